This design comes from an exercise in tuning for small area, a short achievable clock period and few clock cycles on the open sky130 flow, not from production work.
Where RTL was checked, it was by simulation tests only, not by an equivalence proof against the original.
Order is by start time. A run may have started before the one above it ended, and the first run may already hold edits.
Not every run is shown, and edits may drop behaviour that the tests do not exercise.
Only the layout flow was run in runs 2 to 4; the RTL was not checked for function there.
Power is estimated from default activity; no workload was simulated.

==> design.v <==
module PC (
    input clk,
    input reset,
    input en,
    input [31:0] NPC,
    output reg [31:0] PC
);
    always@(posedge clk)begin
        if(reset)begin
            PC<=32'h0000_3000;
        end
        else if(en) begin
            PC<=NPC;
        end
    end
endmodule  
module NPC (
    input [31:0] PC_F,
    input [31:0] PC_D,
    input [31:0] rs,
    input [15:0] imm,
    input [25:0] ins_index,
    input isJr,
    input isJ,
    input isBranchSuccess,
    output [31:0] NPC
);
    assign NPC  =   (isJ)?                  {PC_D[31:28],   ins_index,  2'b00}:
                    (isBranchSuccess)?      PC_D + 4 + { {14{imm[15]}}, imm, 2'b00}:
                    (isJr)?                 rs:
                                            PC_F+4;
endmodule
module GRF (
    input clk,
    input reset,
    input [31:0] PC_W,
    input [4:0] A1,A2,A3,
    input [31:0] WD,
    output [31:0]RD1,RD2
);
    reg [31:0]GRFdeReg[0:31];
    integer i;
    always @(posedge clk) begin
        if(reset)begin
            for(i=0;i<32;i=i+1)begin
                GRFdeReg[i]<=32'h0000_0000;
            end
        end
        else if(A3!=5'd0)begin
            GRFdeReg[A3]<=WD;
        end
    end
    assign RD1  =   ((A1==A3)&(A1!=5'd0))? WD:
                                                GRFdeReg[A1];
    assign RD2  =   ((A2==A3)&(A2!=5'd0))? WD:
                                                GRFdeReg[A2];
endmodule
module ALU(
    input [31:0] A,B,
    input [3:0] ALUOp,
    output [31:0] C
);
    wire isSlt;
    assign isSlt = $signed(A) < $signed(B);
    wire isSltu;
    assign isSltu = A < B;
    assign C =  (ALUOp==4'd0)?  A+B:
                (ALUOp==4'd1)?  A-B:
                (ALUOp==4'd2)?  A&B:
                (ALUOp==4'd3)?  A|B:
                (ALUOp==4'd4)?  B<<16:
                (ALUOp==4'd5)?  {31'd0,isSlt}:
                (ALUOp==4'd6)?  {31'd0,isSltu}:
                                32'd0;
endmodule 
module BE_WD(
    input [31:0]    RD2_M_final,
    input [31:0]    DM_A,
    input           DM_WE_01,
    input [1:0]     DM_Width_02,
    output reg [31:0]   DM_WD_11,
    output reg [3:0]    DM_Byteen_12
);
    always @(*) begin
        if (DM_WE_01) begin
            case (DM_Width_02)
                2'd2: begin
                    case (DM_A[1:0])
                        2'b00:begin
                            DM_WD_11        = {24'd0,RD2_M_final[7:0]};
                            DM_Byteen_12    = 4'b0001;
                        end 
                        2'b01:begin
                            DM_WD_11        = {16'd0,RD2_M_final[7:0],8'd0};
                            DM_Byteen_12    = 4'b0010;
                        end
                        2'b10:begin
                            DM_WD_11        = {8'd0,RD2_M_final[7:0],16'd0};
                            DM_Byteen_12    = 4'b0100;
                        end
                        2'b11:begin
                            DM_WD_11        = {RD2_M_final[7:0],24'd0};
                            DM_Byteen_12    = 4'b1000;
                        end
                    endcase
                end
                2'd1:begin
                    case (DM_A[1])
                        1'b0: begin
                            DM_WD_11        = {16'd0,RD2_M_final[15:0]};
                            DM_Byteen_12    = 4'b0011;
                        end 
                        1'b1:begin
                            DM_WD_11        = {RD2_M_final[15:0],16'd0};
                            DM_Byteen_12    = 4'b1100;
                        end
                    endcase
                end
                default:begin
                            DM_WD_11        = RD2_M_final;
                            DM_Byteen_12    = 4'b1111;
                end
            endcase
        end
        else begin
            DM_WD_11    = 32'd0;
            DM_Byteen_12= 4'b0000;
        end
    end
endmodule  
module BE_RD(
    input [31:0]    DM_RD,
    input [31:0]    DM_A,
    input [1:0]     DM_Width_02,
    output reg [31:0]   DM_RD_13
);
    always @(*) begin
        case (DM_Width_02)
            2'd2: begin
                case (DM_A[1:0])        
                    2'b00: begin
                        DM_RD_13 = {{24{DM_RD[7]}},DM_RD[7:0]};
                    end
                    2'b01:begin
                        DM_RD_13 = {{24{DM_RD[15]}},DM_RD[15:8]};
                    end
                    2'b10:begin
                        DM_RD_13 = {{24{DM_RD[23]}},DM_RD[23:16]};
                    end
                    2'b11:begin
                        DM_RD_13 = {{24{DM_RD[31]}},DM_RD[31:24]};
                    end
                endcase
            end
            2'd1:begin
                case (DM_A[1])
                    1'b0: begin
                        DM_RD_13 = {{16{DM_RD[15]}},DM_RD[15:0]};
                    end
                    1'b1: begin
                        DM_RD_13 = {{16{DM_RD[31]}},DM_RD[31:16]};
                    end
                endcase
            end
            default:begin
                        DM_RD_13 = DM_RD;
            end
        endcase
    end
endmodule  
module EXT(
    input [15:0]imm,
    input zeroOrSigned,
    output [31:0]immHasExted
);
    assign immHasExted  =   (zeroOrSigned==0)?  {16'd0,imm}:
                                                {{16{imm[15]}},imm};
endmodule 
module Controller(
    input [31:0]    ins,
    output          NPC_isJr_01,
    output          NPC_isJ_02,
    output          NPC_isBranch_03,
    output          CMP_Select,
    output          isMDFT,
    output          OutSelect_D,
    output [4:0]    A3_D,
    output [1:0]    Tuse_Rs_D,
    output [1:0]    Tuse_Rt_D,
    output [1:0]    Tnew_D,
    output          ALU_B_01,
    output          ALU_immExt_02,
    output [3:0]    ALU_Op_03,
    output          MDU_Start_01,
    output [2:0]    MDU_Op_02,
    output          MDU_HI_Write_03,
    output          MDU_LO_Write_04,
    output [1:0]    OutSelect_E,
    output          DM_WE_01,
    output [1:0]    DM_Width_02,
    output          OutSelect_M,
    output          isRead_Rs,
    output          isRead_Rt
);
    wire [5:0]  op      =   ins[31:26];
    wire [5:0]  func    =   ins[5:0];
    wire [4:0]  Rs      =   ins[25:21];
    wire [4:0]  Rt      =   ins[20:16];
    wire [4:0]  Rd      =   ins[15:11];
    wire R;
    wire add,sub,and_,or_,slt,sltu;
    wire mult,multu,div,divu;
    wire mfhi,mflo,mthi,mtlo;
    wire jr,jalr;
    wire addi,andi,ori,lui;
    wire beq,bne;
    wire lw,lh,lb;
    wire sw,sh,sb;
    wire j,jal;
    wire nop;
        assign R    = (op==6'b000000);
        assign add  = (R)&(func==6'b100_000);
        assign sub  = (R)&(func==6'b100_010);
        assign and_ = (R)&(func==6'b100_100);
        assign or_  = (R)&(func==6'b100_101);
        assign slt  = (R)&(func==6'b101_010);
        assign sltu = (R)&(func==6'b101_011);
        assign mult = (R)&(func==6'b011_000);
        assign multu= (R)&(func==6'b011_001);
        assign div  = (R)&(func==6'b011_010);
        assign divu = (R)&(func==6'b011_011);
        assign mfhi = (R)&(func==6'b010_000);
        assign mflo = (R)&(func==6'b010_010);
        assign mthi = (R)&(func==6'b010_001);
        assign mtlo = (R)&(func==6'b010_011);
        assign jr   = (R)&(func==6'b001_000);
        assign jalr = (R)&(func==6'b001_001);
        assign addi = (op==6'b001_000);
        assign andi = (op==6'b001_100);
        assign ori  = (op==6'b001_101);
        assign lui  = (op==6'b001_111);
        assign beq  = (op==6'b000_100);
        assign bne  = (op==6'b000_101);
        assign lw   = (op==6'b100_011);
        assign lh   = (op==6'b100_001);
        assign lb   = (op==6'b100_000);
        assign sw   = (op==6'b101_011);
        assign sh   = (op==6'b101_001);
        assign sb   = (op==6'b101_000);
        assign j    = (op==6'b000_010);
        assign jal  = (op==6'b000_011);
        assign nop  = (ins==32'h0000_0000);
    wire isCal_r,isMd,isMf,isMt,isJReg;
    wire isCal_i,isBranch,isLoad,isStore;
    wire isLink,isJ;
    assign isCal_r  =   (add||sub||and_||or_||slt||sltu);
    assign isMd     =   (mult||multu||div||divu);
    assign isMf     =   (mfhi||mflo);
    assign isMt     =   (mthi||mtlo);
    assign isJReg   =   (jr||jalr);
    assign isCal_i  =   (addi||andi||ori||lui);
    assign isBranch =   (beq||bne);
    assign isLoad   =   (lw||lh||lb);
    assign isStore  =   (sw||sh||sb);
    assign isLink   =   (jal||jalr);
    assign isJ      =   (j||jal);
        assign NPC_isJr_01      =   isJReg;
        assign NPC_isJ_02       =   isJ;
        assign NPC_isBranch_03  =   isBranch;
        assign CMP_Select       =   (beq)? 0:1;
        assign isMDFT           = (isMd||isMf||isMt);
        assign OutSelect_D      =   isLink;
        assign A3_D = 
            (isCal_r||isMf)?    Rd:
            (isCal_i||isLoad)?  Rt:
            (isLink)?           5'd31:
                                5'd0;
        assign Tuse_Rs_D = 
            (isJReg||isBranch)?                                 2'd0:
            (isCal_r||isMd||isMt||isCal_i||isLoad||isStore)?    2'd1:
                                                                2'd3;
        assign Tuse_Rt_D = 
            (isBranch)?         2'd0:
            (isCal_r||isMd)?    2'd1:
            (isStore)?          2'd2:
                                2'd3;
        assign Tnew_D = 
            (isLoad)?                   2'd3:
            (isCal_r||isMf||isCal_i)?   2'd2:
            (isLink)?                   2'd1:
                                        2'd0;
        assign ALU_B_01         = (isCal_i||isLoad||isStore);
        assign ALU_immExt_02    = (addi||isLoad||isStore);
        assign ALU_Op_03        = 
            (add||addi||isLoad||isStore)?   4'd0:
            (sub)?                          4'd1:
            (and_||andi)?                   4'd2:
            (or_||ori)?                     4'd3:
            (lui)?                          4'd4:
            (slt)?                          4'd5:
            (sltu)?                         4'd6:
                                            4'd0;
        assign MDU_Start_01 = (isMd);
        assign MDU_Op_02    = 
            (divu)?     3'd3:
            (div)?      3'd2:
            (multu)?    3'd1:
                        3'd0;
        assign MDU_HI_Write_03 = mthi;
        assign MDU_LO_Write_04 = mtlo;
        assign OutSelect_E      = 
            (mflo)?                 2'd3:
            (mfhi)?                 2'd2:
            (isCal_r||isCal_i)?     2'd1:
                                    2'd0;
        assign DM_WE_01     = isStore;
        assign DM_Width_02  = 
            (sb||lb)?   2'd2:
            (sh||lh)?   2'd1:
                        2'd0;
        assign OutSelect_M  = isLoad;
        assign isRead_Rs = (isCal_r||isMd||isMt||isJReg||isCal_i||isBranch||isLoad||isStore);
        assign isRead_Rt = (isCal_r||isMd||isBranch||isStore);
endmodule  
module CMP(
    input [31:0]Rs,
    input [31:0]Rt,
    input CMP_Select,
    output isSuc
);
    assign isSuc = (CMP_Select==1'b0)?  Rs==Rt:
                                        Rs!=Rt;
endmodule  
module DEMW(
    input           clk,reset,en,
    input [31:0]    INS,
    input [31:0]    PC,
    input [4:0]     A3,
    input [1:0]     Tuse_Rs,
    input [1:0]     Tuse_Rt,
    input [1:0]     Tnew,
    input [31:0]    RD1,
    input [31:0]    RD2,
    input [31:0]    Data,
    input [31:0]    ALU,
    output reg [31:0]    INS_n,
    output reg [31:0]    PC_n,
    output reg [4:0]     A3_n,
    output reg [1:0]     Tuse_Rs_n,
    output reg [1:0]     Tuse_Rt_n,
    output reg [1:0]     Tnew_n,
    output reg [31:0]    RD1_n,
    output reg [31:0]    RD2_n,
    output reg [31:0]    Data_n,
    output reg [31:0]    ALU_n
);
    always @(posedge clk) begin
        if(reset)begin
            INS_n       <=32'd0;
            PC_n        <=32'd0;
            A3_n        <=5'd0;
            Tuse_Rs_n   <=2'd3;
            Tuse_Rt_n   <=2'd3;
            Tnew_n      <=2'd0;
            RD1_n       <=32'd0;
            RD2_n       <=32'd0;
            Data_n      <=32'd0;
            ALU_n       <=32'd0;
        end
        else if(en)begin
            INS_n       <=INS;
            PC_n        <=PC;
            A3_n        <=A3;
            Tuse_Rs_n   <=
                ((Tuse_Rs-2'b01)==2'b11)?   2'd0:
                                            Tuse_Rs-2'b01;
            Tuse_Rt_n   <=
                ((Tuse_Rt-2'b01)==2'b11)?   2'd0:
                                            Tuse_Rt-2'b01;
            Tnew_n      <=
                ((Tnew-2'b01)   ==2'b11)?      2'd0:
                                            Tnew-2'b01;
            RD1_n       <=RD1;
            RD2_n       <=RD2;
            Data_n      <=Data;
            ALU_n       <=ALU;
        end
    end
endmodule  
module Hazard(
    input       isRead_Rs_D,
    input [1:0] Tuse_Rs_D,
    input [4:0] Rs_D,
    input       isRead_Rt_D,
    input [1:0] Tuse_Rt_D,
    input [4:0] Rt_D,
    input       isMDFT_D,
    input [4:0] A3_E,
    input [1:0] Tnew_E,
    input       E_Start,
    input       E_Busy,
    input [4:0] A3_M,
    input [1:0] Tnew_M,
    output stallPC,stallID,flushEX
);
    wire clash1;
    assign clash1 = 
        (isRead_Rs_D 
        & (Rs_D===A3_E) & (A3_E!=5'd0) 
        & (Tuse_Rs_D<Tnew_E) );
    wire clash2;
    assign clash2 = 
        (isRead_Rt_D 
        & (Rt_D===A3_E) & (A3_E!=5'd0) 
        & (Tuse_Rt_D<Tnew_E) );
    wire clashMD;
    assign clashMD = 
        ( isMDFT_D
        & (E_Start || E_Busy)
        );
    wire clash3;
    assign clash3 = 
        (isRead_Rs_D 
        & (Rs_D===A3_M) & (A3_M!=5'd0) 
        & (Tuse_Rs_D<Tnew_M) );
    wire clash4;
    assign clash4 = 
        (isRead_Rt_D 
        & (Rt_D===A3_M) & (A3_M!=5'd0) 
        & (Tuse_Rt_D<Tnew_M) );
    wire stall;
    assign stall = (clash1||clash2||clashMD||clash3||clash4);
    assign stallPC = stall;
    assign stallID = stall;
    assign flushEX = stall;
endmodule  
module Forward(
    input [4:0]     D_A1,
    input [4:0]     D_A2,
    input           D_Use_1,
    input           D_Use_2,
    input [31:0]    D_RD1,
    input [31:0]    D_RD2,
    input [4:0]     D_A3,
    input [4:0]     E_A1,
    input [4:0]     E_A2,
    input           E_Use_1,
    input           E_Use_2,
    input [31:0]    E_RD1,
    input [31:0]    E_RD2,
    input [4:0]     E_A3,
    input [4:0]     M_A1,
    input [4:0]     M_A2,
    input           M_Use_1,
    input           M_Use_2,
    input [31:0]    M_RD1,
    input [31:0]    M_RD2,
    input [4:0]     M_A3,
    input [4:0]     W_A3,
    input [31:0]    Data_E,
    input [31:0]    Data_M,
    input [31:0]    Data_W,
    output [31:0]   RD1_D_final,
    output [31:0]   RD2_D_final,
    output [31:0]   RD1_E_final,
    output [31:0]   RD2_E_final,
    output [31:0]   RD1_M_final,
    output [31:0]   RD2_M_final
);
    wire nfd1;
    wire nfd2;
    wire nfd3;
    wire nfd4;
    wire nfd5;
    wire nfd6;
    wire nfd7;
    wire nfd8;
    wire nfd9;
    wire nfd10;
    assign nfd1 = (D_Use_1 & (D_A1===E_A3) & (E_A3!=5'd0));
    assign nfd2 = (D_Use_1 & (D_A1===M_A3) & (M_A3!=5'd0));
    assign nfd3 = (D_Use_2 & (D_A2===E_A3) & (E_A3!=5'd0));
    assign nfd4 = (D_Use_2 & (D_A2===M_A3) & (M_A3!=5'd0));
    assign nfd5 = (E_Use_1 & (E_A1===M_A3) & (M_A3!=5'd0));
    assign nfd6 = (E_Use_1 & (E_A1===W_A3) & (W_A3!=5'd0));
    assign nfd7 = (E_Use_2 & (E_A2===M_A3) & (M_A3!=5'd0));
    assign nfd8 = (E_Use_2 & (E_A2===W_A3) & (W_A3!=5'd0));
   assign nfd9 = (M_Use_1 & (M_A1==W_A3) & (W_A3!=5'd0));
   assign nfd10 = (M_Use_2 & (M_A2==W_A3) & (W_A3!=5'd0));
    assign RD1_D_final =    
        (nfd1)?     Data_E:
        (nfd2)?     Data_M:
                    D_RD1;
    assign RD2_D_final =
        (nfd3)?     Data_E:
        (nfd4)?     Data_M:
                    D_RD2;
    assign RD1_E_final = 
        (nfd5)?     Data_M:
        (nfd6)?     Data_W:
                    E_RD1;
    assign RD2_E_final =
        (nfd7)?     Data_M:
        (nfd8)?     Data_W:
                    E_RD2;
    assign RD1_M_final = 
        (nfd9)?     Data_W:
                    M_RD1;
    assign RD2_M_final = 
        (nfd10)?    Data_W:
                    M_RD2;
endmodule 
module MDU(
    input           clk,reset,start,
    input [31:0]    A,
    input [31:0]    B,
    input [2:0]     MDU_Op, 
    input           HI_Write,
    input           LO_Write,
    output reg [31:0]   HI,
    output reg [31:0]   LO,
    output reg busy
);
    reg [31:0]  HI_temp;
    reg [31:0]  LO_temp;
    reg [3:0]   cnt;
    always @(posedge clk) begin
        if(reset)begin
            HI      <= 32'd0;
            LO      <= 32'd0;
            HI_temp <= 32'd0;
            LO_temp <= 32'd0;
            cnt     <= 4'd0;
            busy    <= 1'b0;
        end
        else if(start) begin
            case (MDU_Op)
                3'd3: begin
                    if(B!=32'd0)begin
                        LO_temp <= A / B;
                        HI_temp <= A % B;
                        cnt <= 10;
                    end 
                    else begin
                        LO_temp <= LO;
                        HI_temp <= HI;
                        cnt <= 10;
                    end
                end
                3'd2: begin
                    if((A==32'h8000_0000)&&(B==32'hffff_ffff))begin
                        LO_temp <= 32'h8000_0000;
                        HI_temp <= 32'd0;
                        cnt <= 10;
                    end
                    else if(B!=32'd0)begin
                        LO_temp <= $signed(A) / $signed(B);
                        HI_temp <= $signed(A) % $signed(B);
                        cnt <= 10;
                    end
                    else begin
                        LO_temp <= LO;
                        HI_temp <= HI;
                        cnt <= 10;
                    end
                end
                3'd1: begin
                    {HI_temp, LO_temp} <= A * B;
					cnt <= 5;
                end
                3'd0: begin
                    {HI_temp, LO_temp} <= $signed(A) * $signed(B);
					cnt <= 5;  
                end
            endcase
            busy <= 1'b1;
        end
        else if(HI_Write)begin
            HI <= A;
        end
        else if(LO_Write)begin
            LO <= A;
        end
        else if( (cnt!=4'd1) & (cnt!=4'd0) )begin
            cnt <= cnt-1;
        end
        else if(cnt==4'd1)begin
            cnt <= cnt - 4'd1;
            busy <= 1'b0;
            HI <= HI_temp;
            LO <= LO_temp;
        end
    end
endmodule  
module mips(
    input clk,
    input reset,
    output  [31:0]  i_inst_addr,  
    input   [31:0]  i_inst_rdata, 
    output  [31:0]  m_data_addr,
    output  [31:0]  m_data_wdata,
    output  [3:0]   m_data_byteen,
    output  [31:0]  m_inst_addr,
    input   [31:0]  m_data_rdata,
    output          w_grf_we,
    output [4:0]    w_grf_addr,
    output [31:0]   w_grf_wdata,
    output [31:0]   w_inst_addr
);
        wire [31:0] PC_F, IN_F;
        wire [31:0] IN_D, PC_D;
        wire [31:0] IN_E, PC_E;
        wire [4:0]  A3_E;
        wire [1:0]  Tuse_Rs_E;
        wire [1:0]  Tuse_Rt_E;
        wire [1:0]  Tnew_E;
        wire [31:0] RD1_E;
        wire [31:0] RD2_E;
        wire [31:0] Data_E;
        wire [31:0] IN_M, PC_M;
        wire [4:0]  A3_M;
        wire [1:0]  Tuse_Rs_M;
        wire [1:0]  Tuse_Rt_M;
        wire [1:0]  Tnew_M;
        wire [31:0] RD1_M;
        wire [31:0] RD2_M;
        wire [31:0] Data_M;
        wire [31:0] DM_A;
        wire [31:0] IN_W, PC_W;
        wire [4:0]  A3_W;
        wire [1:0]  Tuse_Rs_W;
        wire [1:0]  Tuse_Rt_W;
        wire [1:0]  Tnew_W;
        wire [31:0] RD1_W;
        wire [31:0] RD2_W;
        wire [31:0] Data_W;
        wire NPC_isJr_01,   NPC_isJ_02,     NPC_isBranch_03;
        wire CMP_Select;
        wire isMDFT_D;
        wire OutSelect_D;
        wire [4:0] A3_D;
        wire [1:0] Tuse_Rs_D,   Tuse_Rt_D,  Tnew_D;
        wire isRead_Rs_D,   isRead_Rt_D;
        wire ALU_B_01,  ALU_immExt_02;
        wire [3:0] ALU_Op_03;
        wire MDU_Start_01;
        wire [2:0]  MDU_Op_02;
        wire MDU_HI_Write_03,   MDU_LO_Write_04;
        wire [1:0] OutSelect_E;
        wire isRead_Rs_E,   isRead_Rt_E;
        wire DM_WE_01;
        wire [1:0] DM_Width_02;
        wire OutSelect_M;
        wire isRead_Rs_M,   isRead_Rt_M;
        wire isRead_Rs_W,   isRead_Rt_W;
        wire [31:0] RD1_D,  RD2_D;
        wire [31:0] NPC;
        wire isSuc_CMP;
        wire [31:0] Data_D_final;
        wire [31:0] ALU_C;
        wire [31:0] HI, LO;
        wire E_Busy;
        wire [31:0] imm_E_final;
        wire [31:0] Data_E_final;
        wire [31:0] DM_WD;
        wire [3:0]  DM_Byteen;
        wire [31:0] DM_RD;
        wire [31:0] Data_M_final;
        wire stallPC, stallID, flushEX;
        wire [31:0] RD1_D_final, RD2_D_final;
        wire [31:0] RD1_E_final, RD2_E_final;
        wire [31:0] RD1_M_final, RD2_M_final;
    wire enEX,  enMEM,  enWB;
    assign enEX = 1'b1;
    assign enMEM = 1'b1;
    assign enWB = 1'b1;
    wire [4:0]  Rs_D,    Rt_D,   Rd_D;
    wire [15:0] imm_D;
    wire [25:0] ins_index_D; 
    wire [4:0]  Rs_E,    Rt_E,   Rd_E;
    wire [15:0] imm_E;
    wire [25:0] ins_index_E; 
    wire [4:0]  Rs_M,    Rt_M,   Rd_M;
    wire [15:0] imm_M;
    wire [25:0] ins_index_M; 
    wire [4:0]  Rs_W,    Rt_W,   Rd_W;
    wire [15:0] imm_W;
    wire [25:0] ins_index_W; 
    assign Rs_D         = IN_D[25:21];
    assign Rt_D         = IN_D[20:16];
    assign Rd_D         = IN_D[15:11];
    assign imm_D        = IN_D[15:0];
    assign ins_index_D  = IN_D[25:0];
    assign Rs_E         = IN_E[25:21];
    assign Rt_E         = IN_E[20:16];
    assign Rd_E         = IN_E[15:11];
    assign imm_E        = IN_E[15:0];
    assign ins_index_E  = IN_E[25:0];
    assign Rs_M         = IN_M[25:21];
    assign Rt_M         = IN_M[20:16];
    assign Rd_M         = IN_M[15:11];
    assign imm_M        = IN_M[15:0];
    assign ins_index_M  = IN_M[25:0];
    assign Rs_W         = IN_W[25:21];
    assign Rt_W         = IN_W[20:16];
    assign Rd_W         = IN_W[15:11];
    assign imm_W        = IN_W[15:0];
    assign ins_index_W  = IN_W[25:0];
        PC u_PC(
            .clk   	( clk       ),
            .reset 	( reset     ),
            .en    	( ~stallPC  ),
            .NPC   	( NPC       ),
            .PC    	( PC_F      )
        );
        assign i_inst_addr = PC_F;
        assign IN_F = i_inst_rdata;
        DEMW ID(
            .clk       	( clk           ),
            .reset     	( reset         ),
            .en        	( ~stallID      ),
            .INS       	( IN_F        ),
            .PC        	( PC_F         ),
            .INS_n     	( IN_D    ),
            .PC_n      	( PC_D     )
        );
        wire tmp_01;
        assign tmp_01 = (reset||flushEX);
        DEMW EX(
            .clk       	( clk           ),
            .reset     	( tmp_01  ),
            .en        	( enEX         ),
            .INS       	( IN_D       ),
            .PC        	( PC_D         ),
            .A3        	( A3_D         ),
            .Tuse_Rs   	( Tuse_Rs_D    ),
            .Tuse_Rt   	( Tuse_Rt_D    ),
            .Tnew      	( Tnew_D       ),
            .RD1       	( RD1_D_final        ),
            .RD2       	( RD2_D_final        ),
            .Data      	( Data_D_final       ),
            .INS_n     	( IN_E      ),
            .PC_n      	( PC_E       ),
            .A3_n      	( A3_E       ),
            .Tuse_Rs_n 	( Tuse_Rs_E  ),
            .Tuse_Rt_n 	( Tuse_Rt_E  ),
            .Tnew_n    	( Tnew_E     ),
            .RD1_n     	( RD1_E      ),
            .RD2_n     	( RD2_E      ),
            .Data_n    	( Data_E     )
        );
        DEMW MEM(
            .clk       	( clk           ),
            .reset     	( reset  ),
            .en        	( enMEM         ),
            .INS       	( IN_E       ),
            .PC        	( PC_E         ),
            .A3        	( A3_E         ),
            .Tuse_Rs   	( Tuse_Rs_E    ),
            .Tuse_Rt   	( Tuse_Rt_E    ),
            .Tnew      	( Tnew_E       ),
            .RD1       	( RD1_E_final        ),
            .RD2       	( RD2_E_final        ),
            .Data      	( Data_E_final       ),
            .ALU        ( ALU_C     ),
            .INS_n     	( IN_M      ),
            .PC_n      	( PC_M       ),
            .A3_n      	( A3_M       ),
            .Tuse_Rs_n 	( Tuse_Rs_M  ),
            .Tuse_Rt_n 	( Tuse_Rt_M  ),
            .Tnew_n    	( Tnew_M     ),
            .RD1_n     	( RD1_M      ),
            .RD2_n     	( RD2_M      ),
            .Data_n    	( Data_M     ),
            .ALU_n      ( DM_A       )
        );
        DEMW WB(
            .clk       	( clk           ),
            .reset     	( reset  ),
            .en        	( enWB         ),
            .INS       	( IN_M       ),
            .PC        	( PC_M         ),
            .A3        	( A3_M         ),
            .Tuse_Rs   	( Tuse_Rs_M    ),
            .Tuse_Rt   	( Tuse_Rt_M    ),
            .Tnew      	( Tnew_M       ),
            .RD1       	( RD1_M_final        ),
            .RD2       	( RD2_M_final        ),
            .Data      	( Data_M_final       ),
            .INS_n     	( IN_W      ),
            .PC_n      	( PC_W       ),
            .A3_n      	( A3_W       ),
            .Tuse_Rs_n 	( Tuse_Rs_W  ),
            .Tuse_Rt_n 	( Tuse_Rt_W  ),
            .Tnew_n    	( Tnew_W     ),
            .RD1_n     	( RD1_W      ),
            .RD2_n     	( RD2_W      ),
            .Data_n    	( Data_W     )
        );
        Controller u_Controller_D(
            .ins           	( IN_D           ),
            .NPC_isJr_01   	( NPC_isJr_01    ),
            .NPC_isJ_02    	( NPC_isJ_02     ),
            .NPC_isBranch_03  	( NPC_isBranch_03   ),
            .CMP_Select     ( CMP_Select),
            .isMDFT           ( isMDFT_D  ),
            .OutSelect_D   	( OutSelect_D    ),
            .A3_D          	( A3_D           ),
            .Tuse_Rs_D     	( Tuse_Rs_D      ),
            .Tuse_Rt_D     	( Tuse_Rt_D      ),
            .Tnew_D        	( Tnew_D         ),
            .isRead_Rs     	( isRead_Rs_D      ),
            .isRead_Rt     	( isRead_Rt_D      )
        );
        Controller u_Controller_E(
            .ins           	( IN_E            ),
            .ALU_B_01      	( ALU_B_01       ),
            .ALU_immExt_02 	( ALU_immExt_02  ),
            .ALU_Op_03     	( ALU_Op_03      ),
            .MDU_Start_01   (MDU_Start_01   ),
            .MDU_Op_02      (MDU_Op_02      ),
            .MDU_HI_Write_03(MDU_HI_Write_03),
            .MDU_LO_Write_04(MDU_LO_Write_04),
            .OutSelect_E   	( OutSelect_E    ),
            .isRead_Rs     	( isRead_Rs_E      ),
            .isRead_Rt     	( isRead_Rt_E      )
        );
        Controller u_Controller_M(
            .ins           	( IN_M            ),
            .DM_WE_01      	( DM_WE_01       ),
            .DM_Width_02    ( DM_Width_02 ),
            .OutSelect_M   	( OutSelect_M    ),
            .isRead_Rs     	( isRead_Rs_M      ),
            .isRead_Rt     	( isRead_Rt_M      )
        );
        Controller u_Controller_W(
            .ins           	( IN_W            ),
            .isRead_Rs     	( isRead_Rs_W      ),
            .isRead_Rt     	( isRead_Rt_W      )
        );
        GRF u_GRF(
            .clk   	( clk    ),
            .reset 	( reset  ),
            .PC_W  	( PC_W   ),
            .A1    	( Rs_D    ),
            .A2    	( Rt_D    ),
            .A3    	( A3_W     ),
            .WD    	( Data_W     ),
            .RD1   	( RD1_D    ),
            .RD2   	( RD2_D   )
        );
        assign w_grf_we     = (A3_W!=5'd0);
        assign w_grf_addr   = A3_W;
        assign w_grf_wdata  = Data_W;
        assign w_inst_addr  = PC_W;
        wire tmp_02;
        assign tmp_02 = (NPC_isBranch_03 & isSuc_CMP);
        NPC u_NPC(
            .PC_F            	( PC_F             ),
            .PC_D            	( PC_D             ),
            .rs              	( RD1_D_final      ),
            .imm             	( imm_D             ),
            .ins_index       	( ins_index_D        ),
            .isJr            	( NPC_isJr_01           ),
            .isJ             	( NPC_isJ_02             ),
            .isBranchSuccess 	( tmp_02  ),
            .NPC             	( NPC              )
        );
        CMP u_CMP(
            .Rs      	( RD1_D_final       ),
            .Rt      	(  RD2_D_final       ),
            .CMP_Select (CMP_Select),
            .isSuc 	    ( isSuc_CMP )
        );
        EXT u_EXT(
            .imm          	( imm_E           ),
            .zeroOrSigned 	( ALU_immExt_02  ),
            .immHasExted  	( imm_E_final   )
        );
        wire [31:0] tmp_03;
        assign tmp_03 = 
            (ALU_B_01)? imm_E_final: 
                        RD2_E_final;
        ALU u_ALU(
            .A     	( RD1_E_final      ),
            .B     	( tmp_03      ),
            .ALUOp 	( ALU_Op_03  ),
            .C     	( ALU_C      )
        );
        MDU u_MDU(
            .clk        (clk),
            .reset      (reset),
            .start      (MDU_Start_01),
            .A          (RD1_E_final),
            .B          (RD2_E_final),
            .MDU_Op     (MDU_Op_02),
            .HI_Write   (MDU_HI_Write_03),
            .LO_Write   (MDU_LO_Write_04),
            .HI         (HI),
            .LO         (LO),
            .busy       (E_Busy)
        );
        BE_WD u_BE_WD(
                .RD2_M_final    (RD2_M_final),
                .DM_A           (DM_A),
                .DM_WE_01       (DM_WE_01),
                .DM_Width_02    (DM_Width_02),
                .DM_WD_11       (DM_WD),
                .DM_Byteen_12   (DM_Byteen)
        );
        assign m_data_addr      = DM_A;
        assign m_data_wdata     = DM_WD;
        assign m_data_byteen    = DM_Byteen;
        assign m_inst_addr      = PC_M;
        BE_RD u_BE_RD(
            .DM_RD          (m_data_rdata),
            .DM_A           (DM_A),
            .DM_Width_02    (DM_Width_02),
            .DM_RD_13       (DM_RD)
        );
        Hazard u_Hazard(
            .isRead_Rs_D 	( isRead_Rs_D  ),
            .Tuse_Rs_D   	( Tuse_Rs_D    ),
            .Rs_D        	( Rs_D         ),
            .isRead_Rt_D 	( isRead_Rt_D  ),
            .Tuse_Rt_D   	( Tuse_Rt_D    ),
            .Rt_D        	( Rt_D         ),
            .isMDFT_D       ( isMDFT_D     ),
            .A3_E        	( A3_E         ),
            .Tnew_E      	( Tnew_E       ),
            .E_Start        ( MDU_Start_01 ),
            .E_Busy         ( E_Busy       ),
            .A3_M        	( A3_M         ),
            .Tnew_M      	( Tnew_M       ),
            .stallPC     	( stallPC      ),
            .stallID     	( stallID      ),
            .flushEX     	( flushEX      )
        );
        Forward u_Forward(
            .D_A1        	( Rs_D         ),
            .D_A2        	( Rt_D         ),
            .D_Use_1     	( isRead_Rs_D      ),
            .D_Use_2     	( isRead_Rt_D      ),
            .D_RD1       	( RD1_D        ),
            .D_RD2       	( RD2_D        ),
            .D_A3        	( A3_D         ),
            .E_A1        	( Rs_E         ),
            .E_A2        	( Rt_E         ),
            .E_Use_1     	( isRead_Rs_E      ),
            .E_Use_2     	( isRead_Rt_E      ),
            .E_RD1       	( RD1_E        ),
            .E_RD2       	(  RD2_E        ),
            .E_A3        	( A3_E         ),
            .M_A1        	( Rs_M         ),
            .M_A2        	( Rt_M         ),
            .M_Use_1     	( isRead_Rs_M      ),
            .M_Use_2     	( isRead_Rt_M      ),
            .M_RD1       	( RD1_M        ),
            .M_RD2       	(  RD2_M        ),
            .M_A3        	( A3_M         ),
            .W_A3        	( A3_W         ),
            .Data_E      	( Data_E       ),
            .Data_M      	( Data_M       ),
            .Data_W      	( Data_W       ),
            .RD1_D_final 	( RD1_D_final  ),
            .RD2_D_final 	( RD2_D_final  ),
            .RD1_E_final 	( RD1_E_final  ),
            .RD2_E_final 	( RD2_E_final  ),
            .RD1_M_final 	( RD1_M_final  ),
            .RD2_M_final 	( RD2_M_final  )
        );
    assign Data_D_final = (OutSelect_D)?    (PC_D+32'h0000_0008) : 32'd0;
    assign Data_E_final = 
        (OutSelect_E==2'd3)?    LO: 
        (OutSelect_E==2'd2)?    HI: 
        (OutSelect_E==2'd1)?    ALU_C: 
                                Data_E;
    assign Data_M_final = (OutSelect_M)?    DM_RD : Data_M;
endmodule
==> run.sh <==
#!/bin/bash
# synth_recipe.tcl (not shown) runs the flow's synth.tcl, then flattens the netlist and writes it again
# the make line also repeats each setting of config.mk as NAME=value (left out here)
make -C /OpenROAD-flow-scripts/flow DESIGN_CONFIG=/design/flow/config.mk WORK_HOME=/design/flow/orfs CLKGATE_MAP_FILE= SYNTH_SCRIPT=/design/flow/synth_recipe.tcl finish
==> config.mk <==
export PLATFORM = sky130hd
export DESIGN_NAME = mips
export DESIGN_NICKNAME = mips
export VERILOG_FILES = /design/flow/design.v
export SDC_FILE = /design/flow/constraint.sdc
export NUM_CORES = 4
export LEC_CHECK = 0
export CAP_MARGIN = 35
export CORE_MARGIN = 2
export CORE_UTILIZATION = 40
export SLEW_MARGIN = 35
==> constraint.sdc <==
create_clock -name core_clock -period 130.0 [get_ports {clk}]
set_input_delay 26.0000 -clock core_clock [delete_from_list [all_inputs] [get_ports {clk}]]
set_output_delay 26.0000 -clock core_clock [all_outputs]
set_load 0.01 [all_outputs]
==> results by group, run 1 <==
Floorplan
  • Chip height: 711 um
  • I/O Pins: 268
  • Area of the placeable core: 0.498 mm^2
  • Row count: 259
  • Area of the die: 0.506 mm^2
  • Die outline width: 711 um
  • Initial Utilization: 40.2%

STA
  • Slew Limit Fails: 0
  • Final critical path time including I/O delays and setup: 114,750 ps
  • Maximum clock frequency: 8.71 MHz
  • Relative slew margins: 22.2%
  • Total count of hold-check failures in the final report: 0
  • Slew at the pin closest to its max-slew limit: 1170 ps
  • Final worst hold slack: 435 ps
  • Final critical-path setup slack: 15,250 ps
  • Setup repair after global routing missed its margin: no
  • Worst Clk Skew: 117 ps
  • Finish-stage setup viols: 0
  • Setup TNS after final layout: 0 ps
  • Period utilization: 88.3%

Hold path
  • Worst hold path startpoint: EX.PC_n[27]$_SDFF_PP0_
  • Hold EP: MEM.PC_n[27]$_SDFF_PP0_
  • Min-Delay Path Class: reg2reg
  • Count of cells along the worst hold path: 1

Global routing
  • Initial antenna violation count: 136
  • Pin count of the biggest net entering global routing: 132
  • Via count of the first global-routing pass: 181,000
  • Gr ovfl total: 0
  • Overall routing resource usage: 40.3%
  • Global-route wire length before repair: 1,440,000 um

Detailed routing
  • Via-to-Cell Ratio: 6.46
  • Total wire length after detailed routing: 1,050,000 um
  • Length of the first detailed-routing pass in iterations: 8
  • DRC marker count from the first detailed-route iteration: 25,600
  • Residual DRC: 0
  • Antenna-violating nets left: 0
  • Via count: 190,000
  • Routed len/inst: 35.8 um

Placement
  • Post-detail-place hpwl: 792,000 um
  • Port Buf Inserts: 267
  • Last weighted congestion value of the routability-driven placer: 1.12
  • Setup slack at placement: 18,220 ps
  • Cell total after placement: 29,000

Clock tree
  • CTS Root Buffer Type: sky130_fd_sc_hd__clkbuf_16
  • Quantity of hold-fixing buffers added after cts: 0
  • Clock sink count: 1,651
  • Clock latency on the worst-skew pair: 1000 ps
  • Total clock buffers created by CTS: 193
  • CTS-repair resized insts: 0
  • Setup Buffers After CTS: 0
  • Number of levels the H-tree was split into: 4
  • Deepest clock path buffer count: 4
  • Post-CTS clock slew at the launch and capture registers of the worst setup and hold paths: 60 ps
  • CTS tree: yes

Cells and area
  • Total Nets Final: 25,700
  • Commonest non-fill, non-tap cell in the layout: sky130_fd_sc_hd__nand2_1
  • Number of filler instances in the final layout: 49,000
  • Non-filler instance count after layout: 29,400
  • Most frequent cells in the layout: sky130_fd_sc_hd__nand2_1, sky130_fd_sc_hd__nor2_1, sky130_fd_sc_hd__inv_1
  • Layout area overhead: 9.87%
  • Share of post-route cells with drive strength above 1: 10.5%

Synthesis
  • Fraction of registers with async set or reset after synthesis: 0%
  • Avg Cell Area, Syn: 8.83 um^2
  • Share of Yosys cell area claimed by the top area cell type: 15.4%
  • Number of enable flip-flop cells after synthesis: 1,024
  • Number of unique standard cell types used by synthesis: 129
  • Post-synthesis cell count: 22,700
  • Count of synthesis-stage warnings from yosys: 6
  • Cells taking the most area after synthesis: sky130_fd_sc_hd__edfxtp_1, sky130_fd_sc_hd__fa_1, sky130_fd_sc_hd__ha_1
  • Main synth FF type: sky130_fd_sc_hd__edfxtp_1
  • Synth Cell Area: 0.200 mm^2
  • Sequential fraction of the synthesis area: 21.6%
  • Cell accounting for the most synthesized area: sky130_fd_sc_hd__edfxtp_1
  • Number of synthesized register bits: 1,651

Worst setup path
  • Max stage delay cell, worst path: sky130_fd_sc_hd__a21oi_1
  • Crit path max fanout: 43
  • Required time of the worst setup path: 130,810 ps
  • Startpoint of the lowest-slack register-to-register path: WB.A3_n[4]$_SDFF_PP0_
  • Longest individual stage delay on the worst path: 780 ps
  • Terminus of the critical flop-to-flop path: u_MDU.HI_temp[31]$_SDFFE_PP0P_
  • Cell with the most instances on the worst path: sky130_fd_sc_hd__o21a_1
  • Nature of the critical path startpoint: register
  • Data arrival at the endpoint of the critical path: 115,560 ps
  • Endpoint class of the critical path: register
  • CP Class: reg2reg
  • Worst Reg-to-Reg Cells: 416
  • Worst setup slack for register-to-register paths: 15,250 ps

Run status
  • Run status: timing/DRC/antenna clean

Flow run
  • Max-cap violation count: 0
[state kept, by name (all words and copies together), names as in the netlist, 32 cells and up, named ones only]
signal,count
u_MDU.LO_temp,32
u_PC.PC,32
EX.Data_n,32
MEM.ALU_n,32
EX.PC_n,32
EX.INS_n,32
u_MDU.HI,32
WB.Data_n,32
MEM.Data_n,32
WB.PC_n,32
EX.RD1_n,32
u_MDU.HI_temp,32
MEM.PC_n,32
ID.PC_n,32
u_GRF.GRFdeReg,1024
MEM.RD2_n,32
ID.INS_n,32
EX.RD2_n,32
u_MDU.LO,32
[per-stage QoR]
stage | cell area [um^2] | util [%]
6_report | 220000 | 44.2
5_1_grt | 220000 | 44.1
4_1_cts | 219000 | 44.1
3_5_place_dp | 213000 | 42.8
3_3_place_gp | 212000 | 42.7
2_1_floorplan | 200000 | -
[how the worst max path moves through the flow]
stage / start / to / slack [ps] / cells after the start
CTS: WB.A3_n[4]$_SDFF_PP0_ / u_MDU.HI_temp[31]$_SDFFE_PP0P_ / 17840 / 417
global route: WB.A3_n[2]$_SDFF_PP0_ / u_MDU.HI_temp[30]$_SDFFE_PP0P_ / 8430 / 418
detailed placement: WB.A3_n[2]$_SDFF_PP0_ / u_MDU.HI_temp[31]$_SDFFE_PP0P_ / 18220 / 416
global placement: WB.A3_n[4]$_SDFF_PP0_ / u_MDU.HI_temp[31]$_SDFFE_PP0P_ / 18480 / 413
floorplan: WB.A3_n[2]$_SDFF_PP0_ / u_MDU.LO_temp[30]$_SDFFE_PP0P_ / 35180 / 454
finish: WB.A3_n[4]$_SDFF_PP0_ / u_MDU.HI_temp[31]$_SDFFE_PP0P_ / 15250 / 416
[critical path, delay by kind of cell, from the launching register on]
family	cells	cell delay [ps]
AND/OR/NAND/NOR	137	36830
multiplexers	3	1060
flip-flops	1	760
adder cells (fa/ha/maj)	31	10120
XOR/XNOR	1	100
AO/OA/AOI/OAI	218	58030
buffers and inverters	26	7240
[cell families (layout without fill, tap and decap cells)]
logic type               after synthesis  after routing  share of synthesized area [%]
AND/OR/NAND/NOR                     7904           7904                           18.3
multiplexers                         978            978                           8.98
adder cells (fa/ha/maj)             3094           3094                           24.9
flip-flops                          1651           1651                           21.6
buffers and inverters               3320           3299                           6.32
XOR/XNOR                             967            967                           4.24
other                                  1            125                        0.00187
AO/OA/AOI/OAI                       4740           4740                           15.6
[cell usage after synthesis, types with 111 or more instances]
library cell	number
sky130_fd_sc_hd__a21oi_1	1362
sky130_fd_sc_hd__nand3_1	366
sky130_fd_sc_hd__or3_1	167
sky130_fd_sc_hd__mux2i_1	222
sky130_fd_sc_hd__mux2_2	113
sky130_fd_sc_hd__inv_1	1929
sky130_fd_sc_hd__ha_1	1617
sky130_fd_sc_hd__mux4_2	641
sky130_fd_sc_hd__o21a_1	373
sky130_fd_sc_hd__buf_1	233
sky130_fd_sc_hd__o21ai_0	817
sky130_fd_sc_hd__edfxtp_1	1024
sky130_fd_sc_hd__nor2b_1	255
sky130_fd_sc_hd__nand2_1	2241
sky130_fd_sc_hd__xnor2_1	598
sky130_fd_sc_hd__a211oi_1	247
sky130_fd_sc_hd__nor4_1	178
sky130_fd_sc_hd__nor2_1	2211
sky130_fd_sc_hd__o31ai_1	111
sky130_fd_sc_hd__a21o_1	354
sky130_fd_sc_hd__and3_1	127
sky130_fd_sc_hd__o211ai_1	131
sky130_fd_sc_hd__a31oi_1	230
sky130_fd_sc_hd__nand2b_1	138
sky130_fd_sc_hd__clkbuf_1	1044
sky130_fd_sc_hd__fa_1	1477
sky130_fd_sc_hd__o21bai_1	124
sky130_fd_sc_hd__xor2_1	368
sky130_fd_sc_hd__or2_2	153
sky130_fd_sc_hd__nand4_1	185
sky130_fd_sc_hd__nor3_1	1355
sky130_fd_sc_hd__dfxtp_1	627
sky130_fd_sc_hd__and2_1	339
[routing by layer]
metal / part of all wire, % / global-route usage, % / wire length (um)
met1: 38 / 50.1 / 395000
met2: 42 / 59.2 / 442000
met3: 12 / 13.4 / 126000
met4: 8.4 / 27.5 / 88100
met5: 0.077 / 0.547 / 807
[final cells by class]
type | instances | area, um^2 | share of cell area, %
multi-input combinational | 17700 | 146000 | 66.4
tap | 6655 | 8330 | 3.79
antenna | 93 | 233 | 0.106
sequential | 1651 | 43400 | 19.7
timing repair buffer | 980 | 8310 | 3.78
inverter | 1964 | 7370 | 3.36
clock inverter | 105 | 1020 | 0.466
clock buffer | 250 | 5240 | 2.38
Testbench counts, summed over its fixed seeds: cycles 75,323.
Power of run 1 is left out: the tool's default activity adds up to more than one toggle a clock period on the data nets, which glitch-free logic cannot reach.
==> run 2, diff against run 1 <==
==> design.v (replaced) <==
module NPC (
    input  [31:0] PC_F,
    input  [31:0] PC_X,
    input  [31:0] rs,
    input  [15:0] imm,
    input  [25:0] ins_index,
    input         isJ,
    input         isJr,
    input         isBranchSuccess,
    output [31:0] NPC
);
    wire [29:0] btgt = PC_X[31:2] + {{14{imm[15]}}, imm} + 30'd1;
    assign NPC = (isJ)             ? {PC_X[31:28], ins_index, 2'b00} :
                 (isBranchSuccess) ? {btgt, PC_X[1:0]} :
                 (isJr)            ? rs :
                                     PC_F + 32'd4;
endmodule
module GRF (
    input         clk,
    input         reset,
    input  [4:0]  A1, A2, A3,
    input  [31:0] WD,
    output [31:0] RD1, RD2
);
    reg [31:0] r [1:31];
    integer i;
    always @(posedge clk) begin
        if (reset) begin
            for (i = 1; i < 32; i = i + 1) r[i] <= 32'd0;
        end else if (A3 != 5'd0) begin
            r[A3] <= WD;
        end
    end
    assign RD1 = (A1 == 5'd0) ? 32'd0 : r[A1];
    assign RD2 = (A2 == 5'd0) ? 32'd0 : r[A2];
endmodule
module ALU(
    input  [31:0] A, B,
    input  [2:0]  ALUOp,
    output [31:0] C
);
    wire        sb = (ALUOp != 3'd0);
    wire [32:0] s  = {1'b0, A} + {1'b0, B ^ {32{sb}}} + {32'd0, sb};
    wire        ltu = ~s[32];
    wire        lt  = (A[31] ^ B[31]) ? A[31] : s[31];
    assign C =  (ALUOp == 3'd2) ? (A & B) :
                (ALUOp == 3'd3) ? (A | B) :
                (ALUOp == 3'd4) ? {B[15:0], 16'd0} :
                (ALUOp == 3'd5) ? {31'd0, lt} :
                (ALUOp == 3'd6) ? {31'd0, ltu} :
                                  s[31:0];
endmodule
module BE_WD(
    input  [31:0] rt,
    input  [1:0]  addr,
    input         store,
    input  [1:0]  width,
    output [31:0] wd,
    output [3:0]  be
);
    assign wd = (width == 2'd2) ? {4{rt[7:0]}} :
                (width == 2'd1) ? {2{rt[15:0]}} :
                                  rt;
    assign be = ~store          ? 4'b0000 :
                (width == 2'd2) ? (4'b0001 << addr) :
                (width == 2'd1) ? (addr[1] ? 4'b1100 : 4'b0011) :
                                  4'b1111;
endmodule
module BE_RD(
    input  [31:0] rdata,
    input  [1:0]  addr,
    input  [1:0]  width,
    output [31:0] out
);
    wire [15:0] h = addr[1] ? rdata[31:16] : rdata[15:0];
    wire [7:0]  b = addr[0] ? h[15:8] : h[7:0];
    assign out = (width == 2'd2) ? {{24{b[7]}}, b} :
                 (width == 2'd1) ? {{16{h[15]}}, h} :
                                   rdata;
endmodule
module Controller(
    input  [31:0] ins,
    output        rtype,
    output        alu_r,       
    output        imm_sx,      
    output        use_imm,     
    output        lui,
    output        load,
    output        store,
    output        beq,
    output        bne,
    output        j,
    output        jal,
    output        jr,
    output        jalr,
    output        md,          
    output [2:0]  md_fn,       
    output        mfhi,
    output        mflo,
    output        mthi,
    output        mtlo,
    output [2:0]  aluop,       
    output [1:0]  width,       
    output [4:0]  a3,
    output        use_rs,
    output        use_rt
);
    wire [5:0] op = ins[31:26];
    wire [5:0] fn = ins[5:0];
    assign rtype = (op == 6'b000000);
    wire add  = rtype & (fn == 6'b100000);
    wire sub  = rtype & (fn == 6'b100010);
    wire and_ = rtype & (fn == 6'b100100);
    wire or_  = rtype & (fn == 6'b100101);
    wire slt  = rtype & (fn == 6'b101010);
    wire sltu = rtype & (fn == 6'b101011);
    wire mult = rtype & (fn == 6'b011000);
    wire multu= rtype & (fn == 6'b011001);
    wire div  = rtype & (fn == 6'b011010);
    wire divu = rtype & (fn == 6'b011011);
    assign mfhi = rtype & (fn == 6'b010000);
    assign mflo = rtype & (fn == 6'b010010);
    assign mthi = rtype & (fn == 6'b010001);
    assign mtlo = rtype & (fn == 6'b010011);
    assign jr   = rtype & (fn == 6'b001000);
    assign jalr = rtype & (fn == 6'b001001);
    wire addi = (op == 6'b001000);
    wire andi = (op == 6'b001100);
    wire ori  = (op == 6'b001101);
    assign lui  = (op == 6'b001111);
    assign beq  = (op == 6'b000100);
    assign bne  = (op == 6'b000101);
    wire lw   = (op == 6'b100011);
    wire lh   = (op == 6'b100001);
    wire lb   = (op == 6'b100000);
    wire sw   = (op == 6'b101011);
    wire sh   = (op == 6'b101001);
    wire sb   = (op == 6'b101000);
    assign j    = (op == 6'b000010);
    assign jal  = (op == 6'b000011);
    assign load  = lw | lh | lb;
    assign store = sw | sh | sb;
    assign alu_r = add | sub | and_ | or_ | slt | sltu;
    wire   alu_i = addi | andi | ori | lui;
    assign md    = mult | multu | div | divu;
    assign md_fn = {div | divu, multu | divu, 1'b0};
    assign imm_sx  = addi | load | store;
    assign use_imm = alu_i | load | store;
    assign aluop =
        (sub)  ? 3'd1 :
        (and_ | andi) ? 3'd2 :
        (or_  | ori)  ? 3'd3 :
        (lui)  ? 3'd4 :
        (slt)  ? 3'd5 :
        (sltu) ? 3'd6 :
                 3'd0;
    assign width = (sb | lb) ? 2'd2 : (sh | lh) ? 2'd1 : 2'd0;
    assign a3 =
        (alu_r | mfhi | mflo) ? ins[15:11] :
        (alu_i | load)        ? ins[20:16] :
        (jal | jalr)          ? 5'd31 :
                                5'd0;
    assign use_rs = ~(j | jal);
    assign use_rt = rtype | beq | bne | store;
endmodule
module MDU(
    input             clk, reset, start,
    input      [2:0]  md_fn,           
    input             hi_we, lo_we,
    input      [31:0] A, B,
    output reg [31:0] HI, LO,
    output            busy
);
    reg  [31:0] M;         
    reg         ms;        
    reg         hx;        
    reg         mul;       
    reg         sgn;       
    reg  [2:0]  cnt;       
    reg  [1:0]  nch;       
    reg         fix;       
    reg         negq, negr;
    assign busy = (cnt != 3'd0) | fix;
    wire is_div = md_fn[2];
    wire is_uns = md_fn[1];
    wire        bsg  = ~is_uns & B[31];
    wire [31:0] bx   = B ^ {32{bsg}};
    wire        b4   = is_uns ? (bx[31:24] != 8'd0) : (bx[31:23] != 9'd0);
    wire        b3   = is_uns ? (bx[23:16] != 8'd0) : (bx[23:15] != 9'd0);
    wire        b2   = is_uns ? (bx[15:8]  != 8'd0) : (bx[15:7]  != 9'd0);
    wire [1:0]  bn   = b4 ? 2'd3 : b3 ? 2'd2 : b2 ? 2'd1 : 2'd0;
    wire        m_first = start & ~is_div;
    wire [32:0] m_acc = m_first ? 33'd0 : {hx, HI};
    wire [32:0] m_m   = m_first ? {~is_uns & A[31], A} : {ms, M};
    wire [7:0]  m_c   = m_first ? B[7:0] : LO[7:0];
    wire        m_last = m_first ? (bn == 2'd0) : (cnt == 3'd1);
    wire        m_cs  = (m_first ? ~is_uns : sgn) & m_last;
    wire [41:0] m_p   = $signed({{9{m_acc[32]}}, m_acc}) +
                        $signed({{9{m_m[32]}}, m_m}) * $signed({{34{m_cs & m_c[7]}}, m_c});
    wire [1:0]  m_n   = m_first ? bn : nch;
    wire [64:0] m_full = {m_p[40:0], LO[31:8]};
    wire [63:0] m_res =
        (m_n == 2'd3) ? m_full[63:0] :
        (m_n == 2'd2) ? {{8{m_p[40]}}, m_full[63:8]} :
        (m_n == 2'd1) ? {{16{m_p[40]}}, m_full[63:16]} :
                        {{24{m_p[40]}}, m_full[63:24]};
    wire        as  = ~is_uns & A[31];
    wire        bs  = ~is_uns & B[31];
    wire [31:0] aa  = as ? (32'd0 - A) : A;
    wire [31:0] ab  = bs ? (32'd0 - B) : B;
    wire [1:0]  az  = (aa[31:24] != 8'd0) ? 2'd0 :
                      (aa[23:16] != 8'd0) ? 2'd1 :
                      (aa[15:8]  != 8'd0) ? 2'd2 : 2'd3;
    wire [31:0] ash = (az == 2'd0) ? aa :
                      (az == 2'd1) ? {aa[23:0], 8'd0} :
                      (az == 2'd2) ? {aa[15:0], 16'd0} :
                                     {aa[7:0], 24'd0};
    wire        d_first = start & is_div;
    wire [31:0] d_r = d_first ? 32'd0 : HI;
    wire [31:0] d_q = d_first ? ash : LO;
    wire [31:0] d_d = d_first ? ab : M;
    reg  [31:0] r [0:4];
    reg  [31:0] q [0:4];
    reg  [32:0] t;
    integer i;
    always @(*) begin
        r[0] = d_r; q[0] = d_q;
        for (i = 0; i < 4; i = i + 1) begin
            t = {r[i], q[i][31]} - {1'b0, d_d};
            if (!t[32]) begin r[i+1] = t[31:0];            q[i+1] = {q[i][30:0], 1'b1}; end
            else        begin r[i+1] = {r[i][30:0], q[i][31]}; q[i+1] = {q[i][30:0], 1'b0}; end
        end
    end
    wire [2:0]  d_cnt = (az == 2'd0) ? 3'd7 : (az == 2'd1) ? 3'd5 :
                        (az == 2'd2) ? 3'd3 : 3'd1;
    wire [31:0] nq = 32'd0 - LO;
    wire [31:0] nr = 32'd0 - HI;
    always @(posedge clk) begin
        if (reset) begin
            HI <= 32'd0; LO <= 32'd0; M <= 32'd0; ms <= 1'b0; hx <= 1'b0;
            mul <= 1'b0; sgn <= 1'b0; cnt <= 3'd0; nch <= 2'd0; fix <= 1'b0;
            negq <= 1'b0; negr <= 1'b0;
        end else if (start) begin
            mul <= ~is_div;
            sgn <= ~is_uns;
            if (~is_div) begin
                M   <= A;
                ms  <= ~is_uns & A[31];
                nch <= bn;
                cnt <= {1'b0, bn};
                if (bn == 2'd0) begin
                    {HI, LO} <= m_res;
                end else begin
                    {hx, HI} <= m_p[40:8];
                    LO <= {m_p[7:0], B[31:8]};
                end
            end else if (B != 32'd0) begin
                M    <= ab;
                HI   <= r[4];
                LO   <= q[4];
                cnt  <= d_cnt;
                fix  <= as | bs;
                negq <= as ^ bs;
                negr <= as;
            end
        end else if (hi_we) begin
            HI <= A;
        end else if (lo_we) begin
            LO <= A;
        end else if (cnt != 3'd0) begin
            cnt <= cnt - 3'd1;
            if (mul) begin
                if (cnt == 3'd1) {HI, LO} <= m_res;
                else begin
                    {hx, HI} <= m_p[40:8];
                    LO <= {m_p[7:0], LO[31:8]};
                end
            end else begin
                HI <= r[4];
                LO <= q[4];
            end
        end else if (fix) begin
            fix <= 1'b0;
            if (negq) LO <= nq;
            if (negr) HI <= nr;
        end
    end
endmodule
module mips(
    input           clk,
    input           reset,
    output  [31:0]  i_inst_addr,
    input   [31:0]  i_inst_rdata,
    output  [31:0]  m_data_addr,
    output  [31:0]  m_data_wdata,
    output  [3:0]   m_data_byteen,
    output  [31:0]  m_inst_addr,
    input   [31:0]  m_data_rdata,
    output          w_grf_we,
    output  [4:0]   w_grf_addr,
    output  [31:0]  w_grf_wdata,
    output  [31:0]  w_inst_addr
);
    reg  [31:0] pc_f;
    reg  [31:0] ir, pc_x;
    reg  [31:0] res_m, wd_m, pc_m;
    reg  [3:0]  be_m;
    reg  [4:0]  a3_m;
    reg         ld_m;
    reg  [1:0]  lw_m;            
    reg  [31:0] data_w, pc_w;
    reg  [4:0]  a3_w;
    wire [5:0]  op = ir[31:26];
    wire [5:0]  fn = ir[5:0];
    wire [4:0]  rs = ir[25:21];
    wire [4:0]  rt = ir[20:16];
    wire [4:0]  rd = ir[15:11];
    wire [15:0] imm = ir[15:0];
    wire [2:0]  mdu_fn;
    wire        c_rtype, c_alu_r, c_imm_sx, c_imm, c_lui, c_load, c_store;
    wire        c_beq, c_bne, c_j, c_jal, c_jr, c_jalr, c_md, c_mfhi, c_mflo;
    wire        c_mthi, c_mtlo, c_use_rs, c_use_rt;
    wire [2:0]  c_aluop;
    wire [1:0]  c_width;
    wire [4:0]  c_a3;
    Controller u_ctrl(
        .ins(ir), .rtype(c_rtype), .alu_r(c_alu_r), .imm_sx(c_imm_sx), .use_imm(c_imm),
        .lui(c_lui), .load(c_load), .store(c_store), .beq(c_beq), .bne(c_bne),
        .j(c_j), .jal(c_jal), .jr(c_jr), .jalr(c_jalr), .md(c_md), .md_fn(mdu_fn),
        .mfhi(c_mfhi), .mflo(c_mflo), .mthi(c_mthi), .mtlo(c_mtlo),
        .aluop(c_aluop), .width(c_width), .a3(c_a3), .use_rs(c_use_rs), .use_rt(c_use_rt)
    );
    wire [31:0] grf_rs, grf_rt;
    GRF u_grf(
        .clk(clk), .reset(reset),
        .A1(rs), .A2(rt), .A3(a3_w), .WD(data_w),
        .RD1(grf_rs), .RD2(grf_rt)
    );
    wire fw_rs_m = (rs == a3_m) & (a3_m != 5'd0);
    wire fw_rs_w = (rs == a3_w) & (a3_w != 5'd0);
    wire fw_rt_m = (rt == a3_m) & (a3_m != 5'd0);
    wire fw_rt_w = (rt == a3_w) & (a3_w != 5'd0);
    wire [31:0] v_rs = fw_rs_m ? res_m : fw_rs_w ? data_w : grf_rs;
    wire [31:0] v_rt = fw_rt_m ? res_m : fw_rt_w ? data_w : grf_rt;
    wire        mdu_busy;
    wire stall_ld = ld_m & ((c_use_rs & fw_rs_m) | (c_use_rt & fw_rt_m));
    wire stall_md = mdu_busy & (c_md | c_mfhi | c_mflo | c_mthi | c_mtlo);
    wire stall    = stall_ld | stall_md;
    wire [31:0] immx = {{16{c_imm_sx & imm[15]}}, imm};
    wire [31:0] alu_b = c_imm ? immx : v_rt;
    wire [31:0] alu_c;
    ALU u_alu(.A(v_rs), .B(alu_b), .ALUOp(c_aluop), .C(alu_c));
    wire [31:0] hi, lo;
    MDU u_mdu(
        .clk(clk), .reset(reset),
        .start(c_md & ~stall), .md_fn(mdu_fn),
        .hi_we(c_mthi & ~stall), .lo_we(c_mtlo & ~stall),
        .A(v_rs), .B(v_rt),
        .HI(hi), .LO(lo), .busy(mdu_busy)
    );
    wire        eq = (v_rs == v_rt);
    wire        taken = (c_beq & eq) | (c_bne & ~eq);
    wire [31:0] npc;
    NPC u_npc(
        .PC_F(pc_f), .PC_X(pc_x), .rs(v_rs), .imm(imm), .ins_index(ir[25:0]),
        .isJ(c_j | c_jal), .isJr(c_jr | c_jalr), .isBranchSuccess(taken),
        .NPC(npc)
    );
    wire [31:0] link = {pc_x[31:3] + 29'd1, pc_x[2:0]};
    wire [31:0] res_x =
        (c_mfhi)          ? hi   :
        (c_mflo)          ? lo   :
        (c_jal | c_jalr)  ? link :
                            alu_c;
    wire [31:0] wd_x;
    wire [3:0]  be_x;
    BE_WD u_bewd(.rt(v_rt), .addr(alu_c[1:0]), .store(c_store), .width(c_width),
                 .wd(wd_x), .be(be_x));
    always @(posedge clk) begin
        if (reset) begin
            pc_f <= 32'h0000_3000;
            ir   <= 32'd0;
            pc_x <= 32'd0;
        end else if (~stall) begin
            pc_f <= npc;
            ir   <= i_inst_rdata;
            pc_x <= pc_f;
        end
    end
    always @(posedge clk) begin
        if (reset) begin
            res_m <= 32'd0;
            wd_m  <= 32'd0;
            pc_m  <= 32'd0;
            be_m  <= 4'd0;
            a3_m  <= 5'd0;
            ld_m  <= 1'b0;
            lw_m  <= 2'd0;
        end else begin
            res_m <= res_x;
            wd_m  <= wd_x;
            pc_m  <= pc_x;
            be_m  <= stall ? 4'd0 : be_x;
            a3_m  <= stall ? 5'd0 : c_a3;
            ld_m  <= ~stall & c_load;
            lw_m  <= c_width;
        end
    end
    wire [31:0] ld_data;
    BE_RD u_berd(.rdata(m_data_rdata), .addr(res_m[1:0]), .width(lw_m), .out(ld_data));
    always @(posedge clk) begin
        if (reset) begin
            data_w <= 32'd0;
            pc_w   <= 32'd0;
            a3_w   <= 5'd0;
        end else begin
            data_w <= ld_m ? ld_data : res_m;
            pc_w   <= pc_m;
            a3_w   <= a3_m;
        end
    end
    assign i_inst_addr   = pc_f;
    assign m_data_addr   = res_m;
    assign m_data_wdata  = wd_m;
    assign m_data_byteen = be_m;
    assign m_inst_addr   = pc_m;
    assign w_grf_we      = (a3_w != 5'd0);
    assign w_grf_addr    = a3_w;
    assign w_grf_wdata   = data_w;
    assign w_inst_addr   = pc_w;
endmodule
--- a/config.mk
+++ b/config.mk
@@ -6,4 +6,5 @@
 export NUM_CORES = 4
 export LEC_CHECK = 0
+export ABC_AREA = 1
 export CAP_MARGIN = 35
 export CORE_MARGIN = 2
==> results by group, run 2 <==
Detailed routing
  • Length of the first detailed-routing pass in iterations: 6 (-2)
  • Antenna-violating nets left: 0 (unchanged)
  • Via-to-Cell Ratio: 5.97 (-7.7%)
  • Total wire length after detailed routing: 507,000 um (-52%)
  • Via count: 107,000 (-43%)
  • Residual DRC: 0 (unchanged)
  • Routed len/inst: 28.1 um (-21%)
  • DRC marker count from the first detailed-route iteration: 15,600 (-39%)

Worst setup path
  • Endpoint class of the critical path: output pin
  • Worst Reg-to-Reg Cells: 101 (-76%)
  • CP Class: reg2out
  • Nature of the critical path startpoint: register
  • Worst setup slack for register-to-register paths: 109,380 ps (+94,130 ps)
  • Data arrival at the endpoint of the critical path: 2720 ps (-112,840 ps)
  • Crit path max fanout: 8 (-81%)
  • Required time of the worst setup path: 104,000 ps (-26,810 ps)
  • Terminus of the critical flop-to-flop path: u_mdu.HI[5]$_SDFFE_PP0P_

Hold path
  • Count of cells along the worst hold path: 2 (+1)
  • Hold EP: pc_w[21]$_SDFF_PP0_
  • Worst hold path startpoint: pc_m[21]$_SDFF_PP0_
  • Min-Delay Path Class: reg2reg

Run status
  • Run status: timing/DRC/antenna clean

Global routing
  • Gr ovfl total: 0 (unchanged)
  • Pin count of the biggest net entering global routing: 201 (+52%)
  • Via count of the first global-routing pass: 97,500 (-46%)
  • Overall routing resource usage: 36.1% (-4.2 points)
  • Initial antenna violation count: 23 (-83%)
  • Global-route wire length before repair: 715,000 um (-50%)

Placement
  • Last weighted congestion value of the routability-driven placer: 1.04 (-7.0%)
  • Post-detail-place hpwl: 361,000 um (-54%)
  • Port Buf Inserts: 267 (unchanged)

Clock tree
  • CTS-repair resized insts: 0 (unchanged)
  • Clock latency on the worst-skew pair: 890 ps (-110 ps)
  • Quantity of hold-fixing buffers added after cts: 0 (unchanged)
  • CTS tree: yes
  • Post-CTS clock slew at the launch and capture registers of the worst setup and hold paths: 60 ps (about the same)
  • Deepest clock path buffer count: 3 (-1)
  • CTS Root Buffer Type: sky130_fd_sc_hd__clkbuf_16
  • Setup Buffers After CTS: 0 (unchanged)
  • Number of levels the H-tree was split into: 4 (unchanged)
  • Total clock buffers created by CTS: 168 (-13%)
  • Clock sink count: 1,415 (-14%)

Synthesis
  • Cells taking the most area after synthesis: sky130_fd_sc_hd__edfxtp_1, sky130_fd_sc_hd__nand2_1, sky130_fd_sc_hd__dfxtp_1
  • Number of unique standard cell types used by synthesis: 76 (-41%)
  • Share of Yosys cell area claimed by the top area cell type: 28.7% (+13 points)
  • Fraction of registers with async set or reset after synthesis: 0% (unchanged)
  • Main synth FF type: sky130_fd_sc_hd__edfxtp_1
  • Count of synthesis-stage warnings from yosys: 5 (-1)
  • Synth Cell Area: 0.107 mm^2 (-46%)
  • Avg Cell Area, Syn: 7.39 um^2 (-16%)
  • Count leader, synth: sky130_fd_sc_hd__nand2_1
  • Post-synthesis cell count: 14,500 (-36%)
  • Sequential fraction of the synthesis area: 36.0% (+14 points)
  • Number of enable flip-flop cells after synthesis: 1,024 (unchanged)
  • Cell accounting for the most synthesized area: sky130_fd_sc_hd__edfxtp_1
  • Ranking of synthesized cells by instance count: sky130_fd_sc_hd__nand2_1, sky130_fd_sc_hd__nor2_1, sky130_fd_sc_hd__inv_1
  • Number of synthesized register bits: 1,415 (-14%)

STA
  • Relative slew margins: 20.8% (-1.3 points)
  • Finish-stage setup viols: 0 (unchanged)
  • Maximum clock frequency: 34.8 MHz (+300%)
  • Worst Clk Skew: 101 ps (-15.4 ps)
  • Total count of hold-check failures in the final report: 0 (unchanged)
  • Setup TNS after final layout: 0 ps (unchanged)
  • Slew at the pin closest to its max-slew limit: 1170 ps (+5.35 ps)
  • Final critical path time including I/O delays and setup: 28,720 ps (-86,040 ps)
  • Period utilization: 22.1% (-66 points)
  • Setup repair after global routing missed its margin: no
  • Slew Limit Fails: 0 (unchanged)

Cells and area
  • Max FFs per register: 1,024 (unchanged)
  • Layout area overhead: 10.2%
  • Post-layout util: 44.2% (+0.072 points)
  • Share of post-route cells with drive strength above 1: 6.06% (-4.4 points)
  • Total Nets Final: 14,900 (-42%)
  • Most frequent cells in the layout: sky130_fd_sc_hd__nand2_1, sky130_fd_sc_hd__nor2_1, sky130_fd_sc_hd__inv_1
  • Largest register by flop count: u_grf.r
  • Commonest non-fill, non-tap cell in the layout: sky130_fd_sc_hd__nand2_1

Floorplan
  • Area of the die: 0.272 mm^2 (-46%)
  • Row count: 190 (-27%)
  • Chip height: 522 um (-27%)
  • Initial Utilization: 40.1% (-0.065 points)
  • I/O Pins: 268 (unchanged)
  • Area of the placeable core: 0.267 mm^2 (-46%)
  • Die outline width: 522 um (-27%)

Flow run
  • Max-cap violation count: 0 (unchanged)
-- run 2: cell types whose count changed after synthesis, moves of 480 or more --
cell / change
sky130_fd_sc_hd__ha_1: -1322
sky130_fd_sc_hd__nor2_1: -480
sky130_fd_sc_hd__mux4_2: -641
sky130_fd_sc_hd__nand3_1: +1009
sky130_fd_sc_hd__nor3_1: -1247
sky130_fd_sc_hd__clkbuf_1: -506
sky130_fd_sc_hd__o211ai_1: +482
sky130_fd_sc_hd__fa_1: -1200
-- run 2: worst max-delay path by stage --
stage	start	end	slack, ps
final	a3_w[3]$_SDFF_PP0_	w_grf_we	101290
after global routing	reset	u_grf.r[20][24]$_SDFFCE_PN0P_	101300
after CTS	reset	u_grf.r[24][27]$_SDFFCE_PN0P_	101340
after detailed placement	reset	u_grf.r[9][23]$_SDFFCE_PN0P_	100480
after global placement	reset	u_grf.r[11][17]$_SDFFCE_PN0P_	100470
after floorplan	reset	u_grf.r[10][0]$_SDFFCE_PN0P_	101770
-- run 2: worst max-delay path, stage by stage, from the launching register on --
cell and delay, ps:
sky130_fd_sc_hd__dfxtp_1 760, sky130_fd_sc_hd__nor3_4 130, sky130_fd_sc_hd__nand2_2 340, sky130_fd_sc_hd__clkdlybuf4s50_1 620
-- run 2: logic make-up (layout without fill, tap and decap cells) --
| logic type | Yosys count | after routing | synth area share, % |
|---|---|---|---|
| muxes | 11 | 11 | 0.103 |
| and+or+nand+nor | 6174 | 6174 | 24.2 |
| AOI/OAI and AO/OA | 3249 | 3249 | 17.6 |
| xor gates and xnor gates | 388 | 388 | 3.17 |
| DFF | 1415 | 1415 | 36.0 |
| buffers and inverters | 2711 | 2594 | 10.3 |
| adders and majority gates | 572 | 572 | 8.61 |
| other | 1 | 52 | 0.00349 |
-- run 2: area by class of cell --
| class | instances | area [um^2] |
|---|---|---|
| multi-input cells | 10400 | 58200 |
| clock inverters | 80 | 852 |
| inverters | 1719 | 6490 |
| fillers | 27400 | 149000 |
| clock buffers | 221 | 4520 |
| flip-flops and latches | 1415 | 38600 |
| well taps | 3552 | 4440 |
| diodes | 20 | 50.0 |
| repair buffers | 574 | 5130 |
-- run 2: routing by layer --
layer  GRT usage, %  wire length, um
met1           47.7           195000
met2           54.4           218000
met3           6.93            55700
met4           22.3            37800
met5              0               72
-- run 2: per-stage QoR --
stage	instance area (um^2)	instances	hold slack (ps)	setup slack (ps)
2_1_floorplan	107000	14600	438	101770
3_3_place_gp	113000	17700	410	100470
3_5_place_dp	113000	17700	415	100480
4_1_cts	118000	18000	426	101340
5_1_grt	118000	18000	448	101300
6_report	118000	18000	421	101290
Power of run 2 is left out for the same reason.
==> run 3, diff against run 2 <==
--- a/design.v
+++ b/design.v
@@ -8,30 +8,44 @@
     input         isJr,
     input         isBranchSuccess,
-    output [31:0] NPC
+    output [31:0] NPC,
+    output [31:0] LINK
 );
-    wire [29:0] btgt = PC_X[31:2] + {{14{imm[15]}}, imm} + 30'd1;
+    wire [29:0] btgt;
+    wire        bco;
+    RADD #(30) u_bt(.a(PC_X[31:2]), .b({{14{imm[15]}}, imm}), .ci(1'b1), .s(btgt), .co(bco));
+    wire [29:0] seq;
+    RINC #(30) u_seq(.a(PC_F[31:2]), .ci(1'b1), .s(seq));
+    wire [28:0] lk;
+    RINC #(29) u_lk(.a(PC_X[31:3]), .ci(1'b1), .s(lk));
+    assign LINK = {lk, PC_X[2:0]};
     assign NPC = (isJ)             ? {PC_X[31:28], ins_index, 2'b00} :
                  (isBranchSuccess) ? {btgt, PC_X[1:0]} :
                  (isJr)            ? rs :
-                                     PC_F + 32'd4;
+                                     {seq, PC_F[1:0]};
 endmodule
 module GRF (
     input         clk,
-    input         reset,
+    input         clr,
     input  [4:0]  A1, A2, A3,
     input  [31:0] WD,
     output [31:0] RD1, RD2
 );
-    reg [31:0] r [1:31];
-    integer i;
-    always @(posedge clk) begin
-        if (reset) begin
-            for (i = 1; i < 32; i = i + 1) r[i] <= 32'd0;
-        end else if (A3 != 5'd0) begin
-            r[A3] <= WD;
-        end
+    wire [31:0] wdg = WD & {32{~clr}};
+    wire [31:0] s1 = 32'd1 << A1;
+    wire [31:0] s2 = 32'd1 << A2;
+    wire [31:0] o1 [0:31];
+    wire [31:0] o2 [0:31];
+    assign o1[0] = 32'd0;
+    assign o2[0] = 32'd0;
+    genvar i;
+    for (i = 1; i < 32; i = i + 1) begin : g
+        reg [31:0] q;
+        always @(posedge clk)
+            if (clr | (A3 == i)) q <= wdg;
+        assign o1[i] = o1[i-1] | (q & {32{s1[i]}});
+        assign o2[i] = o2[i-1] | (q & {32{s2[i]}});
     end
-    assign RD1 = (A1 == 5'd0) ? 32'd0 : r[A1];
-    assign RD2 = (A2 == 5'd0) ? 32'd0 : r[A2];
+    assign RD1 = o1[31];
+    assign RD2 = o2[31];
 endmodule
 module ALU(
@@ -41,6 +55,8 @@
 );
     wire        sb = (ALUOp != 3'd0);
-    wire [32:0] s  = {1'b0, A} + {1'b0, B ^ {32{sb}}} + {32'd0, sb};
-    wire        ltu = ~s[32];
+    wire [31:0] s;
+    wire        co;
+    RADD #(32) u_add(.a(A), .b(B ^ {32{sb}}), .ci(sb), .s(s), .co(co));
+    wire        ltu = ~co;
     wire        lt  = (A[31] ^ B[31]) ? A[31] : s[31];
     assign C =  (ALUOp == 3'd2) ? (A & B) :
@@ -49,5 +65,5 @@
                 (ALUOp == 3'd5) ? {31'd0, lt} :
                 (ALUOp == 3'd6) ? {31'd0, ltu} :
-                                  s[31:0];
+                                  s;
 endmodule
 module BE_WD(
@@ -79,4 +95,32 @@
                                    rdata;
 endmodule
+module RADD #(parameter N = 32) (
+    input  [N-1:0] a, b,
+    input          ci,
+    output [N-1:0] s,
+    output         co
+);
+    wire [N:0] c;
+    assign c[0] = ci;
+    genvar i;
+    for (i = 0; i < N; i = i + 1) begin : fa
+        assign s[i]   = a[i] ^ b[i] ^ c[i];
+        assign c[i+1] = (a[i] & b[i]) | (c[i] & (a[i] ^ b[i]));
+    end
+    assign co = c[N];
+endmodule
+module RINC #(parameter N = 32) (
+    input  [N-1:0] a,
+    input          ci,
+    output [N-1:0] s
+);
+    wire [N:0] c;
+    assign c[0] = ci;
+    genvar i;
+    for (i = 0; i < N; i = i + 1) begin : ha
+        assign s[i]   = a[i] ^ c[i];
+        assign c[i+1] = a[i] & c[i];
+    end
+endmodule
 module Controller(
     input  [31:0] ins,
@@ -164,6 +208,38 @@
     assign use_rt = rtype | beq | bne | store;
 endmodule
+module BKADD #(parameter N = 33) (
+    input  [N-1:0] a, b,
+    input          ci,
+    output [N-1:0] s,
+    output         co
+);
+    localparam LG = $clog2(N + 1);
+    reg [N:0] g, p, cg, cp;    
+    integer i, l, d;
+    always @(*) begin
+        g[0] = ci; p[0] = 1'b0;
+        for (i = 0; i < N; i = i + 1) begin
+            g[i+1] = a[i] & b[i];
+            p[i+1] = a[i] ^ b[i];
+        end
+        cg = g; cp = p;
+        for (l = 0; l < LG; l = l + 1)
+            for (i = (2 << l) - 1; i <= N; i = i + (2 << l)) begin
+                d = 1 << l;
+                cg[i] = cg[i] | (cp[i] & cg[i-d]);
+                cp[i] = cp[i] & cp[i-d];
+            end
+        for (l = LG - 2; l >= 0; l = l - 1)
+            for (i = 3 * (1 << l) - 1; i <= N; i = i + (2 << l)) begin
+                d = 1 << l;
+                cg[i] = cg[i] | (cp[i] & cg[i-d]);
+                cp[i] = cp[i] & cp[i-d];
+            end
+    end
+    assign s  = p[N:1] ^ cg[N-1:0];
+    assign co = cg[N];
+endmodule
 module MDU(
-    input             clk, reset, start,
+    input             clk, clr, start,
     input      [2:0]  md_fn,           
     input             hi_we, lo_we,
@@ -175,19 +251,18 @@
     reg         ms;        
     reg         hx;        
-    reg         mul;       
-    reg         sgn;       
+    reg         mul;
+    reg         sgn;
     reg  [2:0]  cnt;       
     reg  [1:0]  nch;       
-    reg         fix;       
-    reg         negq, negr;
+    reg         fix, negq, negr;
     assign busy = (cnt != 3'd0) | fix;
     wire is_div = md_fn[2];
     wire is_uns = md_fn[1];
-    wire        bsg  = ~is_uns & B[31];
-    wire [31:0] bx   = B ^ {32{bsg}};
-    wire        b4   = is_uns ? (bx[31:24] != 8'd0) : (bx[31:23] != 9'd0);
-    wire        b3   = is_uns ? (bx[23:16] != 8'd0) : (bx[23:15] != 9'd0);
-    wire        b2   = is_uns ? (bx[15:8]  != 8'd0) : (bx[15:7]  != 9'd0);
-    wire [1:0]  bn   = b4 ? 2'd3 : b3 ? 2'd2 : b2 ? 2'd1 : 2'd0;
+    wire        bsg = ~is_uns & B[31];
+    wire [31:0] bx  = B ^ {32{bsg}};
+    wire        b4  = is_uns ? (bx[31:24] != 8'd0) : (bx[31:23] != 9'd0);
+    wire        b3  = is_uns ? (bx[23:16] != 8'd0) : (bx[23:15] != 9'd0);
+    wire        b2  = is_uns ? (bx[15:8]  != 8'd0) : (bx[15:7]  != 9'd0);
+    wire [1:0]  bn  = b4 ? 2'd3 : b3 ? 2'd2 : b2 ? 2'd1 : 2'd0;
     wire        m_first = start & ~is_div;
     wire [32:0] m_acc = m_first ? 33'd0 : {hx, HI};
@@ -196,49 +271,58 @@
     wire        m_last = m_first ? (bn == 2'd0) : (cnt == 3'd1);
     wire        m_cs  = (m_first ? ~is_uns : sgn) & m_last;
-    wire [41:0] m_p   = $signed({{9{m_acc[32]}}, m_acc}) +
-                        $signed({{9{m_m[32]}}, m_m}) * $signed({{34{m_cs & m_c[7]}}, m_c});
     wire [1:0]  m_n   = m_first ? bn : nch;
-    wire [64:0] m_full = {m_p[40:0], LO[31:8]};
+    wire [32:0] mt [0:8];
+    wire [7:0]  mo;
+    assign mt[0] = m_acc;
+    genvar j;
+    for (j = 0; j < 8; j = j + 1) begin : mrow
+        wire        ng = (j == 7) & m_cs & m_c[j];
+        wire [33:0] y  = {34{m_c[j]}} & ({m_m[32], m_m} ^ {34{ng}});
+        wire [33:0] s;
+        wire        co;
+        RADD #(34) u_row(.a({mt[j][32], mt[j]}), .b(y), .ci(ng), .s(s), .co(co));
+        assign mo[j]   = s[0];
+        assign mt[j+1] = s[33:1];
+    end
+    wire [64:0] m_full = {mt[8], mo, LO[31:8]};
     wire [63:0] m_res =
         (m_n == 2'd3) ? m_full[63:0] :
-        (m_n == 2'd2) ? {{8{m_p[40]}}, m_full[63:8]} :
-        (m_n == 2'd1) ? {{16{m_p[40]}}, m_full[63:16]} :
-                        {{24{m_p[40]}}, m_full[63:24]};
-    wire        as  = ~is_uns & A[31];
-    wire        bs  = ~is_uns & B[31];
-    wire [31:0] aa  = as ? (32'd0 - A) : A;
-    wire [31:0] ab  = bs ? (32'd0 - B) : B;
-    wire [1:0]  az  = (aa[31:24] != 8'd0) ? 2'd0 :
-                      (aa[23:16] != 8'd0) ? 2'd1 :
-                      (aa[15:8]  != 8'd0) ? 2'd2 : 2'd3;
+        (m_n == 2'd2) ? {{8{mt[8][32]}},  m_full[63:8]} :
+        (m_n == 2'd1) ? {{16{mt[8][32]}}, m_full[63:16]} :
+                        {{24{mt[8][32]}}, m_full[63:24]};
+    wire        as = ~is_uns & A[31];
+    wire        bs = ~is_uns & B[31];
+    wire [31:0] aa = as ? (32'd0 - A) : A;
+    wire [31:0] ab = bs ? (32'd0 - B) : B;
+    wire [1:0]  az = (aa[31:24] != 8'd0) ? 2'd0 :
+                     (aa[23:16] != 8'd0) ? 2'd1 :
+                     (aa[15:8]  != 8'd0) ? 2'd2 : 2'd3;
     wire [31:0] ash = (az == 2'd0) ? aa :
                       (az == 2'd1) ? {aa[23:0], 8'd0} :
                       (az == 2'd2) ? {aa[15:0], 16'd0} :
                                      {aa[7:0], 24'd0};
+    wire [2:0]  d_cnt = (az == 2'd0) ? 3'd7 : (az == 2'd1) ? 3'd5 :
+                        (az == 2'd2) ? 3'd3 : 3'd1;
     wire        d_first = start & is_div;
-    wire [31:0] d_r = d_first ? 32'd0 : HI;
-    wire [31:0] d_q = d_first ? ash : LO;
+    wire [31:0] dr [0:4];
+    wire [31:0] dq [0:4];
     wire [31:0] d_d = d_first ? ab : M;
-    reg  [31:0] r [0:4];
-    reg  [31:0] q [0:4];
-    reg  [32:0] t;
-    integer i;
-    always @(*) begin
-        r[0] = d_r; q[0] = d_q;
-        for (i = 0; i < 4; i = i + 1) begin
-            t = {r[i], q[i][31]} - {1'b0, d_d};
-            if (!t[32]) begin r[i+1] = t[31:0];            q[i+1] = {q[i][30:0], 1'b1}; end
-            else        begin r[i+1] = {r[i][30:0], q[i][31]}; q[i+1] = {q[i][30:0], 1'b0}; end
-        end
+    assign dr[0] = d_first ? 32'd0 : HI;
+    assign dq[0] = d_first ? ash : LO;
+    for (j = 0; j < 4; j = j + 1) begin : dstep
+        wire [32:0] t;
+        wire        ok;
+        BKADD #(33) u_sub(.a({dr[j], dq[j][31]}), .b(~{1'b0, d_d}), .ci(1'b1), .s(t), .co(ok));
+        assign dr[j+1] = ok ? t[31:0] : {dr[j][30:0], dq[j][31]};
+        assign dq[j+1] = {dq[j][30:0], ok};
     end
-    wire [2:0]  d_cnt = (az == 2'd0) ? 3'd7 : (az == 2'd1) ? 3'd5 :
-                        (az == 2'd2) ? 3'd3 : 3'd1;
-    wire [31:0] nq = 32'd0 - LO;
-    wire [31:0] nr = 32'd0 - HI;
+    wire [31:0] nq, nr;
+    RINC #(32) u_nq(.a(~LO), .ci(1'b1), .s(nq));
+    RINC #(32) u_nr(.a(~HI), .ci(1'b1), .s(nr));
     always @(posedge clk) begin
-        if (reset) begin
-            HI <= 32'd0; LO <= 32'd0; M <= 32'd0; ms <= 1'b0; hx <= 1'b0;
+        if (clr) begin
+            HI <= 32'd0; LO <= 32'd0;
             mul <= 1'b0; sgn <= 1'b0; cnt <= 3'd0; nch <= 2'd0; fix <= 1'b0;
-            negq <= 1'b0; negr <= 1'b0;
+            negq <= 1'b0; negr <= 1'b0; hx <= 1'b0; ms <= 1'b0;
         end else if (start) begin
             mul <= ~is_div;
@@ -252,11 +336,11 @@
                     {HI, LO} <= m_res;
                 end else begin
-                    {hx, HI} <= m_p[40:8];
-                    LO <= {m_p[7:0], B[31:8]};
+                    {hx, HI} <= mt[8];
+                    LO <= {mo, B[31:8]};
                 end
             end else if (B != 32'd0) begin
                 M    <= ab;
-                HI   <= r[4];
-                LO   <= q[4];
+                HI   <= dr[4];
+                LO   <= dq[4];
                 cnt  <= d_cnt;
                 fix  <= as | bs;
@@ -273,10 +357,10 @@
                 if (cnt == 3'd1) {HI, LO} <= m_res;
                 else begin
-                    {hx, HI} <= m_p[40:8];
-                    LO <= {m_p[7:0], LO[31:8]};
+                    {hx, HI} <= mt[8];
+                    LO <= {mo, LO[31:8]};
                 end
             end else begin
-                HI <= r[4];
-                LO <= q[4];
+                HI <= dr[4];
+                LO <= dq[4];
             end
         end else if (fix) begin
@@ -302,4 +386,5 @@
     output  [31:0]  w_inst_addr
 );
+    reg         rst_q;
     reg  [31:0] pc_f;
     reg  [31:0] ir, pc_x;
@@ -333,5 +418,5 @@
     wire [31:0] grf_rs, grf_rt;
     GRF u_grf(
-        .clk(clk), .reset(reset),
+        .clk(clk), .clr(rst_q),
         .A1(rs), .A2(rt), .A3(a3_w), .WD(data_w),
         .RD1(grf_rs), .RD2(grf_rt)
@@ -353,5 +438,5 @@
     wire [31:0] hi, lo;
     MDU u_mdu(
-        .clk(clk), .reset(reset),
+        .clk(clk), .clr(rst_q),
         .start(c_md & ~stall), .md_fn(mdu_fn),
         .hi_we(c_mthi & ~stall), .lo_we(c_mtlo & ~stall),
@@ -361,11 +446,10 @@
     wire        eq = (v_rs == v_rt);
     wire        taken = (c_beq & eq) | (c_bne & ~eq);
-    wire [31:0] npc;
+    wire [31:0] npc, link;
     NPC u_npc(
         .PC_F(pc_f), .PC_X(pc_x), .rs(v_rs), .imm(imm), .ins_index(ir[25:0]),
         .isJ(c_j | c_jal), .isJr(c_jr | c_jalr), .isBranchSuccess(taken),
-        .NPC(npc)
+        .NPC(npc), .LINK(link)
     );
-    wire [31:0] link = {pc_x[31:3] + 29'd1, pc_x[2:0]};
     wire [31:0] res_x =
         (c_mfhi)          ? hi   :
@@ -377,45 +461,41 @@
     BE_WD u_bewd(.rt(v_rt), .addr(alu_c[1:0]), .store(c_store), .width(c_width),
                  .wd(wd_x), .be(be_x));
+    wire [31:0] ld_data;
+    BE_RD u_berd(.rdata(m_data_rdata), .addr(res_m[1:0]), .width(lw_m), .out(ld_data));
+    always @(posedge clk) rst_q <= reset;
     always @(posedge clk) begin
-        if (reset) begin
+        if (rst_q) begin
             pc_f <= 32'h0000_3000;
             ir   <= 32'd0;
-            pc_x <= 32'd0;
         end else if (~stall) begin
             pc_f <= npc;
             ir   <= i_inst_rdata;
-            pc_x <= pc_f;
         end
     end
     always @(posedge clk) begin
-        if (reset) begin
-            res_m <= 32'd0;
-            wd_m  <= 32'd0;
-            pc_m  <= 32'd0;
-            be_m  <= 4'd0;
-            a3_m  <= 5'd0;
-            ld_m  <= 1'b0;
-            lw_m  <= 2'd0;
+        if (~stall) pc_x <= pc_f;
+        res_m <= res_x;
+        wd_m  <= wd_x;
+        pc_m  <= pc_x;
+        lw_m  <= c_width;
+        data_w <= ld_m ? ld_data : res_m;
+        pc_w   <= pc_m;
+    end
+    always @(posedge clk) begin
+        if (reset | rst_q) begin
+            be_m <= 4'd0;
+            a3_w <= 5'd0;
         end else begin
-            res_m <= res_x;
-            wd_m  <= wd_x;
-            pc_m  <= pc_x;
-            be_m  <= stall ? 4'd0 : be_x;
-            a3_m  <= stall ? 5'd0 : c_a3;
-            ld_m  <= ~stall & c_load;
-            lw_m  <= c_width;
+            be_m <= stall ? 4'd0 : be_x;
+            a3_w <= a3_m;
         end
     end
-    wire [31:0] ld_data;
-    BE_RD u_berd(.rdata(m_data_rdata), .addr(res_m[1:0]), .width(lw_m), .out(ld_data));
     always @(posedge clk) begin
-        if (reset) begin
-            data_w <= 32'd0;
-            pc_w   <= 32'd0;
-            a3_w   <= 5'd0;
+        if (rst_q) begin
+            a3_m <= 5'd0;
+            ld_m <= 1'b0;
         end else begin
-            data_w <= ld_m ? ld_data : res_m;
-            pc_w   <= pc_m;
-            a3_w   <= a3_m;
+            a3_m <= stall ? 5'd0 : c_a3;
+            ld_m <= ~stall & c_load;
         end
     end
--- a/config.mk
+++ b/config.mk
@@ -6,5 +6,4 @@
 export NUM_CORES = 4
 export LEC_CHECK = 0
-export ABC_AREA = 1
 export CAP_MARGIN = 35
 export CORE_MARGIN = 2
==> results by group, run 3 <==
Worst setup path
  • CP Class: reg2out
  • Longest individual stage delay on the worst path: 530 ps (-230 ps)
  • Crit path max fanout: 11 (+3)
  • Data arrival at the endpoint of the critical path: 2590 ps (-130 ps)
  • Nature of the critical path startpoint: register
  • Max stage delay cell, worst path: sky130_fd_sc_hd__clkdlybuf4s50_1
  • Buffer and inverter count on the worst path: 1 (unchanged)
  • Cell-by-cell listing of the critical path: nor3_1 -> nand2_1 -> clkdlybuf4s50_1
  • Top Family by Delay on Critical Path: simple AND/OR/NAND/NOR gates
  • Required time of the worst setup path: 104,000 ps (about the same)
  • Endpoint class of the critical path: output pin

Synthesis
  • Cells taking the most area after synthesis: sky130_fd_sc_hd__edfxtp_1, sky130_fd_sc_hd__fa_1, sky130_fd_sc_hd__dfxtp_1
  • Fraction of registers with async set or reset after synthesis: 0% (unchanged)
  • Number of enable flip-flop cells after synthesis: 1,056 (+3.1%)
  • Ranking of synthesized cells by instance count: sky130_fd_sc_hd__edfxtp_1, sky130_fd_sc_hd__nor2_1, sky130_fd_sc_hd__nand2_1
  • Number of synthesized register bits: 1,374 (-2.9%)
  • Count leader, synth: sky130_fd_sc_hd__edfxtp_1
  • Count of synthesis-stage warnings from yosys: 4 (-1)
  • Avg Cell Area, Syn: 10.3 um^2 (+39%)
  • Number of unique standard cell types used by synthesis: 91 (+20%)
  • Main synth FF type: sky130_fd_sc_hd__edfxtp_1
  • Cell accounting for the most synthesized area: sky130_fd_sc_hd__edfxtp_1
  • Synth Cell Area: 0.0864 mm^2 (-19%)
  • Post-synthesis cell count: 8,408 (-42%)
  • Share of Yosys cell area claimed by the top area cell type: 36.7% (+8.0 points)
  • Sequential fraction of the synthesis area: 44.0% (+8.1 points)

Clock tree
  • Clock latency on the worst-skew pair: 870 ps (-20 ps)
  • Post-CTS clock slew at the launch and capture registers of the worst setup and hold paths: 60 ps (about the same)
  • Total clock buffers created by CTS: 153 (-8.9%)
  • Deepest clock path buffer count: 3 (unchanged)
  • CTS-repair resized insts: 0 (unchanged)
  • CTS tree: yes
  • Setup Buffers After CTS: 0 (unchanged)
  • Quantity of hold-fixing buffers added after cts: 0 (unchanged)
  • Number of levels the H-tree was split into: 4 (unchanged)
  • Clock sink count: 1,374 (-2.9%)
  • CTS Root Buffer Type: sky130_fd_sc_hd__clkbuf_16

Detailed routing
  • Residual DRC: 0 (unchanged)
  • Routed len/inst: 42.1 um (+50%)
  • DRC marker count from the first detailed-route iteration: 16,900 (+8.1%)
  • Antenna-violating nets left: 0 (unchanged)
  • Via count: 85,100 (-21%)
  • Length of the first detailed-routing pass in iterations: 11 (+5)
  • Via-to-Cell Ratio: 7.32 (+23%)
  • Total wire length after detailed routing: 490,000 um (-3.3%)

Run status
  • Run status: timing/DRC/antenna clean

Placement
  • Port Buf Inserts: 267 (unchanged)
  • Post-detail-place hpwl: 323,000 um (-10%)
  • Last weighted congestion value of the routability-driven placer: 1.08 (+3.5%)

STA
  • Worst Clk Skew: 82.5 ps (-18.9 ps)
  • Period utilization: 22.0% (-0.10 points)
  • Relative slew margins: 22.8% (+2.0 points)
  • Slew at the pin closest to its max-slew limit: 1160 ps (-14.8 ps)
  • Maximum clock frequency: 35.0 MHz (+0.45%)
  • Total count of hold-check failures in the final report: 0 (unchanged)
  • Finish-stage setup viols: 0 (unchanged)
  • Setup repair after global routing missed its margin: no
  • Slew Limit Fails: 0 (unchanged)
  • Final critical path time including I/O delays and setup: 28,580 ps (-130 ps)
  • Setup TNS after final layout: 0 ps (unchanged)

Floorplan
  • I/O Pins: 268 (unchanged)
  • Die outline width: 469 um (-10%)
  • Initial Utilization: 40.3% (+0.16 points)
  • Area of the die: 0.220 mm^2 (-19%)
  • Row count: 170 (-11%)
  • Area of the placeable core: 0.215 mm^2 (-20%)
  • Chip height: 469 um (-10%)

Global routing
  • Gr ovfl total: 0 (unchanged)
  • Global-route wire length before repair: 659,000 um (-7.9%)
  • Overall routing resource usage: 43.4% (+7.2 points)
  • Initial antenna violation count: 56 (+140%)
  • Via count of the first global-routing pass: 78,900 (-19%)
  • Pin count of the biggest net entering global routing: 106 (-47%)

Cells and area
  • Layout area overhead: 15.5%
  • Share of post-route cells with drive strength above 1: 11.1% (+5.0 points)
  • Largest register by flop count: u_grf.g.q
  • Max FFs per register: 992 (-3.1%)
  • Most frequent cells in the layout: sky130_fd_sc_hd__edfxtp_1, sky130_fd_sc_hd__nor2_1, sky130_fd_sc_hd__nand2_1
  • Commonest non-fill, non-tap cell in the layout: sky130_fd_sc_hd__edfxtp_1
  • Total Nets Final: 9,299 (-38%)

Hold path
  • Min-Delay Path Class: reg2reg

Flow run
  • Max-cap violation count: 0 (unchanged)
==> run 3: stage by stage <==
| step | cell area (um^2) | cells | util, % | hold WS (ps) | setup WS [ps] |
|---|---|---|---|---|---|
| floorplan | 86400 | 8408 | - | 370 | 102190 |
| global placement | 94000 | 11300 | 43.8 | 340 | 101830 |
| detailed placement | 94500 | 11300 | 44.0 | 341 | 101820 |
| CTS | 99600 | 11600 | 46.4 | 356 | 101450 |
| global route | 99700 | 11600 | 46.5 | 365 | 101300 |
| finish | 99800 | 11600 | 46.5 | 353 | 101420 |
==> run 3: path summary, 6_finish.rpt <==
kind,slack [ps],startpoint,cells past startpoint,endpoint
worst max-delay path,101420,a3_w[4]$_SDFF_PP0_,3,w_grf_we
worst min-delay path,350,pc_m[17]$_DFF_P_,0,pc_w[17]$_DFF_P_
worst min register to register,350,pc_m[17]$_DFF_P_,0,pc_w[17]$_DFF_P_
worst max register to register,102100,ir[23]$_SDFFE_PP0N_,70,u_mdu.HI[31]$_SDFFE_PP0P_
==> run 3: kinds of logic (layout without fill, tap and decap cells) <==
logic type,Yosys count,after routing,share of synthesized area (%)
AO/OA/AOI/OAI,2165,2165,17.7
XOR/XNOR,245,245,2.48
adder cells (fa/ha/maj),637,637,12.5
buffers and inverters,970,1284,4.33
flip-flops,1374,1374,44.0
multiplexers,223,223,2.77
other,0,65,0
AND/OR/NAND/NOR,2794,2794,16.1
==> run 3: per-layer routing <==
layer | vias up | wire [um] | track usage (%)
li1 | 32200 | - | -
met1 | 41300 | 162000 | 50.1
met2 | 8758 | 196000 | 60.7
met3 | 2842 | 79500 | 21.0
met4 | 50 | 51500 | 34.8
met5 | - | 915 | 0.606
==> run 3: final cells by class <==
type                    instances  area [um^2]
repair buffers                661         5840
inverters                     342         1290
fillers                     19700       115000
well taps                    2838         3550
multi-input cells            6064        45800
clock buffers                 189         4150
flip-flops and latches       1374        38100
clock inverters                92          995
diodes                         65          163
Power of run 3 is not shown: the default activity estimate is doubtful for this run.
==> run 4, diff against run 3 <==
--- a/design.v
+++ b/design.v
@@ -85,13 +85,25 @@
 module BE_RD(
     input  [31:0] rdata,
-    input  [1:0]  addr,
-    input  [1:0]  width,
+    input  [31:0] res,
+    input  [7:0]  sel,
     output [31:0] out
 );
-    wire [15:0] h = addr[1] ? rdata[31:16] : rdata[15:0];
-    wire [7:0]  b = addr[0] ? h[15:8] : h[7:0];
-    assign out = (width == 2'd2) ? {{24{b[7]}}, b} :
-                 (width == 2'd1) ? {{16{h[15]}}, h} :
-                                   rdata;
+    wire s_res = sel[7], s_w = sel[6];
+    wire s_b0 = sel[5], s_b1 = sel[4], s_b2 = sel[3], s_b3 = sel[2];
+    wire s_h0 = sel[1], s_h1 = sel[0];
+    wire s_byte = s_b0 | s_b1 | s_b2 | s_b3;
+    wire s_ext  = s_byte | s_h0 | s_h1;
+    wire sg = (s_b0 & rdata[7]) | ((s_b1 | s_h0) & rdata[15]) |
+              (s_b2 & rdata[23]) | ((s_b3 | s_h1) & rdata[31]);
+    wire s_l0 = s_w | s_b0 | s_h0;
+    wire s_l2 = s_b2 | s_h1;
+    wire s_m0 = s_w | s_h0;
+    assign out[7:0]   = ({8{s_res}} & res[7:0]) | ({8{s_l0}} & rdata[7:0]) |
+                        ({8{s_b1}} & rdata[15:8]) | ({8{s_l2}} & rdata[23:16]) |
+                        ({8{s_b3}} & rdata[31:24]);
+    assign out[15:8]  = ({8{s_res}} & res[15:8]) | ({8{s_m0}} & rdata[15:8]) |
+                        ({8{s_h1}} & rdata[31:24]) | ({8{s_byte & sg}});
+    assign out[31:16] = ({16{s_res}} & res[31:16]) | ({16{s_w}} & rdata[31:16]) |
+                        ({16{s_ext & sg}});
 endmodule
 module RADD #(parameter N = 32) (
@@ -265,11 +277,10 @@
     wire        b2  = is_uns ? (bx[15:8]  != 8'd0) : (bx[15:7]  != 9'd0);
     wire [1:0]  bn  = b4 ? 2'd3 : b3 ? 2'd2 : b2 ? 2'd1 : 2'd0;
-    wire        m_first = start & ~is_div;
-    wire [32:0] m_acc = m_first ? 33'd0 : {hx, HI};
-    wire [32:0] m_m   = m_first ? {~is_uns & A[31], A} : {ms, M};
-    wire [7:0]  m_c   = m_first ? B[7:0] : LO[7:0];
-    wire        m_last = m_first ? (bn == 2'd0) : (cnt == 3'd1);
-    wire        m_cs  = (m_first ? ~is_uns : sgn) & m_last;
-    wire [1:0]  m_n   = m_first ? bn : nch;
+    wire [32:0] m_acc = {hx, HI};
+    wire [32:0] m_m   = {ms, M};
+    wire [7:0]  m_c   = LO[7:0];
+    wire        m_last = (cnt == 3'd1);
+    wire        m_cs  = sgn & m_last;
+    wire [1:0]  m_n   = nch;
     wire [32:0] mt [0:8];
     wire [7:0]  mo;
@@ -332,11 +343,8 @@
                 ms  <= ~is_uns & A[31];
                 nch <= bn;
-                cnt <= {1'b0, bn};
-                if (bn == 2'd0) begin
-                    {HI, LO} <= m_res;
-                end else begin
-                    {hx, HI} <= mt[8];
-                    LO <= {mo, B[31:8]};
-                end
+                cnt <= {1'b0, bn} + 3'd1;
+                hx  <= 1'b0;
+                HI  <= 32'd0;
+                LO  <= B;
             end else if (B != 32'd0) begin
                 M    <= ab;
@@ -393,5 +401,6 @@
     reg  [4:0]  a3_m;
     reg         ld_m;
-    reg  [1:0]  lw_m;            
+    reg  [7:0]  ls_m;            
+    reg         we_w;
     reg  [31:0] data_w, pc_w;
     reg  [4:0]  a3_w;
@@ -462,5 +471,11 @@
                  .wd(wd_x), .be(be_x));
     wire [31:0] ld_data;
-    BE_RD u_berd(.rdata(m_data_rdata), .addr(res_m[1:0]), .width(lw_m), .out(ld_data));
+    BE_RD u_berd(.rdata(m_data_rdata), .res(res_m), .sel(ls_m), .out(ld_data));
+    wire [1:0]  ad = alu_c[1:0];
+    wire        x_b = c_load & (c_width == 2'd2);
+    wire        x_h = c_load & (c_width == 2'd1);
+    wire [7:0]  ls_x = {~c_load, c_load & (c_width == 2'd0),
+                        x_b & (ad == 2'd0), x_b & (ad == 2'd1), x_b & (ad == 2'd2), x_b & (ad == 2'd3),
+                        x_h & ~ad[1], x_h & ad[1]};
     always @(posedge clk) rst_q <= reset;
     always @(posedge clk) begin
@@ -478,6 +493,6 @@
         wd_m  <= wd_x;
         pc_m  <= pc_x;
-        lw_m  <= c_width;
-        data_w <= ld_m ? ld_data : res_m;
+        ls_m  <= ls_x;
+        data_w <= ld_data;
         pc_w   <= pc_m;
     end
@@ -486,7 +501,9 @@
             be_m <= 4'd0;
             a3_w <= 5'd0;
+            we_w <= 1'b0;
         end else begin
             be_m <= stall ? 4'd0 : be_x;
             a3_w <= a3_m;
+            we_w <= (a3_m != 5'd0);
         end
     end
@@ -505,5 +522,5 @@
     assign m_data_byteen = be_m;
     assign m_inst_addr   = pc_m;
-    assign w_grf_we      = (a3_w != 5'd0);
+    assign w_grf_we      = we_w;
     assign w_grf_addr    = a3_w;
     assign w_grf_wdata   = data_w;
--- a/config.mk
+++ b/config.mk
@@ -6,6 +6,8 @@
 export NUM_CORES = 4
 export LEC_CHECK = 0
-export CAP_MARGIN = 35
+export CAP_MARGIN = 20
 export CORE_MARGIN = 2
 export CORE_UTILIZATION = 40
-export SLEW_MARGIN = 35
+export CTS_BUF_LIST = sky130_fd_sc_hd__clkbuf_8
+export CTS_CLUSTER_SIZE = 20
+export SLEW_MARGIN = 20
==> results by group, run 4 <==
Placement
  • Port Buf Inserts: 267 (unchanged)
  • Cell area after placement: 0.0929 mm^2 (-1.7%)
  • Setup slack at placement: 102,010 ps (+193 ps)
  • Last weighted congestion value of the routability-driven placer: 1.04 (-3.4%)
  • Post-detail-place hpwl: 297,000 um (-8.1%)

Floorplan
  • Area of the die: 0.218 mm^2 (-0.79%)
  • Row count: 169 (-0.59%)
  • Initial Utilization: 40.4% (+0.075 points)
  • Die outline width: 467 um (-0.40%)
  • Area of the placeable core: 0.213 mm^2 (-0.98%)
  • Chip height: 467 um (-0.40%)
  • I/O Pins: 268 (unchanged)

Clock tree
  • Post-CTS clock slew at the launch and capture registers of the worst setup and hold paths: 60 ps (about the same)
  • Setup Buffers After CTS: 0 (unchanged)
  • CTS Root Buffer Type: sky130_fd_sc_hd__clkbuf_8
  • Deepest clock path buffer count: 3 (unchanged)
  • Total clock buffers created by CTS: 227 (+48%)
  • Clock latency on the worst-skew pair: 1090 ps (+220 ps)
  • Clock sink count: 1,381 (+0.51%)
  • Number of levels the H-tree was split into: 4 (unchanged)
  • CTS-repair resized insts: 0 (unchanged)
  • Quantity of hold-fixing buffers added after cts: 0 (unchanged)
  • CTS tree: yes

Flow run
  • Max-cap violation count: 0 (unchanged)

Hold path
  • Count of cells along the worst hold path: 0 (unchanged)
  • Hold EP: pc_w[6]$_DFF_P_
  • Worst hold path startpoint: pc_m[6]$_DFF_P_
  • Min-Delay Path Class: reg2reg

Synthesis
  • Ranking of synthesized cells by instance count: sky130_fd_sc_hd__edfxtp_1, sky130_fd_sc_hd__nand2_1, sky130_fd_sc_hd__nand3_1
  • Post-synthesis xor/xnor area fraction: 2.48% (about the same)
  • Cells taking the most area after synthesis: sky130_fd_sc_hd__edfxtp_1, sky130_fd_sc_hd__fa_1, sky130_fd_sc_hd__dfxtp_1
  • Fraction of registers with async set or reset after synthesis: 0% (unchanged)
  • Number of enable flip-flop cells after synthesis: 1,056 (unchanged)
  • Synth Cell Area: 0.0858 mm^2 (-0.80%)
  • Main synth FF type: sky130_fd_sc_hd__edfxtp_1
  • Count of synthesis-stage warnings from yosys: 4 (unchanged)
  • Share of Yosys cell area claimed by the top area cell type: 37.0% (+0.29 points)
  • Compound-gate portion of the synthesized area: 17.3% (-0.41 points)
  • Avg Cell Area, Syn: 10.4 um^2 (+1.5%)
  • Sequential fraction of the synthesis area: 44.6% (+0.52 points)
  • Adder and majority cell fraction of the synthesized area: 12.7% (+0.23 points)
  • Number of unique standard cell types used by synthesis: 109 (+20%)
  • Post-synthesis cell count: 8,216 (-2.3%)
  • Proportion of synthesized area in mux cells: 2.22% (-0.55 points)
  • Main combinational cell family by area after synthesis: compound AO/OA/AOI/OAI gates
  • Simple logic cell fraction of the synthesized area: 16.1% (-0.057 points)
  • Cell accounting for the most synthesized area: sky130_fd_sc_hd__edfxtp_1
  • Number of synthesized register bits: 1,381 (+0.51%)
  • Count leader, synth: sky130_fd_sc_hd__edfxtp_1

Cells and area
  • Layout area overhead: 14.0%
  • Most frequent cells in the layout: sky130_fd_sc_hd__edfxtp_1, sky130_fd_sc_hd__nand2_1, sky130_fd_sc_hd__nand3_1
  • Post-layout util: 46.0% (-0.51 points)
  • Max FFs per register: 992 (unchanged)
  • Final design area excluding fillers: 0.0978 mm^2 (-2.1%)
  • Share of post-route cells with drive strength above 1: 11.5% (+0.49 points)
  • Largest register by flop count: u_grf.g.q
  • Number of filler instances in the final layout: 19,700 (-0.31%)
  • Commonest non-fill, non-tap cell in the layout: sky130_fd_sc_hd__edfxtp_1
  • Total Nets Final: 9,124 (-1.9%)

STA
  • Maximum clock frequency: 35.0 MHz (about the same)
  • Slew at the pin closest to its max-slew limit: 1410 ps (+252 ps)
  • Relative slew margins: 6.00% (-17 points)
  • Final critical path time including I/O delays and setup: 28,590 ps (+2.00 ps)
  • Setup repair after global routing missed its margin: no
  • Final critical-path setup slack: 101,410 ps (-2.00 ps)
  • Slew Limit Fails: 0 (unchanged)
  • Setup TNS after final layout: 0 ps (unchanged)
  • Worst Clk Skew: 101 ps (+18.7 ps)
  • Period utilization: 22.0% (about the same)
  • Finish-stage setup viols: 0 (unchanged)
  • Total count of hold-check failures in the final report: 0 (unchanged)

Worst setup path
  • Buffer and inverter count on the worst path: 1 (unchanged)
  • CP Class: reg2out
  • Data arrival at the endpoint of the critical path: 2590 ps (about the same)
  • Longest individual stage delay on the worst path: 830 ps (+300 ps)
  • Startpoint of the lowest-slack register-to-register path: ir[21]$_SDFFE_PP0N_
  • Terminus of the critical flop-to-flop path: u_mdu.HI[17]$_SDFFE_PP0P_
  • Crit path max fanout: 4 (-7)
  • Nature of the critical path startpoint: register
  • Top Family by Delay on Critical Path: flip-flops
  • Worst setup slack for register-to-register paths: 103,650 ps (+1550 ps)
  • Endpoint class of the critical path: output pin
  • Max stage delay cell, worst path: sky130_fd_sc_hd__dfxtp_1
  • Cell-by-cell listing of the critical path: clkdlybuf4s50_1
  • Worst Reg-to-Reg Cells: 79 (+13%)
  • Required time of the worst setup path: 104,000 ps (about the same)

Global routing
  • Initial antenna violation count: 46 (-18%)
  • Via count of the first global-routing pass: 76,600 (-2.9%)
  • Pin count of the biggest net entering global routing: 104 (-1.9%)
  • Gr ovfl total: 0 (unchanged)
  • Global-route wire length before repair: 622,000 um (-5.7%)
  • Overall routing resource usage: 40.8% (-2.6 points)

Detailed routing
  • Total wire length after detailed routing: 458,000 um (-6.5%)
  • Length of the first detailed-routing pass in iterations: 10 (-1)
  • Antenna-violating nets left: 0 (unchanged)
  • Routed len/inst: 39.9 um (-5.3%)
  • DRC marker count from the first detailed-route iteration: 17,100 (+1.2%)
  • Via-to-Cell Ratio: 7.10 (-3.0%)
  • Via count: 81,500 (-4.3%)
  • Residual DRC: 0 (unchanged)

Run status
  • Run status: timing/DRC/antenna clean
run 4: kinds of logic (layout without fill, tap and decap cells):
kind of cell               after synthesis  after routing
buffers and inverters                  996           1391
and+or+nand+nor                       2669           2669
xor gates and xnor gates               243            243
DFF                                   1381           1381
AOI/OAI and AO/OA                     2104           2104
other                                    0             44
adders and majority gates              643            643
muxes                                  180            180
run 4: how the worst max path moves through the flow:
stage | start | endpoint | cells after the start | slack [ps]
final | data_w[9]$_DFF_P_ | w_grf_wdata[9] | 1 | 101410
after global routing | data_w[9]$_DFF_P_ | w_grf_wdata[9] | 1 | 101430
after CTS | data_w[9]$_DFF_P_ | w_grf_wdata[9] | 1 | 101510
after detailed placement | m_data_rdata[23] | data_w[8]$_DFF_P_ | 7 | 102010
after global placement | m_data_rdata[23] | data_w[8]$_DFF_P_ | 7 | 101950
after floorplan | m_data_rdata[7] | data_w[16]$_DFF_P_ | 4 | 103040
run 4: area by class of cell:
type | count | area (um^2) | share of cell area [%]
Inverter | 329 | 1240 | 1.26
Sequential cell | 1381 | 38200 | 39.1
Clock inverter | 173 | 1260 | 1.29
Tap cell | 2821 | 3530 | 3.61
Clock buffer | 252 | 3470 | 3.55
Timing Repair Buffer | 637 | 5480 | 5.61
Antenna cell | 44 | 110 | 0.113
Multi-Input combinational cell | 5839 | 44500 | 45.5
run 4: metrics by stage:
stage / instances / hold slack (ps)
floorplan: 8216 / 370
global placement: 11000 / 336
detailed placement: 11000 / 337
CTS: 11400 / 351
global route: 11400 / 351
finish: 11500 / 350
run 4: layer usage:
metal,GRT usage (%),vias to the layer above,share of wire (%)
li1,-,31500,-
met1,46.8,39500,33
met2,58.6,7895,41
met3,17.8,2592,15
met4,33.3,28,11
met5,1.69,-,0.12
Power of run 4 is not shown: the default activity estimate is doubtful for this run.
==> run 5, diff against run 4 <==
--- a/design.v
+++ b/design.v
@@ -226,5 +226,5 @@
     output         co
 );
-    localparam LG = $clog2(N + 1);
+    localparam LG = (N >= 64) ? 7 : (N >= 32) ? 6 : (N >= 16) ? 5 : (N >= 8) ? 4 : 3;
     reg [N:0] g, p, cg, cp;    
     integer i, l, d;
@@ -261,51 +261,18 @@
 );
     reg  [31:0] M;         
-    reg         ms;        
-    reg         hx;        
     reg         mul;
-    reg         sgn;
-    reg  [2:0]  cnt;       
+    reg  [3:0]  cnt;       
     reg  [1:0]  nch;       
     reg         fix, negq, negr;
-    assign busy = (cnt != 3'd0) | fix;
+    assign busy = (cnt != 4'd0) | fix;
     wire is_div = md_fn[2];
     wire is_uns = md_fn[1];
-    wire        bsg = ~is_uns & B[31];
-    wire [31:0] bx  = B ^ {32{bsg}};
-    wire        b4  = is_uns ? (bx[31:24] != 8'd0) : (bx[31:23] != 9'd0);
-    wire        b3  = is_uns ? (bx[23:16] != 8'd0) : (bx[23:15] != 9'd0);
-    wire        b2  = is_uns ? (bx[15:8]  != 8'd0) : (bx[15:7]  != 9'd0);
-    wire [1:0]  bn  = b4 ? 2'd3 : b3 ? 2'd2 : b2 ? 2'd1 : 2'd0;
-    wire [32:0] m_acc = {hx, HI};
-    wire [32:0] m_m   = {ms, M};
-    wire [7:0]  m_c   = LO[7:0];
-    wire        m_last = (cnt == 3'd1);
-    wire        m_cs  = sgn & m_last;
-    wire [1:0]  m_n   = nch;
-    wire [32:0] mt [0:8];
-    wire [7:0]  mo;
-    assign mt[0] = m_acc;
-    genvar j;
-    for (j = 0; j < 8; j = j + 1) begin : mrow
-        wire        ng = (j == 7) & m_cs & m_c[j];
-        wire [33:0] y  = {34{m_c[j]}} & ({m_m[32], m_m} ^ {34{ng}});
-        wire [33:0] s;
-        wire        co;
-        RADD #(34) u_row(.a({mt[j][32], mt[j]}), .b(y), .ci(ng), .s(s), .co(co));
-        assign mo[j]   = s[0];
-        assign mt[j+1] = s[33:1];
-    end
-    wire [64:0] m_full = {mt[8], mo, LO[31:8]};
-    wire [63:0] m_res =
-        (m_n == 2'd3) ? m_full[63:0] :
-        (m_n == 2'd2) ? {{8{mt[8][32]}},  m_full[63:8]} :
-        (m_n == 2'd1) ? {{16{mt[8][32]}}, m_full[63:16]} :
-                        {{24{mt[8][32]}}, m_full[63:24]};
     wire        as = ~is_uns & A[31];
     wire        bs = ~is_uns & B[31];
     wire [31:0] aa = as ? (32'd0 - A) : A;
     wire [31:0] ab = bs ? (32'd0 - B) : B;
-    wire [1:0]  az = (aa[31:24] != 8'd0) ? 2'd0 :
-                     (aa[23:16] != 8'd0) ? 2'd1 :
+    wire [1:0]  bn = (ab[31:24] != 8'd0) ? 2'd3 : (ab[23:16] != 8'd0) ? 2'd2 :
+                     (ab[15:8]  != 8'd0) ? 2'd1 : 2'd0;
+    wire [1:0]  az = (aa[31:24] != 8'd0) ? 2'd0 : (aa[23:16] != 8'd0) ? 2'd1 :
                      (aa[15:8]  != 8'd0) ? 2'd2 : 2'd3;
     wire [31:0] ash = (az == 2'd0) ? aa :
@@ -313,16 +280,35 @@
                       (az == 2'd2) ? {aa[15:0], 16'd0} :
                                      {aa[7:0], 24'd0};
-    wire [2:0]  d_cnt = (az == 2'd0) ? 3'd7 : (az == 2'd1) ? 3'd5 :
-                        (az == 2'd2) ? 3'd3 : 3'd1;
-    wire        d_first = start & is_div;
+    wire [31:0] ms [0:8];      
+    wire [31:0] mc [0:8];      
+    wire [7:0]  mo;
+    assign ms[0] = HI;
+    assign mc[0] = 32'd0;
+    genvar j;
+    for (j = 0; j < 8; j = j + 1) begin : mrow
+        wire [31:0] p = M & {32{LO[j]}};
+        wire [31:0] s = ms[j] ^ mc[j] ^ p;
+        wire [31:0] c = (ms[j] & mc[j]) | (p & (ms[j] ^ mc[j]));
+        assign mo[j]     = s[0];
+        assign ms[j+1]   = {c[31], s[31:1]};
+        assign mc[j+1]   = {1'b0, c[30:0]};
+    end
+    wire [31:0] macc;
+    wire        mco;
+    BKADD #(32) u_mcpa(.a(ms[8]), .b(mc[8]), .ci(1'b0), .s(macc), .co(mco));
+    wire [63:0] m_full = {macc, mo, LO[31:8]};
+    wire [63:0] m_res =
+        (nch == 2'd3) ? m_full :
+        (nch == 2'd2) ? {8'd0,  m_full[63:8]} :
+        (nch == 2'd1) ? {16'd0, m_full[63:16]} :
+                        {24'd0, m_full[63:24]};
     wire [31:0] dr [0:4];
     wire [31:0] dq [0:4];
-    wire [31:0] d_d = d_first ? ab : M;
-    assign dr[0] = d_first ? 32'd0 : HI;
-    assign dq[0] = d_first ? ash : LO;
+    assign dr[0] = HI;
+    assign dq[0] = LO;
     for (j = 0; j < 4; j = j + 1) begin : dstep
         wire [32:0] t;
         wire        ok;
-        BKADD #(33) u_sub(.a({dr[j], dq[j][31]}), .b(~{1'b0, d_d}), .ci(1'b1), .s(t), .co(ok));
+        BKADD #(33) u_sub(.a({dr[j], dq[j][31]}), .b(~{1'b0, M}), .ci(1'b1), .s(t), .co(ok));
         assign dr[j+1] = ok ? t[31:0] : {dr[j][30:0], dq[j][31]};
         assign dq[j+1] = {dq[j][30:0], ok};
@@ -330,26 +316,26 @@
     wire [31:0] nq, nr;
     RINC #(32) u_nq(.a(~LO), .ci(1'b1), .s(nq));
-    RINC #(32) u_nr(.a(~HI), .ci(1'b1), .s(nr));
+    RINC #(32) u_nr(.a(~HI), .ci(~mul | (LO == 32'd0)), .s(nr));
     always @(posedge clk) begin
         if (clr) begin
             HI <= 32'd0; LO <= 32'd0;
-            mul <= 1'b0; sgn <= 1'b0; cnt <= 3'd0; nch <= 2'd0; fix <= 1'b0;
-            negq <= 1'b0; negr <= 1'b0; hx <= 1'b0; ms <= 1'b0;
+            mul <= 1'b0; cnt <= 4'd0; nch <= 2'd0; fix <= 1'b0;
+            negq <= 1'b0; negr <= 1'b0;
         end else if (start) begin
             mul <= ~is_div;
-            sgn <= ~is_uns;
             if (~is_div) begin
-                M   <= A;
-                ms  <= ~is_uns & A[31];
-                nch <= bn;
-                cnt <= {1'b0, bn} + 3'd1;
-                hx  <= 1'b0;
-                HI  <= 32'd0;
-                LO  <= B;
+                M    <= aa;
+                HI   <= 32'd0;
+                LO   <= ab;
+                nch  <= bn;
+                cnt  <= {2'd0, bn} + 4'd1;
+                fix  <= (as & ~bs & (B != 32'd0)) | (bs & ~as & (A != 32'd0));
+                negq <= 1'b1;
+                negr <= 1'b1;
             end else if (B != 32'd0) begin
                 M    <= ab;
-                HI   <= dr[4];
-                LO   <= dq[4];
-                cnt  <= d_cnt;
+                HI   <= 32'd0;
+                LO   <= ash;
+                cnt  <= {2'd0, ~az, 1'b0} + 4'd2;
                 fix  <= as | bs;
                 negq <= as ^ bs;
@@ -360,10 +346,10 @@
         end else if (lo_we) begin
             LO <= A;
-        end else if (cnt != 3'd0) begin
-            cnt <= cnt - 3'd1;
+        end else if (cnt != 4'd0) begin
+            cnt <= cnt - 4'd1;
             if (mul) begin
-                if (cnt == 3'd1) {HI, LO} <= m_res;
+                if (cnt == 4'd1) {HI, LO} <= m_res;
                 else begin
-                    {hx, HI} <= mt[8];
+                    HI <= macc;
                     LO <= {mo, LO[31:8]};
                 end
@@ -403,4 +389,5 @@
     reg  [7:0]  ls_m;            
     reg         we_w;
+    reg  [4:0]  wa_o;            
     reg  [31:0] data_w, pc_w;
     reg  [4:0]  a3_w;
@@ -501,8 +488,10 @@
             be_m <= 4'd0;
             a3_w <= 5'd0;
+            wa_o <= 5'd0;
             we_w <= 1'b0;
         end else begin
             be_m <= stall ? 4'd0 : be_x;
             a3_w <= a3_m;
+            wa_o <= a3_m;
             we_w <= (a3_m != 5'd0);
         end
@@ -523,5 +512,5 @@
     assign m_inst_addr   = pc_m;
     assign w_grf_we      = we_w;
-    assign w_grf_addr    = a3_w;
+    assign w_grf_addr    = wa_o;
     assign w_grf_wdata   = data_w;
     assign w_inst_addr   = pc_w;
--- a/config.mk
+++ b/config.mk
@@ -6,8 +6,9 @@
 export NUM_CORES = 4
 export LEC_CHECK = 0
-export CAP_MARGIN = 20
+export CAP_MARGIN = 35
 export CORE_MARGIN = 2
 export CORE_UTILIZATION = 40
-export CTS_BUF_LIST = sky130_fd_sc_hd__clkbuf_8
+export CTS_BUF_LIST = sky130_fd_sc_hd__clkbuf_16
+export CTS_CLUSTER_DIAMETER = 100
 export CTS_CLUSTER_SIZE = 20
-export SLEW_MARGIN = 20
+export SLEW_MARGIN = 35
==> results by group, run 5 <==
Run status
  • Run status: timing/DRC/antenna clean

Clock tree
  • CTS-repair resized insts: 0 (unchanged)
  • Setup Buffers After CTS: 0 (unchanged)
  • Deepest clock path buffer count: 3 (unchanged)
  • Number of levels the H-tree was split into: 3 (-1)
  • Total clock buffers created by CTS: 87 (-62%)
  • CTS Root Buffer Type: sky130_fd_sc_hd__clkbuf_16
  • CTS tree: yes
  • Quantity of hold-fixing buffers added after cts: 0 (unchanged)
  • Post-CTS clock slew at the launch and capture registers of the worst setup and hold paths: 100 ps (+40 ps)
  • Clock sink count: 1,379 (-0.14%)
  • Clock latency on the worst-skew pair: 830 ps (-260 ps)

Worst setup path
  • Startpoint of the lowest-slack register-to-register path: ir[22]$_SDFFE_PP0N_
  • Worst Reg-to-Reg Cells: 53 (-33%)
  • Endpoint class of the critical path: output pin
  • Max stage delay cell, worst path: sky130_fd_sc_hd__dfxtp_1
  • Top Family by Delay on Critical Path: flip-flops
  • Terminus of the critical flop-to-flop path: res_m[0]$_DFF_P_
  • Required time of the worst setup path: 104,000 ps (about the same)
  • Longest individual stage delay on the worst path: 880 ps (+50 ps)
  • Buffer and inverter count on the worst path: 1 (unchanged)
  • Worst setup slack for register-to-register paths: 109,360 ps (+5710 ps)
  • Data arrival at the endpoint of the critical path: 2400 ps (-190 ps)
  • Nature of the critical path startpoint: register
  • Cell-by-cell listing of the critical path: clkdlybuf4s50_1
  • CP Class: reg2out
  • Crit path max fanout: 4 (unchanged)

Synthesis
  • Cell accounting for the most synthesized area: sky130_fd_sc_hd__edfxtp_1
  • Count leader, synth: sky130_fd_sc_hd__edfxtp_1
  • Post-synthesis cell count: 8,038 (-2.2%)
  • Fraction of registers with async set or reset after synthesis: 0% (unchanged)
  • Main synth FF type: sky130_fd_sc_hd__edfxtp_1
  • Number of enable flip-flop cells after synthesis: 1,056 (unchanged)
  • Avg Cell Area, Syn: 10.5 um^2 (+0.66%)
  • Cells taking the most area after synthesis: sky130_fd_sc_hd__edfxtp_1, sky130_fd_sc_hd__fa_1, sky130_fd_sc_hd__dfxtp_1
  • Number of synthesized register bits: 1,379 (-0.14%)
  • Sequential fraction of the synthesis area: 45.2% (+0.64 points)
  • Share of Yosys cell area claimed by the top area cell type: 37.5% (+0.57 points)
  • Number of unique standard cell types used by synthesis: 94 (-14%)
  • Ranking of synthesized cells by instance count: sky130_fd_sc_hd__edfxtp_1, sky130_fd_sc_hd__a22oi_1, sky130_fd_sc_hd__nor2_1
  • Synth Cell Area: 0.0845 mm^2 (-1.5%)
  • Count of synthesis-stage warnings from yosys: 5 (+1)

Cells and area
  • Total Nets Final: 8,941 (-2.0%)
  • Multi-input gate area in the final layout: 0.0437 mm^2 (-1.7%)
  • Commonest non-fill, non-tap cell in the layout: sky130_fd_sc_hd__edfxtp_1
  • Share of post-route cells with drive strength above 1: 9.75% (-1.8 points)
  • Number of filler instances in the final layout: 19,700 (+0.21%)
  • Layout area overhead: 12.9%
  • Register cell area after layout: 0.0382 mm^2 (about the same)
  • Max FFs per register: 992 (unchanged)
  • Most frequent cells in the layout: sky130_fd_sc_hd__edfxtp_1, sky130_fd_sc_hd__a22oi_1, sky130_fd_sc_hd__nor2_1
  • Non-filler instance count after layout: 11,100 (-3.1%)
  • Largest register by flop count: u_grf.g.q

STA
  • Setup repair after global routing missed its margin: no
  • Relative slew margins: 25.6% (+20 points)
  • Worst Clk Skew: 77.5 ps (-23.7 ps)
  • Setup TNS after final layout: 0 ps (unchanged)
  • Final critical path time including I/O delays and setup: 28,390 ps (-192 ps)
  • Maximum clock frequency: 35.2 MHz (+0.67%)
  • Finish-stage setup viols: 0 (unchanged)
  • Period utilization: 21.8% (-0.15 points)
  • Slew Limit Fails: 0 (unchanged)
  • Total count of hold-check failures in the final report: 0 (unchanged)
  • Slew at the pin closest to its max-slew limit: 1120 ps (-294 ps)

Flow run
  • Max-cap violation count: 0 (unchanged)

Pwr
  • Leak Pwr: 0.0376 uW
  • Clock network fraction of design power: 10.4%
  • Switching portion of total power: 51.0%
  • Switching power: 1470 uW
  • Power density of the placed cells: 30.2 mW/mm^2
  • Cell internal power dissipation: 1410 uW
  • Worst VDD drop: 0.0659 mV
  • Combinational fraction of design power: 66.2%
  • Relative contribution of sequential cells to total power: 23.3%

Floorplan
  • Initial Utilization: 40.3% (-0.098 points)
  • Area of the die: 0.215 mm^2 (-1.5%)
  • Area of the placeable core: 0.210 mm^2 (-1.3%)
  • Chip height: 463 um (-0.76%)
  • Die outline width: 463 um (-0.76%)
  • Row count: 168 (-0.59%)
  • I/O Pins: 268 (unchanged)

Global routing
  • Pin count of the biggest net entering global routing: 64 (-38%)
  • Via count of the first global-routing pass: 75,200 (-1.9%)
  • Gr ovfl total: 0 (unchanged)
  • Global-route wire length before repair: 629,000 um (+1.2%)
  • Overall routing resource usage: 42.0% (+1.2 points)
  • Initial antenna violation count: 78 (+70%)

Detailed routing
  • Residual DRC: 0 (unchanged)
  • Routed len/inst: 42.0 um (+5.3%)
  • DRC marker count from the first detailed-route iteration: 16,000 (-6.2%)
  • Total wire length after detailed routing: 468,000 um (+2.1%)
  • Antenna-violating nets left: 0 (unchanged)
  • Via count: 81,300 (-0.19%)
  • Length of the first detailed-routing pass in iterations: 14 (+4)
  • Via-to-Cell Ratio: 7.31 (+3.0%)

Hold path
  • Count of cells along the worst hold path: 0 (unchanged)
  • Min-Delay Path Class: reg2reg
  • Hold EP: pc_w[3]$_DFF_P_
  • Worst hold path startpoint: pc_m[3]$_DFF_P_

Placement
  • Cell total after placement: 10,900 (-0.88%)
  • Post-detail-place hpwl: 313,000 um (+5.3%)
  • Port Buf Inserts: 267 (unchanged)
  • Last weighted congestion value of the routability-driven placer: 1.03 (-0.81%)
-- run 5: worst max path at each step --
stage               cells after the start  slack [ps]                  to               start
floorplan                               4      103040  data_w[16]$_DFF_P_     m_data_rdata[7]
global placement                        6      102350  data_w[14]$_DFF_P_    m_data_rdata[31]
detailed placement                      6      102470  data_w[15]$_DFF_P_    m_data_rdata[31]
CTS                                     1      101660     w_grf_wdata[25]  data_w[25]$_DFF_P_
global route                            1      101660     w_grf_wdata[19]  data_w[19]$_DFF_P_
finish                                  1      101610     w_grf_wdata[22]  data_w[22]$_DFF_P_
-- run 5: power by group through the flow --
stage / clock [uW] / sequential [uW] / combinational, uW
floorplan: 0 / 643 / 1160
global placement: 0 / 672 / 1830
global route: 311 / 675 / 2040
detailed placement: 0 / 673 / 1850
finish: 300 / 672 / 1910
CTS: 298 / 664 / 1870
-- run 5: area by class of cell --
type / count / share of cell area (%)
Multi-Input combinational cell: 5719 / 45.9
Sequential cell: 1379 / 40.0
Timing Repair Buffer: 658 / 6.02
Tap cell: 2805 / 3.68
Clock buffer: 88 / 2.31
Inverter: 352 / 1.39
Clock inverter: 51 / 0.516
Antenna cell: 73 / 0.192
-- run 5: cell families (layout without fill, tap and decap cells) --
group	count (synthesis)	after routing	synth area share, %
AO/OA/AOI/OAI	2174	2174	18.1
XOR/XNOR	222	222	2.30
adder cells (fa/ha/maj)	678	678	13.2
buffers and inverters	940	1149	4.27
flip-flops	1379	1379	45.2
multiplexers	153	153	1.89
other	0	73	0
AND/OR/NAND/NOR	2492	2492	15.1
-- run 5: metal layers --
| layer | up-vias | GRT usage (%) | part of all wire, % |
|---|---|---|---|
| li1 | 31000 | - | - |
| met1 | 39700 | 49.4 | 34 |
| met4 | 60 | 34.4 | 10 |
| met2 | 8058 | 59.5 | 41 |
| met3 | 2514 | 17.6 | 15 |
| met5 | - | 0.914 | 0.15 |
-- run 5: metrics by stage --
| step | area [um^2] | power (uW) | util [%] | setup slack, ps | hold slack (ps) |
|---|---|---|---|---|---|
| detailed placement | 92400 | 2530 | 44.0 | 102470 | 336 |
| global placement | 92100 | 2500 | 43.9 | 102350 | 334 |
| floorplan | 84500 | 1800 | - | 103040 | 348 |
| CTS | 95100 | 2830 | 45.3 | 101660 | 349 |
| global route | 95200 | 3030 | 45.4 | 101660 | 356 |
| finish | 95400 | 2880 | 45.5 | 101610 | 338 |
Testbench counts for the RTL of run 5, summed over its fixed seeds: cycles 61,490.
==> run 6, diff against run 5 <==
==> flow/run.sh (new file) <==
#!/bin/bash
# The standard layout (standard.sh), except that the port buffers
# that buffer_ports inserts are buf_2 cells instead of its default choice.
export BUFFER_PORTS_ARGS="-buffer_cell sky130_fd_sc_hd__buf_2"
bash standard.sh > standard.log 2>&1
==> standard.sh (new file) <==
#!/bin/bash
# synth_recipe.tcl (not shown) runs the flow's synth.tcl, then flattens the netlist and writes it again
# the make line also repeats each setting of config.mk as NAME=value (left out here)
make -C /OpenROAD-flow-scripts/flow DESIGN_CONFIG=/design/flow/config.mk WORK_HOME=/design/flow/orfs CLKGATE_MAP_FILE= SYNTH_SCRIPT=/design/flow/synth_recipe.tcl "${@:-finish}"
removed: run.sh
==> results by group, run 6 <==
Run status
  • Run status: complete, but fails checks
  • Violated layout checks: antenna rules

Worst setup path
  • Required time of the worst setup path: 104,000 ps (about the same)
  • Endpoint class of the critical path: output pin
  • Max stage delay cell, worst path: sky130_fd_sc_hd__dfxtp_1
  • Terminus of the critical flop-to-flop path: res_m[0]$_DFF_P_
  • CP Class: reg2out
  • Cell-by-cell listing of the critical path: buf_2
  • Top Family by Delay on Critical Path: flip-flops
  • Worst Reg-to-Reg Cells: 47 (-11%)
  • Crit path max fanout: 4 (unchanged)
  • Nature of the critical path startpoint: register
  • Levels on crit path: 1 (unchanged)
  • Worst setup startpoint: data_w[23]$_DFF_P_
  • Timing endpoint of the critical path: w_grf_wdata[23]
  • Startpoint of the lowest-slack register-to-register path: ir[25]$_SDFFE_PP0N_
  • Buffer and inverter count on the worst path: 1 (unchanged)
  • Data arrival at the endpoint of the critical path: 2130 ps (-270 ps)
  • Worst setup slack for register-to-register paths: 109,000 ps (-360 ps)
  • Longest individual stage delay on the worst path: 1000 ps (+120 ps)

Synthesis
  • Sequential fraction of the synthesis area: 45.2% (unchanged)
  • Avg Cell Area, Syn: 10.5 um^2 (unchanged)
  • Post-synthesis cell count: 8,038 (unchanged)
  • Number of unique standard cell types used by synthesis: 94 (unchanged)
  • Fraction of registers with async set or reset after synthesis: 0% (unchanged)
  • Share of Yosys cell area claimed by the top area cell type: 37.5% (unchanged)
  • Ranking of synthesized cells by instance count: sky130_fd_sc_hd__edfxtp_1, sky130_fd_sc_hd__a22oi_1, sky130_fd_sc_hd__nor2_1
  • Number of synthesized register bits: 1,379 (unchanged)
  • Synth Cell Area: 0.0845 mm^2 (unchanged)
  • Number of enable flip-flop cells after synthesis: 1,056 (unchanged)
  • Cells taking the most area after synthesis: sky130_fd_sc_hd__edfxtp_1, sky130_fd_sc_hd__fa_1, sky130_fd_sc_hd__dfxtp_1
  • Count of synthesis-stage warnings from yosys: 5 (unchanged)
  • Main synth FF type: sky130_fd_sc_hd__edfxtp_1
  • Count leader, synth: sky130_fd_sc_hd__edfxtp_1
  • Cell accounting for the most synthesized area: sky130_fd_sc_hd__edfxtp_1

STA
  • Maximum clock frequency: 35.6 MHz (+0.95%)
  • Worst Clk Skew: 98.0 ps (+20.5 ps)
  • Slew at the pin closest to its max-slew limit: 1180 ps (+64.6 ps)
  • Finish-stage setup viols: 0 (unchanged)
  • Total count of hold-check failures in the final report: 0 (unchanged)
  • Relative slew margins: 20.6% (-5.0 points)
  • Setup repair after global routing missed its margin: no
  • Slew Limit Fails: 0 (unchanged)
  • Period utilization: 21.6% (-0.21 points)
  • Final critical path time including I/O delays and setup: 28,130 ps (-267 ps)
  • Setup TNS after final layout: 0 ps (unchanged)

Placement
  • Cell total after placement: 10,900 (-0.055%)
  • Post-detail-place hpwl: 309,000 um (-1.3%)
  • Last weighted congestion value of the routability-driven placer: 1.03 (-0.53%)
  • Port Buf Inserts: 267 (unchanged)

Global routing
  • Via count of the first global-routing pass: 75,800 (+0.81%)
  • Most heavily used metal layer in global routing: met2
  • Met1 routing resource usage after global routing: 48.7% (-0.68 points)
  • Overall routing resource usage: 41.4% (-0.62 points)
  • Pin count of the biggest net entering global routing: 125 (+95%)
  • Initial antenna violation count: 64 (-18%)
  • Met3 track demand over resource: 17.8% (+0.20 points)
  • Global-route wire length before repair: 623,000 um (-0.94%)
  • Gr ovfl total: 0 (unchanged)
  • Global-route met2 utilization: 58.2% (-1.3 points)

Clock tree
  • CTS tree: yes
  • CTS Root Buffer Type: sky130_fd_sc_hd__clkbuf_16
  • Deepest clock path buffer count: 3 (unchanged)
  • Clock sink count: 1,379 (unchanged)
  • Clock latency on the worst-skew pair: 870 ps (+40 ps)
  • Number of levels the H-tree was split into: 3 (unchanged)
  • Post-CTS clock slew at the launch and capture registers of the worst setup and hold paths: 100 ps (about the same)
  • Setup Buffers After CTS: 0 (unchanged)
  • Total clock buffers created by CTS: 84 (-3.4%)
  • CTS-repair resized insts: 0 (unchanged)
  • Quantity of hold-fixing buffers added after cts: 0 (unchanged)

Detailed routing
  • Total wire length after detailed routing: 462,000 um (-1.2%)
  • Antenna-violating nets left: 1 (+1)
  • Via count: 81,600 (+0.35%)
  • Routed len/inst: 41.6 um (-0.91%)
  • Length of the first detailed-routing pass in iterations: 13 (-1)
  • Via-to-Cell Ratio: 7.36 (+0.62%)
  • Residual DRC: 0 (unchanged)
  • DRC marker count from the first detailed-route iteration: 16,900 (+5.4%)

Cells and area
  • Non-filler instance count after layout: 11,100 (-0.27%)
  • Total Nets Final: 8,932 (-0.10%)
  • Share of post-route cells with drive strength above 1: 12.8% (+3.0 points)
  • Commonest non-fill, non-tap cell in the layout: sky130_fd_sc_hd__edfxtp_1
  • Post-layout util: 44.8% (-0.66 points)
  • Most frequent cells in the layout: sky130_fd_sc_hd__edfxtp_1, sky130_fd_sc_hd__a22oi_1, sky130_fd_sc_hd__nor2_1
  • Number of filler instances in the final layout: 19,800 (+0.39%)
  • Layout area overhead: 11.3%
  • Register cell area after layout: 0.0382 mm^2 (about the same)
  • Largest register by flop count: u_grf.g.q
  • Max FFs per register: 992 (unchanged)
  • Multi-input gate area in the final layout: 0.0438 mm^2 (+0.10%)

Floorplan
  • Row count: 168 (unchanged)
  • Die outline width: 463 um (unchanged)
  • Area of the placeable core: 0.210 mm^2 (unchanged)
  • Initial Utilization: 40.3% (unchanged)
  • Area of the die: 0.215 mm^2 (unchanged)
  • I/O Pins: 268 (unchanged)
  • Chip height: 463 um (unchanged)

Hold path
  • Min-Delay Path Class: reg2reg

Flow run
  • Max-cap violation count: 0 (unchanged)
-- run 6: cell families after synthesis --
group	after synthesis	synth area share (%)
simple gates	2492	15.1
compound gates	2174	18.1
flops	1379	45.2
buf+inv	940	4.27
fa+ha+maj	678	13.2
xor+xnor	222	2.30
mux	153	1.89
-- run 6: metal layers --
layer | routed length, um | vias to the layer above
li1 | - | 30900
met1 | 155000 | 39500
met4 | 48900 | 30
met3 | 71700 | 2654
met5 | 745 | -
met2 | 186000 | 8506
-- run 6: how the worst min path moves through the flow --
stage / startpoint / to / slack [ps] / depth (start not counted)
2_1_floorplan: pc_x[0]$_DFFE_PN_ / pc_m[0]$_DFF_P_ / 350 / 0
3_3_place_gp: pc_m[21]$_DFF_P_ / pc_w[21]$_DFF_P_ / 330 / 0
3_5_place_dp: pc_m[25]$_DFF_P_ / pc_w[25]$_DFF_P_ / 330 / 0
4_1_cts: pc_m[2]$_DFF_P_ / pc_w[2]$_DFF_P_ / 330 / 0
5_1_grt: pc_m[5]$_DFF_P_ / pc_w[5]$_DFF_P_ / 330 / 0
6_report: pc_m[2]$_DFF_P_ / pc_w[2]$_DFF_P_ / 330 / 0
-- run 6: final cells by class --
class                           instances  area share, %
Inverter                              352           1.41
Timing Repair Buffer                  652           4.80
Antenna cell                           62          0.165
Tap cell                             2805           3.73
Clock inverter                         41          0.415
Clock buffer                           85           2.26
Multi-Input combinational cell       5719           46.6
Sequential cell                      1379           40.6
-- run 6: per-stage QoR --
step | setup slack [ps] | hold slack [ps] | cell area, um^2
CTS | 102040 | 326 | 93700
global route | 101930 | 331 | 93900
floorplan | 103040 | 348 | 84500
finish | 101870 | 328 | 94000
global placement | 102010 | 331 | 90700
detailed placement | 102470 | 332 | 91100
Power of run 6 is not shown: the default activity estimate is doubtful for this run.
==> run 7, diff against run 6 <==
==> flow/run.sh (replaced) <==
#!/bin/bash
# The standard layout (standard.sh), except that the port buffers
# that buffer_ports inserts are buf_2 cells instead of its default choice,
# and antenna repair after detailed routing may take more iterations.
export BUFFER_PORTS_ARGS="-buffer_cell sky130_fd_sc_hd__buf_2"
export MAX_REPAIR_ANTENNAS_ITER_DRT=12
bash standard.sh > standard.log 2>&1
==> results by group, run 7 <==
Run status
  • Run status: timing/DRC/antenna clean

Synthesis
  • Cell accounting for the most synthesized area: sky130_fd_sc_hd__edfxtp_1
  • Count of synthesis-stage warnings from yosys: 5 (unchanged)
  • Main combinational cell family by area after synthesis: compound AO/OA/AOI/OAI gates
  • Ranking of synthesized cells by instance count: sky130_fd_sc_hd__edfxtp_1, sky130_fd_sc_hd__a22oi_1, sky130_fd_sc_hd__nor2_1
  • Count leader, synth: sky130_fd_sc_hd__edfxtp_1
  • Compound-gate portion of the synthesized area: 18.1% (unchanged)
  • Main synth FF type: sky130_fd_sc_hd__edfxtp_1
  • Post-synthesis cell count: 8,038 (unchanged)
  • Sequential fraction of the synthesis area: 45.2% (unchanged)
  • Number of unique standard cell types used by synthesis: 94 (unchanged)
  • Fraction of registers with async set or reset after synthesis: 0% (unchanged)
  • Adder and majority cell fraction of the synthesized area: 13.2% (unchanged)
  • Cells taking the most area after synthesis: sky130_fd_sc_hd__edfxtp_1, sky130_fd_sc_hd__fa_1, sky130_fd_sc_hd__dfxtp_1
  • Synth Cell Area: 0.0845 mm^2 (unchanged)
  • Number of enable flip-flop cells after synthesis: 1,056 (unchanged)
  • Share of Yosys cell area claimed by the top area cell type: 37.5% (unchanged)
  • Avg Cell Area, Syn: 10.5 um^2 (unchanged)
  • Post-synthesis xor/xnor area fraction: 2.30% (unchanged)
  • Proportion of synthesized area in mux cells: 1.89% (unchanged)
  • Simple logic cell fraction of the synthesized area: 15.1% (unchanged)
  • Number of synthesized register bits: 1,379 (unchanged)

Floorplan
  • Initial Utilization: 40.3% (unchanged)
  • Area of the die: 0.215 mm^2 (unchanged)
  • I/O Pins: 268 (unchanged)
  • Chip height: 463 um (unchanged)
  • Die outline width: 463 um (unchanged)
  • Area of the placeable core: 0.210 mm^2 (unchanged)
  • Row count: 168 (unchanged)

Worst setup path
  • Endpoint class of the critical path: output pin
  • Cell-by-cell listing of the critical path: buf_2
  • Nature of the critical path startpoint: register
  • Startpoint of the lowest-slack register-to-register path: ir[25]$_SDFFE_PP0N_
  • Top Family by Delay on Critical Path: flip-flops
  • Worst Reg-to-Reg Cells: 47 (unchanged)
  • Max stage delay cell, worst path: sky130_fd_sc_hd__dfxtp_1
  • Required time of the worst setup path: 104,000 ps (about the same)
  • Worst setup slack for register-to-register paths: 109,020 ps (+20 ps)
  • Longest individual stage delay on the worst path: 1000 ps (about the same)
  • Terminus of the critical flop-to-flop path: res_m[0]$_DFF_P_
  • Data arrival at the endpoint of the critical path: 2130 ps (about the same)
  • CP Class: reg2out
  • Crit path max fanout: 4 (unchanged)
  • Buffer and inverter count on the worst path: 1 (unchanged)

Global routing
  • Global-route wire length before repair: 623,000 um (unchanged)
  • Gr ovfl total: 0 (unchanged)
  • Via count of the first global-routing pass: 75,800 (unchanged)
  • Initial antenna violation count: 64 (unchanged)
  • Pin count of the biggest net entering global routing: 125 (unchanged)
  • Overall routing resource usage: 41.4% (unchanged)

Detailed routing
  • Antenna-violating nets left: 0 (-1)
  • Routed len/inst: 41.6 um (about the same)
  • Length of the first detailed-routing pass in iterations: 13 (unchanged)
  • Total wire length after detailed routing: 462,000 um (about the same)
  • Residual DRC: 0 (unchanged)
  • Via-to-Cell Ratio: 7.36 (about the same)
  • Via count: 81,600 (+0.023%)
  • DRC marker count from the first detailed-route iteration: 16,900 (unchanged)

Clock tree
  • Deepest clock path buffer count: 3 (unchanged)
  • Total clock buffers created by CTS: 84 (unchanged)
  • Number of levels the H-tree was split into: 3 (unchanged)
  • Clock latency on the worst-skew pair: 870 ps (about the same)
  • Quantity of hold-fixing buffers added after cts: 0 (unchanged)
  • CTS tree: yes
  • CTS-repair resized insts: 0 (unchanged)
  • CTS Root Buffer Type: sky130_fd_sc_hd__clkbuf_16
  • Post-CTS clock slew at the launch and capture registers of the worst setup and hold paths: 100 ps (about the same)
  • Setup Buffers After CTS: 0 (unchanged)
  • Clock sink count: 1,379 (unchanged)

Cells and area
  • Largest register by flop count: u_grf.g.q
  • Layout area overhead: 11.3% (about the same)
  • Multi-input gate area in the final layout: 0.0438 mm^2 (unchanged)
  • Most frequent cells in the layout: sky130_fd_sc_hd__edfxtp_1, sky130_fd_sc_hd__a22oi_1, sky130_fd_sc_hd__nor2_1
  • Post-layout util: 44.8% (about the same)
  • Number of filler instances in the final layout: 19,800 (-0.025%)
  • Commonest non-fill, non-tap cell in the layout: sky130_fd_sc_hd__edfxtp_1
  • Total Nets Final: 8,932 (unchanged)
  • Final design area excluding fillers: 0.0940 mm^2 (about the same)
  • Register cell area after layout: 0.0382 mm^2 (unchanged)
  • Max FFs per register: 992 (unchanged)
  • Share of post-route cells with drive strength above 1: 12.8% (unchanged)

Placement
  • Port Buf Inserts: 267 (unchanged)
  • Post-detail-place hpwl: 309,000 um (unchanged)
  • Cell area after placement: 0.0911 mm^2 (unchanged)
  • Setup slack at placement: 102,470 ps (unchanged)
  • Last weighted congestion value of the routability-driven placer: 1.03 (unchanged)

STA
  • Slew at the pin closest to its max-slew limit: 1220 ps (+41.1 ps)
  • Period utilization: 21.6% (about the same)
  • Final critical-path setup slack: 101,870 ps (+2.00 ps)
  • Worst Clk Skew: 99.2 ps (+1.17 ps)
  • Setup repair after global routing missed its margin: no
  • Finish-stage setup viols: 0 (unchanged)
  • Final critical path time including I/O delays and setup: 28,130 ps (-2.00 ps)
  • Setup TNS after final layout: 0 ps (unchanged)
  • Maximum clock frequency: 35.6 MHz (about the same)
  • Relative slew margins: 17.8% (-2.8 points)
  • Slew Limit Fails: 0 (unchanged)
  • Total count of hold-check failures in the final report: 0 (unchanged)

Hold path
  • Worst hold path startpoint: pc_m[2]$_DFF_P_
  • Min-Delay Path Class: reg2reg
  • Hold EP: pc_w[2]$_DFF_P_
  • Count of cells along the worst hold path: 0 (unchanged)

Flow run
  • Max-cap violation count: 0 (unchanged)
[run 7: metal layers]
| metal | up-vias | global-route usage, % | wire length, um |
|---|---|---|---|
| li1 | 30900 | - | - |
| met4 | 32 | 33.8 | 49100 |
| met1 | 39600 | 48.7 | 155000 |
| met2 | 8473 | 58.2 | 186000 |
| met5 | - | 1.98 | 739 |
| met3 | 2653 | 17.8 | 71300 |
[run 7: final cells by class]
class / count / share of cell area (%)
Multi-Input combinational cell: 5719 / 46.6
Sequential cell: 1379 / 40.6
Timing Repair Buffer: 652 / 4.80
Tap cell: 2805 / 3.73
Clock buffer: 85 / 2.26
Inverter: 352 / 1.41
Clock inverter: 41 / 0.415
Antenna cell: 67 / 0.178
[run 7: logic make-up (layout without fill, tap and decap cells)]
group | Yosys count | count (layout)
AO/OA/AOI/OAI | 2174 | 2174
AND/OR/NAND/NOR | 2492 | 2492
buffers and inverters | 940 | 1130
other | 0 | 67
multiplexers | 153 | 153
flip-flops | 1379 | 1379
adder cells (fa/ha/maj) | 678 | 678
XOR/XNOR | 222 | 222
[run 7: how the worst max path moves through the flow]
stage / startpoint / to / slack (ps) / depth (start not counted)
after floorplan: m_data_rdata[7] / data_w[16]$_DFF_P_ / 103040 / 4
after global placement: m_data_rdata[7] / data_w[14]$_DFF_P_ / 102010 / 5
after detailed placement: m_data_rdata[7] / data_w[30]$_DFF_P_ / 102470 / 4
after CTS: data_w[23]$_DFF_P_ / w_grf_wdata[23] / 102040 / 1
after global routing: data_w[23]$_DFF_P_ / w_grf_wdata[23] / 101930 / 1
final: data_w[23]$_DFF_P_ / w_grf_wdata[23] / 101870 / 1
[run 7: metrics by stage]
step	hold slack, ps	std cells
6_report	328	11100
5_1_grt	331	11000
4_1_cts	326	11000
3_5_place_dp	332	10900
3_3_place_gp	331	10900
2_1_floorplan	348	8038
Power of run 7 is not shown: the default activity estimate is doubtful for this run.
==> run 8, diff against run 7 <==
--- a/config.mk
+++ b/config.mk
@@ -6,9 +6,9 @@
 export NUM_CORES = 4
 export LEC_CHECK = 0
-export CAP_MARGIN = 35
+export CAP_MARGIN = 20
 export CORE_MARGIN = 2
-export CORE_UTILIZATION = 40
+export CORE_UTILIZATION = 55
 export CTS_BUF_LIST = sky130_fd_sc_hd__clkbuf_16
 export CTS_CLUSTER_DIAMETER = 100
 export CTS_CLUSTER_SIZE = 20
-export SLEW_MARGIN = 35
+export SLEW_MARGIN = 20
==> results by group, run 8 <==
Run status
  • Run status: timing/DRC/antenna clean

Synthesis
  • Post-synthesis cell count: 8,038 (unchanged)
  • Count leader, synth: sky130_fd_sc_hd__edfxtp_1
  • Number of synthesized register bits: 1,379 (unchanged)
  • Number of enable flip-flop cells after synthesis: 1,056 (unchanged)
  • Fraction of registers with async set or reset after synthesis: 0% (unchanged)
  • Count of synthesis-stage warnings from yosys: 5 (unchanged)
  • Ranking of synthesized cells by instance count: sky130_fd_sc_hd__edfxtp_1, sky130_fd_sc_hd__a22oi_1, sky130_fd_sc_hd__nor2_1
  • Share of Yosys cell area claimed by the top area cell type: 37.5% (unchanged)
  • Sequential fraction of the synthesis area: 45.2% (unchanged)
  • Cells taking the most area after synthesis: sky130_fd_sc_hd__edfxtp_1, sky130_fd_sc_hd__fa_1, sky130_fd_sc_hd__dfxtp_1
  • Main synth FF type: sky130_fd_sc_hd__edfxtp_1
  • Synth Cell Area: 0.0845 mm^2 (unchanged)
  • Cell accounting for the most synthesized area: sky130_fd_sc_hd__edfxtp_1
  • Avg Cell Area, Syn: 10.5 um^2 (unchanged)
  • Number of unique standard cell types used by synthesis: 94 (unchanged)

Global routing
  • Overall routing resource usage: 56.1% (+15 points)
  • Via count of the first global-routing pass: 76,300 (+0.70%)
  • Gr ovfl total: 0 (unchanged)
  • Initial antenna violation count: 63 (-1.6%)
  • Pin count of the biggest net entering global routing: 97 (-22%)
  • Global-route wire length before repair: 611,000 um (-2.0%)

Detailed routing
  • Via count: 82,700 (+1.3%)
  • Length of the first detailed-routing pass in iterations: 13 (unchanged)
  • Total wire length after detailed routing: 451,000 um (-2.4%)
  • Via-to-Cell Ratio: 8.03 (+9.1%)
  • Routed len/inst: 43.7 um (+5.1%)
  • Residual DRC: 0 (unchanged)
  • DRC marker count from the first detailed-route iteration: 19,100 (+13%)
  • Antenna-violating nets left: 0 (unchanged)

Cells and area
  • Register cell area after layout: 0.0382 mm^2 (about the same)
  • Largest register by flop count: u_grf.g.q
  • Layout area overhead: 9.35%
  • Multi-input gate area in the final layout: 0.0436 mm^2 (-0.43%)
  • Commonest non-fill, non-tap cell in the layout: sky130_fd_sc_hd__edfxtp_1
  • Number of filler instances in the final layout: 12,600 (-37%)
  • Most frequent cells in the layout: sky130_fd_sc_hd__edfxtp_1, sky130_fd_sc_hd__a22oi_1, sky130_fd_sc_hd__nor2_1
  • Total Nets Final: 8,909 (-0.26%)
  • Share of post-route cells with drive strength above 1: 12.3% (-0.44 points)
  • Max FFs per register: 992 (unchanged)

STA
  • Worst Clk Skew: 87.1 ps (-12.1 ps)
  • Setup TNS after final layout: 0 ps (unchanged)
  • Total count of hold-check failures in the final report: 0 (unchanged)
  • Period utilization: 21.5% (-0.11 points)
  • Slew Limit Fails: 0 (unchanged)
  • Maximum clock frequency: 35.7 MHz (+0.50%)
  • Setup repair after global routing missed its margin: no
  • Finish-stage setup viols: 0 (unchanged)
  • Slew at the pin closest to its max-slew limit: 1300 ps (+74.2 ps)
  • Relative slew margins: 11.4% (-6.4 points)
  • Final critical path time including I/O delays and setup: 27,990 ps (-139 ps)

Worst setup path
  • Required time of the worst setup path: 104,000 ps (about the same)
  • Data arrival at the endpoint of the critical path: 1990 ps (-140 ps)
  • Worst setup startpoint: data_w[23]$_DFF_P_
  • Longest individual stage delay on the worst path: 940 ps (-60 ps)
  • Max stage delay cell, worst path: sky130_fd_sc_hd__dfxtp_1
  • Buffer and inverter count on the worst path: 1 (unchanged)
  • Cell-by-cell listing of the critical path: buf_2
  • Crit path max fanout: 4 (unchanged)
  • Top Family by Delay on Critical Path: flip-flops
  • Endpoint class of the critical path: output pin
  • CP Class: reg2out
  • Nature of the critical path startpoint: register
  • Startpoint of the lowest-slack register-to-register path: ir[23]$_SDFFE_PP0N_

Floorplan
  • Initial Utilization: 55.5% (+15 points)
  • Area of the die: 0.157 mm^2 (-27%)
  • Area of the placeable core: 0.152 mm^2 (-27%)
  • Row count: 143 (-15%)
  • I/O Pins: 268 (unchanged)
  • Chip height: 396 um (-15%)
  • Die outline width: 396 um (-15%)

Clock tree
  • CTS tree: yes
  • Post-CTS clock slew at the launch and capture registers of the worst setup and hold paths: 90 ps (about the same)
  • Deepest clock path buffer count: 3 (unchanged)
  • Quantity of hold-fixing buffers added after cts: 0 (unchanged)
  • Clock latency on the worst-skew pair: 810 ps (-60 ps)
  • Clock sink count: 1,379 (unchanged)
  • Setup Buffers After CTS: 0 (unchanged)
  • CTS Root Buffer Type: sky130_fd_sc_hd__clkbuf_16
  • CTS-repair resized insts: 0 (unchanged)
  • Number of levels the H-tree was split into: 3 (unchanged)
  • Total clock buffers created by CTS: 82 (-2.4%)

Placement
  • Last weighted congestion value of the routability-driven placer: 1.11 (+7.5%)
  • Post-detail-place hpwl: 300,000 um (-2.9%)
  • Port Buf Inserts: 267 (unchanged)

Hold path
  • Worst hold path startpoint: pc_m[21]$_DFF_P_
  • Min-Delay Path Class: reg2reg

Flow run
  • Max-cap violation count: 0 (unchanged)
-- run 8: cell counts after synthesis --
No cell type changed its count.
-- run 8: logic make-up after synthesis --
family | after synthesis | synth area share (%)
and+or+nand+nor | 2492 | 15.1
adders and majority gates | 678 | 13.2
DFF | 1379 | 45.2
xor gates and xnor gates | 222 | 2.30
muxes | 153 | 1.89
buffers and inverters | 940 | 4.27
AOI/OAI and AO/OA | 2174 | 18.1
-- run 8: worst paths after layout --
| path | cells after the start | slack, ps | to |
|---|---|---|---|
| worst max-delay path | 1 | 102010 | w_grf_wdata[23] |
| worst min-delay path | 0 | 340 | pc_w[21]$_DFF_P_ |
| worst max register to register | 52 | 109060 | be_m[0]$_SDFF_PP0_ |
| worst min register to register | 0 | 340 | pc_w[21]$_DFF_P_ |
-- run 8: layout make-up --
type,instances,share of cell area (%)
multi-input combinational,5719,47.2
sequential,1379,41.3
timing repair buffer,631,4.43
tap,2030,2.75
clock buffer,83,2.25
inverter,352,1.43
clock inverter,39,0.385
antenna,75,0.203
-- run 8: routing by layer --
layer	share of wire [%]	GRT usage, %	vias to the layer above	routed length (um)
met5	0.15	3.45	-	678
met4	12	46.9	34	52100
met3	18	30.6	3270	81100
met2	39	75.5	9411	174000
met1	32	64.5	39200	143000
li1	-	-	30900	-
-- run 8: metrics by stage --
stage | cells | utilization [%] | hold slack, ps | setup slack (ps) | instance area (um^2)
after floorplan | 8038 | - | 348 | 103040 | 84500
after detailed placement | 10100 | 58.9 | 333 | 102220 | 89700
after global placement | 10100 | 58.9 | 328 | 102150 | 89600
final | 10300 | 60.7 | 343 | 102010 | 92300
after global routing | 10200 | 60.5 | 341 | 102070 | 92200
after CTS | 10200 | 60.5 | 335 | 102170 | 92100
Power of run 8 is not shown: the default activity estimate is doubtful for this run.
==> run 9, diff against run 8 <==
--- a/config.mk
+++ b/config.mk
@@ -12,3 +12,4 @@
 export CTS_CLUSTER_DIAMETER = 100
 export CTS_CLUSTER_SIZE = 20
+export PLACE_DENSITY = 0.7
 export SLEW_MARGIN = 20
==> results by group, run 9 <==
Synthesis
  • Ranking of synthesized cells by instance count: sky130_fd_sc_hd__edfxtp_1, sky130_fd_sc_hd__a22oi_1, sky130_fd_sc_hd__nor2_1
  • Number of enable flip-flop cells after synthesis: 1,056 (unchanged)
  • Cell accounting for the most synthesized area: sky130_fd_sc_hd__edfxtp_1
  • Main synth FF type: sky130_fd_sc_hd__edfxtp_1
  • Cells taking the most area after synthesis: sky130_fd_sc_hd__edfxtp_1, sky130_fd_sc_hd__fa_1, sky130_fd_sc_hd__dfxtp_1
  • Number of unique standard cell types used by synthesis: 94 (unchanged)
  • Sequential fraction of the synthesis area: 45.2% (unchanged)
  • Number of synthesized register bits: 1,379 (unchanged)
  • Count of synthesis-stage warnings from yosys: 5 (unchanged)
  • Post-synthesis cell count: 8,038 (unchanged)
  • Count leader, synth: sky130_fd_sc_hd__edfxtp_1
  • Synth Cell Area: 0.0845 mm^2 (unchanged)
  • Avg Cell Area, Syn: 10.5 um^2 (unchanged)
  • Share of Yosys cell area claimed by the top area cell type: 37.5% (unchanged)
  • Fraction of registers with async set or reset after synthesis: 0% (unchanged)

Run status
  • Violated layout checks: capacitance limit, slew limit
  • Run status: complete, but fails checks

Worst setup path
  • Worst setup startpoint: data_w[19]$_DFF_P_
  • Data arrival at the endpoint of the critical path: 2010 ps (+20 ps)
  • Cell-by-cell listing of the critical path: buf_2
  • Startpoint of the lowest-slack register-to-register path: ir[23]$_SDFFE_PP0N_
  • Endpoint class of the critical path: output pin
  • Levels on crit path: 1 (unchanged)
  • Terminus of the critical flop-to-flop path: res_m[0]$_DFF_P_
  • Max stage delay cell, worst path: sky130_fd_sc_hd__dfxtp_1
  • Required time of the worst setup path: 104,000 ps (about the same)
  • Buffer and inverter count on the worst path: 1 (unchanged)
  • Nature of the critical path startpoint: register
  • CP Class: reg2out
  • Worst setup slack for register-to-register paths: 109,350 ps (+290 ps)
  • Worst Reg-to-Reg Cells: 49 (-5.8%)
  • Timing endpoint of the critical path: w_grf_wdata[19]
  • Longest individual stage delay on the worst path: 950 ps (about the same)
  • Crit path max fanout: 6 (+2)
  • Top Family by Delay on Critical Path: flip-flops

Cells and area
  • Most frequent cells in the layout: sky130_fd_sc_hd__edfxtp_1, sky130_fd_sc_hd__a22oi_1, sky130_fd_sc_hd__nor2_1
  • Layout area overhead: 9.08%
  • Total Nets Final: 8,898 (-0.12%)
  • Number of filler instances in the final layout: 12,600 (+0.73%)
  • Max FFs per register: 992 (unchanged)
  • Multi-input gate area in the final layout: 0.0436 mm^2 (about the same)
  • Largest register by flop count: u_grf.g.q
  • Register cell area after layout: 0.0382 mm^2 (about the same)
  • Share of post-route cells with drive strength above 1: 12.1% (-0.29 points)
  • Commonest non-fill, non-tap cell in the layout: sky130_fd_sc_hd__edfxtp_1

Clock tree
  • Setup Buffers After CTS: 0 (unchanged)
  • Post-CTS clock slew at the launch and capture registers of the worst setup and hold paths: 100 ps (about the same)
  • CTS-repair resized insts: 0 (unchanged)
  • Total clock buffers created by CTS: 80 (-2.4%)
  • Clock latency on the worst-skew pair: 780 ps (-30 ps)
  • Quantity of hold-fixing buffers added after cts: 0 (unchanged)
  • CTS tree: yes
  • CTS Root Buffer Type: sky130_fd_sc_hd__clkbuf_16
  • Clock sink count: 1,379 (unchanged)
  • Deepest clock path buffer count: 3 (unchanged)
  • Number of levels the H-tree was split into: 3 (unchanged)

Floorplan
  • Initial Utilization: 55.5% (unchanged)
  • Area of the die: 0.157 mm^2 (unchanged)
  • Area of the placeable core: 0.152 mm^2 (unchanged)
  • Row count: 143 (unchanged)
  • Die outline width: 396 um (unchanged)
  • Chip height: 396 um (unchanged)
  • I/O Pins: 268 (unchanged)

Global routing
  • Gr ovfl total: 0 (unchanged)
  • Pin count of the biggest net entering global routing: 64 (-34%)
  • Global-route wire length before repair: 607,000 um (-0.63%)
  • Overall routing resource usage: 55.6% (-0.52 points)
  • Via count of the first global-routing pass: 75,200 (-1.4%)
  • Initial antenna violation count: 61 (-3.2%)

Detailed routing
  • Total wire length after detailed routing: 448,000 um (-0.66%)
  • DRC marker count from the first detailed-route iteration: 18,900 (-0.77%)
  • Routed len/inst: 43.5 um (-0.52%)
  • Residual DRC: 0 (unchanged)
  • Length of the first detailed-routing pass in iterations: 13 (unchanged)
  • Antenna-violating nets left: 0 (unchanged)
  • Via-to-Cell Ratio: 8.00 (-0.36%)
  • Via count: 82,300 (-0.51%)

Placement
  • Last weighted congestion value of the routability-driven placer: 1.14 (+3.2%)
  • Setup slack at placement: 102,710 ps (+496 ps)
  • Port Buf Inserts: 267 (unchanged)
  • Post-detail-place hpwl: 300,000 um (-0.12%)

STA
  • Slew Limit Fails: 1 (+1)
  • Period utilization: 21.5% (about the same)
  • Worst Clk Skew: 83.1 ps (-3.96 ps)
  • Maximum clock frequency: 35.7 MHz (about the same)
  • Slew at the pin closest to its max-slew limit: 1500 ps (+201 ps)
  • Final critical path time including I/O delays and setup: 28,010 ps (+23.0 ps)
  • Total count of hold-check failures in the final report: 0 (unchanged)
  • Setup TNS after final layout: 0 ps (unchanged)
  • Final worst hold slack: 350 ps (+7.86 ps)
  • Finish-stage setup viols: 0 (unchanged)
  • Setup repair after global routing missed its margin: no
  • Final critical-path setup slack: 101,990 ps (-23.0 ps)
  • Relative slew margins: -2.34% (-14 points)

Hold path
  • Min-Delay Path Class: reg2reg

Flow run
  • Max-cap violation count: 1 (+1)
run 9: cell counts after synthesis:
Identical to the previous run, type by type.
run 9: metrics by stage:
step           std cells  utilization, %  area (um^2)
2_1_floorplan       8038               -        84500
3_3_place_gp       10100            58.8        89500
3_5_place_dp       10100            58.8        89500
4_1_cts            10200            60.3        91900
5_1_grt            10200            60.4        92000
6_report           10300            60.5        92100
run 9: kinds of logic after synthesis:
group | count (synthesis) | synth area share [%]
AOI/OAI and AO/OA | 2174 | 18.1
xor gates and xnor gates | 222 | 2.30
adders and majority gates | 678 | 13.2
buffers and inverters | 940 | 4.27
DFF | 1379 | 45.2
muxes | 153 | 1.89
and+or+nand+nor | 2492 | 15.1
run 9: worst min-delay path by stage:
stage                       from  slack (ps)               end  cells past startpoint
2_1_floorplan  pc_x[0]$_DFFE_PN_         350   pc_m[0]$_DFF_P_                      0
3_3_place_gp    pc_m[23]$_DFF_P_         330  pc_w[23]$_DFF_P_                      0
3_5_place_dp    pc_m[21]$_DFF_P_         330  pc_w[21]$_DFF_P_                      0
4_1_cts          pc_m[2]$_DFF_P_         350   pc_w[2]$_DFF_P_                      0
5_1_grt         pc_m[20]$_DFF_P_         360  pc_w[20]$_DFF_P_                      0
6_report         pc_m[2]$_DFF_P_         350   pc_w[2]$_DFF_P_                      0
run 9: layout make-up:
cell class	count	area share [%]
Clock inverter	47	0.364
Clock buffer	80	2.17
Tap cell	2030	2.76
Antenna cell	64	0.174
Sequential cell	1379	41.4
Timing Repair Buffer	622	4.35
Inverter	352	1.44
Multi-Input combinational cell	5719	47.3
run 9: routing by layer:
layer	routed length (um)	up-vias	GRT usage, %	part of all wire (%)
met3	82400	3017	31.2	18
met4	50000	59	43.6	11
met5	1930	-	8.47	0.43
met2	169000	9150	73.2	38
li1	-	30800	-	-
met1	145000	39200	65.4	32
Power of run 9 is not shown: the default activity estimate is doubtful for this run.

-- re-timing with driven ports --
The results above use ideal ports. As a check the final layouts listed here were re-extracted and re-timed, cells and wires unchanged.
Step 1 (the two cells are an assumption about what drives the block):
set clk [get_ports {clk}]
set_driving_cell -lib_cell sky130_fd_sc_hd__clkbuf_16 $clk
set_driving_cell -lib_cell sky130_fd_sc_hd__buf_2 [delete_from_list [all_inputs] $clk]
Step 2 also shifts input and output timing later by t, the mid clock arrival at the registers, as if the neighbouring blocks saw the same clock.
Slacks: ideal ports / drivers / drivers and shift; pairs: ideal ports / drivers.
| run | shift t [ns] | setup slack, ns | worst slew at a driven data input, ns |
|---|---|---|---|
| run 1 | 1.038 | 15.247 / 15.247 / 15.247 | 0.26 |
| run 2 | 0.935 | 101.285 / 101.193 / 100.562 | 0.08 |
| run 3 | 0.909 | 101.415 / 101.334 / 101.746 | 0.11 |
| run 4 | 1.123 | 101.413 / 101.327 / 101.808 | 0.10 |
| run 5 | 0.907 | 101.605 / 101.493 / 102.387 | 0.11 |
| run 6 | 0.900 | 101.872 / 101.781 / 102.419 | 0.08 |
| run 7 | 0.901 | 101.874 / 101.782 / 102.418 | 0.08 |
| run 8 | 0.861 | 102.013 / 101.918 / 102.019 | 0.06 |
| run 9 | 0.835 | 101.990 / 101.902 / 102.644 | 0.08 |
The setup slack of run 2, which loses most, moves by -0.092 ns with the drivers and by -0.723 ns with both steps.
